Context: an optimization exercise on an open-source flow, tuned for small area, a short achievable clock period and few clock cycles per item. The choices shown serve that exercise and are no tape-out recipe. Where RTL was checked, it was by simulation tests only, not by an equivalence proof against the original. Runs are listed by start time; runs that overlapped did not see each other's results, and the first one shown may already differ from the original design. The series may have gaps, and a smaller design here may also do less where the tests do not look. No functional check of the RTL was part of run 25. Power is estimated from default activity; no workload was simulated.

==> flow/design.v <==
`timescale 1ns/1ps
`default_nettype none
module div_unit #(
    parameter integer LATENCY    = 32  
) (
    input  logic        clk_i,
    input  logic        rst_ni,
    input  logic        start_i,       
    input  logic [2:0]  op_type_i,     
    input  logic [31:0] operand_a_i,   
    input  logic [31:0] operand_b_i,   
    output logic [31:0] result_o,
    output logic        done_o,
    output logic        busy_o,
    output logic        exception_valid_o,
    output logic [31:0] exception_cause_o
);
    localparam integer DATA_WIDTH = 32;
    localparam logic [31:0] CAUSE_ILLEGAL_INSTRUCTION = 32'h2;
    localparam logic [2:0] OP_TYPE_DIV  = 3'b100;  
    localparam logic [2:0] OP_TYPE_DIVU = 3'b101;  
    localparam logic [2:0] OP_TYPE_REM  = 3'b110;  
    localparam logic [2:0] OP_TYPE_REMU = 3'b111;  
    logic [31:0] operand_a_q, operand_b_q;
    logic [2:0]  op_type_q;
    logic [31:0] div_result_signed;    
    logic [31:0] div_result_unsigned;  
    logic [31:0] rem_result_signed;    
    logic [31:0] rem_result_unsigned;  
    logic [LATENCY-1:0] busy_q;
    logic div_by_zero;
    logic signed_overflow;
    logic use_default_result;
    always_ff @(posedge clk_i or negedge rst_ni) begin
        if (!rst_ni) begin
            operand_a_q <= '0;
            operand_b_q <= '0;
            op_type_q   <= '0;
        end else if (start_i) begin
            operand_a_q <= operand_a_i;
            operand_b_q <= operand_b_i;
            op_type_q   <= op_type_i;
        end
    end
    assign div_by_zero = (operand_b_q == '0);
    assign signed_overflow = (operand_a_q == {1'b1, {(DATA_WIDTH-1){1'b0}}}) && (operand_b_q == {DATA_WIDTH{1'b1}});
    assign use_default_result = div_by_zero || signed_overflow;
    assign exception_valid_o = use_default_result;
    always_comb begin
        if (div_by_zero) begin
            exception_cause_o = CAUSE_ILLEGAL_INSTRUCTION;
        end else if (signed_overflow) begin
            exception_cause_o = CAUSE_ILLEGAL_INSTRUCTION;
        end else begin
            exception_cause_o = '0;
        end
    end
    assign div_result_signed   = ($signed(operand_a_q) / $signed(operand_b_q));
    assign div_result_unsigned = (operand_a_q / operand_b_q);
    assign rem_result_signed   = ($signed(operand_a_q) % $signed(operand_b_q));
    assign rem_result_unsigned = (operand_a_q % operand_b_q);
    always_comb begin
        if (use_default_result) begin
            case (op_type_q)
                OP_TYPE_DIV:  result_o = div_by_zero ? {DATA_WIDTH{1'b1}} : operand_a_q;  
                OP_TYPE_DIVU: result_o = div_by_zero ? {DATA_WIDTH{1'b1}} : div_result_unsigned;  
                OP_TYPE_REM:  result_o = div_by_zero ? operand_a_q : '0;  
                OP_TYPE_REMU: result_o = operand_a_q;  
                default:      result_o = '0;
            endcase
        end else begin
            case (op_type_q)
                OP_TYPE_DIV:  result_o = div_result_signed;    
                OP_TYPE_DIVU: result_o = div_result_unsigned;  
                OP_TYPE_REM:  result_o = rem_result_signed;    
                OP_TYPE_REMU: result_o = rem_result_unsigned;  
                default:      result_o = '0;
            endcase
        end
    end
    always_ff @(posedge clk_i or negedge rst_ni) begin
        if (!rst_ni) begin
            busy_q <= '0;
        end else begin
            if (start_i) begin
                busy_q <= {{(LATENCY-1){1'b0}}, 1'b1};  
            end else begin
                busy_q <= {busy_q[LATENCY-2:0], 1'b0};  
            end
        end
    end
    assign done_o = busy_q[LATENCY-1];  
    assign busy_o = |busy_q;  
endmodule
==> flow/run.sh <==
#!/bin/bash
# synth_recipe.tcl (not shown) runs the flow's synth.tcl, then flattens the netlist and writes it again
# the make line also repeats each setting of config.mk as NAME=value (left out here)
make -C /OpenROAD-flow-scripts/flow DESIGN_CONFIG=/design/flow/config.mk WORK_HOME=/design/flow/orfs CLKGATE_MAP_FILE= SYNTH_SCRIPT=/design/flow/synth_recipe.tcl finish
==> flow/config.mk <==
export PLATFORM = sky130hd
export DESIGN_NAME = div_unit
export DESIGN_NICKNAME = div_unit
export VERILOG_FILES = /design/flow/design.v
export SDC_FILE = /design/flow/constraint.sdc
export NUM_CORES = 4
export LEC_CHECK = 0
export CAP_MARGIN = 20
export CORE_MARGIN = 2
export CORE_UTILIZATION = 40
export SLEW_MARGIN = 20
==> flow/constraint.sdc <==
create_clock -name core_clock -period 150.0 [get_ports {clk_i}]
set_input_delay 30.0000 -clock core_clock [delete_from_list [all_inputs] [get_ports {clk_i}]]
set_output_delay 30.0000 -clock core_clock [all_outputs]
set_load 0.01 [all_outputs]
==> metrics.md, run 1 <==
| Metric | Value |
|---|---|
| Largest fanout on the critical path | `38` |
| Period Utilization, post-route | `0.872` |
| Cell Area, Placed | `0.0708 mm^2` |
| CTS buffer count | `9` |
| Sequential Area | `roughly 0.0025 mm^2` |
| Startpoint types | `flip-flop` |
| Status | `finished clean` |
| Post-CTS Setup Inserts | `0` |
| Filler cell count | `17500` |
| WL per Instance | `27.5 um` |
| Synth Area per Inst | `around 6.8 um^2` |
| Worst-margin pin slew | `1.14 ns` |
| Worst-path clk slew | `approximately 0.10 ns` |
| Worst skew pair latency | `0.40 ns` |
| Mapped Area | `0.0669 mm^2` |
| Hold slack final | `0.503 ns` |
| TritonCTS clock tree | `done` |
| Final setup TNS | `0 ns` |
| Final instance area | `0.0712 mm^2` |
| Die width | `413 um` |
| Nets | `10900` |
| Post-CTS Resized | `0` |
| Internal | `0.543 mW` |
| Vias per cell | `roughly 6.6` |
| Power per cell area | `around 20 mW/mm^2` |
| Hold Crit Class | `reg2reg` |
| Worst IR Drop VDD | `24.8 uV` |
| Deepest clock path buffer count | `2` |
| Net switching power | `0.912 mW` |
| Yosys warns | `1` |
| Vias in the first global route | `roughly 74000` |
| Sequential area share after synthesis | `0.0371` |
| Largest net degree at the start of global routing | `91` |
| Critical path required time | `120.00 ns` |
| Area Overhead vs Synth | `6.42%` |
| RSZ-0062 raised after global routing | `false` |
| Worst stage delay on the critical path | `~0.96 ns` |
| DRC | `0` |
| Post-Route WL | `~330000 um` |
| Dpl hpwl | `265000 um` |
| Initial DRC count | `9593` |
| Inst Count DP | `12000` |
| First-pass GRT wire length | `roughly 480000 um` |
| Async S/R FF share, synth | `1.00` |
| Min Tclk post-route | `130.75 ns` |
| Routed Antenna Nets | `0` |
| Top FF cell, synth | `dfrtp_1` |
| PortBufs | `105` |
| Top post-synthesis cells by area | `ha_1 20%, xnor2_1 6.8%, a21oi_1 6.5%` |
| Max-slew headroom | `0.234` |
| Critical path type | `reg2out` |
| Top cell type's share of synthesized area | `0.199` |
| Crit path max-delay cell type | `a2111oi_4` |
| Switching power as a share of total power | `0.627` |
| Multi-input logic area | `0.0617 mm^2` |
| Fin Clk Skew | `0.00416 ns` |
| Via count | `~79000` |
| Root buf cell | `clkbuf_16` |
| Sequential share of power | `0.023` |
| Flops & latches, synth | `99` |
| Achievable Freq | `7.65 MHz` |
| Post-synth top area cell | `ha_1` |
| Num Clock Sinks | `99` |
| Core footprint | `between 0.15 and 0.2 mm^2` |
| EDFF count, synth | `0` |
| Final setup viols | `0` |
| Logic pwr share | `0.958` |
| Hold-fix buffer count after cts | `0` |
| Fin cells | `12000` |
| Synth unique cells | `109` |
| Die Height | `413 um` |
| Total Routing Usage GR | `0.372` |
| Crit path DAT | `100.75 ns` |
| GP Congestion | `1.08` |
| Number of max-cap violations | `0` |
| Initial Util | `0.401` |
| Share of cells above drive strength 1 | `0.0615` |
| IO Pins | `around 140` |
| Power Total | `between 1 and 1.5 mW` |
| Mapped Cells | `9878` |
| Clock power share | `0.019` |
| Top cell by count, worst path | `ha_1` |
| Worst setup EP type | `primary output` |
| H-tree levels | `3` |
| Leakage | `roughly 32 nW` |
| Row cnt | `150` |
| Final hold viol count | `0` |
| Die footprint | `0.170 mm^2` |
| GR Overflow Total | `0` |
| First-pass detailed-route iteration total | `7` |
| Initial antenna violation count | `18` |
| Max-slew violations | `0` |
## cells in the final DEF, fill, tap and decap left out, types with 40 or more instances in the layout
master,netlist,layout
nor2_1,994,985
clkdlybuf4s50_1,0,103
inv_1,380,371
a21boi_0,40,40
a211oi_1,98,98
dfrtp_1,99,97
buf_4,34,183
o21bai_1,98,98
mux2i_1,64,63
nand2b_1,100,100
o21a_1,280,280
and2_1,82,82
a221oi_1,40,40
nor2b_1,145,145
and3_1,70,70
o211ai_1,114,114
o21ai_0,616,613
nand4_1,122,122
o31ai_1,96,94
nor3_1,374,370
xnor2_1,522,502
nand2_1,1050,1049
or2_2,106,106
or3_1,148,148
nor4_1,65,64
a31oi_1,149,147
a21o_1,320,320
ha_1,1063,1063
xor2_1,306,305
a21oi_1,868,864
nand3_1,264,264
mux2_2,111,111
## kinds of logic after synthesis
| logic type | share of synthesized area |
|---|---|
| buf+inv | 0.0468 |
| compound gates | 0.320 |
| other cells | 0.0000561 |
| simple gates | 0.260 |
| mux | 0.0283 |
| fa+ha+maj | 0.200 |
| xor+xnor | 0.109 |
| flops | 0.0371 |
## stage by stage
step | util | setup slack (ns)
global placement | 0.425 | 24.78
finish | 0.427 | 19.25
detailed placement | 0.425 | 22.95
floorplan | - | 37.28
CTS | 0.427 | 22.14
global route | 0.427 | 14.25
## Yosys cell counts (145+ instances only)
cell         n
inv_1      380
or3_1      148
nor2_1     994
o21a_1     280
xor2_1     306
nor3_1     374
nor2b_1    145
a21o_1     320
nand3_1    264
nand2_1   1050
clkbuf_1   308
a31oi_1    149
o21ai_0    616
ha_1      1063
xnor2_1    522
a21oi_1    868
## path summary, 6_finish.rpt
check / cells after the start / from / slack, ns / end
max reg2reg: 2 / operand_b_q[0]$_DFFE_PN0P_ / 147.49 / operand_b_q[0]$_DFFE_PN0P_
max in group asynchronous: 2 / rst_ni / 119.01 / operand_a_q[31]$_DFFE_PN0P_
min: 1 / busy_q[12]$_DFF_PN0_ / 0.50 / busy_q[13]$_DFF_PN0_
min reg2reg: 1 / busy_q[12]$_DFF_PN0_ / 0.50 / busy_q[13]$_DFF_PN0_
max: 333 / operand_b_q[0]$_DFFE_PN0P_ / 19.25 / result_o[25]
min in group asynchronous: 1 / rst_ni / 29.58 / operand_a_q[11]$_DFFE_PN0P_
## sequential cells by signal (all words and copies together), names as in the netlist
register / count
operand_a_q: 32
operand_b_q: 32
busy_q: 32
op_type_q: 3
## power by group through the flow
stage / clock, mW / sequential, mW / combinational [mW]
6_report: 0.0275 / 0.0335 / 1.39
5_1_grt: 0.0285 / 0.0335 / 1.49
3_5_place_dp: 0 / 0.0336 / 1.34
2_1_floorplan: 0 / 0.0301 / 0.945
3_3_place_gp: 0 / 0.0336 / 1.34
4_1_cts: 0.0280 / 0.0331 / 1.35
## final cells by class
type,count,area share
Antenna cell,7,0.000246
Clock buffer,9,0.00317
Clock inverter,7,0.00107
Inverter,382,0.0202
Multi-Input combinational cell,9019,0.868
Sequential cell,99,0.0349
Tap cell,2204,0.0388
Timing Repair Buffer,289,0.0341
## worst max-delay path: cells and delay by family, from the launching register on
kind	cells	cell delay, ns
flip-flops	1	0.65
AO/OA/AOI/OAI	157	47.49
adder cells (fa/ha/maj)	32	11.10
XOR/XNOR	2	0.40
buffers and inverters	23	6.52
AND/OR/NAND/NOR	115	32.62
multiplexers	4	1.34
## metal layers
| layer | GRT usage | wire (um) | vias to the layer above |
|---|---|---|---|
| met2 | 0.556 | 135000 | 4389 |
| met4 | 0.189 | 20200 | 14 |
| met5 | 0 | 109 | - |
| met1 | 0.506 | 140000 | 37700 |
| li1 | - | - | 36400 |
| met3 | 0.0699 | 35100 | 901 |
Testbench counts, summed over its fixed seeds: cycles 51,208, ops 1,600.
==> run 2, diff against run 1 <==
==> flow/design.v (replaced) <==
`timescale 1ns/1ps
`default_nettype none
module div_unit #(
    parameter integer K = 4
) (
    input  logic        clk_i,
    input  logic        rst_ni,
    input  logic        start_i,
    input  logic [2:0]  op_type_i,
    input  logic [31:0] operand_a_i,
    input  logic [31:0] operand_b_i,
    output logic [31:0] result_o,
    output logic        done_o,
    output logic        busy_o,
    output logic        exception_valid_o,
    output logic [31:0] exception_cause_o
);
    localparam integer W  = 32 + K - 1;           
    localparam integer MM = (32 + K - 1) / K;     
    logic        busy_q, done_q, first_q;
    logic [3:0]  cnt_q;
    logic [2:0]  op_q;
    logic [31:0] r_q, d_q, q_q;
    logic        nq_q, nr_q, bz_q, exc_q;
    logic        sgn;
    logic [31:0] abs_a, abs_b;
    logic [5:0]  la, lb;
    logic signed [7:0] n;
    logic [3:0]  m;
    logic [W-1:0] d_al;
    logic        bz, ovf;
    assign sgn   = ~op_q[0];
    assign abs_a = (sgn & r_q[31]) ? (~r_q + 32'd1) : r_q;
    assign abs_b = (sgn & d_q[31]) ? (~d_q + 32'd1) : d_q;
    assign bz    = (d_q == 32'd0);
    assign ovf   = (r_q == 32'h80000000) && (d_q == 32'hFFFFFFFF);
    always_comb begin
        la = 6'd0;
        lb = 6'd0;
        for (int i = 0; i < 32; i++) begin
            if (abs_a[i]) la = 6'(i + 1);
            if (abs_b[i]) lb = 6'(i + 1);
        end
    end
    assign n = $signed({2'b00, la}) - $signed({2'b00, lb}) + 8'sd1;
    always_comb begin
        m = 4'd1;
        for (int j = 2; j <= MM; j++)
            if (n > (j - 1) * K) m = 4'(j);
    end
    always_comb begin
        d_al = '0;
        for (int j = 1; j <= MM; j++)
            if (m == 4'(j)) d_al = W'({{(K-1){1'b0}}, abs_b}) << (j * K - 1);
    end
    logic [W-1:0]  dcur;
    logic [31:0]   rs [0:K];
    logic [K-1:0]  qb;
    logic [31:0]   qbase;
    assign dcur  = first_q ? d_al : W'(d_q);
    assign rs[0] = first_q ? abs_a : r_q;
    assign qbase = first_q ? 32'd0 : q_q;
    for (genvar j = 0; j < K; j++) begin : g_step
        logic [W-1:0] dj;
        logic         hi;
        logic [32:0]  diff;
        assign dj   = dcur >> j;
        if (W - j > 32) begin : g_hi
            assign hi = |dj[W-1:32];
        end else begin : g_nohi
            assign hi = 1'b0;
        end
        assign diff = {1'b0, rs[j]} - {1'b0, dj[31:0]};
        assign qb[K-1-j] = ~hi & ~diff[32];
        assign rs[j+1] = qb[K-1-j] ? diff[31:0] : rs[j];
    end
    logic        last, nq, nr, bzc;
    logic [31:0] qf, x, res;
    logic        neg;
    assign last = first_q ? (m == 4'd1) : (cnt_q == 4'd1);
    assign nq   = first_q ? (sgn & (r_q[31] ^ d_q[31])) : nq_q;
    assign nr   = first_q ? (sgn & r_q[31]) : nr_q;
    assign bzc  = first_q ? bz : bz_q;
    assign qf   = {qbase[31-K:0], qb};
    assign x    = op_q[1] ? rs[K] : qf;
    assign neg  = op_q[1] ? nr : nq;
    always_comb begin
        res = (x ^ {32{neg}}) + {31'd0, neg};
        if (bzc & ~op_q[1]) res = 32'hFFFFFFFF;
        if (~op_q[2]) res = 32'd0;
    end
    always_ff @(posedge clk_i or negedge rst_ni) begin
        if (!rst_ni) begin
            busy_q <= 1'b0;
            done_q <= 1'b0;
        end else if (start_i) begin
            busy_q <= 1'b1;
            done_q <= 1'b0;
        end else if (done_q) begin
            busy_q <= 1'b0;
            done_q <= 1'b0;
        end else if (busy_q && last) begin
            done_q <= 1'b1;
        end
    end
    always_ff @(posedge clk_i) begin
        if (start_i) begin
            r_q     <= operand_a_i;
            d_q     <= operand_b_i;
            op_q    <= op_type_i;
            first_q <= 1'b1;
        end else if (busy_q && !done_q) begin
            first_q <= 1'b0;
            r_q     <= rs[K];
            d_q     <= 32'(dcur >> K);
            q_q     <= last ? res : qf;
            cnt_q   <= (first_q ? m : cnt_q) - 4'd1;
            if (first_q) begin
                nq_q  <= sgn & (r_q[31] ^ d_q[31]);
                nr_q  <= sgn & r_q[31];
                bz_q  <= bz;
                exc_q <= bz | ovf;
            end
        end
    end
    assign result_o          = q_q;
    assign done_o            = done_q;
    assign busy_o            = busy_q;
    assign exception_valid_o = exc_q;
    assign exception_cause_o = {30'd0, exc_q, 1'b0};
endmodule
==> run 2 against run 1 <==
  * Utilization rose by 2.0 points
  * Flip-flop and latch count rose by 11
  * Non-clock buffer count fell by 111
  * Largest cell class unchanged
  * Via count fell by 72%
  * Maximum frequency rose to 4.2 times the previous value
  * Synthesized cell count fell by 72%
  * Critical endpoint is now result_o[7]
==> metrics.md, run 2 <==
| Metric | Value |
|---|---|
| Status | `finished clean` |
| Worst skew pair latency | `0.41 ns (about the same)` |
| Post-synth top area cell | `edfxtp_1` |
| Largest net degree at the start of global routing | `73 (-20%)` |
| Achievable Freq | `31.8 MHz (+320%)` |
| DRC | `0 (unchanged)` |
| Hold-fix buffer count after cts | `0 (unchanged)` |
| Routed Antenna Nets | `0 (unchanged)` |
| Post-Route WL | `88500 um (-73%)` |
| Dpl hpwl | `70100 um (-74%)` |
| Startpoint types | `flip-flop` |
| RR Startpoint | `op_q[0]$_DFFE_PP_` |
| Commonest non-fill, non-tap cell in the layout | `nor2_1` |
| Final hold viol count | `0 (unchanged)` |
| Die Height | `229 um (-44%)` |
| GR Overflow Total | `0 (unchanged)` |
| Initial Util | `0.405 (+0.00396)` |
| Via count | `22500 (-72%)` |
| Reg2reg end | `q_q[28]$_DFFE_PP_` |
| Top FF cell, synth | `edfxtp_1` |
| Mapped Cells | `2748 (-72%)` |
| Final core utilization | `0.447 (+0.0200)` |
| Post-CTS Setup Inserts | `0 (unchanged)` |
| First-pass detailed-route iteration total | `7 (unchanged)` |
| Number of max-cap violations | `0 (unchanged)` |
| Cell with the most instances after synthesis | `nor2_1` |
| Worst-path clk slew | `0.10 ns (about the same)` |
| Mapped Area | `0.0203 mm^2 (-70%)` |
| Worst Path Buf+Inv | `1 (-96%)` |
| Synth unique cells | `107 (-1.8%)` |
| Area Overhead vs Synth | `10.3%` |
| Num Clock Sinks | `110 (+11%)` |
| Nets | `2993 (-73%)` |
| Post-CTS Resized | `0 (unchanged)` |
| Largest registers | `d_q: 32 flops, q_q: 32 flops, r_q: 32 flops` |
| Worst setup EP type | `primary output` |
| Worst stage delay on the critical path | `0.57 ns (-0.39 ns)` |
| GP Congestion | `1.02 (-5.7%)` |
| Final setup TNS | `0 ns (unchanged)` |
| Sequential area share after synthesis | `0.162 (+0.125)` |
| Max-slew headroom | `0.250 (+0.0158)` |
| Worst Reg2Reg Path Length in Cells | `85 (+83)` |
| Die width | `229 um (-44%)` |
| Total Routing Usage GR | `0.326 (-0.0454)` |
| Initial DRC count | `3081 (-68%)` |
| Fin Clk Skew | `0.0266 ns (+0.0225 ns)` |
| RSZ-0062 raised after global routing | `false` |
| Synth top cells by count | `266 x nor2_1, 259 x nand2_1, 248 x a21oi_1, 166 x o21ai_0, 163 x xnor2_1` |
| CTS buffer count | `9 (unchanged)` |
| PortBufs | `105 (unchanged)` |
| Min Tclk post-route | `31.41 ns (-99.34 ns)` |
| Max-slew violations | `0 (unchanged)` |
| Most frequent cells in the layout | `263 x nor2_1, 259 x nand2_1, 247 x a21oi_1, 165 x o21ai_0, 163 x xnor2_1` |
| Die footprint | `0.0525 mm^2 (-69%)` |
| EDFF count, synth | `107 (+107)` |
| First-pass GRT wire length | `131000 um (-73%)` |
| WHS Endpoint | `bz_q$_DFFE_PP_` |
| Filler cell count | `5208 (-70%)` |
| Synth Area per Inst | `7.38 um^2 (+9.1%)` |
| Final setup viols | `0 (unchanged)` |
| Crit path max-delay cell type | `clkdlybuf4s50_1` |
| Root buf cell | `clkbuf_16` |
| H-tree levels | `3 (unchanged)` |
| Async S/R FF share, synth | `0.0182 (-0.982)` |
| Vias per cell | `6.51 (-1.4%)` |
| Top post-synthesis cells by area | `edfxtp_1 16%, ha_1 8.6%, xnor2_1 7.0%` |
| Deepest clock path buffer count | `2 (unchanged)` |
| Yosys warns | `2 (+1)` |
| Crit path DAT | `1.41 ns (-99.34 ns)` |
| Flops & latches, synth | `110 (+11%)` |
| WL per Instance | `25.6 um (-7.0%)` |
| Initial antenna violation count | `4 (-14)` |
| TritonCTS clock tree | `done` |
| Critical path type | `reg2out` |
| IO Pins | `137 (unchanged)` |
| Worst-margin pin slew | `1.12 ns (-0.0188 ns)` |
| Period Utilization, post-route | `0.209 (-0.662)` |
| Critical path required time | `120.00 ns (about the same)` |
| Top cell type's share of synthesized area | `0.158 (-0.0405)` |
| Vias in the first global route | `20900 (-72%)` |
| Largest fanout on the critical path | `4 (-89%)` |
| Reg-to-reg slack, setup | `123.87 ns (-23.62 ns)` |
| Cell family with most CP delay | `buffers and inverters` |
| Hold Crit Class | `reg2reg` |
| Core footprint | `0.0501 mm^2 (-70%)` |
| Worst hold path depth | `2 (+1)` |
| Hold path start | `bz_q$_DFFE_PP_` |
| Row cnt | `82 (-45%)` |
| Critical path, cell by cell | `clkdlybuf4s50_1` |
| Share of cells above drive strength 1 | `0.0704 (+0.00890)` |
-- run 2: how the worst max path moves through the flow --
| stage | startpoint | endpoint | slack (ns) | depth (start not counted) |
|---|---|---|---|---|
| detailed placement | start_i | d_q[28]$_DFFE_PP_ | 118.23 | 3 |
| CTS | q_q[7]$_DFFE_PP_ | result_o[7] | 118.58 | 1 |
| global route | q_q[7]$_DFFE_PP_ | result_o[7] | 118.55 | 1 |
| global placement | start_i | d_q[28]$_DFFE_PP_ | 118.26 | 3 |
| finish | q_q[7]$_DFFE_PP_ | result_o[7] | 118.59 | 1 |
| floorplan | start_i | d_q[0]$_DFFE_PP_ | 117.45 | 3 |
-- run 2: metrics by stage --
step | instances | setup WS [ns] | area (um^2) | hold WS [ns]
3_3_place_gp | 3439 | 118.26 | 22000 | 0.589
4_1_cts | 3455 | 118.58 | 22300 | 0.610
5_1_grt | 3456 | 118.55 | 22400 | 0.622
3_5_place_dp | 3439 | 118.23 | 22000 | 0.590
6_report | 3457 | 118.59 | 22400 | 0.613
2_1_floorplan | 2778 | 117.45 | 20400 | 0.550
-- run 2: cell families after synthesis --
logic type,share of synthesized area
xor+xnor,0.110
flops,0.162
compound gates,0.316
fa+ha+maj,0.0907
buf+inv,0.0646
other cells,0.000185
simple gates,0.215
mux,0.0412
-- run 2: final cells by class --
cell class,count,area [um^2],share of cell area
diodes,1,2.50,0.000112
repair buffers,178,1620,0.0722
clock inverters,7,85.1,0.00380
well taps,672,841,0.0376
flip-flops and latches,110,3280,0.147
inverters,123,462,0.0206
multi-input cells,2357,15900,0.709
clock buffers,9,225,0.0101
-- run 2: layer usage --
layer / track usage / vias up / wire length, um
met5: 0 / - / 23
met4: 0.187 / 4 / 5490
met3: 0.0458 / 219 / 7520
met2: 0.534 / 1257 / 40500
met1: 0.412 / 10700 / 35000
li1: - / 10300 / -
Testbench counts for the RTL of run 2, summed over its fixed seeds: cycles 5,628, ops 1,600.
Power of run 2 is left out: the tool's default activity adds up to more than one toggle a clock period on the data nets, which glitch-free logic cannot reach.
==> run 3, diff against run 2 <==
==> flow/design.v (replaced) <==
`timescale 1ns/1ps
`default_nettype none
module div_unit #(
    parameter integer K = 4
) (
    input  logic        clk_i,
    input  logic        rst_ni,
    input  logic        start_i,
    input  logic [2:0]  op_type_i,
    input  logic [31:0] operand_a_i,
    input  logic [31:0] operand_b_i,
    output logic [31:0] result_o,
    output logic        done_o,
    output logic        busy_o,
    output logic        exception_valid_o,
    output logic [31:0] exception_cause_o
);
    localparam integer W  = 32 + K - 1;        
    localparam integer MM = (32 + K - 1) / K;  
    function automatic logic [33:0] add32(input logic [31:0] x, input logic [31:0] y);
        logic [31:0] g, p, gg, pp;
        g  = x & y;
        p  = x ^ y;
        gg = g;
        pp = p;
        for (int l = 0; l < 5; l++)
            for (int i = 0; i < 32; i++)
                if ((i % (2 << l)) == (2 << l) - 1) begin
                    gg[i] = gg[i] | (pp[i] & gg[i - (1 << l)]);
                    pp[i] = pp[i] & pp[i - (1 << l)];
                end
        for (int l = 3; l >= 0; l--)
            for (int i = 0; i < 32; i++)
                if ((i % (2 << l)) == (1 << l) - 1 && i >= (2 << l)) begin
                    gg[i] = gg[i] | (pp[i] & gg[i - (1 << l)]);
                    pp[i] = pp[i] & pp[i - (1 << l)];
                end
        add32 = {gg[31], pp[31], p ^ {gg[30:0], 1'b0}};
    endfunction
    logic        busy_q, done_q, first_q, acc_q;
    logic [3:0]  cnt_q;
    logic [2:0]  op_q;
    logic [31:0] r_q, d_q, q_q;
    logic        sa_q, exc_q;
    logic        sgn, sa0, sa, sb, bz, ovf;
    logic [31:0] x0, bm, nb;
    logic [32:0] cb;
    logic [5:0]  la, lb;
    logic signed [7:0] n;
    logic [3:0]  m, mcur;
    assign sgn = ~op_q[0];
    assign sa0 = sgn & r_q[31];
    assign sa  = first_q ? sa0 : sa_q;
    assign sb  = sgn & d_q[31];
    assign x0  = r_q ^ {32{sa0}};
    assign bm  = d_q ^ {32{sb}};
    assign bz  = (d_q == 32'd0);
    assign ovf = (r_q == 32'h80000000) && (d_q == 32'hFFFFFFFF);
    assign cb[0] = ~sb;
    for (genvar i = 0; i < 32; i++) begin : g_inc
        assign nb[i]    = ~bm[i] ^ cb[i];
        assign cb[i+1] = ~bm[i] & cb[i];
    end
    always_comb begin
        la = 6'd0;
        lb = 6'd0;
        for (int i = 0; i < 32; i++) begin
            if (x0[i]) la = 6'(i + 1);
            if (bm[i]) lb = 6'(i + 1);
        end
    end
    assign n = $signed({2'b00, la}) - $signed({2'b00, lb}) + $signed({7'd0, sa0 & ~sb}) + 8'sd1;
    always_comb begin
        m = 4'd1;
        for (int j = 2; j <= MM; j++)
            if (n > (j - 1) * K) m = 4'(j);
    end
    assign mcur = first_q ? m : cnt_q;
    logic [W-1:0] yw;
    always_comb begin
        yw = '1;
        for (int j = 1; j <= MM; j++)
            if (mcur == 4'(j))
                yw = W'({1'b1, nb}) << (j * K - 1);
    end
    logic [31:0]  rs [0:K];
    logic [K-1:0] qb;
    assign rs[0] = first_q ? x0 : r_q;
    for (genvar j = 0; j < K; j++) begin : g_step
        logic [W-1:0] yj;
        logic         hiok;
        logic [33:0]  sum;
        assign yj = W'({{j{1'b1}}, yw} >> j);
        if (W - j > 32) begin : g_hi
            assign hiok = &yj[W-1-j:32];
        end else begin : g_nohi
            assign hiok = 1'b1;
        end
        assign sum = add32(rs[j], yj[31:0]);
        assign qb[K-1-j] = hiok & ~(sa & rs[j][31]) & (sum[33] | (sa & sum[32]));
        assign rs[j+1] = qb[K-1-j] ? sum[31:0] : rs[j];
    end
    logic        last, negq, cl;
    logic [31:0] qbase, qf, res;
    logic [31-K:0] qhi, qhin;
    logic [32-K:0] ch;
    logic [K-1:0]  qlo;
    assign last  = (mcur == 4'd1);
    assign qbase = first_q ? 32'd0 : q_q;
    assign qf    = {qbase[31-K:0], qb};
    assign negq  = sa ^ sb;
    assign qhi   = qbase[31-K:0] ^ {(32-K){negq}};
    assign ch[0] = negq;
    for (genvar i = 0; i < 32 - K; i++) begin : g_neg
        assign ch[i+1] = ch[i] & qhi[i];
        assign qhin[i] = qhi[i] ^ (ch[i] & cl);
    end
    assign cl  = ~|qb;
    assign qlo = negq ? (~qb + K'(1)) : qb;
    always_comb begin
        if (~op_q[2])           res = 32'd0;
        else if (op_q[1])       res = rs[K] ^ {32{sa}};
        else if (bz)            res = 32'hFFFFFFFF;
        else                    res = {qhin, qlo};
    end
    always_ff @(posedge clk_i or negedge rst_ni) begin
        if (!rst_ni) begin
            busy_q <= 1'b0;
            done_q <= 1'b0;
            acc_q  <= 1'b1;
        end else if (start_i) begin
            busy_q <= 1'b1;
            done_q <= 1'b0;
            acc_q  <= 1'b0;
        end else if (done_q) begin
            busy_q <= 1'b0;
            done_q <= 1'b0;
            acc_q  <= 1'b1;
        end else if (busy_q && last) begin
            done_q <= 1'b1;
            acc_q  <= 1'b1;
        end
    end
    always_ff @(posedge clk_i) begin
        first_q <= start_i;
        cnt_q   <= mcur - 4'd1;
        q_q     <= last ? res : qf;
        if (acc_q) begin
            r_q  <= operand_a_i;
            d_q  <= operand_b_i;
            op_q <= op_type_i;
        end else begin
            r_q  <= rs[K];
        end
        if (first_q) begin
            sa_q  <= sa0;
            exc_q <= bz | ovf;
        end
    end
    assign result_o          = q_q;
    assign done_o            = done_q;
    assign busy_o            = busy_q;
    assign exception_valid_o = exc_q;
    assign exception_cause_o = {30'd0, exc_q, 1'b0};
endmodule
--- a/flow/config.mk
+++ b/flow/config.mk
@@ -5,6 +5,7 @@
 export SDC_FILE = /design/flow/constraint.sdc
 export NUM_CORES = 4
 export LEC_CHECK = 0
+export ABC_AREA = 1
 export CAP_MARGIN = 20
 export CORE_MARGIN = 2
 export CORE_UTILIZATION = 40
==> run 3 against run 2 <==
  * Worst setup slack improved by 0.068 ns
  * Synthesized area down 17%
  * Register-to-register slack worse by 0.49 ns
  * Non-clock buffer count shrank 51
  * Maximum frequency up 0.22%
  * Die area down 17%
  * Via count is 26% lower
  * Sequential share of layout area decreased by 0.80 points
  * Utilization shrank 0.43 points
  * Critical endpoint is now done_o
  * Flip-flop and latch count fell by 1
==> metrics.md, run 3 <==
| Metric | Value |
|---|---|
| Final setup viols | `0 (unchanged)` |
| Hold path start | `done_q$_DFF_PN0_` |
| Critical path type | `reg2out` |
| DRC | `0 (unchanged)` |
| RSZ-0062 raised after global routing | `false` |
| Initial DRC count | `1304 (-58%)` |
| Top cell type's share of synthesized area | `0.137 (-0.0214)` |
| Fin cells | `3120 (-9.7%)` |
| RR Startpoint | `op_q[0]$_DFFE_PP_` |
| Largest fanout on the critical path | `4 (unchanged)` |
| Sequential Area | `0.00256 mm^2 (-22%)` |
| Critical path, cell by cell | `clkdlybuf4s50_1` |
| Mapped Area | `0.0169 mm^2 (-17%)` |
| Post-synth top area cell | `nand2_1` |
| Period Utilization, post-route | `0.209 (-0.000453)` |
| IO Pins | `137 (unchanged)` |
| Critical path origin | `done_q$_DFF_PN0_` |
| Startpoint types | `flip-flop` |
| Hold Crit Class | `reg2reg` |
| Largest net degree at the start of global routing | `101 (+38%)` |
| Synth unique cells | `68 (-36%)` |
| Antenna Cells | `0 (-1)` |
| Achievable Freq | `31.9 MHz (+0.22%)` |
| Number of max-cap violations | `0 (unchanged)` |
| Status | `finished clean` |
| Post-Route WL | `57300 um (-35%)` |
| Worst-margin pin slew | `1.07 ns (-0.0572 ns)` |
| Vias per cell | `5.34 (-18%)` |
| Final instance area | `0.0185 mm^2 (-17%)` |
| Core footprint | `0.0418 mm^2 (-17%)` |
| GR Overflow Total | `0 (unchanged)` |
| Flops & latches, synth | `109 (-0.91%)` |
| Sequential area share after synthesis | `0.152 (-0.0102)` |
| Dpl hpwl | `45700 um (-35%)` |
| Total Routing Usage GR | `0.260 (-0.0661)` |
| Vias in the first global route | `15600 (-25%)` |
| Final hold viol count | `0 (unchanged)` |
| Worst-path clk slew | `0.07 ns (-0.03 ns)` |
| Die width | `209 um (-8.6%)` |
| Fin Clk Skew | `0.0321 ns (+0.00543 ns)` |
| Cell family with most CP delay | `buffers and inverters` |
| Synth Area per Inst | `6.67 um^2 (-9.6%)` |
| First-pass detailed-route iteration total | `6 (-1)` |
| Share of cells above drive strength 1 | `0.0500 (-0.0204)` |
| H-tree levels | `3 (unchanged)` |
| Post-CTS Setup Inserts | `0 (unchanged)` |
| Yosys warns | `2 (unchanged)` |
| Commonest non-fill, non-tap cell in the layout | `nand2_1` |
| Initial antenna violation count | `1 (-3)` |
| Worst hold path depth | `1 (-1)` |
| Top post-synthesis cells by area | `nand2_1 14%, ha_1 13%, inv_1 8.4%` |
| Crit path max-delay cell type | `clkdlybuf4s50_1` |
| PortBufs | `105 (unchanged)` |
| Crit path DAT | `1.34 ns (-0.07 ns)` |
| Row cnt | `75 (-8.5%)` |
| Worst skew pair latency | `0.42 ns (about the same)` |
| Deepest clock path buffer count | `2 (unchanged)` |
| Number of cells on the critical path | `1 (unchanged)` |
| Min Tclk post-route | `31.34 ns (-0.0680 ns)` |
| Multi-input logic area | `0.0122 mm^2 (-23%)` |
| Die footprint | `0.0438 mm^2 (-17%)` |
| TritonCTS clock tree | `done` |
| Mapped Cells | `2528 (-8.0%)` |
| Largest registers | `d_q: 32 flops, q_q: 32 flops, r_q: 32 flops` |
| Critical path required time | `120.00 ns (about the same)` |
| Via count | `16700 (-26%)` |
| Worst setup EP type | `primary output` |
| Initial Util | `0.404 (-0.00104)` |
| Root buf cell | `clkbuf_16` |
| Cell Area, Placed | `0.0181 mm^2 (-18%)` |
| Nets | `2881 (-3.7%)` |
| Worst stage delay on the critical path | `0.56 ns (about the same)` |
| Async S/R FF share, synth | `0.0275 (+0.00934)` |
| Worst Path Buf+Inv | `1 (unchanged)` |
| Filler cell count | `4386 (-16%)` |
| Hold-fix buffer count after cts | `0 (unchanged)` |
| Inst Count DP | `3103 (-9.8%)` |
| Max-slew violations | `0 (unchanged)` |
| EDFF count, synth | `36 (-66%)` |
| Top FF cell, synth | `dfxtp_1` |
| First-pass GRT wire length | `88200 um (-33%)` |
| Area Overhead vs Synth | `9.54%` |
| Num Clock Sinks | `109 (-0.91%)` |
| Final setup TNS | `0 ns (unchanged)` |
| Max-slew headroom | `0.283 (+0.0334)` |
| WL per Instance | `18.4 um (-28%)` |
| Post-CTS Resized | `0 (unchanged)` |
| Worst Reg2Reg Path Length in Cells | `147 (+73%)` |
| Most frequent cells in the layout | `616 x nand2_1, 377 x inv_1, 225 x o21ai_0, 172 x ha_1, 153 x nor2_1` |
| Routed Antenna Nets | `0 (unchanged)` |
| Die Height | `209 um (-8.6%)` |
| GP Congestion | `0.915 (-9.8%)` |
| Cell with the most instances after synthesis | `nand2_1` |
| Synth top cells by count | `616 x nand2_1, 377 x inv_1, 225 x o21ai_0, 172 x ha_1, 154 x nor2_1` |
| CTS buffer count | `9 (unchanged)` |
[run 3: area by class of cell]
cell class | instances | share of cell area
multi-input combinational | 1937 | 0.661
sequential | 109 | 0.139
timing repair buffer | 127 | 0.0669
tap | 539 | 0.0365
clock buffer | 10 | 0.0125
clock inverter | 6 | 0.00460
inverter | 392 | 0.0800
[run 3: metal layers]
metal / up-vias / track usage / part of all wire
li1: 8263 / - / -
met1: 7855 / 0.355 / 0.46
met2: 474 / 0.433 / 0.46
met3: 65 / 0.0356 / 0.056
met4: 2 / 0.0670 / 0.021
met5: - / 0 / 0.00031
[run 3: kinds of logic after synthesis]
kind of cell             share of synthesized area
buffers and inverters                        0.132
AO/OA/AOI/OAI                                0.161
XOR/XNOR                                    0.0866
AND/OR/NAND/NOR                              0.266
adder cells (fa/ha/maj)                      0.202
flip-flops                                   0.152
other                                     0.000222
[run 3: final timing paths]
check	to	slack, ns
worst max-delay path	done_o	118.66
worst min register to register	done_q$_DFF_PN0_	0.51
worst max register to register	q_q[31]$_DFF_P_	123.38
min in group asynchronous	busy_q$_DFFE_PN0P_	29.78
worst min-delay path	done_q$_DFF_PN0_	0.51
max in group asynchronous	acc_q$_DFFE_PN1P_	119.99
[run 3: through the flow]
stage,worst slack [ns],util,hold slack (ns)
2_1_floorplan,119.42,-,0.507
3_3_place_gp,119.09,0.434,0.472
3_5_place_dp,119.08,0.434,0.498
4_1_cts,118.64,0.442,0.509
5_1_grt,118.63,0.443,0.519
6_report,118.66,0.443,0.511
Testbench counts for the RTL of run 3, summed over its fixed seeds: cycles 5,665, ops 1,600.
Power of run 3 is left out for the same reason.
==> run 4, diff against run 3 <==
--- a/flow/design.v
+++ b/flow/design.v
@@ -1,5 +1,35 @@
 `timescale 1ns/1ps
 `default_nettype none
+module div_unit_step (
+    input  logic [31:0] r,
+    input  logic [31:0] y,
+    input  logic        hiok,
+    input  logic        sa,
+    output logic        q,
+    output logic [31:0] rn
+);
+    logic [31:0] g, p, gg, pp;
+    always_comb begin
+        g  = r & y;
+        p  = r ^ y;
+        gg = g;
+        pp = p;
+        for (int l = 0; l < 5; l++)
+            for (int i = 0; i < 32; i++)
+                if ((i % (2 << l)) == (2 << l) - 1) begin
+                    gg[i] = gg[i] | (pp[i] & gg[i - (1 << l)]);
+                    pp[i] = pp[i] & pp[i - (1 << l)];
+                end
+        for (int l = 3; l >= 0; l--)
+            for (int i = 0; i < 32; i++)
+                if ((i % (2 << l)) == (1 << l) - 1 && i >= (2 << l)) begin
+                    gg[i] = gg[i] | (pp[i] & gg[i - (1 << l)]);
+                    pp[i] = pp[i] & pp[i - (1 << l)];
+                end
+    end
+    assign q  = hiok & ~(sa & r[31]) & (gg[31] | (sa & pp[31]));
+    assign rn = q ? (p ^ {gg[30:0], 1'b0}) : r;
+endmodule
 module div_unit #(
     parameter integer K = 4
 ) (
@@ -17,26 +47,6 @@
 );
     localparam integer W  = 32 + K - 1;        
     localparam integer MM = (32 + K - 1) / K;  
-    function automatic logic [33:0] add32(input logic [31:0] x, input logic [31:0] y);
-        logic [31:0] g, p, gg, pp;
-        g  = x & y;
-        p  = x ^ y;
-        gg = g;
-        pp = p;
-        for (int l = 0; l < 5; l++)
-            for (int i = 0; i < 32; i++)
-                if ((i % (2 << l)) == (2 << l) - 1) begin
-                    gg[i] = gg[i] | (pp[i] & gg[i - (1 << l)]);
-                    pp[i] = pp[i] & pp[i - (1 << l)];
-                end
-        for (int l = 3; l >= 0; l--)
-            for (int i = 0; i < 32; i++)
-                if ((i % (2 << l)) == (1 << l) - 1 && i >= (2 << l)) begin
-                    gg[i] = gg[i] | (pp[i] & gg[i - (1 << l)]);
-                    pp[i] = pp[i] & pp[i - (1 << l)];
-                end
-        add32 = {gg[31], pp[31], p ^ {gg[30:0], 1'b0}};
-    endfunction
     logic        busy_q, done_q, first_q, acc_q;
     logic [3:0]  cnt_q;
     logic [2:0]  op_q;
@@ -89,39 +99,40 @@
     for (genvar j = 0; j < K; j++) begin : g_step
         logic [W-1:0] yj;
         logic         hiok;
-        logic [33:0]  sum;
         assign yj = W'({{j{1'b1}}, yw} >> j);
         if (W - j > 32) begin : g_hi
             assign hiok = &yj[W-1-j:32];
         end else begin : g_nohi
             assign hiok = 1'b1;
         end
-        assign sum = add32(rs[j], yj[31:0]);
-        assign qb[K-1-j] = hiok & ~(sa & rs[j][31]) & (sum[33] | (sa & sum[32]));
-        assign rs[j+1] = qb[K-1-j] ? sum[31:0] : rs[j];
+        div_unit_step u_step (
+            .r(rs[j]), .y(yj[31:0]), .hiok(hiok), .sa(sa), .q(qb[K-1-j]), .rn(rs[j+1])
+        );
     end
-    logic        last, negq, cl;
-    logic [31:0] qbase, qf, res;
-    logic [31-K:0] qhi, qhin;
-    logic [32-K:0] ch;
-    logic [K-1:0]  qlo;
+    logic        last, negq, anyq;
+    logic [31:0] qbase, qf, res, divr;
+    logic [32:0] orq;
     assign last  = (mcur == 4'd1);
     assign qbase = first_q ? 32'd0 : q_q;
     assign qf    = {qbase[31-K:0], qb};
     assign negq  = sa ^ sb;
-    assign qhi   = qbase[31-K:0] ^ {(32-K){negq}};
-    assign ch[0] = negq;
-    for (genvar i = 0; i < 32 - K; i++) begin : g_neg
-        assign ch[i+1] = ch[i] & qhi[i];
-        assign qhin[i] = qhi[i] ^ (ch[i] & cl);
+    assign anyq = |qb;
+    assign orq[0] = 1'b0;
+    for (genvar i = 0; i < 32; i++) begin : g_neg
+        if (i < K) begin : g_lo
+            assign orq[i+1] = orq[i] | qb[i];
+        end else if (i == K) begin : g_k
+            assign orq[i+1] = anyq | qbase[i-K];
+        end else begin : g_hi
+            assign orq[i+1] = orq[i] | qbase[i-K];
+        end
+        assign divr[i] = qf[i] ^ (negq & (i > K ? (orq[i] | anyq) : orq[i]));
     end
-    assign cl  = ~|qb;
-    assign qlo = negq ? (~qb + K'(1)) : qb;
     always_comb begin
         if (~op_q[2])           res = 32'd0;
         else if (op_q[1])       res = rs[K] ^ {32{sa}};
         else if (bz)            res = 32'hFFFFFFFF;
-        else                    res = {qhin, qlo};
+        else                    res = divr;
     end
     always_ff @(posedge clk_i or negedge rst_ni) begin
         if (!rst_ni) begin
==> run 4 against run 3 <==
  * Critical path type unchanged
  * Maximum frequency up 0.10%
  * Utilization up 0.64 points
  * Design area down 3.5%
  * Wire length down 2.3%
  * Hold slack worse by 0.019 ns
  * Synthesized area down 4.6%
  * Synthesized cell count down 6.6%
  * First-iteration DRC count up 8.7%
  * Largest cell class unchanged
==> metrics.md, run 4 <==
| Metric | Value |
|---|---|
| WHS Endpoint | `done_q$_DFF_PN0_` |
| Die Height | `205 um (-2.3%)` |
| Fin Clk Skew | `0.0233 ns (-0.00873 ns)` |
| Synth top cells by count | `526 x nand2_1, 328 x inv_1, 246 x o21ai_0, 171 x ha_1, 116 x nor2_1` |
| WL per Instance | `19.0 um (+3.5%)` |
| Root buf cell | `clkbuf_16` |
| Filler cell count | `4133 (-5.8%)` |
| Max-slew headroom | `0.276 (-0.00692)` |
| Post-Route WL | `56000 um (-2.3%)` |
| Mapped Area | `0.0161 mm^2 (-4.6%)` |
| Deepest clock path buffer count | `2 (unchanged)` |
| PortBufs | `105 (unchanged)` |
| Largest net degree at the start of global routing | `101 (unchanged)` |
| Die footprint | `0.0419 mm^2 (-4.5%)` |
| Min Tclk post-route | `31.31 ns (-0.0320 ns)` |
| Period Utilization, post-route | `0.209 (-0.000213)` |
| Worst-margin pin slew | `1.08 ns (+0.0190 ns)` |
| Worst-path clk slew | `0.07 ns (about the same)` |
| Nets | `2719 (-5.6%)` |
| Number of max-cap violations | `0 (unchanged)` |
| Cell Area, Placed | `0.0175 mm^2 (-3.3%)` |
| Crit path DAT | `1.31 ns (-0.03 ns)` |
| Hold slack final | `0.492 ns (-0.0187 ns)` |
| Worst skew pair latency | `0.40 ns (-0.02 ns)` |
| Area Overhead vs Synth | `10.9%` |
| Commonest non-fill, non-tap cell in the layout | `nand2_1` |
| EDFF count, synth | `36 (unchanged)` |
| Final setup viols | `0 (unchanged)` |
| CTS buffer count | `9 (unchanged)` |
| Num Clock Sinks | `109 (unchanged)` |
| GR Overflow Total | `0 (unchanged)` |
| Sequential area share after synthesis | `0.159 (+0.00734)` |
| Share of cells above drive strength 1 | `0.0496 (-0.000353)` |
| Async S/R FF share, synth | `0.0275 (unchanged)` |
| Synth unique cells | `61 (-10%)` |
| Startpoint types | `flip-flop` |
| Inst Count DP | `2927 (-5.7%)` |
| Fin cells | `2945 (-5.6%)` |
| Multi-input logic area | `0.0118 mm^2 (-3.4%)` |
| Achievable Freq | `31.9 MHz (+0.10%)` |
| Worst hold path depth | `1 (unchanged)` |
| Vias per cell | `5.51 (+3.1%)` |
| Crit path max-delay cell type | `clkdlybuf4s50_1` |
| Post-synth top area cell | `ha_1` |
| Flops & latches, synth | `109 (unchanged)` |
| Worst Path Buf+Inv | `1 (unchanged)` |
| Row cnt | `73 (-2.7%)` |
| Reg2reg end | `q_q[28]$_DFF_P_` |
| RSZ-0062 raised after global routing | `false` |
| Worst Reg2Reg Path Length in Cells | `165 (+12%)` |
| Post-CTS Setup Inserts | `0 (unchanged)` |
| Critical path type | `reg2out` |
| Top FF cell, synth | `dfxtp_1` |
| Worst stage delay on the critical path | `0.55 ns (about the same)` |
| Core footprint | `0.0397 mm^2 (-4.9%)` |
| Yosys warns | `4 (+2)` |
| Final setup TNS | `0 ns (unchanged)` |
| Dpl hpwl | `45400 um (-0.54%)` |
| Worst setup EP type | `primary output` |
| Synth Area per Inst | `6.82 um^2 (+2.2%)` |
| Via count | `16200 (-2.6%)` |
| DRC | `0 (unchanged)` |
| Most frequent cells in the layout | `526 x nand2_1, 328 x inv_1, 245 x o21ai_0, 171 x ha_1, 114 x nor2_1` |
| Hold Crit Class | `reg2reg` |
| Critical path required time | `120.00 ns (about the same)` |
| Max-slew violations | `0 (unchanged)` |
| Final instance area | `0.0178 mm^2 (-3.5%)` |
| Sequential Area | `0.00256 mm^2 (about the same)` |
| Initial DRC count | `1417 (+8.7%)` |
| First-pass detailed-route iteration total | `5 (-1)` |
| RR Startpoint | `d_q[31]$_DFFE_PP_` |
| First-pass GRT wire length | `86000 um (-2.5%)` |
| Hold-fix buffer count after cts | `0 (unchanged)` |
| Largest registers | `d_q: 32 flops, q_q: 32 flops, r_q: 32 flops` |
| Status | `finished clean` |
| GP Congestion | `0.982 (+7.3%)` |
| Cell family with most CP delay | `buffers and inverters` |
| IO Pins | `137 (unchanged)` |
| Top cell type's share of synthesized area | `0.133 (-0.00409)` |
| Mapped Cells | `2360 (-6.6%)` |
| Initial Util | `0.405 (+0.000995)` |
| Initial antenna violation count | `0 (-1)` |
| Die width | `205 um (-2.3%)` |
| Final hold viol count | `0 (unchanged)` |
| Cell with the most instances after synthesis | `nand2_1` |
| Total Routing Usage GR | `0.267 (+0.00706)` |
| Vias in the first global route | `14900 (-4.2%)` |
| Post-CTS Resized | `0 (unchanged)` |
| Routed Antenna Nets | `0 (unchanged)` |
| Hold path start | `done_q$_DFF_PN0_` |
| Largest fanout on the critical path | `4 (unchanged)` |
| Critical path, cell by cell | `clkdlybuf4s50_1` |
| H-tree levels | `3 (unchanged)` |
| Reg-to-reg slack, setup | `120.70 ns (-2.68 ns)` |
| TritonCTS clock tree | `done` |
| Top post-synthesis cells by area | `ha_1 13%, nand2_1 12%, dfxtp_1 8.7%` |
-- run 4: cell families after synthesis --
family / Yosys count / synth area share
simple gates: 885 / 0.246
compound gates: 525 / 0.187
buf+inv: 461 / 0.116
fa+ha+maj: 236 / 0.214
xor+xnor: 143 / 0.0778
flops: 109 / 0.159
other cells: 1 / 0.000233
-- run 4: final cells by class --
class,count,share of cell area
Clock inverter,5,0.00217
Tap cell,525,0.0368
Sequential cell,109,0.144
Inverter,345,0.0726
Clock buffer,11,0.0148
Multi-Input combinational cell,1820,0.661
Antenna cell,2,0.000281
Timing Repair Buffer,128,0.0686
-- run 4: worst max path at each step --
stage	startpoint	endpoint	slack, ns	cells after the start
floorplan	exc_q$_DFFE_PP_	exception_cause_o[1]	119.42	1
global placement	done_q$_DFF_PN0_	done_o	119.10	1
detailed placement	done_q$_DFF_PN0_	done_o	119.09	1
CTS	q_q[14]$_DFF_P_	result_o[14]	118.67	1
global route	d_q[31]$_DFFE_PP_	q_q[26]$_DFF_P_	117.84	162
finish	done_q$_DFF_PN0_	done_o	118.69	1
-- run 4: routing by layer --
metal  vias to the layer above  global-route usage  share of wire
met1                      7667               0.392           0.47
met3                        64              0.0285          0.068
met4                         0              0.0782          0.026
li1                       7908                   -              -
met5                         -                   0              0
met2                       580               0.411           0.43
-- run 4: per-stage QoR --
stage / worst slack (ns) / utilization
after CTS: 118.67 / 0.449
after floorplan: 119.42 / -
final: 118.69 / 0.449
after global placement: 119.10 / 0.441
after detailed placement: 119.09 / 0.441
after global routing: 117.84 / 0.449
Testbench counts for the RTL of run 4, summed over its fixed seeds: cycles 5,665, ops 1,600.
Power of run 4 is left out for the same reason.
==> run 5, diff against run 4 <==
==> flow/flow/run.sh (new file) <==
#!/bin/bash
# Standard ORFS layout; only the port buffers are the smallest buffer cell
# instead of the default choice. Each tool's output goes to its own log.
set -euo pipefail
export BUFFER_PORTS_ARGS="-buffer_cell sky130_fd_sc_hd__buf_1"
bash standard.sh > standard_flow.log 2>&1
==> flow/standard.sh (new file) <==
#!/bin/bash
# synth_recipe.tcl (not shown) runs the flow's synth.tcl, then flattens the netlist and writes it again
# the make line also repeats each setting of config.mk as NAME=value (left out here)
make -C /OpenROAD-flow-scripts/flow DESIGN_CONFIG=/design/flow/config.mk WORK_HOME=/design/flow/orfs CLKGATE_MAP_FILE= SYNTH_SCRIPT=/design/flow/synth_recipe.tcl "${@:-finish}"
removed: flow/run.sh
==> run 5 against run 4 <==
  * Still clean on timing, DRC and antenna
  * Non-clock buffer count increased by 2
  * Flip-flop and latch count unchanged
  * Maximum frequency increased by 1.2%
  * Global-route usage decreased by 0.29 points
  * Clock-buffer cell count decreased by 2
  * Cell count unchanged
  * Hold slack got worse by 0.0059 ns
  * Critical path depth unchanged
  * Register-to-register slack improved by 1.5 ns
  * Clock skew decreased by 0.0084 ns
  * First-iteration DRC count decreased by 5.0%
  * Die area unchanged
==> metrics.md, run 5 <==
| Metric | Value |
|---|---|
| Reg2reg end | `q_q[27]$_DFF_P_` |
| Sequential area share after synthesis | `0.159 (unchanged)` |
| Max-slew violations | `0 (unchanged)` |
| Row cnt | `73 (unchanged)` |
| Post-CTS Setup Inserts | `0 (unchanged)` |
| Initial Util | `0.405 (unchanged)` |
| IO Pins | `137 (unchanged)` |
| DRC | `0 (unchanged)` |
| Largest registers | `d_q: 32 flops, q_q: 32 flops, r_q: 32 flops` |
| Mapped Area | `0.0161 mm^2 (unchanged)` |
| Number of max-cap violations | `0 (unchanged)` |
| Crit path DAT | `0.93 ns (-0.38 ns)` |
| Top post-synthesis cells by area | `ha_1 13%, nand2_1 12%, dfxtp_1 8.7%` |
| Die Height | `205 um (unchanged)` |
| Cell with the most instances after synthesis | `nand2_1` |
| RR Startpoint | `d_q[31]$_DFFE_PP_` |
| GR Overflow Total | `0 (unchanged)` |
| First-pass GRT wire length | `85600 um (-0.50%)` |
| Most frequent cells in the layout | `526 x nand2_1, 328 x inv_1, 245 x o21ai_0, 171 x ha_1, 114 x nor2_1` |
| Synth unique cells | `61 (unchanged)` |
| Area Overhead vs Synth | `6.80%` |
| Number of cells on the critical path | `1 (unchanged)` |
| Worst stage delay on the critical path | `0.39 ns (-0.16 ns)` |
| Most Crowded Layer GR | `met2` |
| Nets | `2721 (+0.074%)` |
| M1 GR Usage | `0.393 (+0.00113)` |
| Worst setup EP type | `primary output` |
| Max-slew headroom | `0.313 (+0.0365)` |
| Final instance area | `0.0172 mm^2 (-3.7%)` |
| Filler cell count | `4176 (+1.0%)` |
| Vias in the first global route | `14700 (-1.9%)` |
| Cell family with most CP delay | `flip-flops` |
| Post-synth top area cell | `ha_1` |
| Final hold viol count | `0 (unchanged)` |
| Worst-margin pin slew | `1.02 ns (-0.0644 ns)` |
| Worst-path clk slew | `0.08 ns (about the same)` |
| Initial antenna violation count | `0 (unchanged)` |
| Critical path required time | `120.00 ns (about the same)` |
| Mapped Cells | `2360 (unchanged)` |
| Worst Reg2Reg Path Length in Cells | `163 (-1.2%)` |
| Initial DRC count | `1346 (-5.0%)` |
| Sequential Area | `0.00256 mm^2 (unchanged)` |
| Via count | `16100 (-0.46%)` |
| H-tree levels | `3 (unchanged)` |
| Root buf cell | `clkbuf_16` |
| Status | `finished clean` |
| Synth top cells by count | `526 x nand2_1, 328 x inv_1, 246 x o21ai_0, 171 x ha_1, 116 x nor2_1` |
| Critical path type | `reg2out` |
| Startpoint types | `flip-flop` |
| WL per Instance | `18.8 um (-1.2%)` |
| Min Tclk post-route | `30.93 ns (-0.381 ns)` |
| Commonest non-fill, non-tap cell in the layout | `nand2_1` |
| EDFF count, synth | `36 (unchanged)` |
| Achievable Freq | `32.3 MHz (+1.2%)` |
| Final setup TNS | `0 ns (unchanged)` |
| Post-CTS Resized | `0 (unchanged)` |
| CTS buffer count | `9 (unchanged)` |
| Routed Antenna Nets | `0 (unchanged)` |
| Crit path max-delay cell type | `dfrtp_1` |
| Synth Area per Inst | `6.82 um^2 (unchanged)` |
| Flops & latches, synth | `109 (unchanged)` |
| Deepest clock path buffer count | `2 (unchanged)` |
| Met3 global-route usage | `0.0321 (+0.00366)` |
| Core footprint | `0.0397 mm^2 (unchanged)` |
| Antenna Cells | `0 (-2)` |
| Hold Crit Class | `reg2reg` |
| RSZ-0062 raised after global routing | `false` |
| PortBufs | `105 (unchanged)` |
| Worst Path Buf+Inv | `1 (unchanged)` |
| Fin Clk Skew | `0.0149 ns (-0.00841 ns)` |
| Largest fanout on the critical path | `4 (unchanged)` |
| Critical path, cell by cell | `buf_1` |
| Top FF cell, synth | `dfxtp_1` |
| Die footprint | `0.0419 mm^2 (unchanged)` |
| Reg-to-reg slack, setup | `122.20 ns (+1.50 ns)` |
| Cell Area, Placed | `0.0169 mm^2 (-3.6%)` |
| Period Utilization, post-route | `0.206 (-0.00254)` |
| Hold-fix buffer count after cts | `0 (unchanged)` |
| Num Clock Sinks | `109 (unchanged)` |
| Met2 Track Usage GR | `0.403 (-0.00748)` |
| TritonCTS clock tree | `done` |
| First-pass detailed-route iteration total | `6 (+1)` |
| Worst setup endpoint | `done_o` |
| Worst skew pair latency | `0.39 ns (about the same)` |
| GP Congestion | `0.945 (-3.7%)` |
| Dpl hpwl | `45400 um (-0.13%)` |
| Top cell type's share of synthesized area | `0.133 (unchanged)` |
| Critical path origin | `done_q$_DFF_PN0_` |
| Share of cells above drive strength 1 | `0.0508 (+0.00120)` |
| Largest net degree at the start of global routing | `101 (unchanged)` |
| Async S/R FF share, synth | `0.0275 (unchanged)` |
| Yosys warns | `4 (unchanged)` |
| Total Routing Usage GR | `0.265 (-0.00286)` |
| Multi-input logic area | `0.0118 mm^2 (about the same)` |
| Post-Route WL | `55300 um (-1.2%)` |
| Vias per cell | `5.48 (-0.46%)` |
| Final setup viols | `0 (unchanged)` |
| Die width | `205 um (unchanged)` |
run 5: layout make-up:
type	instances	area share
flip-flops and latches	109	0.149
well taps	525	0.0382
clock inverters	7	0.00393
clock buffers	9	0.0131
repair buffers	130	0.0338
multi-input cells	1820	0.686
inverters	345	0.0753
run 5: cell families after synthesis:
| family | count (synthesis) | share of synthesized area |
|---|---|---|
| flops | 109 | 0.159 |
| fa+ha+maj | 236 | 0.214 |
| other cells | 1 | 0.000233 |
| xor+xnor | 143 | 0.0778 |
| compound gates | 525 | 0.187 |
| buf+inv | 461 | 0.116 |
| simple gates | 885 | 0.246 |
run 5: how the worst min path moves through the flow:
stage / startpoint / to / slack [ns] / cells past startpoint
2_1_floorplan: first_q$_DFF_P_ / exc_q$_DFFE_PP_ / 0.43 / 0
3_3_place_gp: done_q$_DFF_PN0_ / done_q$_DFF_PN0_ / 0.47 / 1
3_5_place_dp: done_q$_DFF_PN0_ / done_q$_DFF_PN0_ / 0.48 / 1
4_1_cts: done_q$_DFF_PN0_ / done_q$_DFF_PN0_ / 0.49 / 1
5_1_grt: done_q$_DFF_PN0_ / done_q$_DFF_PN0_ / 0.54 / 1
6_report: done_q$_DFF_PN0_ / done_q$_DFF_PN0_ / 0.49 / 1
run 5: layer usage:
metal  wire length (um)  vias up
li1                   -     7909
met4               1020        0
met3               3840       50
met5                  0        -
met1              26500     7637
met2              23900      548
run 5: worst reg2reg max path, delay by kind of cell (launching register included):
family,cells,cell delay [ns]
AOI/OAI and AO/OA,40,10.53
adders and majority gates,11,3.23
buffers and inverters,29,5.08
DFF,1,0.55
and+or+nand+nor,83,8.27
run 5: metrics by stage:
| stage | setup WS, ns | util | hold slack, ns | cells |
|---|---|---|---|---|
| after floorplan | 119.42 | - | 0.429 | 2390 |
| after global placement | 119.48 | 0.425 | 0.468 | 2929 |
| after detailed placement | 119.48 | 0.425 | 0.479 | 2929 |
| after CTS | 119.05 | 0.433 | 0.490 | 2945 |
| after global routing | 119.00 | 0.433 | 0.535 | 2945 |
| final | 119.07 | 0.433 | 0.486 | 2945 |
Power of run 5 is left out for the same reason.
==> run 6, diff against run 5 <==
--- a/flow/design.v
+++ b/flow/design.v
@@ -31,7 +31,7 @@
     assign rn = q ? (p ^ {gg[30:0], 1'b0}) : r;
 endmodule
 module div_unit #(
-    parameter integer K = 4
+    parameter integer K = 5
 ) (
     input  logic        clk_i,
     input  logic        rst_ni,
@@ -62,7 +62,7 @@
     assign sa0 = sgn & r_q[31];
     assign sa  = first_q ? sa0 : sa_q;
     assign sb  = sgn & d_q[31];
-    assign x0  = r_q ^ {32{sa0}};
+    assign x0  = r_q ^ {32{first_q & sa0}};
     assign bm  = d_q ^ {32{sb}};
     assign bz  = (d_q == 32'd0);
     assign ovf = (r_q == 32'h80000000) && (d_q == 32'hFFFFFFFF);
@@ -95,7 +95,7 @@
     end
     logic [31:0]  rs [0:K];
     logic [K-1:0] qb;
-    assign rs[0] = first_q ? x0 : r_q;
+    assign rs[0] = x0;
     for (genvar j = 0; j < K; j++) begin : g_step
         logic [W-1:0] yj;
         logic         hiok;
==> run 6 against run 5 <==
  * First-iteration DRC count down 2.6%
  * Via count increased by 4.5%
  * Still clean
  * Critical endpoint unchanged
  * Highest routed layer is now met5
  * Hold slack better by 0.029 ns
  * Worst setup slack got worse by 0.027 ns
  * Die area is 6.4% higher
  * Critical path type unchanged
  * Register-to-register slack worse by 0.07 ns
  * Utilization is 0.087 points higher
==> metrics.md, run 6 <==
| Metric | Value |
|---|---|
| Async S/R FF share, synth | `0.0275 (unchanged)` |
| Synth unique cells | `65 (+6.6%)` |
| Critical path type | `reg2out` |
| Synth Area per Inst | `6.96 um^2 (+2.0%)` |
| Post-CTS Setup Inserts | `0 (unchanged)` |
| TritonCTS clock tree | `done` |
| Root buf cell | `clkbuf_16` |
| First-pass detailed-route iteration total | `6 (unchanged)` |
| Critical path, cell by cell | `buf_1` |
| Max-slew violations | `0 (unchanged)` |
| IO Pins | `137 (unchanged)` |
| Post-Route WL | `57900 um (+4.7%)` |
| Dpl hpwl | `48200 um (+6.2%)` |
| Hold-fix buffer count after cts | `0 (unchanged)` |
| RSZ-0062 raised after global routing | `false` |
| Fin Clk Skew | `0.0145 ns (-0.000402 ns)` |
| Top cell type's share of synthesized area | `0.145 (+0.0123)` |
| Routed Antenna Nets | `0 (unchanged)` |
| CTS buffer count | `9 (unchanged)` |
| EDFF count, synth | `36 (unchanged)` |
| Initial Util | `0.407 (+0.00188)` |
| DRC | `0 (unchanged)` |
| Largest registers | `d_q: 32 flops, q_q: 32 flops, r_q: 32 flops` |
| First-pass GRT wire length | `90400 um (+5.6%)` |
| Achievable Freq | `32.3 MHz (about the same)` |
| Most frequent cells in the layout | `561 x nand2_1, 321 x inv_1, 245 x o21ai_0, 199 x ha_1, 111 x a21oi_1` |
| Worst-margin pin slew | `1.07 ns (+0.0472 ns)` |
| Multi-input logic area | `0.0128 mm^2 (+8.8%)` |
| Synth top cells by count | `561 x nand2_1, 321 x inv_1, 245 x o21ai_0, 199 x ha_1, 112 x a21oi_1` |
| Min Tclk post-route | `30.96 ns (+0.0270 ns)` |
| Final setup TNS | `0 ns (unchanged)` |
| Mapped Cells | `2465 (+4.4%)` |
| Top post-synthesis cells by area | `ha_1 15%, nand2_1 12%, fa_1 9.1%` |
| Initial DRC count | `1311 (-2.6%)` |
| Commonest non-fill, non-tap cell in the layout | `nand2_1` |
| Worst setup EP type | `primary output` |
| Initial antenna violation count | `3 (+3)` |
| Area Overhead vs Synth | `6.52%` |
| PortBufs | `105 (unchanged)` |
| Die footprint | `0.0445 mm^2 (+6.4%)` |
| Startpoint types | `flip-flop` |
| Top FF cell, synth | `dfxtp_1` |
| Largest fanout on the critical path | `4 (unchanged)` |
| Flops & latches, synth | `109 (unchanged)` |
| Number of max-cap violations | `0 (unchanged)` |
| Hold slack final | `0.515 ns (+0.0291 ns)` |
| Antenna Cells | `0 (unchanged)` |
| Share of cells above drive strength 1 | `0.0560 (+0.00517)` |
| GR Overflow Total | `0 (unchanged)` |
| Total Routing Usage GR | `0.262 (-0.00235)` |
| Hold Crit Class | `reg2reg` |
| Critical path required time | `120.00 ns (about the same)` |
| GP Congestion | `0.952 (+0.68%)` |
| Nets | `2878 (+5.8%)` |
| Cell with the most instances after synthesis | `nand2_1` |
| DP Worst Slack | `119.45 ns (-0.0280 ns)` |
| Worst skew pair latency | `0.39 ns (about the same)` |
| Final worst slack | `119.04 ns (-0.0270 ns)` |
| WL per Instance | `18.8 um (+0.27%)` |
| Sequential area share after synthesis | `0.149 (-0.00976)` |
| Status | `finished clean` |
| Filler cell count | `4382 (+4.9%)` |
| H-tree levels | `3 (unchanged)` |
| Yosys warns | `4 (unchanged)` |
| Core footprint | `0.0421 mm^2 (+6.0%)` |
| Cell family with most CP delay | `flip-flops` |
| Fin cells | `3075 (+4.4%)` |
| Row cnt | `75 (+2.7%)` |
| Worst stage delay on the critical path | `0.40 ns (about the same)` |
| Largest net degree at the start of global routing | `101 (unchanged)` |
| Final setup viols | `0 (unchanged)` |
| Via count | `16900 (+4.5%)` |
| Crit path DAT | `0.96 ns (+0.03 ns)` |
| Worst Path Buf+Inv | `1 (unchanged)` |
| Die width | `211 um (+3.2%)` |
| Period Utilization, post-route | `0.206 (about the same)` |
| Deepest clock path buffer count | `2 (unchanged)` |
| Num Clock Sinks | `109 (unchanged)` |
| Post-CTS Resized | `0 (unchanged)` |
| Sequential Area | `0.00256 mm^2 (unchanged)` |
| Crit path max-delay cell type | `dfrtp_1` |
| Vias in the first global route | `16300 (+11%)` |
| Max-slew headroom | `0.281 (-0.0318)` |
| Final hold viol count | `0 (unchanged)` |
| Die Height | `211 um (+3.2%)` |
| Worst-path clk slew | `0.07 ns (about the same)` |
| Mapped Area | `0.0171 mm^2 (+6.5%)` |
| Post-synth top area cell | `ha_1` |
| Vias per cell | `5.49 (about the same)` |
| Inst Count DP | `3059 (+4.4%)` |
## run 6: cell types whose count changed in the layout (fill, tap and decap cells not counted), moves of 11 or more
cell,before,now
fa_1,65,78
ha_1,171,199
nand2_1,526,561
nand4_1,40,51
nor3_1,29,8
o21a_1,3,14
or2_2,10,26
xnor2_1,52,65
## run 6: area by class of cell
type                    count  area share
well taps                 539      0.0369
flip-flops and latches    109       0.140
clock buffers              12      0.0143
multi-input cells        1935       0.703
clock inverters             4     0.00158
inverters                 343      0.0706
repair buffers            133      0.0331
## run 6: cells by family after synthesis
logic type,count (synthesis),share of synthesized area
simple gates,936,0.245
fa+ha+maj,277,0.236
compound gates,528,0.177
flops,109,0.149
other cells,1,0.000219
buf+inv,451,0.109
xor+xnor,163,0.0837
## run 6: metrics by stage
stage                     instance area, um^2   util
after floorplan                         17300      -
after global placement                  18000  0.427
after detailed placement                18000  0.427
after CTS                               18300  0.433
after global routing                    18300  0.433
final                                   18300  0.433
## run 6: path summary, 6_finish.rpt
check	slack (ns)	startpoint	cells past startpoint	to
setup / recovery	119.04	done_q$_DFF_PN0_	1	done_o
hold / removal	0.52	done_q$_DFF_PN0_	1	done_q$_DFF_PN0_
setup reg to reg	122.13	first_q$_DFF_P_	138	q_q[29]$_DFF_P_
hold reg to reg	0.52	done_q$_DFF_PN0_	1	done_q$_DFF_PN0_
max in group asynchronous	120.35	rst_ni	1	acc_q$_DFFE_PN1P_
min in group asynchronous	29.42	rst_ni	1	busy_q$_DFFE_PN0P_
## run 6: layer usage
metal	share of wire	GRT usage	wire length [um]
met1	0.43	0.330	24900
met2	0.47	0.454	27400
met3	0.053	0.0339	3050
met4	0.044	0.102	2520
met5	0.00041	0	24
Testbench counts for the RTL of run 6, summed over its fixed seeds: cycles 5,099, ops 1,600.
Power of run 6 is left out for the same reason.
==> run 7, diff against run 6 <==
--- a/flow/config.mk
+++ b/flow/config.mk
@@ -8,5 +8,5 @@
 export ABC_AREA = 1
 export CAP_MARGIN = 20
 export CORE_MARGIN = 2
-export CORE_UTILIZATION = 40
+export CORE_UTILIZATION = 65
 export SLEW_MARGIN = 20
==> run 7 against run 6 <==
  * Still clean
  * Register-to-register slack improved by 1.1 ns
  * First-iteration DRC count increased by 29%
  * Wire length decreased by 8.1%
  * Via count increased by 1.6%
  * Design area decreased by 1.7%
  * Utilization increased by 26 points
  * Global-route usage increased by 12 points
  * Cell count decreased by 7.0%
  * Sequential share of layout area increased by 0.24 points
  * Non-clock buffer count decreased by 10
==> metrics.md, run 7 <==
| Metric | Value |
|---|---|
| Die Height | `166 um (-21%)` |
| Die footprint | `0.0277 mm^2 (-38%)` |
| Row cnt | `59 (-21%)` |
| Sequential area share after synthesis | `0.149 (unchanged)` |
| CTS buffer count | `9 (unchanged)` |
| Nets | `2868 (-0.35%)` |
| Critical path, cell by cell | `buf_1` |
| Vias per cell | `5.99 (+9.2%)` |
| Largest registers | `d_q: 32 flops, q_q: 32 flops, r_q: 32 flops` |
| Initial antenna violation count | `0 (-3)` |
| First-pass detailed-route iteration total | `6 (unchanged)` |
| EDFF count, synth | `36 (unchanged)` |
| Final setup viols | `0 (unchanged)` |
| Worst-margin pin slew | `1.17 ns (+0.104 ns)` |
| Fin Clk Skew | `0.0142 ns (-0.000287 ns)` |
| Flops & latches, synth | `109 (unchanged)` |
| Yosys warns | `4 (unchanged)` |
| Dpl hpwl | `43700 um (-9.4%)` |
| Final worst slack | `119.05 ns (+0.00900 ns)` |
| Num Clock Sinks | `109 (unchanged)` |
| RSZ-0062 raised after global routing | `false` |
| Area Overhead vs Synth | `4.74%` |
| Cell with the most instances after synthesis | `nand2_1` |
| M1 GR Usage | `0.494 (+0.163)` |
| Worst setup EP type | `primary output` |
| IO Pins | `137 (unchanged)` |
| Most frequent cells in the layout | `561 x nand2_1, 321 x inv_1, 245 x o21ai_0, 199 x ha_1, 111 x a21oi_1` |
| H-tree levels | `3 (unchanged)` |
| Root buf cell | `clkbuf_16` |
| DRC | `0 (unchanged)` |
| Final hold viol count | `0 (unchanged)` |
| Most Crowded Layer GR | `met2` |
| Worst Path Buf+Inv | `1 (unchanged)` |
| Top FF cell, synth | `dfxtp_1` |
| Top cell type's share of synthesized area | `0.145 (unchanged)` |
| Hold-fix buffer count after cts | `0 (unchanged)` |
| Worst-path clk slew | `0.08 ns (about the same)` |
| Hold Crit Class | `reg2reg` |
| Post-synth top area cell | `ha_1` |
| Share of cells above drive strength 1 | `0.0530 (-0.00295)` |
| Met2 Track Usage GR | `0.630 (+0.176)` |
| DP Worst Slack | `119.45 ns (-0.00200 ns)` |
| Synth unique cells | `65 (unchanged)` |
| Achievable Freq | `32.3 MHz (about the same)` |
| Max-slew violations | `0 (unchanged)` |
| Final setup TNS | `0 ns (unchanged)` |
| Inst Count DP | `2845 (-7.0%)` |
| Post-CTS Resized | `0 (unchanged)` |
| Largest fanout on the critical path | `4 (unchanged)` |
| Critical path required time | `120.00 ns (about the same)` |
| Crit path DAT | `0.95 ns (about the same)` |
| Max-slew headroom | `0.211 (-0.0701)` |
| Fin cells | `2861 (-7.0%)` |
| GR Overflow Total | `0 (unchanged)` |
| First-pass GRT wire length | `84300 um (-6.8%)` |
| Crit path max-delay cell type | `dfrtp_1` |
| TritonCTS clock tree | `done` |
| Min Tclk post-route | `30.95 ns (-0.00900 ns)` |
| Mapped Area | `0.0171 mm^2 (unchanged)` |
| Post-Route WL | `53200 um (-8.1%)` |
| Async S/R FF share, synth | `0.0275 (unchanged)` |
| Largest net degree at the start of global routing | `101 (unchanged)` |
| Worst skew pair latency | `0.36 ns (-0.03 ns)` |
| GP Congestion | `0.999 (+5.0%)` |
| Vias in the first global route | `16100 (-1.4%)` |
| Synth Area per Inst | `6.96 um^2 (unchanged)` |
| WL per Instance | `18.6 um (-1.2%)` |
| Critical path type | `reg2out` |
| Worst stage delay on the critical path | `0.41 ns (about the same)` |
| Startpoint types | `flip-flop` |
| Met3 global-route usage | `0.0587 (+0.0248)` |
| Mapped Cells | `2465 (unchanged)` |
| Cell family with most CP delay | `flip-flops` |
| Initial Util | `0.660 (+0.253)` |
| Routed Antenna Nets | `0 (unchanged)` |
| Period Utilization, post-route | `0.206 (about the same)` |
| Top post-synthesis cells by area | `ha_1 15%, nand2_1 12%, fa_1 9.1%` |
| Core footprint | `0.0260 mm^2 (-38%)` |
| Deepest clock path buffer count | `2 (unchanged)` |
| Number of max-cap violations | `0 (unchanged)` |
| Status | `finished clean` |
| Antenna Cells | `0 (unchanged)` |
| Commonest non-fill, non-tap cell in the layout | `nand2_1` |
| Synth top cells by count | `561 x nand2_1, 321 x inv_1, 245 x o21ai_0, 199 x ha_1, 112 x a21oi_1` |
| Post-CTS Setup Inserts | `0 (unchanged)` |
| Via count | `17100 (+1.6%)` |
| Die width | `166 um (-21%)` |
| PortBufs | `105 (unchanged)` |
| Total Routing Usage GR | `0.378 (+0.116)` |
| Initial DRC count | `1697 (+29%)` |
run 7: final timing paths:
kind	from	end	slack, ns	cells after the start
max in group asynchronous	rst_ni	acc_q$_DFFE_PN1P_	120.33	1
hold / removal	done_q$_DFF_PN0_	done_q$_DFF_PN0_	0.54	1
setup / recovery	done_q$_DFF_PN0_	done_o	119.05	1
hold reg to reg	done_q$_DFF_PN0_	done_q$_DFF_PN0_	0.54	1
min in group asynchronous	rst_ni	busy_q$_DFFE_PN0P_	29.44	1
setup reg to reg	first_q$_DFF_P_	q_q[24]$_DFF_P_	123.27	119
run 7: metrics by stage:
| stage | instance area, um^2 | util | hold slack (ns) |
|---|---|---|---|
| after global routing | 18000 | 0.691 | 0.532 |
| final | 18000 | 0.691 | 0.541 |
| after detailed placement | 17600 | 0.679 | 0.511 |
| after floorplan | 17300 | - | 0.509 |
| after global placement | 17600 | 0.679 | 0.471 |
| after CTS | 18000 | 0.691 | 0.522 |
run 7: cell families after synthesis:
logic type,Yosys count,share of synthesized area
adders and majority gates,277,0.236
buffers and inverters,451,0.109
xor gates and xnor gates,163,0.0837
and+or+nand+nor,936,0.245
other,1,0.000219
AOI/OAI and AO/OA,528,0.177
DFF,109,0.149
run 7: area by class of cell:
cell class / count / area, um^2
Multi-Input combinational cell: 1935 / 12800
Fill cell: 2369 / 8030
Sequential cell: 109 / 2560
Inverter: 343 / 1290
Timing Repair Buffer: 123 / 529
Tap cell: 335 / 419
Clock buffer: 9 / 225
Clock inverter: 7 / 88.8
run 7: layer usage:
| layer | up-vias | routed length [um] | part of all wire |
|---|---|---|---|
| met4 | 0 | 2410 | 0.045 |
| met2 | 752 | 24600 | 0.46 |
| met5 | - | 0 | 0 |
| met1 | 7982 | 21600 | 0.41 |
| li1 | 8268 | - | - |
| met3 | 142 | 4580 | 0.086 |
Power of run 7 is left out for the same reason.
==> run 8, diff against run 7 <==
==> flow/flow/run.sh (replaced) <==
#!/bin/bash
# Standard ORFS layout with two changes: the logic is mapped with the ABC
# script in flow/abc_area.script, and the port buffers are the smallest
# buffer cell. Each tool's output goes to its own log file.
set -euo pipefail
rm -rf orfs_scripts
cp -r "$FLOW_HOME/scripts" orfs_scripts
cp flow/abc_area.script orfs_scripts/abc_area.script
export SCRIPTS_DIR="$PWD/orfs_scripts"
export BUFFER_PORTS_ARGS="-buffer_cell sky130_fd_sc_hd__buf_1"
bash standard.sh > standard_flow.log 2>&1
==> flow/flow/abc_area.script (new file) <==
strash
dch
amap
topo
==> run 8 against run 7 <==
  * Utilization increased by 2.3 points
  * Highest routed layer is now met5
  * Global-route usage increased by 4.8 points
  * Synthesized area decreased by 9.3%
  * Clock skew increased by 0.0069 ns
  * Clock-buffer cell count increased by 1
  * Die area decreased by 9.1%
  * Via count increased by 1.2%
  * Critical path depth increased by 144
  * Wire length increased by 0.33%
  * Largest cell class unchanged
  * Still clean
  * Flip-flop and latch count unchanged
  * Hold slack got worse by 0.051 ns
  * Worst setup slack got worse by 6.4 ns
==> metrics.md, run 8 <==
| Metric | Value |
|---|---|
| Simple-gate share of the synthesized area | `0.179 (-0.0656)` |
| Sequential area share after synthesis | `0.165 (+0.0154)` |
| Num Clock Sinks | `109 (unchanged)` |
| Initial DRC count | `2024 (+19%)` |
| Row cnt | `56 (-5.1%)` |
| CTS buffer count | `9 (unchanged)` |
| Crit path max-delay cell type | `clkinv_1` |
| Total Routing Usage GR | `0.426 (+0.0477)` |
| Die Height | `159 um (-4.7%)` |
| Most frequent cells in the layout | `324 x nor2_1, 320 x clkinv_1, 199 x ha_1, 174 x a21oi_1, 167 x o22ai_1` |
| Post-CTS Resized | `0 (unchanged)` |
| EDFF count, synth | `36 (unchanged)` |
| Max-slew violations | `0 (unchanged)` |
| Number of max-cap violations | `0 (unchanged)` |
| Hold Crit Class | `reg2reg` |
| Routed Antenna Nets | `0 (unchanged)` |
| Commonest non-fill, non-tap cell in the layout | `nor2_1` |
| Main combinational cell family by area after synthesis | `compound AO/OA/AOI/OAI gates` |
| Worst-path clk slew | `0.10 ns (+0.02 ns)` |
| Post-Route WL | `53400 um (+0.33%)` |
| Root buf cell | `clkbuf_16` |
| Worst Reg2Reg Path Length in Cells | `145 (+22%)` |
| Synth top cells by count | `326 x nor2_1, 321 x clkinv_1, 199 x ha_1, 177 x a21oi_1, 168 x o22ai_1` |
| Hold path start | `q_q[16]$_DFF_P_` |
| Largest fanout on the critical path | `62 (+58)` |
| Worst skew pair latency | `0.39 ns (+0.03 ns)` |
| H-tree levels | `3 (unchanged)` |
| Fin Clk Skew | `0.0212 ns (+0.00693 ns)` |
| Deepest clock path buffer count | `2 (unchanged)` |
| Achievable Freq | `26.8 MHz (-17%)` |
| PortBufs | `105 (unchanged)` |
| TritonCTS clock tree | `done` |
| Core footprint | `0.0235 mm^2 (-9.7%)` |
| Startpoint types | `flip-flop` |
| Nets | `2597 (-9.4%)` |
| Critical path required time | `150.25 ns (+30.25 ns)` |
| RR Startpoint | `first_q$_DFF_P_` |
| Die footprint | `0.0252 mm^2 (-9.1%)` |
| Min Tclk post-route | `37.31 ns (+6.36 ns)` |
| First-pass detailed-route iteration total | `6 (unchanged)` |
| Synth Area in Adders | `0.261 (+0.0244)` |
| Crit path DAT | `37.56 ns (+36.61 ns)` |
| Worst-margin pin slew | `1.11 ns (-0.0582 ns)` |
| Worst setup EP type | `flip-flop` |
| Final setup viols | `0 (unchanged)` |
| Critical path type | `reg2reg` |
| Yosys warns | `4 (unchanged)` |
| Initial Util | `0.662 (+0.00235)` |
| Synth unique cells | `46 (-29%)` |
| Mux cell area share after synthesis | `0 (unchanged)` |
| Hold-fix buffer count after cts | `0 (unchanged)` |
| GP Congestion | `1.05 (+4.8%)` |
| IO Pins | `137 (unchanged)` |
| Flops & latches, synth | `109 (unchanged)` |
| Final hold viol count | `0 (unchanged)` |
| Via count | `17300 (+1.2%)` |
| Top cell by count, worst path | `nor2_1` |
| Cell with the most instances after synthesis | `nor2_1` |
| Mapped Cells | `2108 (-14%)` |
| Reg2reg end | `q_q[31]$_DFF_P_` |
| Vias in the first global route | `16200 (+0.59%)` |
| Top post-synthesis cells by area | `ha_1 16%, fa_1 10%, dfxtp_1 9.0%` |
| RSZ-0062 raised after global routing | `false` |
| Synth Area per Inst | `7.37 um^2 (+6.0%)` |
| Worst stage delay on the critical path | `0.90 ns (+0.49 ns)` |
| Synth Area in XOR/XNOR | `0.00507 (-0.0786)` |
| Status | `finished clean` |
| WHS Endpoint | `q_q[21]$_DFF_P_` |
| Final setup TNS | `0 ns (unchanged)` |
| Period Utilization, post-route | `0.249 (+0.0424)` |
| Post-synth top area cell | `ha_1` |
| Mapped Area | `0.0155 mm^2 (-9.3%)` |
| Post-CTS Setup Inserts | `0 (unchanged)` |
| WL per Instance | `20.7 um (+12%)` |
| Compound-cell area share of the yosys netlist | `0.297 (+0.121)` |
| Cell Area, Placed | `0.0165 mm^2 (-6.6%)` |
| Share of cells above drive strength 1 | `0.0239 (-0.0291)` |
| Dpl hpwl | `42700 um (-2.3%)` |
| Largest registers | `d_q: 32 flops, q_q: 32 flops, r_q: 32 flops` |
| DRC | `0 (unchanged)` |
| Final instance area | `0.0168 mm^2 (-6.7%)` |
| Die width | `159 um (-4.7%)` |
| Antenna Cells | `0 (unchanged)` |
| Top FF cell, synth | `dfxtp_1` |
| First-pass GRT wire length | `83300 um (-1.1%)` |
| Largest net degree at the start of global routing | `63 (-38%)` |
| Max-slew headroom | `0.253 (+0.0424)` |
| Top cell type's share of synthesized area | `0.160 (+0.0150)` |
| Area Overhead vs Synth | `7.83%` |
| Worst hold path depth | `2 (+1)` |
| Reg-to-reg slack, setup | `112.69 ns (-10.58 ns)` |
| Vias per cell | `6.74 (+12%)` |
| GR Overflow Total | `0 (unchanged)` |
| Async S/R FF share, synth | `0.0275 (unchanged)` |
| Initial antenna violation count | `2 (+2)` |
==> run 8: worst max-delay path by stage <==
stage               cells after the start         startpoint  slack (ns)         endpoint
floorplan                             137  d_q[31]$_DFFE_PP_      111.61  q_q[31]$_DFF_P_
global placement                      147    first_q$_DFF_P_      114.71  q_q[31]$_DFF_P_
detailed placement                    146    first_q$_DFF_P_      114.13  q_q[31]$_DFF_P_
CTS                                   146    first_q$_DFF_P_      113.93  q_q[31]$_DFF_P_
global route                          150    first_q$_DFF_P_      110.31  q_q[31]$_DFF_P_
finish                                145    first_q$_DFF_P_      112.69  q_q[31]$_DFF_P_
==> run 8: kinds of logic (layout without fill, tap and decap cells) <==
kind of cell	Yosys count	in the layout
AOI/OAI and AO/OA	723	723
xor gates and xnor gates	9	9
adders and majority gates	277	277
buffers and inverters	353	470
DFF	109	109
other	1	31
and+or+nand+nor	636	636
==> run 8: layer usage <==
layer,routed length (um),vias to the layer above,global-route usage
li1,-,8025,-
met1,20400,8021,0.545
met2,23900,1077,0.681
met3,6330,215,0.0917
met4,2750,4,0.212
met5,25,-,0
==> run 8: stage by stage <==
stage          cells   util  setup WS, ns  hold slack, ns
6_report        2574  0.714        112.69           0.489
5_1_grt         2574  0.714        110.31           0.533
4_1_cts         2574  0.714        113.93           0.499
3_5_place_dp    2558  0.702        114.13           0.499
3_3_place_gp    2558  0.702        114.71           0.484
2_1_floorplan   2138      -        111.61           0.499
==> run 8: cell type report <==
cell class | count | area [um^2]
clock buffers | 10 | 229
inverters | 321 | 1200
multi-input cells | 1676 | 11700
fillers | 1984 | 6710
repair buffers | 133 | 604
well taps | 319 | 399
clock inverters | 6 | 52.6
flip-flops and latches | 109 | 2560
==> run 8: critical path: cells and delay by family (launching register included) <==
kind	cells	cell delay [ns]
adder cells (fa/ha/maj)	9	3.50
buffers and inverters	26	7.00
AO/OA/AOI/OAI	49	13.85
AND/OR/NAND/NOR	61	12.21
flip-flops	1	0.44
Power of run 8 is left out for the same reason.
==> run 9, diff against run 8 <==
==> flow/flow/abc_area.script (replaced) <==
strash
dch
map -a
topo
stime -c
buffer -c
upsize -c
dnsize -c
==> run 9 against run 8 <==
  * Synthesized cell count rose by 7.2%
  * Via count fell by 6.0%
  * Clock-buffer cell count fell by 1
  * Wire length fell by 2.8%
  * Global-route usage fell by 4.2 points
  * Cell count rose by 3.1%
  * Still clean on timing, DRC and antenna
  * Critical path depth rose by 2
  * Flip-flop and latch count did not move
  * Die area rose by 6.8%
==> metrics.md, run 9 <==
| Metric | Value |
|---|---|
| Top cell type's share of synthesized area | `0.150 (-0.0104)` |
| Synth top cells by count | `294 x nand2_1, 292 x inv_1, 246 x o21ai_0, 199 x ha_1, 178 x a21oi_1` |
| PortBufs | `105 (unchanged)` |
| Num Clock Sinks | `109 (unchanged)` |
| Worst skew pair latency | `0.36 ns (-0.03 ns)` |
| Top FF cell, synth | `dfxtp_1` |
| Achievable Freq | `31.7 MHz (+18%)` |
| WHS Endpoint | `done_q$_DFF_PN0_` |
| Sequential area share after synthesis | `0.154 (-0.0107)` |
| Hold path start | `done_q$_DFF_PN0_` |
| Hold-fix buffer count after cts | `0 (unchanged)` |
| Commonest non-fill, non-tap cell in the layout | `nand2_1` |
| Die width | `164 um (+3.3%)` |
| IO Pins | `137 (unchanged)` |
| Mapped Cells | `2259 (+7.2%)` |
| Multi-input logic area | `0.0125 mm^2 (+6.5%)` |
| Via count | `16300 (-6.0%)` |
| WL per Instance | `19.6 um (-5.7%)` |
| Synth Area per Inst | `7.36 um^2 (-0.20%)` |
| Cell with the most instances after synthesis | `nand2_1` |
| Vias in the first global route | `15100 (-6.9%)` |
| Mux cell area share after synthesis | `0.0102 (+0.0102)` |
| Die Height | `164 um (+3.3%)` |
| Synth Area in XOR/XNOR | `0.0943 (+0.0892)` |
| Startpoint types | `flip-flop` |
| First-pass detailed-route iteration total | `7 (+1)` |
| Worst setup EP type | `flip-flop` |
| First-pass GRT wire length | `80000 um (-4.0%)` |
| Largest registers | `d_q: 32 flops, q_q: 32 flops, r_q: 32 flops` |
| Main combinational cell family by area after synthesis | `adder cells` |
| Number of max-cap violations | `0 (unchanged)` |
| GR Overflow Total | `0 (unchanged)` |
| Simple-gate share of the synthesized area | `0.170 (-0.00960)` |
| Hold Crit Class | `reg2reg` |
| Yosys warns | `4 (unchanged)` |
| Vias per cell | `6.15 (-8.8%)` |
| Final setup viols | `0 (unchanged)` |
| Post-CTS Setup Inserts | `0 (unchanged)` |
| Final setup TNS | `0 ns (unchanged)` |
| Post-Route WL | `51900 um (-2.8%)` |
| Initial DRC count | `1764 (-13%)` |
| H-tree levels | `3 (unchanged)` |
| Worst hold path depth | `1 (-1)` |
| Share of cells above drive strength 1 | `0.0736 (+0.0496)` |
| Worst Path Buf+Inv | `25 (-3.8%)` |
| Core footprint | `0.0252 mm^2 (+7.3%)` |
| Reg-to-reg slack, setup | `118.47 ns (+5.78 ns)` |
| Critical path required time | `150.22 ns (-0.03 ns)` |
| Mapped Area | `0.0166 mm^2 (+6.9%)` |
| Post-synth top area cell | `ha_1` |
| Filler cell count | `2186 (+10%)` |
| Largest net degree at the start of global routing | `53 (-16%)` |
| Post-CTS Resized | `0 (unchanged)` |
| Reg2reg end | `q_q[31]$_DFF_P_` |
| Status | `finished clean` |
| Row cnt | `58 (+3.6%)` |
| Max-slew headroom | `0.162 (-0.0912)` |
| Min Tclk post-route | `31.53 ns (-5.78 ns)` |
| Top post-synthesis cells by area | `ha_1 15%, fa_1 9.4%, dfxtp_1 8.4%` |
| Initial antenna violation count | `0 (-2)` |
| Nets | `2666 (+2.7%)` |
| Synth Area in Adders | `0.244 (-0.0169)` |
| Compound-cell area share of the yosys netlist | `0.223 (-0.0739)` |
| Worst Reg2Reg Path Length in Cells | `147 (+1.4%)` |
| Sequential Area | `0.00256 mm^2 (unchanged)` |
| Crit path max-delay cell type | `clkinv_1` |
| GP Congestion | `1.01 (-3.8%)` |
| Worst stage delay on the critical path | `0.97 ns (+0.07 ns)` |
| Worst-path clk slew | `0.07 ns (-0.03 ns)` |
| Fin Clk Skew | `0.0151 ns (-0.00605 ns)` |
| Worst-margin pin slew | `1.24 ns (+0.130 ns)` |
| TritonCTS clock tree | `done` |
| CTS buffer count | `9 (unchanged)` |
| RSZ-0062 raised after global routing | `false` |
| Critical path type | `reg2reg` |
| Flops & latches, synth | `109 (unchanged)` |
| Total Routing Usage GR | `0.384 (-0.0416)` |
| Async S/R FF share, synth | `0.0275 (unchanged)` |
| Crit path DAT | `31.74 ns (-5.82 ns)` |
| Die footprint | `0.0269 mm^2 (+6.8%)` |
| Synth unique cells | `67 (+46%)` |
| Largest fanout on the critical path | `50 (-19%)` |
| RR Startpoint | `first_q$_DFF_P_` |
| Top cell by count, worst path | `a21oi_1` |
| Max-slew violations | `0 (unchanged)` |
| Antenna Cells | `0 (unchanged)` |
| Initial Util | `0.660 (-0.00207)` |
| Period Utilization, post-route | `0.210 (-0.0385)` |
| Deepest clock path buffer count | `2 (unchanged)` |
| Cell family with most CP delay | `compound AO/OA/AOI/OAI gates` |
| Dpl hpwl | `42400 um (-0.58%)` |
| Routed Antenna Nets | `0 (unchanged)` |
| Area Overhead vs Synth | `5.29%` |
| Most frequent cells in the layout | `293 x nand2_1, 292 x inv_1, 245 x o21ai_0, 199 x ha_1, 177 x a21oi_1` |
| Final hold viol count | `0 (unchanged)` |
| Root buf cell | `clkbuf_16` |
| DRC | `0 (unchanged)` |
| EDFF count, synth | `36 (unchanged)` |
==> run 9: cell types whose count changed after synthesis, moves of 69 or more <==
cell / before / now
clkbuf_1: 0 / 69
o22ai_1: 168 / 36
xor2_1: 0 / 101
clkinv_1: 321 / 2
nand2_1: 131 / 294
inv_1: 0 / 292
nor2_1: 326 / 137
xnor2_1: 9 / 78
o21ai_0: 112 / 246
==> run 9: through the flow <==
step | setup slack, ns | instance area, um^2 | std cells | utilization | hold WS (ns)
after floorplan | 119.42 | 16700 | 2289 | - | 0.501
after global placement | 119.44 | 17200 | 2638 | 0.684 | 0.473
after detailed placement | 119.31 | 17200 | 2638 | 0.684 | 0.490
after CTS | 119.05 | 17500 | 2654 | 0.695 | 0.506
after global routing | 116.27 | 17500 | 2654 | 0.695 | 0.521
final | 118.47 | 17500 | 2654 | 0.695 | 0.503
==> run 9: area by class of cell <==
class | instances | share of cell area
Timing Repair Buffer | 128 | 0.0324
Sequential cell | 109 | 0.146
Tap cell | 330 | 0.0236
Multi-Input combinational cell | 1752 | 0.713
Inverter | 319 | 0.0686
Clock buffer | 9 | 0.0129
Clock inverter | 7 | 0.00372
==> run 9: cell families after synthesis <==
group                      after synthesis
xor gates and xnor gates               179
DFF                                    109
buffers and inverters                  428
muxes                                   15
adders and majority gates              277
other                                    1
and+or+nand+nor                        624
AOI/OAI and AO/OA                      626
==> run 9: worst max path at each step <==
stage | startpoint | endpoint | cells past startpoint
global placement | q_q[22]$_DFF_P_ | result_o[22] | 1
detailed placement | first_q$_DFF_P_ | q_q[31]$_DFF_P_ | 147
floorplan | exc_q$_DFFE_PP_ | exception_cause_o[1] | 1
finish | first_q$_DFF_P_ | q_q[31]$_DFF_P_ | 147
CTS | q_q[22]$_DFF_P_ | result_o[22] | 1
global route | first_q$_DFF_P_ | q_q[31]$_DFF_P_ | 148
==> run 9: metal layers <==
metal  up-vias  routed length (um)  GRT usage
li1       7747                   -          -
met4         0                2300      0.158
met5         -                   0          0
met2       891               22300      0.593
met3       152                5320     0.0674
met1      7520               22000      0.533
==> run 9: worst reg2reg max path, delay by kind of cell, from the launching register on <==
family / cells / cell delay [ns]
xor+xnor: 2 / 0.38
flops: 1 / 0.51
fa+ha+maj: 8 / 2.69
compound gates: 72 / 15.65
simple gates: 40 / 5.73
buf+inv: 25 / 6.43
Power of run 9 is left out for the same reason.
==> run 10, diff against run 9 <==
--- a/flow/design.v
+++ b/flow/design.v
@@ -109,30 +109,26 @@
             .r(rs[j]), .y(yj[31:0]), .hiok(hiok), .sa(sa), .q(qb[K-1-j]), .rn(rs[j+1])
         );
     end
-    logic        last, negq, anyq;
-    logic [31:0] qbase, qf, res, divr;
+    logic        last, is_rem, negl, rflip;
+    logic [31:0] qbase, qf, qn;
     logic [32:0] orq;
-    assign last  = (mcur == 4'd1);
-    assign qbase = first_q ? 32'd0 : q_q;
-    assign qf    = {qbase[31-K:0], qb};
-    assign negq  = sa ^ sb;
-    assign anyq = |qb;
-    assign orq[0] = 1'b0;
-    for (genvar i = 0; i < 32; i++) begin : g_neg
+    assign last   = (mcur == 4'd1);
+    assign is_rem = op_q[2] & op_q[1];
+    assign qbase  = first_q ? 32'd0 : q_q;
+    assign qf     = {qbase[31-K:0], qb & {K{op_q[2]}}};
+    assign negl   = last & op_q[2] & ~op_q[1] & ((sa ^ sb) | bz);
+    assign rflip  = sa;
+    logic [32-K:0] orh;
+    assign orq[0] = bz;
+    assign orh[0] = 1'b0;
+    for (genvar i = 0; i < 32; i++) begin : g_res
         if (i < K) begin : g_lo
-            assign orq[i+1] = orq[i] | qb[i];
-        end else if (i == K) begin : g_k
-            assign orq[i+1] = anyq | qbase[i-K];
+            assign orq[i+1] = orq[i] | qf[i];
         end else begin : g_hi
-            assign orq[i+1] = orq[i] | qbase[i-K];
+            assign orh[i-K+1] = orh[i-K] | qf[i];
+            assign orq[i+1]   = orq[K] | orh[i-K+1];
         end
-        assign divr[i] = qf[i] ^ (negq & (i > K ? (orq[i] | anyq) : orq[i]));
-    end
-    always_comb begin
-        if (~op_q[2])           res = 32'd0;
-        else if (op_q[1])       res = rs[K] ^ {32{sa}};
-        else if (bz)            res = 32'hFFFFFFFF;
-        else                    res = divr;
+        assign qn[i] = is_rem ? (rs[K][i] ^ rflip) : (qf[i] ^ (negl & orq[i]));
     end
     always_ff @(posedge clk_i or negedge rst_ni) begin
         if (!rst_ni) begin
@@ -155,7 +151,7 @@
     always_ff @(posedge clk_i) begin
         first_q <= start_i;
         cnt_q   <= mcur - 4'd1;
-        q_q     <= last ? res : qf;
+        q_q     <= qn;
         if (acc_q) begin
             r_q  <= operand_a_i;
             d_q  <= operand_b_i;
==> flow/flow/abc_area.script (replaced) <==
strash
dch
map -B 0.9 -D 14000
topo
stime -c
buffer -c
upsize -c -D 14000
dnsize -c -D 14000
==> run 10 against run 9 <==
  * Via count grew 4.4%
  * Cell count grew 6.6%
  * Clock-buffer cell count grew 3
  * Synthesized cell count grew 7.7%
  * Wire length grew 0.67%
  * Non-clock buffer count grew 3
  * Flip-flop and latch count is the same
  * Sequential share of layout area is essentially flat
  * Register-to-register slack gained 4.2 ns
  * Global-route usage grew 0.66 points
  * Critical path type is now reg2out
==> metrics.md, run 10 <==
| Metric | Value |
|---|---|
| Status | `finished clean` |
| Worst-margin pin slew | `1.13 ns (-0.110 ns)` |
| Top post-synthesis cells by area | `ha_1 15%, nand2_1 13%, fa_1 9.4%` |
| RR Startpoint | `first_q$_DFF_P_` |
| Sequential area share after synthesis | `0.154 (about the same)` |
| Largest net degree at the start of global routing | `101 (+91%)` |
| TritonCTS clock tree | `done` |
| Max-slew violations | `0 (unchanged)` |
| Hold path start | `done_q$_DFF_PN0_` |
| Critical path type | `reg2out` |
| First-pass GRT wire length | `82000 um (+2.5%)` |
| Met2 Wirelength | `22900 um (+2.9%)` |
| Die Height | `164 um (about the same)` |
| Reg2reg end | `q_q[7]$_DFF_P_` |
| PortBufs | `105 (unchanged)` |
| Max layer used | `met4` |
| Final hold viol count | `0 (unchanged)` |
| Vias per cell | `6.02 (-2.0%)` |
| Mapped Area | `0.0166 mm^2 (about the same)` |
| GR Overflow Total | `0 (unchanged)` |
| Worst Reg2Reg Path Length in Cells | `121 (-18%)` |
| EDFF count, synth | `36 (unchanged)` |
| Initial DRC count | `1964 (+11%)` |
| First-pass detailed-route iteration total | `5 (-2)` |
| IO Pins | `137 (unchanged)` |
| Fin Clk Skew | `0.0156 ns (+0.000478 ns)` |
| Mapped Cells | `2432 (+7.7%)` |
| Post-CTS Setup Inserts | `0 (unchanged)` |
| Critical path required time | `120.00 ns (-30.22 ns)` |
| Commonest non-fill, non-tap cell in the layout | `nand2_1` |
| Vias in the first global route | `15700 (+4.4%)` |
| Top FF cell, synth | `dfxtp_1` |
| Async S/R FF share, synth | `0.0275 (unchanged)` |
| Hold-fix buffer count after cts | `0 (unchanged)` |
| Crit path DAT | `0.92 ns (-30.82 ns)` |
| GP Congestion | `1.01 (+0.58%)` |
| Die footprint | `0.0269 mm^2 (about the same)` |
| Post-synth top area cell | `ha_1` |
| Root buf cell | `clkbuf_16` |
| Min Tclk post-route | `30.92 ns (-0.601 ns)` |
| Total Routing Usage GR | `0.391 (+0.00664)` |
| Nets | `2841 (+6.6%)` |
| Top cell type's share of synthesized area | `0.150 (about the same)` |
| Row cnt | `58 (unchanged)` |
| Deepest clock path buffer count | `2 (unchanged)` |
| Synth top cells by count | `569 x nand2_1, 336 x inv_1, 228 x o21ai_0, 199 x ha_1, 132 x nor2_1` |
| H-tree levels | `3 (unchanged)` |
| RSZ-0062 raised after global routing | `false` |
| Worst-path clk slew | `0.07 ns (about the same)` |
| Initial antenna violation count | `0 (unchanged)` |
| Hold Crit Class | `reg2reg` |
| Met3 WL | `5350 um (+0.45%)` |
| Cell with the most instances after synthesis | `nand2_1` |
| Met1 WL | `21900 um (-0.31%)` |
| Worst skew pair latency | `0.36 ns (about the same)` |
| Final setup viols | `0 (unchanged)` |
| Max-slew headroom | `0.236 (+0.0743)` |
| Largest registers | `d_q: 32 flops, q_q: 32 flops, r_q: 32 flops` |
| Flops & latches, synth | `109 (unchanged)` |
| Via count | `17000 (+4.4%)` |
| Filler cell count | `2294 (+4.9%)` |
| Crit path max-delay cell type | `dfrtp_1` |
| Worst hold path depth | `1 (unchanged)` |
| Final setup TNS | `0 ns (unchanged)` |
| Worst stage delay on the critical path | `0.41 ns (-0.56 ns)` |
| Reg-to-reg slack, setup | `122.64 ns (+4.17 ns)` |
| Initial Util | `0.660 (about the same)` |
| Post-Route WL | `52300 um (+0.67%)` |
| Critical path, cell by cell | `buf_1` |
| CTS buffer count | `9 (unchanged)` |
| Cell family with most CP delay | `flip-flops` |
| Share of cells above drive strength 1 | `0.0260 (-0.0476)` |
| Post-CTS Resized | `0 (unchanged)` |
| Achievable Freq | `32.3 MHz (+1.9%)` |
| Most frequent cells in the layout | `567 x nand2_1, 336 x inv_1, 228 x o21ai_0, 199 x ha_1, 132 x nor2_1` |
| Largest fanout on the critical path | `4 (-92%)` |
| Startpoint types | `flip-flop` |
| Die width | `164 um (about the same)` |
| WL per Instance | `18.5 um (-5.6%)` |
| Worst setup EP type | `primary output` |
| Synth Area per Inst | `6.84 um^2 (-7.1%)` |
| DRC | `0 (unchanged)` |
| Synth unique cells | `48 (-28%)` |
| Yosys warns | `4 (unchanged)` |
| Antenna Cells | `0 (unchanged)` |
| Period Utilization, post-route | `0.206 (-0.00401)` |
| WHS Endpoint | `done_q$_DFF_PN0_` |
| Routed Antenna Nets | `0 (unchanged)` |
| Number of max-cap violations | `0 (unchanged)` |
| Dpl hpwl | `43100 um (+1.7%)` |
| Core footprint | `0.0252 mm^2 (unchanged)` |
| Num Clock Sinks | `109 (unchanged)` |
| Area Overhead vs Synth | `5.42%` |
| Worst Path Buf+Inv | `1 (-96%)` |
[run 10: cell count changes in the layout (fill, tap and decap cells not counted), sizes merged, moves of 21 or more]
cell	delta
a21oi	-89
nand2	+268
nand3	+79
nor2	-21
o21ai	-43
o22ai	-21
xnor2	-37
[run 10: logic make-up (layout without fill, tap and decap cells)]
kind of cell / after synthesis / in the layout / share of synthesized area
buf+inv: 451 / 488 / 0.109
xor+xnor: 160 / 160 / 0.0843
simple gates: 962 / 962 / 0.246
fa+ha+maj: 277 / 277 / 0.244
flops: 109 / 109 / 0.154
other cells: 1 / 31 / 0.000226
compound gates: 472 / 472 / 0.163
[run 10: area by class of cell]
| class | count | area [um^2] | area share |
|---|---|---|---|
| clock buffer | 12 | 268 | 0.0153 |
| clock inverter | 4 | 27.5 | 0.00157 |
| inverter | 341 | 1280 | 0.0730 |
| multi-input combinational | 1902 | 12400 | 0.707 |
| sequential | 109 | 2560 | 0.146 |
| tap | 330 | 413 | 0.0236 |
| timing repair buffer | 131 | 589 | 0.0336 |
[run 10: how the worst max path moves through the flow]
stage / from / endpoint / depth (start not counted)
after floorplan: exc_q$_DFFE_PP_ / exception_cause_o[1] / 1
after global placement: done_q$_DFF_PN0_ / done_o / 1
after detailed placement: done_q$_DFF_PN0_ / done_o / 1
after CTS: done_q$_DFF_PN0_ / done_o / 1
after global routing: done_q$_DFF_PN0_ / done_o / 1
final: done_q$_DFF_PN0_ / done_o / 1
[run 10: routing by layer]
| metal | vias up | global-route usage |
|---|---|---|
| met4 | 0 | 0.151 |
| li1 | 8167 | - |
| met2 | 827 | 0.622 |
| met1 | 7902 | 0.539 |
| met5 | - | 0 |
| met3 | 137 | 0.0528 |
[run 10: per-stage QoR]
stage / hold WS (ns) / std cells / utilization / instance area [um^2] / setup WS (ns)
3_3_place_gp: 0.465 / 2813 / 0.684 / 17200 / 119.49
5_1_grt: 0.543 / 2829 / 0.696 / 17500 / 119.04
4_1_cts: 0.521 / 2829 / 0.696 / 17500 / 119.07
3_5_place_dp: 0.514 / 2813 / 0.684 / 17200 / 119.45
2_1_floorplan: 0.432 / 2462 / - / 16700 / 119.42
6_report: 0.522 / 2829 / 0.696 / 17500 / 119.08
Testbench counts for the RTL of run 10, summed over its fixed seeds: cycles 5,099, ops 1,600.
Power of run 10 is left out for the same reason.
==> run 11, diff against run 10 <==
==> flow/flow/abc_area.script (replaced) <==
strash
dch
map -B 0.7 -D 12000
topo
stime -c
buffer -c
upsize -c -D 14000
dnsize -c -D 14000
==> run 11 against run 10 <==
  * Maximum frequency about the same
  * Utilization decreased by 0.066 points
  * Non-clock buffer count increased by 6
  * Die area decreased by 1.1%
  * Clock-buffer cell count unchanged
  * Register-to-register slack got worse by 0.17 ns
  * Flip-flop and latch count unchanged
  * Global-route usage decreased by 0.97 points
  * Sequential share of layout area increased by 0.099 points
  * Cell count decreased by 1.5%
  * Clock skew about the same
  * Largest cell class unchanged
==> metrics.md, run 11 <==
| Metric | Value |
|---|---|
| Sequential Area | `0.00256 mm^2 (unchanged)` |
| Multi-input logic area | `0.0123 mm^2 (-0.62%)` |
| Final instance area | `0.0174 mm^2 (-0.67%)` |
| Crit path DAT | `0.90 ns (-0.02 ns)` |
| Hold path start | `done_q$_DFF_PN0_` |
| Largest registers | `d_q: 32 flops, q_q: 32 flops, r_q: 32 flops` |
| Critical path origin | `done_q$_DFF_PN0_` |
| Worst hold path depth | `1 (unchanged)` |
| Max-slew violations | `0 (unchanged)` |
| Filler cell count | `2256 (-1.7%)` |
| Fin cells | `2786 (-1.5%)` |
| Max-slew headroom | `0.245 (+0.00902)` |
| EDFF count, synth | `36 (unchanged)` |
| Synth Area in XOR/XNOR | `0.0858 (+0.00151)` |
| Worst skew pair latency | `0.36 ns (about the same)` |
| Critical path type | `reg2out` |
| Worst stage delay on the critical path | `0.40 ns (about the same)` |
| Number of cells on the critical path | `1 (unchanged)` |
| WHS Endpoint | `done_q$_DFF_PN0_` |
| Inst Count DP | `2770 (-1.5%)` |
| Die footprint | `0.0266 mm^2 (-1.1%)` |
| Fin Clk Skew | `0.0159 ns (+0.000310 ns)` |
| Mapped Area | `0.0164 mm^2 (-1.1%)` |
| Area Overhead vs Synth | `5.93%` |
| Min Tclk post-route | `30.90 ns (-0.0210 ns)` |
| Vias per cell | `5.99 (-0.49%)` |
| Dpl hpwl | `41600 um (-3.4%)` |
| Mux cell area share after synthesis | `0.00266 (+0.00266)` |
| Achievable Freq | `32.4 MHz (about the same)` |
| Crit path max-delay cell type | `dfrtp_1` |
| Worst-margin pin slew | `1.12 ns (-0.0134 ns)` |
| Row cnt | `58 (unchanged)` |
| WL per Instance | `18.3 um (-1.0%)` |
| Main combinational cell family by area after synthesis | `adder cells` |
| Number of max-cap violations | `0 (unchanged)` |
| Worst-path clk slew | `0.07 ns (about the same)` |
| CTS buffer count | `9 (unchanged)` |
| Via count | `16700 (-2.0%)` |
| PortBufs | `105 (unchanged)` |
| Status | `finished clean` |
| Hold Crit Class | `reg2reg` |
| Initial antenna violation count | `0 (unchanged)` |
| Post-Route WL | `51000 um (-2.5%)` |
| Die width | `163 um (-0.56%)` |
| H-tree levels | `3 (unchanged)` |
| Initial Util | `0.657 (-0.00377)` |
| Final setup viols | `0 (unchanged)` |
| Synth unique cells | `43 (-10%)` |
| Reg2reg end | `q_q[5]$_DFF_P_` |
| Worst Path Buf+Inv | `1 (unchanged)` |
| Commonest non-fill, non-tap cell in the layout | `nand2_1` |
| GR Overflow Total | `0 (unchanged)` |
| Mapped Cells | `2382 (-2.1%)` |
| Cell family with most CP delay | `flip-flops` |
| Deepest clock path buffer count | `2 (unchanged)` |
| Sequential area share after synthesis | `0.156 (+0.00178)` |
| Top post-synthesis cells by area | `ha_1 15%, nand2_1 13%, fa_1 9.5%` |
| Cell Area, Placed | `0.0171 mm^2 (-0.83%)` |
| Largest net degree at the start of global routing | `98 (-3.0%)` |
| Post-CTS Setup Inserts | `0 (unchanged)` |
| Root buf cell | `clkbuf_16` |
| DRC | `0 (unchanged)` |
| Critical path required time | `120.00 ns (about the same)` |
| Synth Area per Inst | `6.90 um^2 (+0.93%)` |
| Largest fanout on the critical path | `4 (unchanged)` |
| Most frequent cells in the layout | `559 x nand2_1, 307 x inv_1, 232 x o21ai_0, 199 x ha_1, 143 x a21oi_1` |
| Top cell type's share of synthesized area | `0.151 (+0.00173)` |
| Vias in the first global route | `15400 (-1.9%)` |
| Post-CTS Resized | `0 (unchanged)` |
| RR Startpoint | `first_q$_DFF_P_` |
| Synth top cells by count | `560 x nand2_1, 307 x inv_1, 232 x o21ai_0, 199 x ha_1, 144 x a21oi_1` |
| Post-synth top area cell | `ha_1` |
| Compound-cell area share of the yosys netlist | `0.173 (+0.0100)` |
| Final hold viol count | `0 (unchanged)` |
| Top FF cell, synth | `dfxtp_1` |
| Synth Area in Adders | `0.246 (+0.00282)` |
| Num Clock Sinks | `109 (unchanged)` |
| Nets | `2798 (-1.5%)` |
| Period Utilization, post-route | `0.206 (about the same)` |
| Startpoint types | `flip-flop` |
| Cell with the most instances after synthesis | `nand2_1` |
| GP Congestion | `1.04 (+2.7%)` |
| Die Height | `163 um (-0.56%)` |
| Initial DRC count | `1854 (-5.6%)` |
| Core footprint | `0.0250 mm^2 (-0.58%)` |
| Critical path, cell by cell | `buf_1` |
| Simple-gate share of the synthesized area | `0.233 (-0.0130)` |
| RSZ-0062 raised after global routing | `false` |
| First-pass detailed-route iteration total | `6 (+1)` |
| Flops & latches, synth | `109 (unchanged)` |
| Final setup TNS | `0 ns (unchanged)` |
| Total Routing Usage GR | `0.381 (-0.00975)` |
| Worst Reg2Reg Path Length in Cells | `137 (+13%)` |
| TritonCTS clock tree | `done` |
| Share of cells above drive strength 1 | `0.0305 (+0.00453)` |
| Yosys warns | `4 (unchanged)` |
| IO Pins | `137 (unchanged)` |
| Hold-fix buffer count after cts | `0 (unchanged)` |
| Reg-to-reg slack, setup | `122.47 ns (-0.17 ns)` |
| Async S/R FF share, synth | `0.0275 (unchanged)` |
| Antenna Cells | `0 (unchanged)` |
| Worst setup EP type | `primary output` |
| First-pass GRT wire length | `79700 um (-2.7%)` |
| Routed Antenna Nets | `0 (unchanged)` |
run 11: cell type report:
class	count	share of cell area
Inverter	311	0.0670
Timing Repair Buffer	137	0.0364
Clock buffer	12	0.0166
Sequential cell	109	0.147
Tap cell	330	0.0237
Clock inverter	4	0.00187
Multi-Input combinational cell	1883	0.707
run 11: how the worst max path moves through the flow:
| stage | endpoint | slack (ns) |
|---|---|---|
| 6_report | done_o | 119.10 |
| 5_1_grt | result_o[3] | 119.04 |
| 3_3_place_gp | done_o | 119.49 |
| 3_5_place_dp | done_o | 119.47 |
| 2_1_floorplan | exception_cause_o[1] | 119.42 |
| 4_1_cts | done_o | 119.10 |
run 11: stage by stage:
step | setup slack (ns) | utilization | hold slack, ns
floorplan | 119.42 | - | 0.432
detailed placement | 119.47 | 0.683 | 0.490
global route | 119.04 | 0.696 | 0.514
finish | 119.10 | 0.696 | 0.509
global placement | 119.49 | 0.683 | 0.464
CTS | 119.10 | 0.696 | 0.500
run 11: per-layer routing:
metal  share of wire  up-vias  global-route usage  routed length (um)
met4           0.044        0               0.156                2220
met3           0.095      127              0.0510                4850
li1                -     8056                   -                   -
met2            0.45      808               0.625               22800
met1            0.41     7701               0.508               21100
met5               0        -                   0                   0
run 11: logic make-up after synthesis:
logic type	after synthesis
multiplexers	4
other	1
AO/OA/AOI/OAI	507
AND/OR/NAND/NOR	903
flip-flops	109
buffers and inverters	420
adder cells (fa/ha/maj)	277
XOR/XNOR	161
Power of run 11 is left out for the same reason.
==> run 12, diff against run 11 <==
==> flow/flow/run.sh (replaced) <==
#!/bin/bash
# Standard ORFS layout with two changes: the logic is mapped with the ABC
# script in flow/abc_area.script, and constant outputs share one tie cell, and the port buffers are the smallest
# buffer cell. Each tool's output goes to its own log file.
set -euo pipefail
rm -rf orfs_scripts
cp -r "$FLOW_HOME/scripts" orfs_scripts
cp flow/abc_area.script orfs_scripts/abc_area.script
export SCRIPTS_DIR="$PWD/orfs_scripts"
export SKIP_REPAIR_TIE_FANOUT=1
export BUFFER_PORTS_ARGS="-buffer_cell sky130_fd_sc_hd__buf_1"
bash standard.sh > standard_flow.log 2>&1
==> run 12 against run 11 <==
  * Register-to-register slack better by 0.42 ns
  * Synthesized cell count stayed put
  * First-iteration DRC count is 1.5% lower
  * Clock skew is 0.0029 ns lower
  * Critical endpoint unchanged
  * Non-clock buffer count is 1 higher
  * Wire length is 3.7% higher
  * Clock-buffer cell count is 1 lower
  * Hold slack better by 0.0039 ns
  * Worst setup slack worse by 0.012 ns
  * Largest cell class unchanged
  * Utilization is 0.57 points lower
  * Maximum frequency hardly changed
==> metrics.md, run 12 <==
| Metric | Value |
|---|---|
| Achievable Freq | `32.3 MHz (about the same)` |
| Num Clock Sinks | `109 (unchanged)` |
| Final setup viols | `0 (unchanged)` |
| Cell Area, Placed | `0.0170 mm^2 (-0.61%)` |
| Cell family with most CP delay | `flip-flops` |
| H-tree levels | `3 (unchanged)` |
| RSZ-0062 raised after global routing | `false` |
| CTS buffer count | `9 (unchanged)` |
| DRC | `0 (unchanged)` |
| Final worst slack | `119.08 ns (-0.0120 ns)` |
| Number of max-cap violations | `0 (unchanged)` |
| Main combinational cell family by area after synthesis | `adder cells` |
| Share of cells above drive strength 1 | `0.0309 (+0.000365)` |
| Routed Antenna Nets | `0 (unchanged)` |
| EDFF count, synth | `36 (unchanged)` |
| Crit path DAT | `0.92 ns (+0.02 ns)` |
| DP Worst Slack | `119.46 ns (-0.0130 ns)` |
| Worst Reg2Reg Path Length in Cells | `135 (-1.5%)` |
| Status | `finished clean` |
| Deepest clock path buffer count | `2 (unchanged)` |
| Post-synth top area cell | `ha_1` |
| Mapped Cells | `2382 (unchanged)` |
| Worst skew pair latency | `0.35 ns (about the same)` |
| Vias per cell | `6.02 (+0.49%)` |
| Number of cells on the critical path | `1 (unchanged)` |
| IO Pins | `137 (unchanged)` |
| Cell with the most instances after synthesis | `nand2_1` |
| Die footprint | `0.0266 mm^2 (unchanged)` |
| Most frequent cells in the layout | `559 x nand2_1, 307 x inv_1, 232 x o21ai_0, 199 x ha_1, 143 x a21oi_1` |
| Final instance area | `0.0173 mm^2 (-0.83%)` |
| Top post-synthesis cells by area | `ha_1 15%, nand2_1 13%, fa_1 9.5%` |
| Max-slew headroom | `0.227 (-0.0186)` |
| Synth Area in XOR/XNOR | `0.0858 (unchanged)` |
| Synth top cells by count | `560 x nand2_1, 307 x inv_1, 232 x o21ai_0, 199 x ha_1, 144 x a21oi_1` |
| Async S/R FF share, synth | `0.0275 (unchanged)` |
| First-pass detailed-route iteration total | `8 (+2)` |
| Period Utilization, post-route | `0.206 (about the same)` |
| Initial antenna violation count | `0 (unchanged)` |
| Crit path max-delay cell type | `dfrtp_1` |
| Row cnt | `58 (unchanged)` |
| Final setup TNS | `0 ns (unchanged)` |
| Simple-gate share of the synthesized area | `0.233 (unchanged)` |
| Nets | `2769 (-1.0%)` |
| Post-CTS Setup Inserts | `0 (unchanged)` |
| Post-Route WL | `52800 um (+3.7%)` |
| TritonCTS clock tree | `done` |
| Post-CTS Resized | `0 (unchanged)` |
| Root buf cell | `clkbuf_16` |
| Die width | `163 um (unchanged)` |
| First-pass GRT wire length | `81200 um (+1.9%)` |
| Final hold viol count | `0 (unchanged)` |
| Largest net degree at the start of global routing | `98 (unchanged)` |
| Largest fanout on the critical path | `4 (unchanged)` |
| Vias in the first global route | `15100 (-2.2%)` |
| Top FF cell, synth | `dfxtp_1` |
| Synth Area in Adders | `0.246 (unchanged)` |
| Antenna Cells | `0 (unchanged)` |
| Initial DRC count | `1826 (-1.5%)` |
| Fin Clk Skew | `0.0130 ns (-0.00285 ns)` |
| Worst Path Buf+Inv | `1 (unchanged)` |
| Fin cells | `2757 (-1.0%)` |
| Worst setup EP type | `primary output` |
| PortBufs | `105 (unchanged)` |
| Max-slew violations | `0 (unchanged)` |
| Inst Count DP | `2741 (-1.0%)` |
| Worst hold path depth | `1 (unchanged)` |
| Initial Util | `0.657 (unchanged)` |
| Die Height | `163 um (unchanged)` |
| Hold Crit Class | `reg2reg` |
| Min Tclk post-route | `30.92 ns (+0.0120 ns)` |
| Top cell type's share of synthesized area | `0.151 (unchanged)` |
| Synth unique cells | `43 (unchanged)` |
| GR Overflow Total | `0 (unchanged)` |
| Largest registers | `d_q: 32 flops, q_q: 32 flops, r_q: 32 flops` |
| Yosys warns | `4 (unchanged)` |
| Synth Area per Inst | `6.90 um^2 (unchanged)` |
| Startpoint types | `flip-flop` |
| GP Congestion | `1.03 (-0.66%)` |
| Dpl hpwl | `43200 um (+3.7%)` |
| Total Routing Usage GR | `0.392 (+0.0105)` |
| Core footprint | `0.0250 mm^2 (unchanged)` |
| Compound-cell area share of the yosys netlist | `0.173 (unchanged)` |
| Worst-path clk slew | `0.07 ns (about the same)` |
| Critical path, cell by cell | `buf_1` |
| Area Overhead vs Synth | `5.05%` |
| Mapped Area | `0.0164 mm^2 (unchanged)` |
| Worst stage delay on the critical path | `0.40 ns (about the same)` |
| Hold-fix buffer count after cts | `0 (unchanged)` |
| Commonest non-fill, non-tap cell in the layout | `nand2_1` |
| Sequential area share after synthesis | `0.156 (unchanged)` |
| Worst-margin pin slew | `1.15 ns (+0.0276 ns)` |
| Reg-to-reg slack, setup | `122.89 ns (+0.42 ns)` |
| Mux cell area share after synthesis | `0.00266 (unchanged)` |
| Flops & latches, synth | `109 (unchanged)` |
| Critical path required time | `120.00 ns (about the same)` |
| Critical path type | `reg2out` |
| Via count | `16600 (-0.55%)` |
| WL per Instance | `19.2 um (+4.8%)` |
[run 12: changes by cell type in the layout (fill, tap and decap cells not counted), sizes merged]
cell | before | now
conb | 31 | 1
inv | 309 | 311
buf | 137 | 138
clkinvlp | 1 | 0
clkbuf | 12 | 11
[run 12: layout make-up]
class                      count  area (um^2)
tap                          330          413
clock buffer                  11          243
inverter                     311         1170
multi-input combinational   1853        12200
sequential                   109         2560
clock inverter                 5         40.0
fill                        2209         7770
timing repair buffer         138          642
[run 12: path summary, 6_finish.rpt]
path                                           end              start
worst max-delay path                        done_o   done_q$_DFF_PN0_
worst min-delay path              done_q$_DFF_PN0_   done_q$_DFF_PN0_
worst max register to register      q_q[5]$_DFF_P_  op_q[0]$_DFFE_PP_
worst min register to register    done_q$_DFF_PN0_   done_q$_DFF_PN0_
max in group asynchronous        acc_q$_DFFE_PN1P_             rst_ni
min in group asynchronous       busy_q$_DFFE_PN0P_             rst_ni
[run 12: logic make-up after synthesis]
kind of cell / count (synthesis)
buffers and inverters: 420
DFF: 109
AOI/OAI and AO/OA: 507
adders and majority gates: 277
and+or+nand+nor: 903
xor gates and xnor gates: 161
other: 1
muxes: 4
[run 12: routing by layer]
| layer | wire length [um] | global-route usage | share of wire |
|---|---|---|---|
| met1 | 23100 | 0.554 | 0.44 |
| met4 | 1850 | 0.128 | 0.035 |
| met2 | 23300 | 0.625 | 0.44 |
| met5 | 0 | 0 | 0 |
| met3 | 4580 | 0.0449 | 0.087 |
[run 12: stage by stage]
step                      hold slack, ns   util
after global routing               0.533  0.690
after detailed placement           0.501  0.679
after CTS                          0.516  0.690
final                              0.513  0.690
after floorplan                    0.432      -
after global placement             0.468  0.679
Power of run 12 is left out for the same reason.
==> run 13, diff against run 12 <==
--- a/flow/design.v
+++ b/flow/design.v
@@ -47,8 +47,9 @@
 );
     localparam integer W  = 32 + K - 1;        
     localparam integer MM = (32 + K - 1) / K;  
-    logic        busy_q, done_q, first_q, acc_q;
-    logic [3:0]  cnt_q;
+    localparam integer CW = (MM >= 8) ? 4 : 3;   
+    logic        busy_q, done_q, first_q, acc;
+    logic [CW-1:0] cnt_q;
     logic [2:0]  op_q;
     logic [31:0] r_q, d_q, q_q;
     logic        sa_q, exc_q;
@@ -57,7 +58,7 @@
     logic [32:0] cb;
     logic [5:0]  la, lb;
     logic signed [7:0] n;
-    logic [3:0]  m, mcur;
+    logic [CW-1:0] m, mcur;
     assign sgn = ~op_q[0];
     assign sa0 = sgn & r_q[31];
     assign sa  = first_q ? sa0 : sa_q;
@@ -81,16 +82,16 @@
     end
     assign n = $signed({2'b00, la}) - $signed({2'b00, lb}) + $signed({7'd0, sa0 & ~sb}) + 8'sd1;
     always_comb begin
-        m = 4'd1;
+        m = CW'(1);
         for (int j = 2; j <= MM; j++)
-            if (n > (j - 1) * K) m = 4'(j);
+            if (n > (j - 1) * K) m = CW'(j);
     end
     assign mcur = first_q ? m : cnt_q;
     logic [W-1:0] yw;
     always_comb begin
         yw = '1;
         for (int j = 1; j <= MM; j++)
-            if (mcur == 4'(j))
+            if (mcur == CW'(j))
                 yw = W'({1'b1, nb}) << (j * K - 1);
     end
     logic [31:0]  rs [0:K];
@@ -112,7 +113,7 @@
     logic        last, is_rem, negl, rflip;
     logic [31:0] qbase, qf, qn;
     logic [32:0] orq;
-    assign last   = (mcur == 4'd1);
+    assign last   = (mcur == CW'(1));
     assign is_rem = op_q[2] & op_q[1];
     assign qbase  = first_q ? 32'd0 : q_q;
     assign qf     = {qbase[31-K:0], qb & {K{op_q[2]}}};
@@ -134,25 +135,22 @@
         if (!rst_ni) begin
             busy_q <= 1'b0;
             done_q <= 1'b0;
-            acc_q  <= 1'b1;
         end else if (start_i) begin
             busy_q <= 1'b1;
             done_q <= 1'b0;
-            acc_q  <= 1'b0;
         end else if (done_q) begin
             busy_q <= 1'b0;
             done_q <= 1'b0;
-            acc_q  <= 1'b1;
         end else if (busy_q && last) begin
             done_q <= 1'b1;
-            acc_q  <= 1'b1;
         end
     end
+    assign acc = ~busy_q | done_q;
     always_ff @(posedge clk_i) begin
         first_q <= start_i;
-        cnt_q   <= mcur - 4'd1;
+        cnt_q   <= mcur - CW'(1);
         q_q     <= qn;
-        if (acc_q) begin
+        if (acc) begin
             r_q  <= operand_a_i;
             d_q  <= operand_b_i;
             op_q <= op_type_i;
==> flow/flow/abc_area.script (replaced) <==
strash
dch
map -B 0.5 -D 12000
topo
stime -c
buffer -c
upsize -c -D 14000
dnsize -c -D 14000
==> run 13 against run 12 <==
  * Still clean on timing, DRC and antenna
  * Wire length shrank 4.3%
  * Synthesized area shrank 2.7%
  * Via count shrank 3.9%
  * Cell count shrank 4.4%
  * Critical path depth is the same
  * First-iteration DRC count shrank 18%
  * Die area shrank 2.7%
  * Clock-buffer cell count shrank 2
  * Non-clock buffer count shrank 2
  * Synthesized cell count shrank 4.8%
  * Sequential share of layout area grew 0.10 points
==> metrics.md, run 13 <==
| Metric | Value |
|---|---|
| Num Clock Sinks | `107 (-1.8%)` |
| GP Congestion | `0.987 (-4.5%)` |
| Critical path, cell by cell | `buf_1` |
| EDFF count, synth | `36 (unchanged)` |
| Initial antenna violation count | `1 (+1)` |
| Sequential area share after synthesis | `0.157 (+0.00146)` |
| Hold Crit Class | `reg2reg` |
| Post-CTS Setup Inserts | `0 (unchanged)` |
| Crit path max-delay cell type | `dfrtp_1` |
| Nets | `2651 (-4.3%)` |
| Number of max-cap violations | `0 (unchanged)` |
| Antenna Cells | `0 (unchanged)` |
| Flops & latches, synth | `107 (-1.8%)` |
| Status | `finished clean` |
| Yosys warns | `4 (unchanged)` |
| Post-synth top area cell | `ha_1` |
| Vias in the first global route | `15100 (+0.22%)` |
| Synth top cells by count | `454 x nand2_1, 248 x inv_1, 232 x o21ai_0, 196 x a21oi_1, 196 x ha_1` |
| First-pass GRT wire length | `78700 um (-3.1%)` |
| Core footprint | `0.0242 mm^2 (-3.1%)` |
| Root buf cell | `clkbuf_16` |
| Final setup TNS | `0 ns (unchanged)` |
| Worst-path clk slew | `0.08 ns (about the same)` |
| Final hold viol count | `0 (unchanged)` |
| Achievable Freq | `32.3 MHz (about the same)` |
| Largest net degree at the start of global routing | `102 (+4.1%)` |
| Die footprint | `0.0259 mm^2 (-2.7%)` |
| Top post-synthesis cells by area | `ha_1 15%, nand2_1 11%, fa_1 9.8%` |
| Min Tclk post-route | `30.91 ns (-0.00300 ns)` |
| Dpl hpwl | `41200 um (-4.6%)` |
| Final setup viols | `0 (unchanged)` |
| Mapped Area | `0.0160 mm^2 (-2.7%)` |
| Largest fanout on the critical path | `2 (-2)` |
| Total Routing Usage GR | `0.386 (-0.00537)` |
| Crit path DAT | `0.91 ns (about the same)` |
| Share of cells above drive strength 1 | `0.0324 (+0.00154)` |
| Post-CTS Resized | `0 (unchanged)` |
| IO Pins | `137 (unchanged)` |
| Cell with the most instances after synthesis | `nand2_1` |
| Sequential Area | `0.00251 mm^2 (-2.0%)` |
| Largest registers | `d_q: 32 flops, q_q: 32 flops, r_q: 32 flops` |
| Top cell type's share of synthesized area | `0.153 (+0.00190)` |
| Final core utilization | `0.694 (+0.00380)` |
| H-tree levels | `3 (unchanged)` |
| Die width | `161 um (-1.3%)` |
| Worst-margin pin slew | `1.03 ns (-0.117 ns)` |
| Fin Clk Skew | `0.0184 ns (+0.00534 ns)` |
| Die Height | `161 um (-1.3%)` |
| Filler cell count | `2188 (-0.95%)` |
| Period Utilization, post-route | `0.206 (about the same)` |
| Max-slew headroom | `0.313 (+0.0860)` |
| Most frequent cells in the layout | `452 x nand2_1, 248 x inv_1, 232 x o21ai_0, 196 x ha_1, 195 x a21oi_1` |
| Synth unique cells | `46 (+7.0%)` |
| Deepest clock path buffer count | `2 (unchanged)` |
| Reg-to-reg slack, setup | `122.30 ns (-0.59 ns)` |
| Initial DRC count | `1499 (-18%)` |
| Cell family with most CP delay | `flip-flops` |
| Vias per cell | `6.05 (+0.55%)` |
| Critical path type | `reg2out` |
| Commonest non-fill, non-tap cell in the layout | `nand2_1` |
| Top FF cell, synth | `dfxtp_1` |
| Worst setup EP type | `primary output` |
| Routed Antenna Nets | `0 (unchanged)` |
| Mapped Cells | `2267 (-4.8%)` |
| Max-slew violations | `0 (unchanged)` |
| Post-Route WL | `50500 um (-4.3%)` |
| Startpoint types | `flip-flop` |
| Worst Path Buf+Inv | `1 (unchanged)` |
| RSZ-0062 raised after global routing | `false` |
| PortBufs | `105 (unchanged)` |
| Worst skew pair latency | `0.37 ns (+0.02 ns)` |
| Row cnt | `57 (-1.7%)` |
| First-pass detailed-route iteration total | `7 (-1)` |
| CTS buffer count | `9 (unchanged)` |
| Hold-fix buffer count after cts | `0 (unchanged)` |
| DRC | `0 (unchanged)` |
| Synth Area per Inst | `7.05 um^2 (+2.2%)` |
| Worst stage delay on the critical path | `0.39 ns (about the same)` |
| Initial Util | `0.659 (+0.00287)` |
| WL per Instance | `19.2 um (about the same)` |
| Via count | `16000 (-3.9%)` |
| TritonCTS clock tree | `done` |
| Area Overhead vs Synth | `5.17%` |
| Async S/R FF share, synth | `0.0187 (-0.00883)` |
| Critical path required time | `120.00 ns (about the same)` |
| GR Overflow Total | `0 (unchanged)` |
| Multi-input logic area | `0.0120 mm^2 (-1.4%)` |
run 13: area by class of cell:
| cell class | count | area share |
|---|---|---|
| Multi-Input combinational cell | 1799 | 0.716 |
| Sequential cell | 107 | 0.149 |
| Inverter | 254 | 0.0567 |
| Timing Repair Buffer | 136 | 0.0373 |
| Tap cell | 324 | 0.0241 |
| Clock buffer | 9 | 0.0134 |
| Clock inverter | 7 | 0.00365 |
run 13: logic make-up (layout without fill, tap and decap cells):
logic type                 after synthesis  count (layout)  share of synthesized area
DFF                                    107             107                      0.157
buffers and inverters                  361             406                     0.0922
AOI/OAI and AO/OA                      578             578                      0.202
muxes                                    1               1                   0.000704
xor gates and xnor gates               174             174                     0.0953
adders and majority gates              274             274                      0.251
other                                    1               1                   0.000234
and+or+nand+nor                        771             771                      0.202
run 13: stage by stage:
step                hold slack, ns  worst slack (ns)  std cells  instance area, um^2
floorplan                    0.432            119.42       2267                16000
global placement             0.537            119.47       2620                16500
detailed placement           0.561            119.47       2620                16500
CTS                          0.569            119.08       2636                16800
global route                 0.624            119.06       2636                16800
finish                       0.564            119.09       2636                16800
run 13: path summary, 6_finish.rpt:
kind / depth (start not counted) / to / start
max in group asynchronous: 1 / busy_q$_DFFE_PN0P_ / rst_ni
min in group asynchronous: 1 / busy_q$_DFFE_PN0P_ / rst_ni
worst max-delay path: 1 / busy_o / busy_q$_DFFE_PN0P_
worst min register to register: 1 / cnt_q[0]$_DFF_P_ / cnt_q[0]$_DFF_P_
worst max register to register: 134 / q_q[31]$_DFF_P_ / first_q$_DFF_P_
worst min-delay path: 1 / cnt_q[0]$_DFF_P_ / cnt_q[0]$_DFF_P_
run 13: metal layers:
layer	part of all wire	GRT usage	up-vias
met5	0.00026	0	-
met4	0.059	0.213	2
met3	0.070	0.0444	151
met2	0.47	0.659	710
met1	0.40	0.478	7367
li1	-	-	7729
Testbench counts for the RTL of run 13, summed over its fixed seeds: cycles 5,099, ops 1,600.
Power of run 13 is left out for the same reason.
==> run 14, diff against run 13 <==
--- a/flow/config.mk
+++ b/flow/config.mk
@@ -6,7 +6,7 @@
 export NUM_CORES = 4
 export LEC_CHECK = 0
 export ABC_AREA = 1
-export CAP_MARGIN = 20
+export CAP_MARGIN = 0
 export CORE_MARGIN = 2
 export CORE_UTILIZATION = 65
-export SLEW_MARGIN = 20
+export SLEW_MARGIN = 0
==> run 14 against run 13 <==
  * Largest cell class unchanged
  * Critical path type unchanged
  * Synthesized cell count is the same
  * Clock-buffer cell count is the same
  * Flip-flop and latch count is the same
  * First-iteration DRC count is the same
  * Via count is the same
==> metrics.md, run 14 <==
| Metric | Value |
|---|---|
| Synth top cells by count | `454 x nand2_1, 248 x inv_1, 232 x o21ai_0, 196 x a21oi_1, 196 x ha_1` |
| Max-slew violations | `0 (unchanged)` |
| Post-CTS Resized | `0 (unchanged)` |
| Initial antenna violation count | `1 (unchanged)` |
| Hold Crit Class | `reg2reg` |
| Synth Area in XOR/XNOR | `0.0953 (unchanged)` |
| Die footprint | `0.0259 mm^2 (unchanged)` |
| Synth unique cells | `46 (unchanged)` |
| Initial Util | `0.659 (unchanged)` |
| Yosys warns | `4 (unchanged)` |
| Critical path type | `reg2out` |
| PortBufs | `105 (unchanged)` |
| Nets | `2651 (unchanged)` |
| Min Tclk post-route | `30.91 ns (unchanged)` |
| DP Worst Slack | `119.47 ns (unchanged)` |
| Worst-margin pin slew | `1.03 ns (unchanged)` |
| Worst-path clk slew | `0.08 ns (about the same)` |
| Fin Clk Skew | `0.0184 ns (unchanged)` |
| Die Height | `161 um (unchanged)` |
| Post-Route WL | `50500 um (unchanged)` |
| Critical path, cell by cell | `buf_1` |
| Area Overhead vs Synth | `5.17% (unchanged)` |
| DRC | `0 (unchanged)` |
| GP Congestion | `0.987 (unchanged)` |
| Largest fanout on the critical path | `2 (unchanged)` |
| CTS buffer count | `9 (unchanged)` |
| Commonest non-fill, non-tap cell in the layout | `nand2_1` |
| Max-slew headroom | `0.313 (unchanged)` |
| RR Startpoint | `first_q$_DFF_P_` |
| Initial DRC count | `1499 (unchanged)` |
| Critical path required time | `120.00 ns (about the same)` |
| Worst setup EP type | `primary output` |
| Share of cells above drive strength 1 | `0.0324 (unchanged)` |
| Mapped Area | `0.0160 mm^2 (unchanged)` |
| Startpoint types | `flip-flop` |
| Final setup TNS | `0 ns (unchanged)` |
| EDFF count, synth | `36 (unchanged)` |
| Filler cell count | `2188 (unchanged)` |
| Die width | `161 um (unchanged)` |
| Number of max-cap violations | `0 (unchanged)` |
| RSZ-0062 raised after global routing | `false` |
| Row cnt | `57 (unchanged)` |
| Async S/R FF share, synth | `0.0187 (unchanged)` |
| Worst Path Buf+Inv | `1 (unchanged)` |
| Largest registers | `d_q: 32 flops, q_q: 32 flops, r_q: 32 flops` |
| Worst skew pair latency | `0.37 ns (about the same)` |
| Largest net degree at the start of global routing | `102 (unchanged)` |
| TritonCTS clock tree | `done` |
| Hold-fix buffer count after cts | `0 (unchanged)` |
| Total Routing Usage GR | `0.386 (unchanged)` |
| Period Utilization, post-route | `0.206 (unchanged)` |
| Compound-cell area share of the yosys netlist | `0.202 (unchanged)` |
| Crit path max-delay cell type | `dfrtp_1` |
| Sequential Area | `0.00251 mm^2 (unchanged)` |
| GR Overflow Total | `0 (unchanged)` |
| Status | `finished clean` |
| Top cell type's share of synthesized area | `0.153 (unchanged)` |
| Num Clock Sinks | `107 (unchanged)` |
| Critical path origin | `busy_q$_DFFE_PN0P_` |
| First-pass GRT wire length | `78700 um (unchanged)` |
| Synth Area per Inst | `7.05 um^2 (unchanged)` |
| WL per Instance | `19.2 um (unchanged)` |
| Mux cell area share after synthesis | `0.000704 (unchanged)` |
| Final worst slack | `119.09 ns (unchanged)` |
| Number of cells on the critical path | `1 (unchanged)` |
| Post-synth top area cell | `ha_1` |
| Dpl hpwl | `41200 um (unchanged)` |
| IO Pins | `137 (unchanged)` |
| H-tree levels | `3 (unchanged)` |
| Antenna Cells | `0 (unchanged)` |
| Flops & latches, synth | `107 (unchanged)` |
| Final setup viols | `0 (unchanged)` |
| Hold path start | `cnt_q[0]$_DFF_P_` |
| Main combinational cell family by area after synthesis | `adder cells` |
| Worst stage delay on the critical path | `0.39 ns (about the same)` |
| Vias per cell | `6.05 (unchanged)` |
| Worst hold path depth | `1 (unchanged)` |
| Top FF cell, synth | `dfxtp_1` |
| Multi-input logic area | `0.0120 mm^2 (unchanged)` |
| Cell with the most instances after synthesis | `nand2_1` |
| Top post-synthesis cells by area | `ha_1 15%, nand2_1 11%, fa_1 9.8%` |
| Via count | `16000 (unchanged)` |
| Routed Antenna Nets | `0 (unchanged)` |
| Achievable Freq | `32.3 MHz (unchanged)` |
| Core footprint | `0.0242 mm^2 (unchanged)` |
| Worst Reg2Reg Path Length in Cells | `134 (unchanged)` |
| Crit path DAT | `0.91 ns (about the same)` |
| Deepest clock path buffer count | `2 (unchanged)` |
| Post-CTS Setup Inserts | `0 (unchanged)` |
| Sequential area share after synthesis | `0.157 (unchanged)` |
| Mapped Cells | `2267 (unchanged)` |
| Synth Area in Adders | `0.251 (unchanged)` |
| Most frequent cells in the layout | `452 x nand2_1, 248 x inv_1, 232 x o21ai_0, 196 x ha_1, 195 x a21oi_1` |
| First-pass detailed-route iteration total | `7 (unchanged)` |
| Final hold viol count | `0 (unchanged)` |
| Vias in the first global route | `15100 (unchanged)` |
| Cell family with most CP delay | `flip-flops` |
| Simple-gate share of the synthesized area | `0.202 (unchanged)` |
| Root buf cell | `clkbuf_16` |
## run 14: cell counts in the layout (fill, tap and decap cells not counted)
Identical to the previous run, type by type.
## run 14: layer usage
metal | GRT usage | vias up | part of all wire
li1 | - | 7729 | -
met1 | 0.478 | 7367 | 0.40
met2 | 0.659 | 710 | 0.47
met3 | 0.0444 | 151 | 0.070
met4 | 0.213 | 2 | 0.059
met5 | 0 | - | 0.00026
## run 14: cell families after synthesis
kind of cell | Yosys count
adders and majority gates | 274
muxes | 1
DFF | 107
AOI/OAI and AO/OA | 578
buffers and inverters | 361
xor gates and xnor gates | 174
other | 1
and+or+nand+nor | 771
## run 14: worst paths after layout
path / endpoint / slack [ns]
worst max-delay path: busy_o / 119.09
worst min-delay path: cnt_q[0]$_DFF_P_ / 0.56
worst max register to register: q_q[31]$_DFF_P_ / 122.30
worst min register to register: cnt_q[0]$_DFF_P_ / 0.56
max in group asynchronous: busy_q$_DFFE_PN0P_ / 120.46
min in group asynchronous: busy_q$_DFFE_PN0P_ / 29.41
## run 14: cell type report
cell class,count,share of cell area
inverter,254,0.0567
tap,324,0.0241
clock inverter,7,0.00365
timing repair buffer,136,0.0373
clock buffer,9,0.0134
sequential,107,0.149
multi-input combinational,1799,0.716
## run 14: per-stage QoR
step / hold WS (ns) / area [um^2] / std cells / util
global placement: 0.537 / 16500 / 2620 / 0.682
global route: 0.624 / 16800 / 2636 / 0.694
CTS: 0.569 / 16800 / 2636 / 0.694
floorplan: 0.432 / 16000 / 2267 / -
finish: 0.564 / 16800 / 2636 / 0.694
detailed placement: 0.561 / 16500 / 2620 / 0.682
## run 14: worst register-to-register path, delay by kind of cell, from the launching register on
kind,cells,cell delay (ns)
compound gates,50,12.56
simple gates,47,6.53
buf+inv,27,5.05
fa+ha+maj,8,2.35
flops,1,0.68
xor+xnor,2,0.45
Power of run 14 is left out for the same reason.
==> run 15, diff against run 14 <==
--- a/flow/design.v
+++ b/flow/design.v
@@ -129,7 +129,7 @@
             assign orh[i-K+1] = orh[i-K] | qf[i];
             assign orq[i+1]   = orq[K] | orh[i-K+1];
         end
-        assign qn[i] = is_rem ? (rs[K][i] ^ rflip) : (qf[i] ^ (negl & orq[i]));
+        assign qn[i] = (is_rem ? rs[K][i] : qf[i]) ^ (is_rem ? rflip : (negl & orq[i]));
     end
     always_ff @(posedge clk_i or negedge rst_ni) begin
         if (!rst_ni) begin
--- a/flow/config.mk
+++ b/flow/config.mk
@@ -6,7 +6,7 @@
 export NUM_CORES = 4
 export LEC_CHECK = 0
 export ABC_AREA = 1
-export CAP_MARGIN = 0
+export CAP_MARGIN = 20
 export CORE_MARGIN = 2
 export CORE_UTILIZATION = 65
-export SLEW_MARGIN = 0
+export SLEW_MARGIN = 20
==> run 15 against run 14 <==
  * Clock-buffer cell count rose by 2
  * Design area is 2.3% lower
  * Utilization grew 0.23 points
  * Critical path type unchanged
==> metrics.md, run 15 <==
| Metric | Value |
|---|---|
| Final hold viol count | `0 (unchanged)` |
| Max-slew violations | `0 (unchanged)` |
| Post-synth top area cell | `ha_1` |
| Top post-synthesis cells by area | `ha_1 16%, nand2_1 11%, fa_1 9.9%` |
| Share of cells above drive strength 1 | `0.0204 (-0.0120)` |
| Worst stage delay on the critical path | `0.39 ns (about the same)` |
| Mux cell area share after synthesis | `0.000637 (-0.0000674)` |
| Via count | `15400 (-3.3%)` |
| H-tree levels | `3 (unchanged)` |
| Worst-margin pin slew | `1.04 ns (+0.0132 ns)` |
| Total Routing Usage GR | `0.373 (-0.0137)` |
| DRC | `0 (unchanged)` |
| Nets | `2591 (-2.3%)` |
| Simple-gate share of the synthesized area | `0.202 (+0.000792)` |
| Row cnt | `56 (-1.8%)` |
| Compound-cell area share of the yosys netlist | `0.190 (-0.0119)` |
| Number of max-cap violations | `0 (unchanged)` |
| Critical path, cell by cell | `buf_1` |
| Startpoint types | `flip-flop` |
| Vias in the first global route | `14700 (-2.8%)` |
| Filler cell count | `2152 (-1.6%)` |
| Area Overhead vs Synth | `4.54%` |
| Synth Area in XOR/XNOR | `0.0992 (+0.00388)` |
| Hold-fix buffer count after cts | `0 (unchanged)` |
| Cell with the most instances after synthesis | `nand2_1` |
| EDFF count, synth | `36 (unchanged)` |
| Async S/R FF share, synth | `0.0187 (unchanged)` |
| TritonCTS clock tree | `done` |
| Top FF cell, synth | `dfxtp_1` |
| IO Pins | `137 (unchanged)` |
| Main combinational cell family by area after synthesis | `adder cells` |
| Initial Util | `0.666 (+0.00620)` |
| Final setup TNS | `0 ns (unchanged)` |
| Largest net degree at the start of global routing | `102 (unchanged)` |
| Yosys warns | `4 (unchanged)` |
| CTS buffer count | `9 (unchanged)` |
| Vias per cell | `6.00 (-0.90%)` |
| Die Height | `160 um (-0.83%)` |
| Largest fanout on the critical path | `2 (unchanged)` |
| Deepest clock path buffer count | `2 (unchanged)` |
| Initial DRC count | `1576 (+5.1%)` |
| Synth unique cells | `46 (unchanged)` |
| Top cell type's share of synthesized area | `0.156 (+0.00266)` |
| Period Utilization, post-route | `0.206 (about the same)` |
| WL per Instance | `18.3 um (-4.5%)` |
| Post-CTS Setup Inserts | `0 (unchanged)` |
| Worst-path clk slew | `0.08 ns (about the same)` |
| RSZ-0062 raised after global routing | `false` |
| Num Clock Sinks | `107 (unchanged)` |
| M1 GR Usage | `0.504 (+0.0269)` |
| Worst setup EP type | `primary output` |
| Critical path type | `reg2out` |
| Die footprint | `0.0254 mm^2 (-1.7%)` |
| GP Congestion | `0.960 (-2.7%)` |
| Most frequent cells in the layout | `466 x nand2_1, 246 x inv_1, 239 x o21ai_0, 196 x ha_1, 165 x a21oi_1` |
| Fin Clk Skew | `0.0126 ns (-0.00574 ns)` |
| Mapped Cells | `2220 (-2.1%)` |
| Die width | `160 um (-0.83%)` |
| Post-CTS Resized | `0 (unchanged)` |
| Sequential area share after synthesis | `0.160 (+0.00273)` |
| Crit path max-delay cell type | `dfrtp_1` |
| Post-Route WL | `47100 um (-6.8%)` |
| Root buf cell | `clkbuf_16` |
| Status | `finished clean` |
| Max-slew headroom | `0.304 (-0.00879)` |
| Met2 Track Usage GR | `0.607 (-0.0518)` |
| Achievable Freq | `32.3 MHz (about the same)` |
| Dpl hpwl | `38100 um (-7.4%)` |
| Synth Area in Adders | `0.255 (+0.00436)` |
| Flops & latches, synth | `107 (unchanged)` |
| Commonest non-fill, non-tap cell in the layout | `nand2_1` |
| First-pass detailed-route iteration total | `6 (-1)` |
| Final setup viols | `0 (unchanged)` |
| GR Overflow Total | `0 (unchanged)` |
| Mapped Area | `0.0157 mm^2 (-1.7%)` |
| Critical path required time | `120.00 ns (about the same)` |
| Synth top cells by count | `468 x nand2_1, 246 x inv_1, 239 x o21ai_0, 196 x ha_1, 165 x a21oi_1` |
| Min Tclk post-route | `30.92 ns (+0.0120 ns)` |
| Crit path DAT | `0.92 ns (about the same)` |
| Hold Crit Class | `reg2reg` |
| Routed Antenna Nets | `0 (unchanged)` |
| Worst skew pair latency | `0.37 ns (about the same)` |
| DP Worst Slack | `119.46 ns (-0.0170 ns)` |
| Largest registers | `d_q: 32 flops, q_q: 32 flops, r_q: 32 flops` |
| Synth Area per Inst | `7.08 um^2 (+0.38%)` |
| Worst Path Buf+Inv | `1 (unchanged)` |
| PortBufs | `105 (unchanged)` |
| Final worst slack | `119.08 ns (-0.0120 ns)` |
| Cell family with most CP delay | `flip-flops` |
| First-pass GRT wire length | `76300 um (-3.0%)` |
| Initial antenna violation count | `0 (-1)` |
| Most Crowded Layer GR | `met2` |
| Core footprint | `0.0236 mm^2 (-2.6%)` |
| Antenna Cells | `0 (unchanged)` |
| Met3 global-route usage | `0.0469 (+0.00247)` |
[run 15: cell count changes after synthesis, sizes merged, moves of 8 or more]
cell,change
a31oi,-11
or2,-9
nand2,+14
nor2,-17
a21oi,-31
and3,-8
nand3,+26
[run 15: per-layer routing]
metal	up-vias	part of all wire
met5	-	0
met4	0	0.043
met3	129	0.079
met2	654	0.45
met1	7126	0.43
li1	7516	-
[run 15: layout make-up]
type                            instances  area (um^2)  share of cell area
Clock buffer                           11          243              0.0148
Clock inverter                          5         45.0             0.00274
Inverter                              250          938              0.0571
Multi-Input combinational cell       1758        11800               0.717
Sequential cell                       107         2510               0.153
Tap cell                              319          399              0.0243
Timing Repair Buffer                  121          514              0.0313
[run 15: kinds of logic (layout without fill, tap and decap cells)]
| family | Yosys count | after routing |
|---|---|---|
| flip-flops | 107 | 107 |
| AND/OR/NAND/NOR | 769 | 769 |
| XOR/XNOR | 178 | 178 |
| multiplexers | 1 | 1 |
| AO/OA/AOI/OAI | 535 | 535 |
| other | 1 | 1 |
| adder cells (fa/ha/maj) | 274 | 274 |
| buffers and inverters | 355 | 387 |
[run 15: final timing paths]
path,from,to,slack (ns),depth (start not counted)
max,busy_q$_DFFE_PN0P_,busy_o,119.08,1
min,cnt_q[0]$_DFF_P_,cnt_q[0]$_DFF_P_,0.56,1
min reg2reg,cnt_q[0]$_DFF_P_,cnt_q[0]$_DFF_P_,0.56,1
max reg2reg,first_q$_DFF_P_,q_q[9]$_DFF_P_,120.98,130
max in group asynchronous,rst_ni,busy_q$_DFFE_PN0P_,120.47,1
min in group asynchronous,rst_ni,busy_q$_DFFE_PN0P_,29.41,1
[run 15: through the flow]
stage               instance area (um^2)  hold slack (ns)  instances  utilization
floorplan                          15700            0.432       2220            -
global placement                   16100            0.519       2555        0.684
detailed placement                 16100            0.542       2555        0.684
CTS                                16400            0.552       2571        0.696
global route                       16400            0.593       2571        0.696
finish                             16400            0.557       2571        0.696
Testbench counts for the RTL of run 15, summed over its fixed seeds: cycles 5,099, ops 1,600.
Power of run 15 is left out for the same reason.
==> run 16, diff against run 15 <==
--- a/flow/design.v
+++ b/flow/design.v
@@ -58,7 +58,7 @@
     logic [32:0] cb;
     logic [5:0]  la, lb;
     logic signed [7:0] n;
-    logic [CW-1:0] m, mcur;
+    logic [CW-1:0] mm1, rc;
     assign sgn = ~op_q[0];
     assign sa0 = sgn & r_q[31];
     assign sa  = first_q ? sa0 : sa_q;
@@ -82,18 +82,18 @@
     end
     assign n = $signed({2'b00, la}) - $signed({2'b00, lb}) + $signed({7'd0, sa0 & ~sb}) + 8'sd1;
     always_comb begin
-        m = CW'(1);
-        for (int j = 2; j <= MM; j++)
-            if (n > (j - 1) * K) m = CW'(j);
+        mm1 = '0;
+        for (int j = 1; j < MM; j++)
+            if (n > j * K) mm1 = CW'(j);
     end
-    assign mcur = first_q ? m : cnt_q;
+    assign rc = first_q ? mm1 : cnt_q;
+    logic [W-1:0] ys [0:CW];
+    assign ys[0] = W'({1'b1, nb}) << (K - 1);
+    for (genvar i = 0; i < CW; i++) begin : g_align
+        assign ys[i+1] = rc[i] ? (ys[i] << (K << i)) : ys[i];
+    end
     logic [W-1:0] yw;
-    always_comb begin
-        yw = '1;
-        for (int j = 1; j <= MM; j++)
-            if (mcur == CW'(j))
-                yw = W'({1'b1, nb}) << (j * K - 1);
-    end
+    assign yw = ys[CW];
     logic [31:0]  rs [0:K];
     logic [K-1:0] qb;
     assign rs[0] = x0;
@@ -113,7 +113,7 @@
     logic        last, is_rem, negl, rflip;
     logic [31:0] qbase, qf, qn;
     logic [32:0] orq;
-    assign last   = (mcur == CW'(1));
+    assign last   = (rc == '0);
     assign is_rem = op_q[2] & op_q[1];
     assign qbase  = first_q ? 32'd0 : q_q;
     assign qf     = {qbase[31-K:0], qb & {K{op_q[2]}}};
@@ -148,7 +148,7 @@
     assign acc = ~busy_q | done_q;
     always_ff @(posedge clk_i) begin
         first_q <= start_i;
-        cnt_q   <= mcur - CW'(1);
+        cnt_q   <= rc - CW'(1);
         q_q     <= qn;
         if (acc) begin
             r_q  <= operand_a_i;
==> flow/flow/abc_area.script (replaced) <==
strash
dch
map -B 0.7 -D 12000
topo
stime -c
buffer -c
upsize -c -D 14000
dnsize -c -D 14000
==> run 16 against run 15 <==
  * Highest routed layer unchanged
  * Clock-buffer cell count down 2
  * Wire length down 3.6%
  * Still clean
  * Critical path depth is the same
  * Critical path type unchanged
  * Design area shrank 1.9%
  * Cell count down 0.35%
  * Via count fell by 3.4%
  * Register-to-register slack lost 0.28 ns
  * Worst setup slack gained 0.024 ns
  * Non-clock buffer count up 11
==> metrics.md, run 16 <==
| Metric | Value |
|---|---|
| Status | `finished clean` |
| Worst Path Buf+Inv | `1 (unchanged)` |
| Top cell type's share of synthesized area | `0.155 (-0.000950)` |
| Top FF cell, synth | `dfxtp_1` |
| Fin Clk Skew | `0.0160 ns (+0.00339 ns)` |
| Final core utilization | `0.691 (-0.00516)` |
| Worst skew pair latency | `0.36 ns (about the same)` |
| TritonCTS clock tree | `done` |
| Die Height | `158 um (-1.2%)` |
| Most frequent cells in the layout | `526 x nand2_1, 291 x inv_1, 240 x o21ai_0, 190 x ha_1, 137 x xor2_1` |
| Async S/R FF share, synth | `0.0187 (unchanged)` |
| Reg-to-reg slack, setup | `120.70 ns (-0.28 ns)` |
| Share of cells above drive strength 1 | `0.0290 (+0.00857)` |
| Synth Area per Inst | `6.97 um^2 (-1.5%)` |
| DRC | `0 (unchanged)` |
| Vias in the first global route | `14000 (-4.7%)` |
| Sequential area share after synthesis | `0.164 (+0.00404)` |
| Met1 WL | `19100 um (-5.3%)` |
| Critical path required time | `120.00 ns (about the same)` |
| Via count | `14900 (-3.4%)` |
| Largest registers | `d_q: 32 flops, q_q: 32 flops, r_q: 32 flops` |
| Largest fanout on the critical path | `3 (+1)` |
| IO Pins | `137 (unchanged)` |
| Initial Util | `0.657 (-0.00863)` |
| Yosys warns | `6 (+2)` |
| Commonest non-fill, non-tap cell in the layout | `nand2_1` |
| Number of cells on the critical path | `1 (unchanged)` |
| Area Overhead vs Synth | `5.13%` |
| Met3 WL | `3440 um (-7.5%)` |
| Hold Crit Class | `reg2reg` |
| Cell with the most instances after synthesis | `nand2_1` |
| Die width | `158 um (-1.2%)` |
| Final setup TNS | `0 ns (unchanged)` |
| Period Utilization, post-route | `0.206 (about the same)` |
| Worst-margin pin slew | `1.25 ns (+0.202 ns)` |
| Core footprint | `0.0233 mm^2 (-1.2%)` |
| Deepest clock path buffer count | `2 (unchanged)` |
| Number of max-cap violations | `0 (unchanged)` |
| Post-CTS Setup Inserts | `0 (unchanged)` |
| Min Tclk post-route | `30.90 ns (-0.0240 ns)` |
| Largest net degree at the start of global routing | `94 (-7.8%)` |
| Critical path origin | `q_q[17]$_DFF_P_` |
| First-pass detailed-route iteration total | `6 (unchanged)` |
| Root buf cell | `clkbuf_16` |
| Synth unique cells | `40 (-13%)` |
| Final hold viol count | `0 (unchanged)` |
| Vias per cell | `5.81 (-3.1%)` |
| Max layer used | `met4` |
| Worst Reg2Reg Path Length in Cells | `127 (-2.3%)` |
| Reg2reg end | `q_q[14]$_DFF_P_` |
| Max-slew headroom | `0.161 (-0.143)` |
| Startpoint types | `flip-flop` |
| Cell family with most CP delay | `flip-flops` |
| CTS buffer count | `9 (unchanged)` |
| Max-slew violations | `0 (unchanged)` |
| Crit path max-delay cell type | `dfxtp_1` |
| Worst setup endpoint | `result_o[17]` |
| RSZ-0062 raised after global routing | `false` |
| Initial antenna violation count | `0 (unchanged)` |
| Worst setup EP type | `primary output` |
| H-tree levels | `3 (unchanged)` |
| Critical path, cell by cell | `buf_1` |
| Dpl hpwl | `37500 um (-1.6%)` |
| Mapped Area | `0.0153 mm^2 (-2.5%)` |
| Routed Antenna Nets | `0 (unchanged)` |
| Final setup viols | `0 (unchanged)` |
| RR Startpoint | `op_q[0]$_DFFE_PP_` |
| Total Routing Usage GR | `0.369 (-0.00366)` |
| Top post-synthesis cells by area | `ha_1 16%, nand2_1 13%, fa_1 9.7%` |
| Initial DRC count | `1476 (-6.3%)` |
| Flops & latches, synth | `107 (unchanged)` |
| Row cnt | `56 (unchanged)` |
| Crit path DAT | `0.90 ns (-0.02 ns)` |
| Hold-fix buffer count after cts | `0 (unchanged)` |
| First-pass GRT wire length | `71500 um (-6.4%)` |
| Worst stage delay on the critical path | `0.38 ns (about the same)` |
| Met2 Wirelength | `20800 um (-1.6%)` |
| Critical path type | `reg2out` |
| GP Congestion | `0.976 (+1.7%)` |
| Post-Route WL | `45400 um (-3.6%)` |
| Mapped Cells | `2198 (-0.99%)` |
| Synth top cells by count | `526 x nand2_1, 292 x inv_1, 241 x o21ai_0, 190 x ha_1, 137 x xor2_1` |
| Worst-path clk slew | `0.07 ns (about the same)` |
| EDFF count, synth | `36 (unchanged)` |
| Num Clock Sinks | `107 (unchanged)` |
| Achievable Freq | `32.4 MHz (about the same)` |
| PortBufs | `105 (unchanged)` |
| Post-synth top area cell | `ha_1` |
| WL per Instance | `17.7 um (-3.3%)` |
| GR Overflow Total | `0 (unchanged)` |
| Post-CTS Resized | `0 (unchanged)` |
| Nets | `2571 (-0.77%)` |
| Die footprint | `0.0248 mm^2 (-2.4%)` |
run 16: changes by cell type in the layout (fill, tap and decap cells not counted), moves of 10 or more:
cell	previous run	this run
a21oi_1	165	111
xnor2_1	24	34
nand2_1	466	526
o22ai_1	18	0
nor2_1	144	86
o221ai_1	16	2
inv_1	246	291
xor2_1	154	137
buf_4	16	27
nand3_1	68	86
run 16: logic make-up after synthesis:
logic type                 synth area share
xor gates and xnor gates             0.0977
muxes                               0.00131
and+or+nand+nor                       0.220
AOI/OAI and AO/OA                     0.159
buffers and inverters                 0.106
adders and majority gates             0.252
other                              0.000245
DFF                                   0.164
run 16: metrics by stage:
step           setup WS, ns  hold slack [ns]  instances  instance area [um^2]
6_report             119.10            0.618       2562                 16100
5_1_grt              118.71            0.668       2561                 16100
4_1_cts              119.09            0.624       2561                 16100
3_5_place_dp         119.48            0.612       2545                 15800
3_3_place_gp         119.49            0.596       2545                 15800
2_1_floorplan        119.42            0.432       2198                 15300
run 16: area by class of cell:
| cell class | instances | area [um^2] |
|---|---|---|
| flip-flops and latches | 107 | 2510 |
| multi-input cells | 1689 | 11200 |
| fillers | 2141 | 7220 |
| well taps | 319 | 399 |
| clock inverters | 7 | 56.3 |
| diodes | 1 | 2.50 |
| clock buffers | 9 | 225 |
| inverters | 298 | 1120 |
| repair buffers | 132 | 597 |
run 16: worst min path at each step:
stage                          from               to  slack (ns)  cells past startpoint
floorplan           first_q$_DFF_P_  exc_q$_DFFE_PP_        0.43                      0
global placement    q_q[25]$_DFF_P_  q_q[31]$_DFF_P_        0.60                      2
detailed placement  q_q[26]$_DFF_P_  q_q[31]$_DFF_P_        0.61                      3
CTS                  q_q[5]$_DFF_P_  q_q[10]$_DFF_P_        0.62                      2
global route         q_q[5]$_DFF_P_  q_q[10]$_DFF_P_        0.67                      2
finish               q_q[5]$_DFF_P_  q_q[10]$_DFF_P_        0.62                      2
run 16: routing by layer:
layer / global-route usage / vias up
met5: 0 / -
met4: 0.157 / 0
met3: 0.0517 / 129
met2: 0.617 / 595
met1: 0.478 / 6852
li1: - / 7321
Testbench counts for the RTL of run 16, summed over its fixed seeds: cycles 5,099, ops 1,600.
Power of run 16 is left out for the same reason.
==> run 17, diff against run 16 <==
--- a/flow/design.v
+++ b/flow/design.v
@@ -31,7 +31,7 @@
     assign rn = q ? (p ^ {gg[30:0], 1'b0}) : r;
 endmodule
 module div_unit #(
-    parameter integer K = 5
+    parameter integer K = 4
 ) (
     input  logic        clk_i,
     input  logic        rst_ni,
@@ -47,7 +47,7 @@
 );
     localparam integer W  = 32 + K - 1;        
     localparam integer MM = (32 + K - 1) / K;  
-    localparam integer CW = (MM >= 8) ? 4 : 3;   
+    localparam integer CW = (MM > 8) ? 4 : 3;    
     logic        busy_q, done_q, first_q, acc;
     logic [CW-1:0] cnt_q;
     logic [2:0]  op_q;
==> flow/flow/abc_area.script (replaced) <==
strash
dch
amap -m
topo
stime -c
buffer -c
upsize -c
dnsize -c
==> run 17 against run 16 <==
  * Via count shrank 8.1%
  * Die area shrank 12%
  * Hold slack gained 0.011 ns
  * First-iteration DRC count shrank 17%
  * Design area shrank 12%
  * Critical endpoint is now done_o
  * Critical path depth is the same
  * Largest cell class unchanged
  * Maximum frequency is essentially flat
  * Flip-flop and latch count is the same
  * Worst setup slack lost 0.027 ns
==> metrics.md, run 17 <==
| Metric | Value |
|---|---|
| Final setup TNS | `0 ns (unchanged)` |
| Die Height | `148 um (-6.0%)` |
| Largest fanout on the critical path | `2 (-1)` |
| Deepest clock path buffer count | `2 (unchanged)` |
| Top cell type's share of synthesized area | `0.149 (-0.00570)` |
| Critical path type | `reg2out` |
| Reg-to-reg slack, setup | `123.44 ns (+2.74 ns)` |
| Hold Crit Class | `reg2reg` |
| H-tree levels | `3 (unchanged)` |
| Core footprint | `0.0203 mm^2 (-13%)` |
| Initial DRC count | `1220 (-17%)` |
| EDFF count, synth | `36 (unchanged)` |
| Fin Clk Skew | `0.0163 ns (+0.000288 ns)` |
| CTS buffer count | `9 (unchanged)` |
| TritonCTS clock tree | `done` |
| Flops & latches, synth | `107 (unchanged)` |
| Final worst slack | `119.07 ns (-0.0270 ns)` |
| Share of cells above drive strength 1 | `0.0526 (+0.0236)` |
| Top FF cell, synth | `dfxtp_1` |
| Startpoint types | `flip-flop` |
| DRC | `0 (unchanged)` |
| Largest registers | `d_q: 32 flops, q_q: 32 flops, r_q: 32 flops` |
| Crit path DAT | `0.93 ns (+0.03 ns)` |
| Sequential area share after synthesis | `0.186 (+0.0224)` |
| Synth top cells by count | `234 x nor2_1, 205 x inv_1, 163 x o22ai_1, 161 x ha_1, 150 x nand2_1` |
| First-pass detailed-route iteration total | `6 (unchanged)` |
| Worst Reg2Reg Path Length in Cells | `124 (-2.4%)` |
| Max-slew violations | `0 (unchanged)` |
| Synth Area per Inst | `7.39 um^2 (+5.9%)` |
| Hold path start | `q_q[27]$_DFF_P_` |
| Achievable Freq | `32.3 MHz (about the same)` |
| Status | `finished clean` |
| Via count | `13700 (-8.1%)` |
| Yosys warns | `6 (unchanged)` |
| Min Tclk post-route | `30.93 ns (+0.0270 ns)` |
| Vias in the first global route | `12800 (-8.5%)` |
| First-pass GRT wire length | `65200 um (-8.8%)` |
| Max-slew headroom | `0.270 (+0.109)` |
| Cell Area, Placed | `0.0139 mm^2 (-12%)` |
| Initial antenna violation count | `0 (unchanged)` |
| Largest net degree at the start of global routing | `63 (-33%)` |
| Worst setup EP type | `primary output` |
| Commonest non-fill, non-tap cell in the layout | `nor2_1` |
| Period Utilization, post-route | `0.206 (about the same)` |
| Top post-synthesis cells by area | `ha_1 15%, dfxtp_1 10%, fa_1 8.8%` |
| Routed Antenna Nets | `0 (unchanged)` |
| Number of cells on the critical path | `1 (unchanged)` |
| PortBufs | `105 (unchanged)` |
| Post-CTS Setup Inserts | `0 (unchanged)` |
| Num Clock Sinks | `107 (unchanged)` |
| Dpl hpwl | `33100 um (-12%)` |
| Die width | `148 um (-6.0%)` |
| WL per Instance | `19.2 um (+8.2%)` |
| Worst-path clk slew | `0.07 ns (about the same)` |
| Worst skew pair latency | `0.37 ns (about the same)` |
| Post-synth top area cell | `ha_1` |
| Critical path, cell by cell | `buf_1` |
| Worst-margin pin slew | `1.09 ns (-0.154 ns)` |
| Root buf cell | `clkbuf_16` |
| Critical path required time | `120.00 ns (about the same)` |
| Mapped Cells | `1825 (-17%)` |
| Die footprint | `0.0219 mm^2 (-12%)` |
| RR Startpoint | `first_q$_DFF_P_` |
| Post-Route WL | `40900 um (-9.9%)` |
| GR Overflow Total | `0 (unchanged)` |
| Worst hold path depth | `2 (unchanged)` |
| Most frequent cells in the layout | `233 x nor2_1, 204 x inv_1, 162 x o22ai_1, 161 x ha_1, 150 x nand2_1` |
| Hold-fix buffer count after cts | `0 (unchanged)` |
| Async S/R FF share, synth | `0.0187 (unchanged)` |
| Critical path origin | `done_q$_DFF_PN0_` |
| Final hold viol count | `0 (unchanged)` |
| Mapped Area | `0.0135 mm^2 (-12%)` |
| Initial Util | `0.664 (+0.00732)` |
| DP Worst Slack | `119.45 ns (-0.0300 ns)` |
| GP Congestion | `0.984 (+0.84%)` |
| Total Routing Usage GR | `0.372 (+0.00290)` |
| Vias per cell | `6.42 (+10%)` |
| RSZ-0062 raised after global routing | `false` |
| WHS Endpoint | `q_q[31]$_DFF_P_` |
| Final instance area | `0.0142 mm^2 (-12%)` |
| Cell with the most instances after synthesis | `nor2_1` |
| IO Pins | `137 (unchanged)` |
| Worst stage delay on the critical path | `0.39 ns (about the same)` |
| Row cnt | `52 (-7.1%)` |
| Post-CTS Resized | `0 (unchanged)` |
| Antenna Cells | `0 (-1)` |
| Reg2reg end | `q_q[10]$_DFF_P_` |
| Final setup viols | `0 (unchanged)` |
| Nets | `2148 (-16%)` |
| Number of max-cap violations | `0 (unchanged)` |
| Worst Path Buf+Inv | `1 (unchanged)` |
| Crit path max-delay cell type | `dfrtp_1` |
| Synth unique cells | `66 (+65%)` |
| Cell family with most CP delay | `flip-flops` |
| Area Overhead vs Synth | `5.25%` |
## run 17: kinds of logic (layout without fill, tap and decap cells)
kind of cell,count (synthesis),in the layout,synth area share
adders and majority gates,220,220,0.237
other,1,1,0.000278
AOI/OAI and AO/OA,600,600,0.285
xor gates and xnor gates,1,1,0.000650
DFF,107,107,0.186
buffers and inverters,323,361,0.100
and+or+nand+nor,573,573,0.191
## run 17: layer usage
metal  share of wire  GRT usage
met1            0.39      0.460
met3           0.077     0.0509
met5               0          0
met4           0.054      0.192
met2            0.48      0.634
## run 17: cell type report
type	instances	area (um^2)
clock buffer	9	225
clock inverter	7	82.6
fill	1773	6100
inverter	221	833
multi-input combinational	1395	9670
sequential	107	2510
tap	270	338
timing repair buffer	124	537
## run 17: worst max path at each step
stage | to | slack [ns]
finish | done_o | 119.07
global route | result_o[0] | 119.05
CTS | done_o | 119.06
detailed placement | done_o | 119.45
global placement | done_o | 119.47
floorplan | exception_cause_o[1] | 119.42
## run 17: through the flow
| step | utilization | hold slack, ns | cells |
|---|---|---|---|
| 2_1_floorplan | - | 0.524 | 1825 |
| 3_3_place_gp | 0.684 | 0.580 | 2117 |
| 3_5_place_dp | 0.684 | 0.602 | 2117 |
| 4_1_cts | 0.699 | 0.618 | 2133 |
| 5_1_grt | 0.699 | 0.681 | 2133 |
| 6_report | 0.699 | 0.630 | 2133 |
Testbench counts for the RTL of run 17, summed over its fixed seeds: cycles 5,665, ops 1,600.
Power of run 17 is left out for the same reason.
==> run 18, diff against run 17 <==
==> flow/flow/abc_area.script (replaced) <==
strash
dch
amap -m
topo
stime -c
buffer -c
dnsize -c
==> run 18 against run 17 <==
  * Die area is 1.5% lower
  * Hold slack better by 0.0061 ns
  * Maximum frequency about the same
  * Critical path depth unchanged
  * Highest routed layer unchanged
  * Synthesized area shrank 1.5%
==> metrics.md, run 18 <==
| Metric | Value |
|---|---|
| First-pass detailed-route iteration total | `6 (unchanged)` |
| Startpoint types | `flip-flop` |
| Status | `finished clean` |
| Post-CTS Setup Inserts | `0 (unchanged)` |
| Post-synth top area cell | `ha_1` |
| H-tree levels | `3 (unchanged)` |
| Commonest non-fill, non-tap cell in the layout | `nor2_1` |
| GR Overflow Total | `0 (unchanged)` |
| GP Congestion | `0.966 (-1.8%)` |
| Achievable Freq | `32.3 MHz (about the same)` |
| Initial antenna violation count | `0 (unchanged)` |
| Fin Clk Skew | `0.0122 ns (-0.00411 ns)` |
| Top post-synthesis cells by area | `ha_1 15%, dfxtp_1 10%, fa_1 8.9%` |
| Most frequent cells in the layout | `236 x nor2_1, 214 x inv_1, 166 x o22ai_1, 161 x ha_1, 152 x nand2_1` |
| Total Routing Usage GR | `0.376 (+0.00354)` |
| Async S/R FF share, synth | `0.0187 (unchanged)` |
| Die width | `147 um (-0.75%)` |
| Worst stage delay on the critical path | `0.38 ns (about the same)` |
| EDFF count, synth | `36 (unchanged)` |
| Worst skew pair latency | `0.37 ns (about the same)` |
| Mapped Cells | `1825 (unchanged)` |
| Worst hold path depth | `2 (unchanged)` |
| Die Height | `147 um (-0.75%)` |
| Dpl hpwl | `32900 um (-0.51%)` |
| DRC | `0 (unchanged)` |
| Post-CTS Resized | `0 (unchanged)` |
| Num Clock Sinks | `107 (unchanged)` |
| Critical path type | `reg2out` |
| Period Utilization, post-route | `0.206 (about the same)` |
| Reg2reg end | `q_q[25]$_DFF_P_` |
| Hold-fix buffer count after cts | `0 (unchanged)` |
| Worst-path clk slew | `0.08 ns (about the same)` |
| Final setup TNS | `0 ns (unchanged)` |
| Worst setup EP type | `primary output` |
| Initial Util | `0.658 (-0.00601)` |
| Critical path required time | `120.00 ns (about the same)` |
| Largest net degree at the start of global routing | `63 (unchanged)` |
| Largest registers | `d_q: 32 flops, q_q: 32 flops, r_q: 32 flops` |
| Hold Crit Class | `reg2reg` |
| WL per Instance | `19.0 um (-0.74%)` |
| Die footprint | `0.0216 mm^2 (-1.5%)` |
| TritonCTS clock tree | `done` |
| Sequential Area | `0.00251 mm^2 (unchanged)` |
| Critical path origin | `q_q[0]$_DFF_P_` |
| Area Overhead vs Synth | `5.94%` |
| Critical path, cell by cell | `buf_1` |
| Nets | `2152 (+0.19%)` |
| Cell with the most instances after synthesis | `nor2_1` |
| Deepest clock path buffer count | `2 (unchanged)` |
| Synth top cells by count | `237 x nor2_1, 215 x inv_1, 169 x o22ai_1, 161 x ha_1, 152 x nand2_1` |
| CTS buffer count | `9 (unchanged)` |
| PortBufs | `105 (unchanged)` |
| Flops & latches, synth | `107 (unchanged)` |
| Worst Reg2Reg Path Length in Cells | `130 (+4.8%)` |
| First-pass GRT wire length | `64600 um (-0.86%)` |
| Crit path DAT | `0.92 ns (about the same)` |
| RR Startpoint | `d_q[31]$_DFFE_PP_` |
| Share of cells above drive strength 1 | `0.0354 (-0.0173)` |
| Post-Route WL | `40700 um (-0.55%)` |
| Yosys warns | `6 (unchanged)` |
| Row cnt | `52 (unchanged)` |
| Worst setup endpoint | `result_o[0]` |
| Worst-margin pin slew | `1.05 ns (-0.0409 ns)` |
| Synth Area per Inst | `7.28 um^2 (-1.5%)` |
| Number of max-cap violations | `0 (unchanged)` |
| Final hold viol count | `0 (unchanged)` |
| RSZ-0062 raised after global routing | `false` |
| Reg-to-reg slack, setup | `122.64 ns (-0.80 ns)` |
| Synth unique cells | `49 (-26%)` |
| Antenna Cells | `0 (unchanged)` |
| Final setup viols | `0 (unchanged)` |
| Vias in the first global route | `12900 (+1.0%)` |
| Routed Antenna Nets | `0 (unchanged)` |
| Max-slew violations | `0 (unchanged)` |
| Multi-input logic area | `0.00950 mm^2 (-1.8%)` |
| Core footprint | `0.0202 mm^2 (-0.64%)` |
| Crit path max-delay cell type | `dfxtp_1` |
| Initial DRC count | `964 (-21%)` |
| Worst Path Buf+Inv | `1 (unchanged)` |
| Top FF cell, synth | `dfxtp_1` |
| Filler cell count | `1799 (+1.5%)` |
| Vias per cell | `6.34 (-1.2%)` |
| Via count | `13600 (-0.98%)` |
| Min Tclk post-route | `30.92 ns (-0.00600 ns)` |
| Top cell type's share of synthesized area | `0.152 (+0.00234)` |
| Mapped Area | `0.0133 mm^2 (-1.5%)` |
| Max-slew headroom | `0.298 (+0.0273)` |
| Largest fanout on the critical path | `3 (+1)` |
| Sequential area share after synthesis | `0.189 (+0.00291)` |
| Number of cells on the critical path | `1 (unchanged)` |
| Cell family with most CP delay | `flip-flops` |
| Root buf cell | `clkbuf_16` |
| IO Pins | `137 (unchanged)` |
[run 18: worst min-delay path by stage]
stage / start / endpoint / slack (ns)
2_1_floorplan: first_q$_DFF_P_ / exc_q$_DFFE_PP_ / 0.51
4_1_cts: q_q[27]$_DFF_P_ / q_q[31]$_DFF_P_ / 0.61
3_3_place_gp: q_q[27]$_DFF_P_ / q_q[31]$_DFF_P_ / 0.60
5_1_grt: q_q[27]$_DFF_P_ / q_q[31]$_DFF_P_ / 0.69
3_5_place_dp: q_q[27]$_DFF_P_ / q_q[31]$_DFF_P_ / 0.60
6_report: q_q[27]$_DFF_P_ / q_q[31]$_DFF_P_ / 0.64
[run 18: worst register-to-register path, delay by kind of cell (launching register included)]
kind,cells,cell delay [ns]
adders and majority gates,7,2.33
DFF,1,0.37
buffers and inverters,27,6.43
AOI/OAI and AO/OA,47,11.90
and+or+nand+nor,49,6.27
[run 18: cell type report]
type,instances,area share
flip-flops and latches,107,0.179
well taps,270,0.0240
multi-input cells,1395,0.675
repair buffers,128,0.0403
clock buffers,11,0.0196
clock inverters,5,0.00338
inverters,221,0.0591
[run 18: logic make-up after synthesis]
kind of cell	share of synthesized area
adders and majority gates	0.241
and+or+nand+nor	0.192
DFF	0.189
AOI/OAI and AO/OA	0.277
xor gates and xnor gates	0.000660
buffers and inverters	0.100
other	0.000282
[run 18: stage by stage]
step           utilization  std cells  cell area (um^2)  worst slack, ns  hold WS [ns]
4_1_cts              0.697       2137             14100           119.07         0.613
2_1_floorplan            -       1825             13300           119.42         0.515
3_3_place_gp         0.681       2121             13700           119.47         0.602
3_5_place_dp         0.681       2121             13700           119.46         0.597
6_report             0.697       2137             14100           119.08         0.636
5_1_grt              0.697       2137             14100           119.05         0.692
[run 18: routing by layer]
layer / vias up / global-route usage / share of wire
met2: 598 / 0.656 / 0.48
met5: - / 0 / 0
li1: 6607 / - / -
met1: 6230 / 0.450 / 0.39
met4: 0 / 0.181 / 0.053
met3: 124 / 0.0637 / 0.075
Power of run 18 is left out for the same reason.
==> run 19, diff against run 18 <==
--- a/flow/flow/run.sh
+++ b/flow/flow/run.sh
@@ -8,5 +8,6 @@
 cp flow/abc_area.script orfs_scripts/abc_area.script
 export SCRIPTS_DIR="$PWD/orfs_scripts"
 export SKIP_REPAIR_TIE_FANOUT=1
+export REMOVE_ABC_BUFFERS=1
 export BUFFER_PORTS_ARGS="-buffer_cell sky130_fd_sc_hd__buf_1"
 bash standard.sh > standard_flow.log 2>&1
==> flow/flow/abc_area.script (replaced) <==
strash
dch
amap -m
topo
stime -c
buffer -c
upsize -c
dnsize -c
==> run 19 against run 18 <==
  * Still clean on timing, DRC and antenna
  * Wire length decreased by 0.14%
  * Non-clock buffer count down 4
  * Via count up 0.69%
  * Critical path depth unchanged
  * Die area rose by 1.5%
  * Hold slack better by 0.021 ns
  * Clock-buffer cell count down 2
  * Synthesized cell count is the same
  * Cell count down 0.19%
  * Critical endpoint is now done_o
==> metrics.md, run 19 <==
| Metric | Value |
|---|---|
| Nets | `2148 (-0.19%)` |
| Largest fanout on the critical path | `2 (-1)` |
| Mapped Area | `0.0135 mm^2 (+1.6%)` |
| Worst-margin pin slew | `1.02 ns (-0.0281 ns)` |
| IO Pins | `137 (unchanged)` |
| Deepest clock path buffer count | `2 (unchanged)` |
| Worst stage delay on the critical path | `0.39 ns (about the same)` |
| Vias per cell | `6.40 (+0.88%)` |
| Core footprint | `0.0203 mm^2 (+0.65%)` |
| Flops & latches, synth | `107 (unchanged)` |
| Worst-path clk slew | `0.08 ns (about the same)` |
| Largest net degree at the start of global routing | `63 (unchanged)` |
| Worst Reg2Reg Path Length in Cells | `128 (-1.5%)` |
| Die Height | `148 um (+0.76%)` |
| Area Overhead vs Synth | `5.29%` |
| Post-synth top area cell | `ha_1` |
| Die width | `148 um (+0.76%)` |
| Mapped Cells | `1825 (unchanged)` |
| RSZ-0062 raised after global routing | `false` |
| Cell family with most CP delay | `flip-flops` |
| Top FF cell, synth | `dfxtp_1` |
| Most frequent cells in the layout | `233 x nor2_1, 204 x inv_1, 162 x o22ai_1, 161 x ha_1, 150 x nand2_1` |
| Async S/R FF share, synth | `0.0187 (unchanged)` |
| Max-slew violations | `0 (unchanged)` |
| Status | `finished clean` |
| Final hold viol count | `0 (unchanged)` |
| Synth unique cells | `66 (+35%)` |
| Total Routing Usage GR | `0.371 (-0.00422)` |
| Initial antenna violation count | `0 (unchanged)` |
| Min Tclk post-route | `30.92 ns (-0.00500 ns)` |
| WL per Instance | `19.0 um (about the same)` |
| Initial DRC count | `1273 (+32%)` |
| Initial Util | `0.664 (+0.00601)` |
| RR Startpoint | `first_q$_DFF_P_` |
| Critical path, cell by cell | `buf_1` |
| DRC | `0 (unchanged)` |
| Synth top cells by count | `234 x nor2_1, 205 x inv_1, 163 x o22ai_1, 161 x ha_1, 150 x nand2_1` |
| CTS buffer count | `9 (unchanged)` |
| Post-CTS Resized | `0 (unchanged)` |
| Crit path max-delay cell type | `dfrtp_1` |
| Largest registers | `d_q: 32 flops, q_q: 32 flops, r_q: 32 flops` |
| Critical path type | `reg2out` |
| Routed Antenna Nets | `0 (unchanged)` |
| Fin Clk Skew | `0.0157 ns (+0.00350 ns)` |
| First-pass GRT wire length | `64700 um (+0.12%)` |
| Hold path start | `q_q[26]$_DFF_P_` |
| Dpl hpwl | `32700 um (-0.59%)` |
| WHS Endpoint | `q_q[30]$_DFF_P_` |
| GR Overflow Total | `0 (unchanged)` |
| Period Utilization, post-route | `0.206 (about the same)` |
| Worst Path Buf+Inv | `1 (unchanged)` |
| Number of max-cap violations | `0 (unchanged)` |
| Antenna Cells | `0 (unchanged)` |
| Startpoint types | `flip-flop` |
| Commonest non-fill, non-tap cell in the layout | `nor2_1` |
| Crit path DAT | `0.92 ns (about the same)` |
| Hold Crit Class | `reg2reg` |
| Reg-to-reg slack, setup | `122.31 ns (-0.33 ns)` |
| Num Clock Sinks | `107 (unchanged)` |
| Critical path required time | `120.00 ns (about the same)` |
| Post-CTS Setup Inserts | `0 (unchanged)` |
| GP Congestion | `0.972 (+0.60%)` |
| Via count | `13700 (+0.69%)` |
| Top cell type's share of synthesized area | `0.149 (-0.00234)` |
| Die footprint | `0.0219 mm^2 (+1.5%)` |
| EDFF count, synth | `36 (unchanged)` |
| Yosys warns | `6 (unchanged)` |
| Max-slew headroom | `0.313 (+0.0156)` |
| Worst skew pair latency | `0.38 ns (about the same)` |
| Worst hold path depth | `3 (+1)` |
| Synth Area per Inst | `7.39 um^2 (+1.6%)` |
| Worst setup EP type | `primary output` |
| Row cnt | `52 (unchanged)` |
| Reg2reg end | `q_q[25]$_DFF_P_` |
| Top post-synthesis cells by area | `ha_1 15%, dfxtp_1 10%, fa_1 8.8%` |
| Vias in the first global route | `12800 (-1.5%)` |
| H-tree levels | `3 (unchanged)` |
| Final setup TNS | `0 ns (unchanged)` |
| Final setup viols | `0 (unchanged)` |
| Cell with the most instances after synthesis | `nor2_1` |
| Achievable Freq | `32.3 MHz (about the same)` |
| First-pass detailed-route iteration total | `6 (unchanged)` |
| Share of cells above drive strength 1 | `0.0531 (+0.0178)` |
| PortBufs | `105 (unchanged)` |
| Hold-fix buffer count after cts | `0 (unchanged)` |
| Sequential area share after synthesis | `0.186 (-0.00291)` |
| TritonCTS clock tree | `done` |
| Post-Route WL | `40600 um (-0.14%)` |
| Root buf cell | `clkbuf_16` |
## run 19: final cells by class
class | count | area [um^2]
Clock buffer | 9 | 225
Clock inverter | 7 | 81.3
Fill cell | 1823 | 6100
Inverter | 221 | 832
Multi-Input combinational cell | 1395 | 9670
Sequential cell | 107 | 2510
Tap cell | 270 | 338
Timing Repair Buffer | 124 | 537
## run 19: worst max path at each step
stage | start | to | slack (ns) | cells after the start
floorplan | exc_q$_DFFE_PP_ | exception_cause_o[1] | 119.55 | 0
finish | done_q$_DFF_PN0_ | done_o | 119.08 | 1
global route | done_q$_DFF_PN0_ | done_o | 119.04 | 1
detailed placement | done_q$_DFF_PN0_ | done_o | 119.47 | 1
CTS | done_q$_DFF_PN0_ | done_o | 119.08 | 1
global placement | done_q$_DFF_PN0_ | done_o | 119.48 | 1
## run 19: cell families after synthesis
| logic type | after synthesis | synth area share |
|---|---|---|
| fa+ha+maj | 220 | 0.237 |
| compound gates | 600 | 0.285 |
| simple gates | 573 | 0.191 |
| buf+inv | 323 | 0.100 |
| other cells | 1 | 0.000278 |
| xor+xnor | 1 | 0.000650 |
| flops | 107 | 0.186 |
## run 19: layer usage
metal  up-vias  wire, um  global-route usage  share of wire
li1       6624         -                   -              -
met2       599     19500               0.646           0.48
met4         0      1740               0.159          0.043
met3       101      2910              0.0386          0.072
met1      6329     16500               0.469           0.41
met5         -         0                   0              0
## run 19: stage by stage
step,setup WS [ns],instances,instance area [um^2],utilization,hold WS [ns]
2_1_floorplan,119.55,1723,13000,-,0.617
3_3_place_gp,119.48,2117,13900,0.684,0.633
3_5_place_dp,119.47,2117,13900,0.684,0.631
4_1_cts,119.08,2133,14200,0.699,0.651
5_1_grt,119.04,2133,14200,0.700,0.691
6_report,119.08,2133,14200,0.700,0.657
Power of run 19 is left out for the same reason.
==> run 20, diff against run 19 <==
--- a/flow/design.v
+++ b/flow/design.v
@@ -65,7 +65,6 @@
     assign sb  = sgn & d_q[31];
     assign x0  = r_q ^ {32{first_q & sa0}};
     assign bm  = d_q ^ {32{sb}};
-    assign bz  = (d_q == 32'd0);
     assign ovf = (r_q == 32'h80000000) && (d_q == 32'hFFFFFFFF);
     assign cb[0] = ~sb;
     for (genvar i = 0; i < 32; i++) begin : g_inc
@@ -80,6 +79,7 @@
             if (bm[i]) lb = 6'(i + 1);
         end
     end
+    assign bz = (lb == 6'd0) & ~sb;
     assign n = $signed({2'b00, la}) - $signed({2'b00, lb}) + $signed({7'd0, sa0 & ~sb}) + 8'sd1;
     always_comb begin
         mm1 = '0;
--- a/flow/flow/run.sh
+++ b/flow/flow/run.sh
@@ -8,6 +8,5 @@
 cp flow/abc_area.script orfs_scripts/abc_area.script
 export SCRIPTS_DIR="$PWD/orfs_scripts"
 export SKIP_REPAIR_TIE_FANOUT=1
-export REMOVE_ABC_BUFFERS=1
 export BUFFER_PORTS_ARGS="-buffer_cell sky130_fd_sc_hd__buf_1"
 bash standard.sh > standard_flow.log 2>&1
==> flow/flow/abc_area.script (replaced) <==
strash
dch -f
amap -m
topo
stime -c
buffer -c
dnsize -c
==> run 20 against run 19 <==
  * Still clean on timing, DRC and antenna
  * Critical path depth stayed put
  * Flip-flop and latch count did not move
  * Synthesized cell count grew 0.99%
  * Clock skew is 0.0027 ns higher
  * Maximum frequency barely moved
  * Clock-buffer cell count did not move
  * Cell count rose by 0.89%
  * Die area down 2.0%
  * Wire length fell by 3.3%
  * Critical endpoint is now result_o[3]
==> metrics.md, run 20 <==
| Metric | Value |
|---|---|
| Die Height | `147 um (-0.99%)` |
| Dpl hpwl | `31400 um (-4.0%)` |
| Min Tclk post-route | `30.90 ns (-0.0180 ns)` |
| DRC | `0 (unchanged)` |
| Commonest non-fill, non-tap cell in the layout | `nor2_1` |
| Status | `finished clean` |
| Yosys warns | `6 (unchanged)` |
| First-pass detailed-route iteration total | `6 (unchanged)` |
| Mapped Cells | `1843 (+0.99%)` |
| Post-synth top area cell | `ha_1` |
| Final core utilization | `0.694 (-0.00509)` |
| Antenna Cells | `0 (unchanged)` |
| Achievable Freq | `32.4 MHz (about the same)` |
| Synth Area per Inst | `7.17 um^2 (-3.0%)` |
| Root buf cell | `clkbuf_16` |
| Core footprint | `0.0201 mm^2 (-0.96%)` |
| Worst skew pair latency | `0.38 ns (about the same)` |
| Post-CTS Resized | `0 (unchanged)` |
| H-tree levels | `3 (unchanged)` |
| EDFF count, synth | `36 (unchanged)` |
| WL per Instance | `18.3 um (-4.1%)` |
| Largest fanout on the critical path | `2 (unchanged)` |
| CTS buffer count | `9 (unchanged)` |
| Hold Crit Class | `reg2reg` |
| Initial DRC count | `969 (-24%)` |
| Critical path type | `reg2out` |
| Synth unique cells | `49 (-26%)` |
| Worst-path clk slew | `0.09 ns (about the same)` |
| Die width | `147 um (-0.99%)` |
| Initial Util | `0.657 (-0.00712)` |
| GP Congestion | `0.987 (+1.6%)` |
| Share of cells above drive strength 1 | `0.0324 (-0.0207)` |
| Critical path required time | `120.00 ns (about the same)` |
| Cell family with most CP delay | `flip-flops` |
| GR Overflow Total | `0 (unchanged)` |
| Top cell type's share of synthesized area | `0.152 (+0.00308)` |
| Fin Clk Skew | `0.0184 ns (+0.00266 ns)` |
| Crit path max-delay cell type | `dfxtp_1` |
| Most frequent cells in the layout | `270 x nor2_1, 216 x inv_1, 181 x o22ai_1, 161 x a21oi_1, 161 x ha_1` |
| Startpoint types | `flip-flop` |
| Mapped Area | `0.0132 mm^2 (-2.0%)` |
| Worst Path Buf+Inv | `1 (unchanged)` |
| Cell with the most instances after synthesis | `nor2_1` |
| Vias per cell | `6.27 (-2.1%)` |
| PortBufs | `105 (unchanged)` |
| Largest registers | `d_q: 32 flops, q_q: 32 flops, r_q: 32 flops` |
| Post-CTS Setup Inserts | `0 (unchanged)` |
| RSZ-0062 raised after global routing | `false` |
| Vias in the first global route | `12700 (-0.74%)` |
| IO Pins | `137 (unchanged)` |
| Routed Antenna Nets | `0 (unchanged)` |
| Max-slew headroom | `0.330 (+0.0166)` |
| Period Utilization, post-route | `0.206 (about the same)` |
| Crit path DAT | `0.90 ns (-0.02 ns)` |
| Async S/R FF share, synth | `0.0187 (unchanged)` |
| Post-Route WL | `39300 um (-3.3%)` |
| Total Routing Usage GR | `0.362 (-0.00904)` |
| Largest net degree at the start of global routing | `101 (+60%)` |
| Synth top cells by count | `271 x nor2_1, 217 x inv_1, 182 x o22ai_1, 161 x a21oi_1, 161 x ha_1` |
| Die footprint | `0.0215 mm^2 (-2.0%)` |
| Via count | `13500 (-1.2%)` |
| Worst-margin pin slew | `0.998 ns (-0.0247 ns)` |
| TritonCTS clock tree | `done` |
| Sequential area share after synthesis | `0.190 (+0.00385)` |
| Hold-fix buffer count after cts | `0 (unchanged)` |
| Number of max-cap violations | `0 (unchanged)` |
| Area Overhead vs Synth | `5.65%` |
| Final setup TNS | `0 ns (unchanged)` |
| Flops & latches, synth | `107 (unchanged)` |
| Final hold viol count | `0 (unchanged)` |
| Max-slew violations | `0 (unchanged)` |
| Final setup viols | `0 (unchanged)` |
| Top FF cell, synth | `dfxtp_1` |
| Num Clock Sinks | `107 (unchanged)` |
| Top post-synthesis cells by area | `ha_1 15%, dfxtp_1 10%, fa_1 8.9%` |
| Initial antenna violation count | `0 (unchanged)` |
| Critical path, cell by cell | `buf_1` |
| Row cnt | `52 (unchanged)` |
| Worst setup EP type | `primary output` |
| Worst stage delay on the critical path | `0.36 ns (-0.03 ns)` |
| First-pass GRT wire length | `62300 um (-3.7%)` |
| Deepest clock path buffer count | `2 (unchanged)` |
| Nets | `2167 (+0.88%)` |
| Filler cell count | `1744 (-4.3%)` |
[run 20: cells by family after synthesis]
family,count (synthesis),share of synthesized area
buffers and inverters,324,0.101
other,1,0.000284
xor gates and xnor gates,1,0.000663
AOI/OAI and AO/OA,604,0.273
and+or+nand+nor,586,0.193
DFF,107,0.190
adders and majority gates,220,0.242
[run 20: area by class of cell]
| type | count | area, um^2 | area share |
|---|---|---|---|
| clock buffer | 9 | 225 | 0.0161 |
| clock inverter | 7 | 67.6 | 0.00484 |
| inverter | 221 | 830 | 0.0594 |
| multi-input combinational | 1412 | 9440 | 0.676 |
| sequential | 107 | 2510 | 0.180 |
| tap | 270 | 338 | 0.0242 |
| timing repair buffer | 126 | 552 | 0.0395 |
[run 20: worst paths after layout]
path | start | end | slack [ns] | depth (start not counted)
setup / recovery | q_q[3]$_DFF_P_ | result_o[3] | 119.10 | 1
min in group asynchronous | rst_ni | done_q$_DFF_PN0_ | 29.40 | 1
max in group asynchronous | rst_ni | busy_q$_DFFE_PN0P_ | 120.48 | 1
setup reg to reg | first_q$_DFF_P_ | q_q[23]$_DFF_P_ | 123.98 | 128
hold / removal | first_q$_DFF_P_ | exc_q$_DFFE_PP_ | 0.59 | 0
hold reg to reg | first_q$_DFF_P_ | exc_q$_DFFE_PP_ | 0.59 | 0
[run 20: stage by stage]
stage	instance area (um^2)	hold WS, ns	setup slack (ns)	instances
after floorplan	13200	0.499	119.42	1843
after global placement	13700	0.569	119.50	2136
after detailed placement	13700	0.572	119.49	2136
after CTS	14000	0.590	119.10	2152
after global routing	14000	0.599	119.07	2152
final	14000	0.589	119.10	2152
[run 20: layer usage]
metal | track usage | vias to the layer above | wire length, um
met5 | 0 | - | 0
li1 | - | 6626 | -
met3 | 0.0444 | 122 | 2810
met1 | 0.452 | 6213 | 15800
met4 | 0.198 | 0 | 2240
met2 | 0.612 | 531 | 18400
Testbench counts for the RTL of run 20, summed over its fixed seeds: cycles 5,665, ops 1,600.
Power of run 20 is left out for the same reason.
==> run 21, diff against run 20 <==
==> flow/flow/abc_area.script (replaced) <==
strash
dch
amap -m -A 4 -F 2
topo
stime -c
buffer -c
dnsize -c
==> run 21 against run 20 <==
  * Still clean on timing, DRC and antenna
  * Non-clock buffer count increased by 2
  * Die area hardly changed
  * Wire length increased by 1.4%
  * Utilization decreased by 0.056 points
  * Clock-buffer cell count is the same
  * Clock skew down 0.0033 ns
  * First-iteration DRC count rose by 43%
  * Flip-flop and latch count unchanged
  * Via count rose by 0.28%
  * Critical path depth unchanged
==> metrics.md, run 21 <==
| Metric | Value |
|---|---|
| Initial DRC count | `1390 (+43%)` |
| Most Crowded Layer GR | `met2` |
| First-pass detailed-route iteration total | `5 (-1)` |
| Vias per cell | `6.46 (+3.0%)` |
| Nets | `2111 (-2.6%)` |
| Period Utilization, post-route | `0.206 (about the same)` |
| PortBufs | `105 (unchanged)` |
| Largest fanout on the critical path | `2 (unchanged)` |
| Multi-input logic area | `0.00942 mm^2 (-0.21%)` |
| CTS buffer count | `9 (unchanged)` |
| M1 GR Usage | `0.472 (+0.0208)` |
| Async S/R FF share, synth | `0.0187 (unchanged)` |
| Number of max-cap violations | `0 (unchanged)` |
| DRC | `0 (unchanged)` |
| Routed Antenna Nets | `0 (unchanged)` |
| Worst setup EP type | `primary output` |
| Core footprint | `0.0201 mm^2 (unchanged)` |
| Synth unique cells | `58 (+18%)` |
| Status | `finished clean` |
| Crit path DAT | `0.89 ns (about the same)` |
| Antenna Cells | `0 (unchanged)` |
| Post-CTS Setup Inserts | `0 (unchanged)` |
| Most frequent cells in the layout | `211 x inv_1, 185 x nor2_1, 172 x o22ai_1, 161 x ha_1, 158 x o21ai_0` |
| Total Routing Usage GR | `0.374 (+0.0114)` |
| Worst-path clk slew | `0.07 ns (-0.02 ns)` |
| Synth Area per Inst | `7.41 um^2 (+3.3%)` |
| Sequential Area | `0.00251 mm^2 (unchanged)` |
| Final setup viols | `0 (unchanged)` |
| Top FF cell, synth | `dfxtp_1` |
| Min Tclk post-route | `30.89 ns (-0.00800 ns)` |
| Synth top cells by count | `211 x inv_1, 186 x nor2_1, 173 x o22ai_1, 161 x ha_1, 158 x o21ai_0` |
| Final setup TNS | `0 ns (unchanged)` |
| Commonest non-fill, non-tap cell in the layout | `inv_1` |
| Die width | `147 um (about the same)` |
| Worst skew pair latency | `0.37 ns (about the same)` |
| Row cnt | `52 (unchanged)` |
| WL per Instance | `19.0 um (+4.1%)` |
| Root buf cell | `clkbuf_16` |
| Post-CTS Resized | `0 (unchanged)` |
| Critical path, cell by cell | `buf_1` |
| Area Overhead vs Synth | `5.65% (about the same)` |
| Achievable Freq | `32.4 MHz (about the same)` |
| IO Pins | `137 (unchanged)` |
| First-pass GRT wire length | `64200 um (+3.2%)` |
| Final hold viol count | `0 (unchanged)` |
| EDFF count, synth | `36 (unchanged)` |
| Cell with the most instances after synthesis | `inv_1` |
| Flops & latches, synth | `107 (unchanged)` |
| Largest registers | `d_q: 32 flops, q_q: 32 flops, r_q: 32 flops` |
| Cell family with most CP delay | `flip-flops` |
| Num Clock Sinks | `107 (unchanged)` |
| Hold-fix buffer count after cts | `0 (unchanged)` |
| Deepest clock path buffer count | `2 (unchanged)` |
| Initial antenna violation count | `0 (unchanged)` |
| Yosys warns | `6 (unchanged)` |
| H-tree levels | `3 (unchanged)` |
| RSZ-0062 raised after global routing | `false` |
| Hold Crit Class | `reg2reg` |
| Initial Util | `0.657 (about the same)` |
| Mapped Cells | `1783 (-3.3%)` |
| Worst Path Buf+Inv | `1 (unchanged)` |
| Max-slew violations | `0 (unchanged)` |
| Met2 Track Usage GR | `0.629 (+0.0173)` |
| Mapped Area | `0.0132 mm^2 (about the same)` |
| Top post-synthesis cells by area | `ha_1 15%, dfxtp_1 10%, fa_1 8.9%` |
| Post-synth top area cell | `ha_1` |
| Share of cells above drive strength 1 | `0.0323 (-0.000101)` |
| Met3 global-route usage | `0.0422 (-0.00219)` |
| Die footprint | `0.0215 mm^2 (about the same)` |
| GR Overflow Total | `0 (unchanged)` |
| Worst-margin pin slew | `1.02 ns (+0.0268 ns)` |
| Dpl hpwl | `32200 um (+2.4%)` |
| GP Congestion | `0.970 (-1.7%)` |
| Critical path required time | `120.00 ns (about the same)` |
| Crit path max-delay cell type | `edfxtp_1` |
| Fin Clk Skew | `0.0151 ns (-0.00328 ns)` |
| Critical path type | `reg2out` |
| TritonCTS clock tree | `done` |
| Top cell type's share of synthesized area | `0.153 (about the same)` |
| Filler cell count | `1750 (+0.34%)` |
| Sequential area share after synthesis | `0.190 (about the same)` |
| Max-slew headroom | `0.312 (-0.0180)` |
| Vias in the first global route | `12600 (-0.24%)` |
| Die Height | `147 um (about the same)` |
| Largest net degree at the start of global routing | `63 (-38%)` |
| Startpoint types | `flip-flop` |
| Worst stage delay on the critical path | `0.39 ns (+0.03 ns)` |
| Via count | `13500 (+0.28%)` |
| Post-Route WL | `39800 um (+1.4%)` |
## run 21: cell types whose count changed after synthesis, moves of 12 or more
cell,change
a21o_1,+13
and3_1,-26
nor2b_1,+33
nor2_1,-85
o22a_1,+30
nand4_1,+12
and2_1,-14
a21oi_1,-37
o21ai_0,+18
## run 21: kinds of logic (layout without fill, tap and decap cells)
kind of cell / Yosys count / in the layout / synth area share
compound gates: 633 / 633 / 0.296
xor+xnor: 2 / 2 / 0.00133
fa+ha+maj: 220 / 220 / 0.242
buf+inv: 319 / 362 / 0.0998
flops: 107 / 107 / 0.190
other cells: 1 / 1 / 0.000284
simple gates: 501 / 501 / 0.170
## run 21: final timing paths
kind	cells past startpoint	slack, ns	endpoint	from
setup / recovery	1	119.11	exception_valid_o	exc_q$_DFFE_PP_
hold / removal	2	0.59	q_q[31]$_DFF_P_	q_q[27]$_DFF_P_
min in group asynchronous	1	29.41	done_q$_DFF_PN0_	rst_ni
setup reg to reg	122	123.71	q_q[22]$_DFF_P_	d_q[31]$_DFFE_PP_
hold reg to reg	2	0.59	q_q[31]$_DFF_P_	q_q[27]$_DFF_P_
max in group asynchronous	1	120.47	busy_q$_DFFE_PN0P_	rst_ni
## run 21: stage by stage
| stage | util | instances | hold WS, ns | setup WS (ns) | cell area [um^2] |
|---|---|---|---|---|---|
| 6_report | 0.694 | 2096 | 0.593 | 119.11 | 13900 |
| 5_1_grt | 0.694 | 2096 | 0.660 | 119.08 | 13900 |
| 4_1_cts | 0.694 | 2096 | 0.594 | 119.11 | 13900 |
| 3_5_place_dp | 0.679 | 2080 | 0.570 | 119.49 | 13700 |
| 3_3_place_gp | 0.679 | 2080 | 0.572 | 119.50 | 13700 |
| 2_1_floorplan | - | 1783 | 0.432 | 119.42 | 13200 |
## run 21: routing by layer
metal	part of all wire	vias to the layer above
met5	0	-
met4	0.057	0
met3	0.070	123
met2	0.47	619
met1	0.41	6247
li1	-	6541
## run 21: cell type report
type,count,share of cell area
clock buffers,9,0.0161
clock inverters,7,0.00511
multi-input cells,1357,0.675
repair buffers,128,0.0406
well taps,270,0.0242
inverters,218,0.0587
flip-flops and latches,107,0.180
Power of run 21 is left out for the same reason.
==> run 22, diff against run 21 <==
==> flow/flow/abc_area.script (replaced) <==
strash
dch -f
amap -m
topo
stime -c
buffer -c
dnsize -c
--- a/flow/config.mk
+++ b/flow/config.mk
@@ -8,5 +8,5 @@
 export ABC_AREA = 1
 export CAP_MARGIN = 20
 export CORE_MARGIN = 2
-export CORE_UTILIZATION = 65
+export CORE_UTILIZATION = 75
 export SLEW_MARGIN = 20
==> run 22 against run 21 <==
  * Sequential share of layout area is 0.060 points higher
  * Register-to-register slack worse by 0.11 ns
  * Wire length is 1.4% higher
  * Synthesized cell count is 3.4% higher
  * Via count is 4.1% higher
  * Critical endpoint unchanged
  * Largest cell class unchanged
==> metrics.md, run 22 <==
| Metric | Value |
|---|---|
| Min Tclk post-route | `30.89 ns (+0.00200 ns)` |
| Worst stage delay on the critical path | `0.39 ns (about the same)` |
| Share of cells above drive strength 1 | `0.0319 (-0.000413)` |
| Nets | `2166 (+2.6%)` |
| Synth top cells by count | `271 x nor2_1, 217 x inv_1, 182 x o22ai_1, 161 x a21oi_1, 161 x ha_1` |
| WL per Instance | `19.2 um (+0.88%)` |
| RSZ-0062 raised after global routing | `false` |
| TritonCTS clock tree | `done` |
| Critical path, cell by cell | `buf_1` |
| Critical path type | `reg2out` |
| Final hold viol count | `0 (unchanged)` |
| Initial Util | `0.767 (+0.110)` |
| Mapped Area | `0.0132 mm^2 (about the same)` |
| Via count | `14100 (+4.1%)` |
| PortBufs | `105 (unchanged)` |
| Worst-path clk slew | `0.07 ns (about the same)` |
| Row cnt | `48 (-7.7%)` |
| GP Congestion | `0.993 (+2.4%)` |
| First-pass GRT wire length | `63500 um (-1.2%)` |
| First-pass detailed-route iteration total | `6 (+1)` |
| Dpl hpwl | `31900 um (-0.82%)` |
| Fin cells | `2106 (+0.48%)` |
| Hold-fix buffer count after cts | `0 (unchanged)` |
| Die footprint | `0.0187 mm^2 (-13%)` |
| Initial antenna violation count | `0 (unchanged)` |
| Top cell type's share of synthesized area | `0.152 (about the same)` |
| Hold Crit Class | `reg2reg` |
| Total Routing Usage GR | `0.431 (+0.0573)` |
| Cell with the most instances after synthesis | `nor2_1` |
| Crit path DAT | `0.89 ns (about the same)` |
| Top post-synthesis cells by area | `ha_1 15%, dfxtp_1 10%, fa_1 8.9%` |
| Antenna Cells | `0 (unchanged)` |
| Vias per cell | `6.69 (+3.6%)` |
| Post-CTS Setup Inserts | `0 (unchanged)` |
| Top FF cell, synth | `dfxtp_1` |
| Startpoint types | `flip-flop` |
| Max-slew violations | `0 (unchanged)` |
| Largest fanout on the critical path | `2 (unchanged)` |
| Synth unique cells | `49 (-16%)` |
| Area Overhead vs Synth | `5.22%` |
| Async S/R FF share, synth | `0.0187 (unchanged)` |
| Filler cell count | `1306 (-25%)` |
| Die width | `137 um (-6.7%)` |
| Fin Clk Skew | `0.0163 ns (+0.00123 ns)` |
| Worst setup EP type | `primary output` |
| Status | `finished clean` |
| Vias in the first global route | `13600 (+7.5%)` |
| Core footprint | `0.0172 mm^2 (-14%)` |
| IO Pins | `137 (unchanged)` |
| DRC | `0 (unchanged)` |
| CTS buffer count | `9 (unchanged)` |
| Synth Area per Inst | `7.17 um^2 (-3.2%)` |
| Most frequent cells in the layout | `270 x nor2_1, 215 x inv_1, 181 x o22ai_1, 161 x a21oi_1, 161 x ha_1` |
| EDFF count, synth | `36 (unchanged)` |
| Die Height | `137 um (-6.7%)` |
| Number of max-cap violations | `0 (unchanged)` |
| Period Utilization, post-route | `0.206 (about the same)` |
| Final setup TNS | `0 ns (unchanged)` |
| Post-Route WL | `40400 um (+1.4%)` |
| Largest registers | `d_q: 32 flops, q_q: 32 flops, r_q: 32 flops` |
| Routed Antenna Nets | `0 (unchanged)` |
| Deepest clock path buffer count | `2 (unchanged)` |
| Mapped Cells | `1843 (+3.4%)` |
| Flops & latches, synth | `107 (unchanged)` |
| Hold slack final | `0.594 ns (+0.000948 ns)` |
| Cell family with most CP delay | `flip-flops` |
| Root buf cell | `clkbuf_16` |
| Critical path required time | `120.00 ns (about the same)` |
| Inst Count DP | `2089 (+0.43%)` |
| Final core utilization | `0.807 (+0.113)` |
| Commonest non-fill, non-tap cell in the layout | `nor2_1` |
| Largest net degree at the start of global routing | `68 (+7.9%)` |
| Achievable Freq | `32.4 MHz (about the same)` |
| Sequential area share after synthesis | `0.190 (about the same)` |
| GR Overflow Total | `0 (unchanged)` |
| Post-synth top area cell | `ha_1` |
| Worst-margin pin slew | `1.03 ns (+0.00573 ns)` |
| H-tree levels | `3 (unchanged)` |
| Num Clock Sinks | `107 (unchanged)` |
| Worst Path Buf+Inv | `1 (unchanged)` |
| Post-CTS Resized | `0 (unchanged)` |
| Yosys warns | `6 (unchanged)` |
| Final setup viols | `0 (unchanged)` |
| Crit path max-delay cell type | `edfxtp_1` |
| Max-slew headroom | `0.306 (-0.00582)` |
| Worst skew pair latency | `0.38 ns (about the same)` |
| Initial DRC count | `1424 (+2.4%)` |
## run 22: changes by cell type after synthesis, sizes merged, moves of 9 or more
cell and delta:
and2 +14, o21ai -28, and3 +26, nor2b -33, a21oi +37, nor2 +85
a221oi +9, o22a -30, nand4 -12, a21o -13
## run 22: stage by stage
stage          cell area, um^2  setup WS [ns]
6_report                 13900         119.11
3_3_place_gp             13600         119.50
2_1_floorplan            13200         119.42
4_1_cts                  13900         119.10
5_1_grt                  13900         119.07
3_5_place_dp             13600         119.49
## run 22: final timing paths
path	start	cells past startpoint	end	slack, ns
max	exc_q$_DFFE_PP_	1	exception_valid_o	119.11
min	first_q$_DFF_P_	0	exc_q$_DFFE_PP_	0.59
max reg2reg	first_q$_DFF_P_	127	q_q[12]$_DFF_P_	123.60
min reg2reg	first_q$_DFF_P_	0	exc_q$_DFFE_PP_	0.59
max in group asynchronous	rst_ni	1	done_q$_DFF_PN0_	120.47
min in group asynchronous	rst_ni	1	busy_q$_DFFE_PN0P_	29.40
## run 22: worst reg2reg max path: cells and delay by family (launching register included)
family	cells	cell delay [ns]
flip-flops	1	0.49
AO/OA/AOI/OAI	41	11.90
adder cells (fa/ha/maj)	6	1.66
AND/OR/NAND/NOR	56	7.27
buffers and inverters	24	5.00
## run 22: cells by family (layout without fill, tap and decap cells)
logic type / count (synthesis) / after routing / share of synthesized area
buffers and inverters: 324 / 362 / 0.101
AND/OR/NAND/NOR: 586 / 586 / 0.193
XOR/XNOR: 1 / 1 / 0.000663
AO/OA/AOI/OAI: 604 / 604 / 0.273
adder cells (fa/ha/maj): 220 / 220 / 0.242
other: 1 / 1 / 0.000284
flip-flops: 107 / 107 / 0.190
## run 22: area by class of cell
cell class / instances / area [um^2] / share of cell area
sequential: 107 / 2510 / 0.181
clock inverter: 7 / 66.3 / 0.00477
inverter: 221 / 830 / 0.0597
timing repair buffer: 125 / 552 / 0.0397
multi-input combinational: 1412 / 9440 / 0.679
clock buffer: 9 / 225 / 0.0162
tap: 225 / 282 / 0.0202
## run 22: per-layer routing
| layer | track usage | vias to the layer above | part of all wire |
|---|---|---|---|
| li1 | - | 6640 | - |
| met1 | 0.484 | 6356 | 0.36 |
| met2 | 0.730 | 841 | 0.47 |
| met3 | 0.0863 | 243 | 0.094 |
| met4 | 0.304 | 0 | 0.075 |
| met5 | 0 | - | 0 |
Power of run 22 is left out for the same reason.
==> run 23, diff against run 22 <==
==> flow/flow/run.sh (replaced) <==
#!/bin/bash
# Standard ORFS layout (bash standard.sh) with three changes:
#  - the logic is mapped with the area-oriented ABC script in
#    flow/abc_area.script (used through a copy of the ORFS scripts folder);
#  - constant outputs keep the single tie cell from synthesis
#    (SKIP_REPAIR_TIE_FANOUT);
#  - the input and output port buffers are sky130_fd_sc_hd__buf_1.
# The flow's full output is in standard_flow.log; ORFS keeps each step's log
# under orfs/logs/.
set -euo pipefail
rm -rf orfs_scripts
cp -r "$FLOW_HOME/scripts" orfs_scripts
cp flow/abc_area.script orfs_scripts/abc_area.script
export SCRIPTS_DIR="$PWD/orfs_scripts"
export SKIP_REPAIR_TIE_FANOUT=1
export BUFFER_PORTS_ARGS="-buffer_cell sky130_fd_sc_hd__buf_1"
bash standard.sh > standard_flow.log 2>&1
==> flow/flow/abc_area.script (replaced) <==
strash
dch
amap -m -A 4 -F 2
topo
stime -c
buffer -c
dnsize -c
--- a/flow/config.mk
+++ b/flow/config.mk
@@ -8,5 +8,5 @@
 export ABC_AREA = 1
 export CAP_MARGIN = 20
 export CORE_MARGIN = 2
-export CORE_UTILIZATION = 75
+export CORE_UTILIZATION = 65
 export SLEW_MARGIN = 20
==> run 23 against run 22 <==
  * Critical path depth did not move
  * Hold slack got worse by 0.00095 ns
  * Non-clock buffer count rose by 3
  * Die area rose by 15%
  * Cell count fell by 0.47%
  * Wire length fell by 1.3%
  * Maximum frequency barely moved
  * Sequential share of layout area fell by 0.060 points
  * Global-route usage fell by 5.7 points
  * Worst setup slack improved by 0.0020 ns
  * Critical path type unchanged
  * Still clean
  * Clock-buffer cell count did not move
==> metrics.md, run 23 <==
| Metric | Value |
|---|---|
| Status | `finished clean` |
| Worst setup EP type | `primary output` |
| Hold Crit Class | `reg2reg` |
| Die footprint | `0.0215 mm^2 (+15%)` |
| Vias per cell | `6.46 (-3.4%)` |
| PortBufs | `105 (unchanged)` |
| Routed Antenna Nets | `0 (unchanged)` |
| GP Congestion | `0.970 (-2.3%)` |
| GR Overflow Total | `0 (unchanged)` |
| Top FF cell, synth | `dfxtp_1` |
| Post-CTS Setup Inserts | `0 (unchanged)` |
| Commonest non-fill, non-tap cell in the layout | `inv_1` |
| Most frequent cells in the layout | `211 x inv_1, 185 x nor2_1, 172 x o22ai_1, 161 x ha_1, 158 x o21ai_0` |
| Nets | `2111 (-2.5%)` |
| H-tree levels | `3 (unchanged)` |
| Worst-path clk slew | `0.07 ns (about the same)` |
| Worst-margin pin slew | `1.02 ns (-0.00573 ns)` |
| First-pass GRT wire length | `64200 um (+1.2%)` |
| Top post-synthesis cells by area | `ha_1 15%, dfxtp_1 10%, fa_1 8.9%` |
| Die width | `147 um (+7.2%)` |
| Worst Reg2Reg Path Length in Cells | `122 (-3.9%)` |
| Async S/R FF share, synth | `0.0187 (unchanged)` |
| Num Clock Sinks | `107 (unchanged)` |
| Yosys warns | `6 (unchanged)` |
| Synth top cells by count | `211 x inv_1, 186 x nor2_1, 173 x o22ai_1, 161 x ha_1, 158 x o21ai_0` |
| TritonCTS clock tree | `done` |
| Initial antenna violation count | `0 (unchanged)` |
| Largest registers | `d_q: 32 flops, q_q: 32 flops, r_q: 32 flops` |
| Final setup viols | `0 (unchanged)` |
| Critical path type | `reg2out` |
| Total Routing Usage GR | `0.374 (-0.0573)` |
| Largest net degree at the start of global routing | `63 (-7.4%)` |
| Cell Area, Placed | `0.0137 mm^2 (+0.40%)` |
| RSZ-0062 raised after global routing | `false` |
| Share of cells above drive strength 1 | `0.0323 (+0.000413)` |
| Crit path DAT | `0.89 ns (about the same)` |
| WL per Instance | `19.0 um (-0.87%)` |
| Post-CTS Resized | `0 (unchanged)` |
| Initial DRC count | `1390 (-2.4%)` |
| Number of cells on the critical path | `1 (unchanged)` |
| Top cell type's share of synthesized area | `0.153 (about the same)` |
| Synth unique cells | `58 (+18%)` |
| Row cnt | `52 (+8.3%)` |
| Critical path, cell by cell | `buf_1` |
| Area Overhead vs Synth | `5.65%` |
| Via count | `13500 (-3.9%)` |
| Post-synth top area cell | `ha_1` |
| Number of max-cap violations | `0 (unchanged)` |
| Worst hold path depth | `2 (+2)` |
| Period Utilization, post-route | `0.206 (about the same)` |
| Worst Path Buf+Inv | `1 (unchanged)` |
| Post-Route WL | `39800 um (-1.3%)` |
| Antenna Cells | `0 (unchanged)` |
| Root buf cell | `clkbuf_16` |
| Crit path max-delay cell type | `edfxtp_1` |
| Cell with the most instances after synthesis | `inv_1` |
| DRC | `0 (unchanged)` |
| Final setup TNS | `0 ns (unchanged)` |
| Worst stage delay on the critical path | `0.39 ns (about the same)` |
| Core footprint | `0.0201 mm^2 (+17%)` |
| Largest fanout on the critical path | `2 (unchanged)` |
| Final hold viol count | `0 (unchanged)` |
| Achievable Freq | `32.4 MHz (about the same)` |
| Startpoint types | `flip-flop` |
| Mapped Area | `0.0132 mm^2 (about the same)` |
| Mapped Cells | `1783 (-3.3%)` |
| Flops & latches, synth | `107 (unchanged)` |
| Min Tclk post-route | `30.89 ns (-0.00200 ns)` |
| Synth Area per Inst | `7.41 um^2 (+3.3%)` |
| Fin Clk Skew | `0.0151 ns (-0.00123 ns)` |
| IO Pins | `137 (unchanged)` |
| Sequential area share after synthesis | `0.190 (about the same)` |
| Worst skew pair latency | `0.37 ns (about the same)` |
| Dpl hpwl | `32200 um (+0.82%)` |
| Cell family with most CP delay | `flip-flops` |
| First-pass detailed-route iteration total | `5 (-1)` |
| Max-slew headroom | `0.312 (+0.00582)` |
| Critical path required time | `120.00 ns (about the same)` |
| Hold-fix buffer count after cts | `0 (unchanged)` |
| Vias in the first global route | `12600 (-7.0%)` |
| Die Height | `147 um (+7.2%)` |
| Initial Util | `0.657 (-0.110)` |
| Max-slew violations | `0 (unchanged)` |
| Final instance area | `0.0139 mm^2 (+0.33%)` |
| Deepest clock path buffer count | `2 (unchanged)` |
| EDFF count, synth | `36 (unchanged)` |
| CTS buffer count | `9 (unchanged)` |
-- run 23: cell types whose count changed after synthesis, sizes merged, moves of 9 or more --
cell,delta
nor2b,+33
nor2,-85
a221oi,-9
o21ai,+28
o22a,+30
and3,-26
a21oi,-37
nand4,+12
a21o,+13
and2,-14
-- run 23: cell families after synthesis --
family,synth area share
compound gates,0.296
xor+xnor,0.00133
fa+ha+maj,0.242
buf+inv,0.0998
flops,0.190
other cells,0.000284
simple gates,0.170
-- run 23: layer usage --
| metal | vias up | track usage | routed length (um) |
|---|---|---|---|
| li1 | 6541 | - | - |
| met1 | 6247 | 0.472 | 16200 |
| met2 | 619 | 0.629 | 18600 |
| met3 | 123 | 0.0422 | 2800 |
| met4 | 0 | 0.200 | 2290 |
| met5 | - | 0 | 0 |
-- run 23: cell type report --
| cell class | instances | area [um^2] |
|---|---|---|
| clock inverters | 7 | 71.3 |
| multi-input cells | 1357 | 9420 |
| repair buffers | 128 | 567 |
| well taps | 270 | 338 |
| fillers | 1750 | 6150 |
| inverters | 218 | 820 |
| flip-flops and latches | 107 | 2510 |
| clock buffers | 9 | 225 |
-- run 23: per-stage QoR --
stage,setup slack [ns],cells,hold WS (ns),utilization
after detailed placement,119.49,2080,0.570,0.679
after floorplan,119.42,1783,0.432,-
after CTS,119.11,2096,0.594,0.694
final,119.11,2096,0.593,0.694
after global routing,119.08,2096,0.660,0.694
after global placement,119.50,2080,0.572,0.679
-- run 23: final timing paths --
kind / endpoint / startpoint / slack [ns]
worst max-delay path: exception_valid_o / exc_q$_DFFE_PP_ / 119.11
worst min-delay path: q_q[31]$_DFF_P_ / q_q[27]$_DFF_P_ / 0.59
worst max register to register: q_q[22]$_DFF_P_ / d_q[31]$_DFFE_PP_ / 123.71
worst min register to register: q_q[31]$_DFF_P_ / q_q[27]$_DFF_P_ / 0.59
min in group asynchronous: done_q$_DFF_PN0_ / rst_ni / 29.41
max in group asynchronous: busy_q$_DFFE_PN0P_ / rst_ni / 120.47
Power of run 23 is left out for the same reason.
==> run 24, diff against run 23 <==
--- a/flow/design.v
+++ b/flow/design.v
@@ -31,7 +31,7 @@
     assign rn = q ? (p ^ {gg[30:0], 1'b0}) : r;
 endmodule
 module div_unit #(
-    parameter integer K = 4
+    parameter integer K = 5
 ) (
     input  logic        clk_i,
     input  logic        rst_ni,
==> flow/flow/run.sh (replaced) <==
#!/bin/bash
# Standard ORFS layout (bash standard.sh) with four changes:
#  - the logic is mapped with the area-oriented ABC script in
#    flow/abc_area.script (used through a copy of the ORFS scripts folder);
#  - Yosys does not pre-map full and half adders (ADDER_MAP_FILE empty), so
#    ABC maps all the logic;
#  - constant outputs keep the single tie cell from synthesis
#    (SKIP_REPAIR_TIE_FANOUT);
#  - the input and output port buffers are sky130_fd_sc_hd__buf_1.
# The flow's full output is in standard_flow.log; ORFS keeps each step's log
# under orfs/logs/.
set -euo pipefail
rm -rf orfs_scripts
cp -r "$FLOW_HOME/scripts" orfs_scripts
cp flow/abc_area.script orfs_scripts/abc_area.script
export SCRIPTS_DIR="$PWD/orfs_scripts"
export ADDER_MAP_FILE=
export SKIP_REPAIR_TIE_FANOUT=1
export BUFFER_PORTS_ARGS="-buffer_cell sky130_fd_sc_hd__buf_1"
bash standard.sh > standard_flow.log 2>&1
==> flow/flow/abc_area.script (replaced) <==
strash
balance
rewrite
refactor
balance
rewrite
rewrite -z
balance
refactor -z
rewrite -z
balance
dch
amap -m
topo
stime -c
buffer -c
dnsize -c
==> run 24 against run 23 <==
  * Maximum frequency about the same
  * Worst setup slack worse by 0.024 ns
  * Clock-buffer cell count up 2
  * Non-clock buffer count rose by 3
  * Flip-flop and latch count did not move
  * Wire length grew 25%
  * Sequential share of layout area down 0.43 points
  * Register-to-register slack worse by 2.2 ns
  * Critical path type unchanged
==> metrics.md, run 24 <==
| Metric | Value |
|---|---|
| Status | `finished clean` |
| Synth Area per Inst | `5.71 um^2 (-23%)` |
| Largest fanout on the critical path | `2 (unchanged)` |
| Final setup viols | `0 (unchanged)` |
| Die width | `148 um (+1.3%)` |
| IO Pins | `137 (unchanged)` |
| Num Clock Sinks | `107 (unchanged)` |
| Initial DRC count | `2219 (+60%)` |
| Commonest non-fill, non-tap cell in the layout | `nor2_1` |
| Initial Util | `0.666 (+0.00955)` |
| Post-synth top area cell | `nor2_1` |
| Top post-synthesis cells by area | `nor2_1 16%, a21oi_1 11%, dfxtp_1 10%` |
| TritonCTS clock tree | `done` |
| First-pass detailed-route iteration total | `8 (+3)` |
| Worst setup endpoint | `exception_valid_o` |
| Number of max-cap violations | `0 (unchanged)` |
| Initial antenna violation count | `1 (+1)` |
| Die Height | `148 um (+1.3%)` |
| PortBufs | `105 (unchanged)` |
| Share of cells above drive strength 1 | `0.0328 (+0.000483)` |
| Dpl hpwl | `39700 um (+23%)` |
| GR Overflow Total | `0 (unchanged)` |
| Worst setup EP type | `primary output` |
| Worst skew pair latency | `0.35 ns (-0.02 ns)` |
| Vias per cell | `6.63 (+2.8%)` |
| Critical path required time | `120.00 ns (about the same)` |
| Routed Antenna Nets | `0 (unchanged)` |
| Cell family with most CP delay | `flip-flops` |
| Post-Route WL | `49800 um (+25%)` |
| GP Congestion | `1.09 (+13%)` |
| Largest registers | `d_q: 32 flops, q_q: 32 flops, r_q: 32 flops` |
| Worst Reg2Reg Path Length in Cells | `127 (+4.1%)` |
| Sequential Area | `0.00251 mm^2 (unchanged)` |
| H-tree levels | `3 (unchanged)` |
| Hold Crit Class | `reg2reg` |
| Worst Path Buf+Inv | `1 (unchanged)` |
| RSZ-0062 raised after global routing | `false` |
| Sequential area share after synthesis | `0.185 (-0.00512)` |
| Worst-path clk slew | `0.07 ns (about the same)` |
| Via count | `17800 (+31%)` |
| Worst stage delay on the critical path | `0.42 ns (+0.03 ns)` |
| Reg-to-reg slack, setup | `121.55 ns (-2.16 ns)` |
| Most frequent cells in the layout | `594 x nor2_1, 303 x a21oi_1, 256 x o21ai_0, 223 x inv_1, 199 x nand2_1` |
| Min Tclk post-route | `30.92 ns (+0.0240 ns)` |
| Flops & latches, synth | `107 (unchanged)` |
| Largest net degree at the start of global routing | `56 (-11%)` |
| Total Routing Usage GR | `0.435 (+0.0618)` |
| Crit path max-delay cell type | `edfxtp_1` |
| Post-CTS Setup Inserts | `0 (unchanged)` |
| Cell with the most instances after synthesis | `nor2_1` |
| EDFF count, synth | `36 (unchanged)` |
| Top cell type's share of synthesized area | `0.165 (+0.0120)` |
| Core footprint | `0.0204 mm^2 (+1.3%)` |
| Root buf cell | `clkbuf_16` |
| Max-slew headroom | `0.297 (-0.0150)` |
| Deepest clock path buffer count | `2 (unchanged)` |
| Synth top cells by count | `595 x nor2_1, 304 x a21oi_1, 256 x o21ai_0, 224 x inv_1, 199 x nand2_1` |
| Yosys warns | `6 (unchanged)` |
| Hold-fix buffer count after cts | `0 (unchanged)` |
| Row cnt | `52 (unchanged)` |
| Final setup TNS | `0 ns (unchanged)` |
| DRC | `0 (unchanged)` |
| Synth unique cells | `57 (-1.7%)` |
| CTS buffer count | `9 (unchanged)` |
| First-pass GRT wire length | `76700 um (+19%)` |
| Mapped Cells | `2375 (+33%)` |
| Area Overhead vs Synth | `5.32%` |
| Top FF cell, synth | `dfxtp_1` |
| Fin Clk Skew | `0.00996 ns (-0.00513 ns)` |
| Critical path type | `reg2out` |
| Reg2reg end | `q_q[9]$_DFF_P_` |
| RR Startpoint | `first_q$_DFF_P_` |
| Vias in the first global route | `15200 (+20%)` |
| Period Utilization, post-route | `0.206 (about the same)` |
| Mapped Area | `0.0136 mm^2 (+2.8%)` |
| Final hold viol count | `0 (unchanged)` |
| Post-CTS Resized | `0 (unchanged)` |
| Achievable Freq | `32.3 MHz (about the same)` |
| Async S/R FF share, synth | `0.0187 (unchanged)` |
| Startpoint types | `flip-flop` |
| Critical path, cell by cell | `buf_1` |
| Filler cell count | `1841 (+5.2%)` |
| WL per Instance | `18.6 um (-2.3%)` |
| Multi-input logic area | `0.00969 mm^2 (+2.9%)` |
| Die footprint | `0.0220 mm^2 (+2.7%)` |
| Worst-margin pin slew | `1.05 ns (+0.0292 ns)` |
| Critical path origin | `exc_q$_DFFE_PP_` |
| Number of cells on the critical path | `1 (unchanged)` |
| Nets | `2474 (+17%)` |
| Max-slew violations | `0 (unchanged)` |
| Crit path DAT | `0.91 ns (+0.02 ns)` |
| Antenna Cells | `0 (unchanged)` |
run 24: area by class of cell:
class,instances,area share
inverter,232,0.0609
clock buffer,11,0.0170
timing repair buffer,131,0.0412
multi-input combinational,1923,0.678
sequential,107,0.176
clock inverter,5,0.00324
tap,270,0.0236
run 24: cells by family after synthesis:
logic type	Yosys count	share of synthesized area
DFF	107	0.185
other	1	0.000276
buffers and inverters	345	0.105
AOI/OAI and AO/OA	910	0.393
and+or+nand+nor	1012	0.317
run 24: worst min-delay path by stage:
stage / startpoint / end / slack, ns / cells past startpoint
after floorplan: first_q$_DFF_P_ / exc_q$_DFFE_PP_ / 0.49 / 0
after global placement: first_q$_DFF_P_ / exc_q$_DFFE_PP_ / 0.60 / 0
after detailed placement: first_q$_DFF_P_ / exc_q$_DFFE_PP_ / 0.59 / 0
after CTS: first_q$_DFF_P_ / exc_q$_DFFE_PP_ / 0.62 / 0
after global routing: first_q$_DFF_P_ / exc_q$_DFFE_PP_ / 0.62 / 0
final: first_q$_DFF_P_ / exc_q$_DFFE_PP_ / 0.63 / 0
run 24: metal layers:
layer | part of all wire | track usage | vias to the layer above
li1 | - | - | 8517
met1 | 0.39 | 0.578 | 7800
met2 | 0.42 | 0.674 | 1264
met3 | 0.14 | 0.0975 | 189
met4 | 0.052 | 0.204 | 0
met5 | 0 | 0 | -
run 24: per-stage QoR:
| stage | utilization | instances | hold slack, ns | worst slack, ns | cell area (um^2) |
|---|---|---|---|---|---|
| after global routing | 0.702 | 2679 | 0.619 | 119.07 | 14300 |
| after detailed placement | 0.688 | 2663 | 0.595 | 119.46 | 14000 |
| after CTS | 0.702 | 2679 | 0.616 | 119.08 | 14300 |
| after floorplan | - | 2375 | 0.495 | 119.42 | 13600 |
| final | 0.702 | 2679 | 0.627 | 119.09 | 14300 |
| after global placement | 0.688 | 2663 | 0.601 | 119.45 | 14000 |
Testbench counts for the RTL of run 24, summed over its fixed seeds: cycles 5,099, ops 1,600.
Power of run 24 is left out for the same reason.
==> run 25, diff against run 24 <==
--- a/flow/design.v
+++ b/flow/design.v
@@ -31,7 +31,7 @@
     assign rn = q ? (p ^ {gg[30:0], 1'b0}) : r;
 endmodule
 module div_unit #(
-    parameter integer K = 5
+    parameter integer K = 6
 ) (
     input  logic        clk_i,
     input  logic        rst_ni,
==> run 25 against run 24 <==
  * Clock-buffer cell count is the same
  * Wire length grew 12%
  * Maximum frequency shrank 5.8%
  * Cell count is 7.9% higher
  * Via count rose by 11%
  * Sequential share of layout area down 1.3 points
  * Global-route usage is 1.6 points higher
  * Highest routed layer unchanged
  * Design area increased by 7.7%
  * Critical path type is now reg2reg
  * Still clean
  * First-iteration DRC count grew 48%
  * Clock skew rose by 0.0066 ns
==> metrics.md, run 25 <==
| Metric | Value |
|---|---|
| Worst hold path depth | `2 (+2)` |
| Num Clock Sinks | `107 (unchanged)` |
| Share of cells above drive strength 1 | `0.0314 (-0.00139)` |
| Flops & latches, synth | `107 (unchanged)` |
| GP Congestion | `1.08 (-1.6%)` |
| DRC | `0 (unchanged)` |
| Row cnt | `54 (+3.8%)` |
| Period Utilization, post-route | `0.219 (+0.0126)` |
| Final setup viols | `0 (unchanged)` |
| Area Overhead vs Synth | `5.31% (about the same)` |
| Vias in the first global route | `17300 (+14%)` |
| Yosys warns | `6 (unchanged)` |
| Synth unique cells | `57 (unchanged)` |
| Die width | `154 um (+3.7%)` |
| WL per Instance | `19.2 um (+3.6%)` |
| Commonest non-fill, non-tap cell in the layout | `nor2_1` |
| Sequential area share after synthesis | `0.172 (-0.0132)` |
| Compound-cell area share of the yosys netlist | `0.414 (+0.0218)` |
| Die footprint | `0.0237 mm^2 (+7.5%)` |
| Routed Antenna Nets | `0 (unchanged)` |
| Initial antenna violation count | `0 (-1)` |
| Simple-gate share of the synthesized area | `0.305 (-0.0122)` |
| Synth Area in Adders | `0 (unchanged)` |
| Final hold viol count | `0 (unchanged)` |
| Fin Clk Skew | `0.0165 ns (+0.00656 ns)` |
| Final instance area | `0.0154 mm^2 (+7.7%)` |
| Main combinational cell family by area after synthesis | `compound AO/OA/AOI/OAI gates` |
| Top cell type's share of synthesized area | `0.162 (-0.00275)` |
| Post-synth top area cell | `nor2_1` |
| Worst Reg2Reg Path Length in Cells | `145 (+14%)` |
| EDFF count, synth | `36 (unchanged)` |
| Status | `finished clean` |
| CTS buffer count | `9 (unchanged)` |
| Mux cell area share after synthesis | `0 (unchanged)` |
| Min Tclk post-route | `32.80 ns (+1.89 ns)` |
| Met3 WL | `8310 um (+17%)` |
| Post-CTS Setup Inserts | `0 (unchanged)` |
| Critical path type | `reg2reg` |
| Largest net degree at the start of global routing | `57 (+1.8%)` |
| First-pass detailed-route iteration total | `11 (+3)` |
| Top cell by count, worst path | `nor2_1` |
| Largest fanout on the critical path | `35 (+33)` |
| Synth Area per Inst | `5.66 um^2 (-0.95%)` |
| Worst stage delay on the critical path | `0.88 ns (+0.46 ns)` |
| Cell Area, Placed | `0.0151 mm^2 (+7.6%)` |
| Post-Route WL | `55600 um (+12%)` |
| Hold-fix buffer count after cts | `0 (unchanged)` |
| H-tree levels | `3 (unchanged)` |
| Post-CTS Resized | `0 (unchanged)` |
| Final worst slack | `117.20 ns (-1.89 ns)` |
| Dpl hpwl | `43500 um (+9.6%)` |
| First-pass GRT wire length | `86700 um (+13%)` |
| Cell with the most instances after synthesis | `nor2_1` |
| Largest registers | `d_q: 32 flops, q_q: 32 flops, r_q: 32 flops` |
| Initial Util | `0.665 (-0.000905)` |
| Die Height | `154 um (+3.7%)` |
| GR Overflow Total | `0 (unchanged)` |
| Initial DRC count | `3280 (+48%)` |
| Synth top cells by count | `630 x nor2_1, 319 x a21oi_1, 277 x o21ai_0, 249 x inv_1` |
| Mapped Cells | `2582 (+8.7%)` |
| PortBufs | `105 (unchanged)` |
| Achievable Freq | `30.5 MHz (-5.8%)` |
| Worst-path clk slew | `0.08 ns (about the same)` |
| Met1 WL | `20700 um (+7.7%)` |
| Synth Area in XOR/XNOR | `0.00120 (+0.00120)` |
| Most frequent cells in the layout | `629 x nor2_1, 319 x a21oi_1, 275 x o21ai_0, 248 x inv_1` |
| Core footprint | `0.0220 mm^2 (+7.8%)` |
| Worst setup EP type | `flip-flop` |
| Top post-synthesis cells by area | `nor2_1 16%, a21oi_1 11%, o22ai_1 9.8%` |
| Mapped Area | `0.0146 mm^2 (+7.7%)` |
| Total Routing Usage GR | `0.452 (+0.0161)` |
| Worst-margin pin slew | `1.10 ns (+0.0416 ns)` |
| Number of max-cap violations | `0 (unchanged)` |
| TritonCTS clock tree | `done` |
| Via count | `19600 (+11%)` |
| Critical path required time | `150.22 ns (+30.22 ns)` |
| Hold Crit Class | `reg2reg` |
| Max layer used | `met4` |
| Vias per cell | `6.79 (+2.4%)` |
| Crit path DAT | `33.02 ns (+32.11 ns)` |
| Deepest clock path buffer count | `2 (unchanged)` |
| Worst skew pair latency | `0.36 ns (about the same)` |
| Root buf cell | `clkbuf_16` |
| Crit path max-delay cell type | `o21ai_0` |
| Max-slew headroom | `0.265 (-0.0319)` |
| Async S/R FF share, synth | `0.0187 (unchanged)` |
| Startpoint types | `flip-flop` |
| Final core utilization | `0.701 (-0.00103)` |
| Max-slew violations | `0 (unchanged)` |
| Top FF cell, synth | `dfxtp_1` |
| Met2 Wirelength | `23400 um (+12%)` |
| DP Worst Slack | `119.27 ns (-0.187 ns)` |
| Final setup TNS | `0 ns (unchanged)` |
| RSZ-0062 raised after global routing | `false` |
| IO Pins | `137 (unchanged)` |
| Antenna Cells | `0 (unchanged)` |
| Nets | `2676 (+8.2%)` |
==> run 25: cell count changes in the layout (fill, tap and decap cells not counted), sizes merged, moves of 12 or more <==
cell | before | now
a21o | 9 | 21
a21oi | 304 | 319
inv | 226 | 253
nand2 | 199 | 228
nor2 | 595 | 630
o21a | 17 | 30
o21ai | 257 | 281
o22ai | 193 | 228
==> run 25: area by class of cell <==
cell class,instances,area [um^2]
Clock inverter,5,55.1
Inverter,263,987
Tap cell,280,350
Clock buffer,11,264
Fill cell,1990,6570
Multi-Input combinational cell,2091,10600
Sequential cell,107,2510
Timing Repair Buffer,134,612
==> run 25: worst paths after layout <==
path	to	slack (ns)	from
worst min register to register	cnt_q[1]$_DFF_P_	0.60	cnt_q[1]$_DFF_P_
worst min-delay path	cnt_q[1]$_DFF_P_	0.60	cnt_q[1]$_DFF_P_
worst max register to register	q_q[31]$_DFF_P_	117.20	first_q$_DFF_P_
min in group asynchronous	busy_q$_DFFE_PN0P_	29.42	rst_ni
max in group asynchronous	busy_q$_DFFE_PN0P_	120.46	rst_ni
worst max-delay path	q_q[31]$_DFF_P_	117.20	first_q$_DFF_P_
==> run 25: cell families (layout without fill, tap and decap cells) <==
logic type | Yosys count | count (layout)
and+or+nand+nor | 1064 | 1064
AOI/OAI and AO/OA | 1024 | 1024
xor gates and xnor gates | 2 | 2
DFF | 107 | 107
other | 1 | 1
buffers and inverters | 384 | 413
==> run 25: critical path, delay by kind of cell, from the launching register on <==
kind,cells,cell delay [ns]
AOI/OAI and AO/OA,55,14.77
buffers and inverters,28,6.57
DFF,1,0.56
and+or+nand+nor,62,10.62
==> run 25: per-layer routing <==
metal / GRT usage / up-vias
met3: 0.109 / 291
met4: 0.223 / 0
met5: 0 / -
met2: 0.714 / 1454
li1: - / 9279
met1: 0.578 / 8615
==> run 25: metrics by stage <==
step | instances | hold WS (ns)
finish | 2891 | 0.604
global route | 2891 | 0.636
CTS | 2891 | 0.589
detailed placement | 2875 | 0.570
global placement | 2875 | 0.551
floorplan | 2582 | 0.503
Power of run 25 is left out for the same reason.
==> run 26, diff against run 25 <==
--- a/flow/design.v
+++ b/flow/design.v
@@ -31,7 +31,7 @@
     assign rn = q ? (p ^ {gg[30:0], 1'b0}) : r;
 endmodule
 module div_unit #(
-    parameter integer K = 6
+    parameter integer K = 5
 ) (
     input  logic        clk_i,
     input  logic        rst_ni,
@@ -48,6 +48,33 @@
     localparam integer W  = 32 + K - 1;        
     localparam integer MM = (32 + K - 1) / K;  
     localparam integer CW = (MM > 8) ? 4 : 3;    
+    function automatic logic [5:0] lzc32(input logic [31:0] v);
+        logic [15:0] z2;  logic [15:0] p2;
+        logic [7:0]  z4;  logic [15:0] p4;
+        logic [3:0]  z8;  logic [11:0] p8;
+        logic [1:0]  z16; logic [7:0]  p16;
+        for (int i = 0; i < 16; i++) begin
+            z2[i] = ~(v[2*i+1] | v[2*i]);
+            p2[i] = ~v[2*i+1];
+        end
+        for (int i = 0; i < 8; i++) begin
+            z4[i] = z2[2*i+1] & z2[2*i];
+            p4[2*i+1] = z2[2*i+1];
+            p4[2*i]   = z2[2*i+1] ? p2[2*i] : p2[2*i+1];
+        end
+        for (int i = 0; i < 4; i++) begin
+            z8[i] = z4[2*i+1] & z4[2*i];
+            p8[3*i+2] = z4[2*i+1];
+            p8[3*i+1 -: 2] = z4[2*i+1] ? p4[4*i+1 -: 2] : p4[4*i+3 -: 2];
+        end
+        for (int i = 0; i < 2; i++) begin
+            z16[i] = z8[2*i+1] & z8[2*i];
+            p16[4*i+3] = z8[2*i+1];
+            p16[4*i+2 -: 3] = z8[2*i+1] ? p8[6*i+2 -: 3] : p8[6*i+5 -: 3];
+        end
+        if (z16[1] & z16[0]) lzc32 = 6'd32;
+        else lzc32 = {1'b0, z16[1], z16[1] ? p16[3:0] : p16[7:4]};
+    endfunction
     logic        busy_q, done_q, first_q, acc;
     logic [CW-1:0] cnt_q;
     logic [2:0]  op_q;
@@ -71,14 +98,8 @@
         assign nb[i]    = ~bm[i] ^ cb[i];
         assign cb[i+1] = ~bm[i] & cb[i];
     end
-    always_comb begin
-        la = 6'd0;
-        lb = 6'd0;
-        for (int i = 0; i < 32; i++) begin
-            if (x0[i]) la = 6'(i + 1);
-            if (bm[i]) lb = 6'(i + 1);
-        end
-    end
+    assign la = 6'd32 - lzc32(x0);
+    assign lb = 6'd32 - lzc32(bm);
     assign bz = (lb == 6'd0) & ~sb;
     assign n = $signed({2'b00, la}) - $signed({2'b00, lb}) + $signed({7'd0, sa0 & ~sb}) + 8'sd1;
     always_comb begin
==> run 26 against run 25 <==
  * Still clean
  * Global-route usage down 0.85 points
  * Non-clock buffer count increased by 3
  * Synthesized cell count down 9.9%
  * Design area fell by 7.5%
  * Critical endpoint is now done_o
==> metrics.md, run 26 <==
| Metric | Value |
|---|---|
| Status | `finished clean` |
| Critical path required time | `120.00 ns (-30.22 ns)` |
| Share of cells above drive strength 1 | `0.0317 (+0.000320)` |
| Period Utilization, post-route | `0.206 (-0.0125)` |
| Largest net degree at the start of global routing | `59 (+3.5%)` |
| Mux cell area share after synthesis | `0 (unchanged)` |
| Critical path origin | `done_q$_DFF_PN0_` |
| Synth Area in Adders | `0 (unchanged)` |
| GR Overflow Total | `0 (unchanged)` |
| Antenna Cells | `0 (unchanged)` |
| Yosys warns | `6 (unchanged)` |
| Max layer used | `met4` |
| Area Overhead vs Synth | `5.56%` |
| Compound-cell area share of the yosys netlist | `0.417 (+0.00258)` |
| Final setup viols | `0 (unchanged)` |
| Fin Clk Skew | `0.00951 ns (-0.00701 ns)` |
| Initial Util | `0.664 (-0.00121)` |
| Vias in the first global route | `15200 (-12%)` |
| Met1 WL | `19300 um (-6.7%)` |
| Final hold viol count | `0 (unchanged)` |
| Via count | `17800 (-9.2%)` |
| CTS buffer count | `9 (unchanged)` |
| Commonest non-fill, non-tap cell in the layout | `nor2_1` |
| GP Congestion | `1.09 (+1.0%)` |
| Top cell type's share of synthesized area | `0.131 (-0.0307)` |
| Post-synth top area cell | `nor2_1` |
| Mapped Cells | `2326 (-9.9%)` |
| Routed Antenna Nets | `0 (unchanged)` |
| EDFF count, synth | `36 (unchanged)` |
| Number of max-cap violations | `0 (unchanged)` |
| Mapped Area | `0.0135 mm^2 (-7.7%)` |
| Most frequent cells in the layout | `471 x nor2_1, 277 x o21ai_0, 276 x nand2_1, 264 x a21oi_1, 211 x inv_1` |
| Die width | `148 um (-3.8%)` |
| Max-slew violations | `0 (unchanged)` |
| Root buf cell | `clkbuf_16` |
| Final instance area | `0.0142 mm^2 (-7.5%)` |
| Top FF cell, synth | `dfxtp_1` |
| Crit path max-delay cell type | `dfrtp_1` |
| Top post-synthesis cells by area | `nor2_1 13%, o21ai_0 10%, dfxtp_1 10%` |
| Worst skew pair latency | `0.35 ns (about the same)` |
| WL per Instance | `19.2 um (-0.46%)` |
| Met3 WL | `7420 um (-11%)` |
| TritonCTS clock tree | `done` |
| Die Height | `148 um (-3.8%)` |
| Worst setup EP type | `primary output` |
| Sequential area share after synthesis | `0.186 (+0.0144)` |
| Cell Area, Placed | `0.0140 mm^2 (-7.4%)` |
| Deepest clock path buffer count | `2 (unchanged)` |
| Critical path, cell by cell | `buf_1` |
| RR Startpoint | `r_q[31]$_DFF_P_` |
| Hold path start | `first_q$_DFF_P_` |
| Final setup TNS | `0 ns (unchanged)` |
| Filler cell count | `1852 (-6.9%)` |
| H-tree levels | `3 (unchanged)` |
| Worst-margin pin slew | `1.09 ns (-0.00528 ns)` |
| Largest registers | `d_q: 32 flops, q_q: 32 flops, r_q: 32 flops` |
| Initial antenna violation count | `0 (unchanged)` |
| Worst Path Buf+Inv | `1 (-96%)` |
| Hold Crit Class | `reg2reg` |
| Dpl hpwl | `39900 um (-8.3%)` |
| Post-Route WL | `50500 um (-9.3%)` |
| Max-slew headroom | `0.273 (+0.00767)` |
| Crit path DAT | `0.92 ns (-32.10 ns)` |
| Async S/R FF share, synth | `0.0187 (unchanged)` |
| Core footprint | `0.0203 mm^2 (-7.6%)` |
| DRC | `0 (unchanged)` |
| Cell family with most CP delay | `flip-flops` |
| Die footprint | `0.0219 mm^2 (-7.5%)` |
| Worst stage delay on the critical path | `0.40 ns (-0.48 ns)` |
| Hold-fix buffer count after cts | `0 (unchanged)` |
| Post-CTS Resized | `0 (unchanged)` |
| Synth Area per Inst | `5.80 um^2 (+2.4%)` |
| Cell with the most instances after synthesis | `nor2_1` |
| Post-CTS Setup Inserts | `0 (unchanged)` |
| Startpoint types | `flip-flop` |
| Largest fanout on the critical path | `2 (-94%)` |
| PortBufs | `105 (unchanged)` |
| Met2 Wirelength | `21100 um (-10%)` |
| Nets | `2429 (-9.2%)` |
| Achievable Freq | `32.3 MHz (+6.1%)` |
| RSZ-0062 raised after global routing | `false` |
| First-pass detailed-route iteration total | `7 (-4)` |
| Main combinational cell family by area after synthesis | `compound AO/OA/AOI/OAI gates` |
| Simple-gate share of the synthesized area | `0.290 (-0.0155)` |
| Flops & latches, synth | `107 (unchanged)` |
| Synth unique cells | `61 (+7.0%)` |
| Initial DRC count | `2302 (-30%)` |
| Synth top cells by count | `471 x nor2_1, 278 x o21ai_0, 276 x nand2_1, 265 x a21oi_1, 212 x inv_1` |
| Row cnt | `52 (-3.7%)` |
| Vias per cell | `6.77 (-0.31%)` |
| Min Tclk post-route | `30.92 ns (-1.88 ns)` |
| First-pass GRT wire length | `78100 um (-9.9%)` |
| Num Clock Sinks | `107 (unchanged)` |
| IO Pins | `137 (unchanged)` |
| Total Routing Usage GR | `0.443 (-0.00854)` |
| Synth Area in XOR/XNOR | `0.00390 (+0.00270)` |
| Critical path type | `reg2out` |
| Worst-path clk slew | `0.07 ns (about the same)` |
[run 26: cell count changes after synthesis, sizes merged, moves of 7 or more]
cell / delta
inv: -37
a222oi: -7
o22ai: -24
nor2: -159
nand3: -15
nor4: +15
a21oi: -54
nand2: +48
a211oi: +8
[run 26: area by class of cell]
cell class	count	area, um^2	area share
tap	270	338	0.0237
clock inverter	6	52.6	0.00369
multi-input combinational	1882	9630	0.677
sequential	107	2510	0.177
clock buffer	10	229	0.0161
timing repair buffer	137	634	0.0446
inverter	222	833	0.0585
[run 26: logic make-up (layout without fill, tap and decap cells)]
family | after synthesis | count (layout)
AOI/OAI and AO/OA | 945 | 945
and+or+nand+nor | 930 | 930
buffers and inverters | 337 | 375
DFF | 107 | 107
xor gates and xnor gates | 6 | 6
other | 1 | 1
[run 26: through the flow]
step | hold WS (ns) | util | cells | setup slack (ns)
after floorplan | 0.464 | - | 2326 | 119.42
after global placement | 0.575 | 0.687 | 2618 | 119.46
after detailed placement | 0.553 | 0.687 | 2618 | 119.44
after CTS | 0.568 | 0.701 | 2634 | 119.07
after global routing | 0.570 | 0.701 | 2634 | 119.05
final | 0.581 | 0.701 | 2634 | 119.08
[run 26: worst paths after layout]
check | endpoint | slack, ns | cells past startpoint
max reg2reg | q_q[3]$_DFF_P_ | 123.72 | 95
min reg2reg | exc_q$_DFFE_PP_ | 0.58 | 0
max in group asynchronous | done_q$_DFF_PN0_ | 120.42 | 1
min in group asynchronous | busy_q$_DFFE_PN0P_ | 29.43 | 1
min | exc_q$_DFFE_PP_ | 0.58 | 0
max | done_o | 119.08 | 1
[run 26: layer usage]
metal | global-route usage | vias up
li1 | - | 8435
met1 | 0.601 | 7884
met2 | 0.684 | 1309
met3 | 0.0818 | 209
met4 | 0.205 | 0
met5 | 0 | -
Testbench counts for the RTL of run 26, summed over its fixed seeds: cycles 5,099, ops 1,600.
Power of run 26 is left out for the same reason.
==> run 27, diff against run 26 <==
--- a/flow/config.mk
+++ b/flow/config.mk
@@ -9,4 +9,6 @@
 export CAP_MARGIN = 20
 export CORE_MARGIN = 2
 export CORE_UTILIZATION = 65
+export CTS_BUF_LIST = sky130_fd_sc_hd__clkbuf_8 sky130_fd_sc_hd__clkbuf_16
+export CTS_CLUSTER_SIZE = 20
 export SLEW_MARGIN = 20
==> run 27 against run 26 <==
  * Register-to-register slack improved by 0.03 ns
  * Die area unchanged
  * Design area unchanged
  * Global-route usage unchanged
  * Non-clock buffer count unchanged
  * Synthesized cell count unchanged
  * Highest routed layer unchanged
==> metrics.md, run 27 <==
| Metric | Value |
|---|---|
| Root buf cell | `clkbuf_16` |
| Vias in the first global route | `15200 (unchanged)` |
| Most frequent cells in the layout | `471 x nor2_1, 277 x o21ai_0, 276 x nand2_1, 264 x a21oi_1, 212 x inv_1` |
| Crit path max-delay cell type | `dfrtp_1` |
| Async S/R FF share, synth | `0.0187 (unchanged)` |
| Dpl hpwl | `39900 um (unchanged)` |
| Final setup TNS | `0 ns (unchanged)` |
| Antenna Cells | `0 (unchanged)` |
| Worst Path Buf+Inv | `1 (unchanged)` |
| Area Overhead vs Synth | `5.56% (unchanged)` |
| Final setup viols | `0 (unchanged)` |
| RSZ-0062 raised after global routing | `false` |
| Top FF cell, synth | `dfxtp_1` |
| Critical path, cell by cell | `buf_1` |
| H-tree levels | `3 (unchanged)` |
| Worst-margin pin slew | `1.09 ns (+0.00180 ns)` |
| TritonCTS clock tree | `done` |
| Num Clock Sinks | `107 (unchanged)` |
| Reg-to-reg slack, setup | `123.75 ns (+0.03 ns)` |
| CTS buffer count | `9 (unchanged)` |
| Commonest non-fill, non-tap cell in the layout | `nor2_1` |
| Post-CTS Resized | `0 (unchanged)` |
| Die width | `148 um (unchanged)` |
| Post-synth top area cell | `nor2_1` |
| Hold-fix buffer count after cts | `0 (unchanged)` |
| Synth Area per Inst | `5.80 um^2 (unchanged)` |
| Post-Route WL | `50400 um (-0.12%)` |
| Core footprint | `0.0203 mm^2 (unchanged)` |
| Via count | `17800 (-0.24%)` |
| Routed Antenna Nets | `0 (unchanged)` |
| Final instance area | `0.0142 mm^2 (unchanged)` |
| Hold Crit Class | `reg2reg` |
| Post-CTS Setup Inserts | `0 (unchanged)` |
| Largest net degree at the start of global routing | `59 (unchanged)` |
| Worst-path clk slew | `0.07 ns (about the same)` |
| Max-slew violations | `0 (unchanged)` |
| Status | `finished clean` |
| IO Pins | `137 (unchanged)` |
| Cell with the most instances after synthesis | `nor2_1` |
| Initial DRC count | `2302 (unchanged)` |
| Final worst slack | `119.08 ns (unchanged)` |
| Number of max-cap violations | `0 (unchanged)` |
| Vias per cell | `6.76 (-0.24%)` |
| Sequential area share after synthesis | `0.186 (unchanged)` |
| Worst stage delay on the critical path | `0.40 ns (about the same)` |
| DP Worst Slack | `119.44 ns (unchanged)` |
| Top cell type's share of synthesized area | `0.131 (unchanged)` |
| Synth unique cells | `61 (unchanged)` |
| Nets | `2429 (unchanged)` |
| Total Routing Usage GR | `0.443 (unchanged)` |
| Fin Clk Skew | `0.00959 ns (+0.0000826 ns)` |
| PortBufs | `105 (unchanged)` |
| Synth top cells by count | `471 x nor2_1, 278 x o21ai_0, 276 x nand2_1, 265 x a21oi_1, 212 x inv_1` |
| Startpoint types | `flip-flop` |
| Row cnt | `52 (unchanged)` |
| Largest fanout on the critical path | `2 (unchanged)` |
| Worst skew pair latency | `0.35 ns (about the same)` |
| Die footprint | `0.0219 mm^2 (unchanged)` |
| EDFF count, synth | `36 (unchanged)` |
| Die Height | `148 um (unchanged)` |
| Top post-synthesis cells by area | `nor2_1 13%, o21ai_0 10%, dfxtp_1 10%` |
| Achievable Freq | `32.3 MHz (about the same)` |
| Max-slew headroom | `0.271 (-0.00120)` |
| Yosys warns | `6 (unchanged)` |
| First-pass detailed-route iteration total | `7 (unchanged)` |
| Min Tclk post-route | `30.92 ns (unchanged)` |
| GP Congestion | `1.09 (unchanged)` |
| Largest registers | `d_q: 32 flops, q_q: 32 flops, r_q: 32 flops` |
| Worst setup EP type | `primary output` |
| Flops & latches, synth | `107 (unchanged)` |
| Critical path type | `reg2out` |
| Final hold viol count | `0 (unchanged)` |
| DRC | `0 (unchanged)` |
| Critical path required time | `120.00 ns (about the same)` |
| First-pass GRT wire length | `78100 um (unchanged)` |
| GR Overflow Total | `0 (unchanged)` |
| Mapped Area | `0.0135 mm^2 (unchanged)` |
| Crit path DAT | `0.92 ns (about the same)` |
| Period Utilization, post-route | `0.206 (unchanged)` |
| Cell Area, Placed | `0.0140 mm^2 (unchanged)` |
| Deepest clock path buffer count | `2 (unchanged)` |
| Mapped Cells | `2326 (unchanged)` |
| Share of cells above drive strength 1 | `0.0317 (unchanged)` |
| WL per Instance | `19.1 um (-0.12%)` |
| Cell family with most CP delay | `flip-flops` |
| Initial antenna violation count | `0 (unchanged)` |
| Initial Util | `0.664 (unchanged)` |
-- run 27: cell counts after synthesis --
No cell type changed its count.
-- run 27: cell families after synthesis --
group | after synthesis | synth area share
AOI/OAI and AO/OA | 945 | 0.417
xor gates and xnor gates | 6 | 0.00390
buffers and inverters | 337 | 0.103
DFF | 107 | 0.186
other | 1 | 0.000278
and+or+nand+nor | 930 | 0.290
-- run 27: final cells by class --
cell class	instances	area, um^2
clock buffer	9	225
fill	1852	6070
sequential	107	2510
timing repair buffer	137	634
tap	270	338
clock inverter	7	56.3
inverter	222	833
multi-input combinational	1882	9630
-- run 27: per-layer routing --
metal / vias up / routed length [um] / global-route usage
met1: 7864 / 19400 / 0.601
li1: 8436 / - / -
met4: 0 / 2670 / 0.205
met5: - / 0 / 0
met3: 193 / 7330 / 0.0818
met2: 1301 / 21000 / 0.684
-- run 27: path summary, 6_finish.rpt --
kind,cells past startpoint,from,end
max in group asynchronous,1,rst_ni,done_q$_DFF_PN0_
hold / removal,0,first_q$_DFF_P_,exc_q$_DFFE_PP_
setup / recovery,1,done_q$_DFF_PN0_,done_o
setup reg to reg,95,r_q[31]$_DFF_P_,q_q[3]$_DFF_P_
min in group asynchronous,1,rst_ni,busy_q$_DFFE_PN0P_
hold reg to reg,0,first_q$_DFF_P_,exc_q$_DFFE_PP_
-- run 27: per-stage QoR --
stage          hold WS (ns)  cells   util
3_3_place_gp          0.575   2618  0.687
5_1_grt               0.570   2634  0.701
6_report              0.581   2634  0.701
2_1_floorplan         0.464   2326      -
4_1_cts               0.568   2634  0.701
3_5_place_dp          0.553   2618  0.687
Power of run 27 is left out for the same reason.

[afterwards: timing with drivers on the ports]
In the flow no input, the clock included, has a driving cell. The finished layouts below were timed again as built, in two steps.
Step 1 (the two cells are an assumption about what drives the block):
set clk [get_ports {clk_i}]
set_driving_cell -lib_cell sky130_fd_sc_hd__clkbuf_16 $clk
set_driving_cell -lib_cell sky130_fd_sc_hd__buf_2 [delete_from_list [all_inputs] $clk]
Step 2 times the ports against the registers' clock, not the clock port: input delays grow and output delays shrink by t, the midpoint of the rising clock arrivals with the driver on.
a / b / c = no drivers / after step 1 / after step 2; a / b = the first two.
| run | shift t [ns] | setup slack, ns | hold slack, ns | clock arrival spread, ns |
|---|---|---|---|---|
| run 1 | 0.465 | 19.250 / 19.191 / 19.655 | 0.503 / 0.503 / 0.503 | 0.040 / 0.039 |
| run 2 | 0.452 | 118.590 / 118.532 / 118.210 | 0.613 / 0.613 / 0.613 | 0.026 / 0.027 |
| run 3 | 0.457 | 118.658 / 118.605 / 119.062 | 0.511 / 0.511 / 0.511 | 0.032 / 0.032 |
| run 4 | 0.430 | 118.690 / 118.644 / 119.074 | 0.492 / 0.492 / 0.492 | 0.023 / 0.023 |
| run 5 | 0.433 | 119.071 / 119.021 / 119.455 | 0.486 / 0.486 / 0.486 | 0.015 / 0.015 |
| run 6 | 0.430 | 119.044 / 118.992 / 119.422 | 0.515 / 0.515 / 0.515 | 0.015 / 0.014 |
| run 7 | 0.404 | 119.053 / 119.002 / 119.406 | 0.541 / 0.541 / 0.541 | 0.014 / 0.014 |
| run 8 | 0.428 | 112.692 / 112.692 / 112.692 | 0.489 / 0.489 / 0.489 | 0.021 / 0.021 |
| run 9 | 0.397 | 118.474 / 118.474 / 118.474 | 0.503 / 0.503 / 0.503 | 0.015 / 0.015 |
| run 10 | 0.397 | 119.075 / 119.028 / 119.425 | 0.522 / 0.522 / 0.522 | 0.015 / 0.016 |
| run 11 | 0.392 | 119.096 / 119.053 / 119.445 | 0.509 / 0.509 / 0.509 | 0.016 / 0.016 |
| run 12 | 0.392 | 119.084 / 119.040 / 119.432 | 0.513 / 0.513 / 0.513 | 0.013 / 0.013 |
| run 13 | 0.403 | 119.087 / 119.043 / 119.446 | 0.564 / 0.564 / 0.564 | 0.019 / 0.019 |
| run 14 | 0.403 | 119.087 / 119.043 / 119.446 | 0.564 / 0.564 / 0.564 | 0.019 / 0.019 |
| run 15 | 0.416 | 119.075 / 119.024 / 119.440 | 0.557 / 0.557 / 0.557 | 0.012 / 0.013 |
| run 16 | 0.397 | 119.099 / 119.056 / 119.453 | 0.618 / 0.618 / 0.618 | 0.016 / 0.016 |
| run 17 | 0.414 | 119.072 / 119.022 / 119.436 | 0.630 / 0.630 / 0.630 | 0.016 / 0.017 |
| run 18 | 0.412 | 119.078 / 119.027 / 119.439 | 0.636 / 0.636 / 0.636 | 0.012 / 0.012 |
| run 19 | 0.420 | 119.083 / 119.035 / 119.455 | 0.657 / 0.657 / 0.657 | 0.016 / 0.016 |
| run 20 | 0.415 | 119.101 / 119.052 / 119.467 | 0.589 / 0.589 / 0.589 | 0.018 / 0.018 |
| run 21 | 0.408 | 119.109 / 119.060 / 119.468 | 0.593 / 0.593 / 0.593 | 0.015 / 0.016 |
| run 22 | 0.421 | 119.107 / 119.054 / 119.475 | 0.594 / 0.594 / 0.594 | 0.016 / 0.016 |
| run 23 | 0.408 | 119.109 / 119.060 / 119.468 | 0.593 / 0.593 / 0.593 | 0.015 / 0.016 |
| run 24 | 0.383 | 119.085 / 119.044 / 119.427 | 0.627 / 0.627 / 0.627 | 0.010 / 0.010 |
| run 25 | 0.394 | 117.197 / 117.197 / 117.197 | 0.604 / 0.604 / 0.604 | 0.016 / 0.017 |
| run 26 | 0.384 | 119.076 / 119.038 / 119.422 | 0.581 / 0.581 / 0.581 | 0.010 / 0.010 |
| run 27 | 0.383 | 119.076 / 119.038 / 119.421 | 0.581 / 0.581 / 0.581 | 0.010 / 0.010 |
After both steps every run listed still meets setup and hold. For run 2, which loses most, drivers alone change the setup slack by -0.058 ns; drivers and shift together by -0.380 ns.
